This is an optimization exercise on Yosys and OpenROAD, whose aim is small area, not a production implementation.
At most, simulation tests tie the RTL to the original design; equivalence was not proved.
Order is by start time. A run may have started before the one above it ended, and the first run may already hold edits.
Some runs may be left out. An edit can pass the tests and still lose a function that they never use.
No functional check of the RTL was part of runs 3, 4 and 6.
Power is estimated from default activity; no workload was simulated.

===== run.sh =====
#!/bin/bash
# synth_recipe.tcl (not shown) runs the flow's synth.tcl, then flattens the netlist and writes it again
# the make line also repeats each setting of config.mk as NAME=value (left out here)
make -C /OpenROAD-flow-scripts/flow DESIGN_CONFIG=/design/flow/config.mk WORK_HOME=/design/flow/orfs CLKGATE_MAP_FILE= SYNTH_SCRIPT=/design/flow/synth_recipe.tcl finish

===== config.mk =====
export PLATFORM = sky130hd
export DESIGN_NAME = Car_Simulator_Top
export DESIGN_NICKNAME = Car_Simulator_Top
export VERILOG_FILES = /design/flow/design.v
export SDC_FILE = /design/flow/constraint.sdc
export NUM_CORES = 4
export LEC_CHECK = 0
export CAP_MARGIN = 20
export CORE_MARGIN = 2
export CORE_UTILIZATION = 40
export SLEW_MARGIN = 20

===== constraint.sdc =====
create_clock -name core_clock -period 125.0 [get_ports {CLK}]
set_input_delay 25.0000 -clock core_clock [delete_from_list [all_inputs] [get_ports {CLK}]]
set_output_delay 25.0000 -clock core_clock [all_outputs]
set_load 0.01 [all_outputs]

===== design.v =====
module Clock_Gen (
    input clk,               
    input rst,
    output reg tick_1sec,    
    output reg tick_speed,   
    output reg tick_scan     
);
    reg [25:0] cnt_1sec;
    reg [21:0] cnt_speed; 
    reg [15:0] cnt_scan;
    always @(posedge clk) begin
        if (rst) begin
            cnt_1sec <= 0; cnt_speed <= 0; cnt_scan <= 0;
            tick_1sec <= 0; tick_speed <= 0; tick_scan <= 0;
        end else begin
            if (cnt_1sec >= 250 - 1) begin
                cnt_1sec <= 0; tick_1sec <= 1;
            end else begin
                cnt_1sec <= cnt_1sec + 1; tick_1sec <= 0;
            end
            if (cnt_speed >= 125 - 1) begin
                cnt_speed <= 0; tick_speed <= 1;
            end else begin
                cnt_speed <= cnt_speed + 1; tick_speed <= 0;
            end
            if (cnt_scan >= 50 - 1) begin
                cnt_scan <= 0; tick_scan <= 1;
            end else begin
                cnt_scan <= cnt_scan + 1; tick_scan <= 0;
            end
        end
    end
endmodule
module SPI_ADC_Controller (
    input clk, 
    input rst,
    output reg spi_sck, 
    output reg spi_cs_n, 
    output reg spi_mosi, 
    input spi_miso,
    output reg [7:0] adc_accel,   
    output reg [7:0] adc_cds      
);
    reg [15:0] clk_cnt;
    reg sck_enable_rise; 
    reg sck_enable_fall; 
    always @(posedge clk) begin
        if (rst) begin
            clk_cnt <= 0;
            spi_sck <= 0;
            sck_enable_rise <= 0;
            sck_enable_fall <= 0;
        end else begin
            sck_enable_rise <= 0;
            sck_enable_fall <= 0;
            if (clk_cnt >= 2) begin  
                clk_cnt <= 0;
                spi_sck <= ~spi_sck;
                if (spi_sck == 0) sck_enable_rise <= 1;  
                else sck_enable_fall <= 1;               
            end else begin
                clk_cnt <= clk_cnt + 1;
            end
        end
    end
    reg [1:0] state;
    reg [4:0] bit_cnt;
    reg [2:0] channel_addr;  
    reg [2:0] prev_addr;     
    reg [15:0] shift_in;     
    localparam S_IDLE = 0;
    localparam S_TRANS = 1;
    localparam S_DONE = 2;
    always @(posedge clk) begin
        if (rst) begin
            spi_cs_n <= 1;
            spi_mosi <= 0;
            state <= S_IDLE;
            bit_cnt <= 0;
            channel_addr <= 0; 
            prev_addr <= 0;
            adc_accel <= 0;
            adc_cds <= 0;
            shift_in <= 0;
        end else begin
            case (state)
                S_IDLE: begin
                    spi_cs_n <= 1;
                    if (sck_enable_fall) begin 
                        state <= S_TRANS;
                        spi_cs_n <= 0;  
                        bit_cnt <= 0;
                    end
                end
                S_TRANS: begin
                    if (sck_enable_rise) begin
                        if (bit_cnt >= 1 && bit_cnt <= 16) begin
                             shift_in <= {shift_in[14:0], spi_miso};
                        end
                        case (bit_cnt)
                            0: spi_mosi <= 1;  
                            1: spi_mosi <= 0;  
                            2: spi_mosi <= 0;  
                            3: spi_mosi <= channel_addr[2];  
                            4: spi_mosi <= channel_addr[1];  
                            5: spi_mosi <= channel_addr[0];  
                            6: spi_mosi <= 1;  
                            7: spi_mosi <= 1;  
                            8: spi_mosi <= 0;  
                            9: spi_mosi <= 0;  
                            10: spi_mosi <= 1;  
                            11: spi_mosi <= 1;  
                            default: spi_mosi <= 0;
                        endcase
                        bit_cnt <= bit_cnt + 1;
                        if (bit_cnt == 16) begin
                            state <= S_DONE;
                            spi_cs_n <= 1;
                        end
                    end
                end
                S_DONE: begin
                    if (prev_addr == 0) adc_cds <= shift_in[12:5];         
                    else if (prev_addr == 1) adc_accel <= shift_in[12:5];  
                    prev_addr <= channel_addr;
                    if (channel_addr == 0) channel_addr <= 1;
                    else channel_addr <= 0;
                    state <= S_IDLE;
                end
            endcase
        end
    end
endmodule
module Warning_Light_Logic (
    input clk,
    input rst,
    input tick_1sec,          
    input sw_hazard,          
    input ess_trigger,        
    input is_accel_pressed,   
    output reg blink_out,      
    output wire ess_active_out  
);
    reg [2:0] ess_timer;      
    reg ess_active;           
    assign ess_active_out = ess_active;
    always @(posedge clk) begin
        if (rst) begin
            ess_active <= 0;
            ess_timer <= 0;
        end else begin
            if (ess_trigger) begin
                ess_active <= 1;
                ess_timer <= 3;  
            end
            else if (ess_active) begin
                if (is_accel_pressed) begin
                    ess_active <= 0;
                    ess_timer <= 0;
                end
                else if (ess_timer == 0) begin
                    ess_active <= 0;
                end
                else if (tick_1sec) begin
                    ess_timer <= ess_timer - 1;
                end
            end
        end
    end
    reg [25:0] blink_cnt;
    wire blink_pulse;
    always @(posedge clk) begin
        if (rst) blink_cnt <= 0;
        else if (blink_cnt >= 50_000) blink_cnt <= 0;
        else blink_cnt <= blink_cnt + 1;
    end
    assign blink_pulse = (blink_cnt < 25_000);  
    always @(*) begin
        if (sw_hazard || ess_active) begin
            blink_out = blink_pulse;
        end else begin
            blink_out = 0;
        end
    end
endmodule
module Turn_Signal_Logic (
    input clk, input rst,
    input sw_left, input sw_right, input sw_hazard, input ess_active,
    output wire led_left, output wire led_right
);
    reg [25:0] blink_cnt;
    wire blink_pulse;
    always @(posedge clk) begin
        if (rst) blink_cnt <= 0;
        else if (blink_cnt >= 50_000) blink_cnt <= 0;  
        else blink_cnt <= blink_cnt + 1;
    end
    assign blink_pulse = (blink_cnt < 25_000);  
    assign led_left  = (sw_left || sw_hazard || ess_active) ? blink_pulse : 1'b0;
    assign led_right = (sw_right || sw_hazard || ess_active) ? blink_pulse : 1'b0;
endmodule
module Vehicle_Logic (
    input clk, input rst,
    input engine_on,
    input tick_1sec, input tick_speed,
    input [3:0] current_gear,  
    input is_low_gear_mode,  
    input [2:0] max_gear_limit,  
    input is_side_brake,  
    input [7:0] adc_accel,
    input is_brake_normal, input is_brake_hard,
    input is_fuel_drain,
    output reg [7:0] speed,
    output reg [13:0] rpm,
    output reg [7:0] fuel,
    output reg [7:0] temp,       
    output reg [31:0] odometer_raw,  
    output reg ess_trigger,
    output reg [2:0] gear_num  
);
    parameter IDLE_RPM = 800;
    reg [9:0] power;       
    reg [9:0] resistance;  
    reg [4:0] decel_counter;  
    wire [7:0] effective_accel;
    assign effective_accel = (adc_accel > 5) ? (adc_accel - 5) : 8'd0;
    wire [7:0] rpm_accel;
    assign rpm_accel = adc_accel;
    reg [13:0] calc_rpm; 
    reg [13:0] base_rpm; 
    reg [2:0] target_gear;  
    reg [1:0] rpm_jitter;
    reg [7:0] smooth_accel;  
    always @(posedge clk) begin
        if (rst) begin
            rpm_jitter <= 0;
            smooth_accel <= 0;
        end
        else if (tick_speed) begin
            rpm_jitter <= rpm_jitter + 1;
            if (effective_accel > smooth_accel) begin
                smooth_accel <= effective_accel;  
            end else if (effective_accel < smooth_accel) begin
                if (smooth_accel >= 8) smooth_accel <= smooth_accel - 8;
                else smooth_accel <= effective_accel;
            end
        end
    end
    always @(posedge clk) begin
        if (rst) begin 
            speed <= 0;
            ess_trigger <= 0; 
            decel_counter <= 0;
            gear_num <= 1;
        end
        else if (tick_speed) begin
            if (engine_on && current_gear == 4'd12) power = effective_accel;        
            else if (engine_on && current_gear == 4'd6) power = effective_accel / 2;  
            else power = 0;  
            resistance = speed + 5 + ((speed >= 180) ? 100 : 0);
            if (is_side_brake) resistance = resistance + 210;
            if (is_brake_hard) begin 
                if (speed > 150) begin
                    if(speed >= 2) speed <= speed - 2; else speed <= 0;
                end else if (speed > 80) begin
                    if(speed >= 4) speed <= speed - 4; else speed <= 0;
                end else begin
                    if(speed >= 8) speed <= speed - 8; else speed <= 0;
                end
                if(speed > 50) ess_trigger <= 1;
                else ess_trigger <= 0;
            end 
            else if (is_brake_normal) begin 
                if (speed > 150) begin
                    if(speed >= 1) speed <= speed - 1; else speed <= 0;
                end else if (speed > 80) begin
                    if(speed >= 2) speed <= speed - 2; else speed <= 0;
                end else begin
                    if(speed >= 3) speed <= speed - 3; else speed <= 0;
                end
                ess_trigger <= 0;
            end 
            else begin 
                ess_trigger <= 0;
                if (power > resistance) begin
                    decel_counter <= 0;  
                    if (current_gear == 4'd6 && speed >= 50) begin
                    end 
                    else if (is_low_gear_mode && current_gear == 4'd12) begin
                        if (max_gear_limit == 1 && speed >= 35) begin 
                            if (speed > 35) speed <= speed - 1;  
                        end
                        else if (max_gear_limit == 2 && speed >= 65) begin 
                            if (speed > 65) speed <= speed - 1;  
                        end
                        else if (max_gear_limit == 3 && speed >= 95) begin 
                            if (speed > 95) speed <= speed - 1;  
                        end
                        else if (speed < 250 && rpm < 7900) speed <= speed + 1;
                    end
                    else if (speed < 250 && rpm < 7900) begin  
                        speed <= speed + 1;
                    end
                end 
                else if (power < resistance) begin
                    if (is_side_brake) begin
                        if (speed > 0) begin
                            if (decel_counter >= 2) begin 
                                speed <= speed - 1; 
                                decel_counter <= 0; 
                            end else begin
                                decel_counter <= decel_counter + 1;
                            end
                        end
                    end
                    else begin
                        decel_counter <= decel_counter + 1;
                        if (speed > 0) begin
                            case (gear_num)
                                6: begin
                                    if (speed >= 170) begin 
                                        if (decel_counter >= 2) begin speed <= speed - 1; decel_counter <= 0; end
                                    end else if (speed >= 140) begin
                                        if (decel_counter >= 5) begin speed <= speed - 1; decel_counter <= 0; end
                                    end else begin
                                        if (decel_counter >= 20) begin speed <= speed - 1; decel_counter <= 0; end
                                    end
                                end
                                5: begin
                                    if (speed >= 120) begin
                                        if (decel_counter >= 8) begin speed <= speed - 1; decel_counter <= 0; end
                                    end else begin
                                        if (decel_counter >= 15) begin speed <= speed - 1; decel_counter <= 0; end
                                    end
                                end
                                4: if (decel_counter >= 10) begin speed <= speed - 1; decel_counter <= 0; end
                                3: if (decel_counter >= 6) begin speed <= speed - 1; decel_counter <= 0; end
                                2: if (decel_counter >= 3) begin speed <= speed - 1; decel_counter <= 0; end
                                1: if (decel_counter >= 1) begin speed <= speed - 1; decel_counter <= 0; end
                                default: begin speed <= speed - 1; decel_counter <= 0; end
                            endcase
                        end
                    end
                end
                else begin
                    decel_counter <= 0;
                end
                if (current_gear == 4'd12) begin  
                    if (effective_accel == 0) begin
                        if (speed < 20) gear_num <= 1;
                        else if (speed < 31) gear_num <= 2;
                        else if (speed < 50) gear_num <= 3;
                        else if (speed < 71) gear_num <= 4;
                        else if (speed < 105) gear_num <= 5;
                        else gear_num <= 6;
                    end else begin
                        case (gear_num)
                            1: if (speed >= 25) gear_num <= 2;
                            2: begin
                                if (speed < 20) gear_num <= 1;
                                else if (speed >= 36) gear_num <= 3;
                            end
                            3: begin
                                if (speed < 31) gear_num <= 2;
                                else if (speed >= 55) gear_num <= 4;
                            end
                            4: begin
                                if (speed < 50) gear_num <= 3;
                                else if (speed >= 76) gear_num <= 5;
                            end
                            5: begin
                                if (speed < 71) gear_num <= 4;
                                else if (speed >= 110) gear_num <= 6;
                            end
                            6: begin
                                if (speed < 105) gear_num <= 5;
                            end
                            default: gear_num <= 1;
                        endcase
                    end
                    if (is_low_gear_mode && gear_num > max_gear_limit) gear_num <= max_gear_limit;
                end else begin
                    gear_num <= 1;  
                end
            end
        end
    end
    always @(*) begin
        rpm = 0;
        calc_rpm = 0;
        base_rpm = IDLE_RPM;
        if (!engine_on) begin
            rpm = 0;
        end
        else if (current_gear == 4'd3 || current_gear == 4'd9) begin 
            calc_rpm = IDLE_RPM + (rpm_accel * 20) + rpm_jitter;
            if (calc_rpm > 4000) rpm = 4000 + rpm_jitter;
            else rpm = calc_rpm;
        end
        else begin 
            case (gear_num)
                1: base_rpm = speed * 100;   
                2: base_rpm = speed * 60;   
                3: base_rpm = speed * 40;   
                4: base_rpm = speed * 30;   
                5: base_rpm = speed * 24;    
                6: base_rpm = speed * 18;    
                default: base_rpm = IDLE_RPM;
            endcase
            if (base_rpm < IDLE_RPM) base_rpm = IDLE_RPM;
            if (base_rpm > 10000) base_rpm = IDLE_RPM;  
            rpm = base_rpm + (smooth_accel * 2) + rpm_jitter;
            if (rpm > 8000) rpm = 8000;
        end
    end
    reg [15:0] fuel_acc;       
    reg [15:0] temp_acc;       
    reg [31:0] dist_m_acc;     
    always @(posedge clk) begin
        if (rst) begin 
            fuel <= 100;
            temp <= 25;        
            odometer_raw <= 0; 
            fuel_acc <= 0;
            temp_acc <= 0;
            dist_m_acc <= 0;
        end
        else if (tick_1sec) begin
            if (engine_on && speed > 0) begin
                dist_m_acc <= dist_m_acc + (speed * 278);  
                if (dist_m_acc >= 10_000) begin
                    odometer_raw <= odometer_raw + 1;
                    dist_m_acc <= dist_m_acc - 10_000;
                end
            end
            if (is_fuel_drain) begin
                if (fuel >= 8) begin
                    fuel <= fuel - 8; 
                end
                else begin
                    fuel <= 0; 
                end
            end
            else if (engine_on) begin
                fuel_acc <= fuel_acc + 10 + (rpm / 100) + effective_accel;
                if (fuel_acc >= 5000) begin
                    if (fuel > 0) fuel <= fuel - 1;
                    fuel_acc <= 0;
                end
            end
            if (engine_on && rpm > 3500) begin
                if (temp < 130) begin
                    temp_acc <= temp_acc + 1;
                    if (temp_acc >= 3) begin  
                        temp <= temp + 1;
                        temp_acc <= 0;
                    end
                end
            end
            else if (engine_on) begin
                if (temp < 90) begin
                    temp_acc <= temp_acc + 1;
                    if (temp_acc >= 10) begin  
                        temp <= temp + 1;
                        temp_acc <= 0;
                    end
                end
                else if (temp >= 90) begin
                    if (temp > 90) begin
                        temp_acc <= temp_acc + 1;
                        if (temp_acc >= 15) begin  
                            temp <= temp - 1;
                            temp_acc <= 0;
                        end
                    end
                    else begin
                        temp_acc <= 0;
                    end
                end
            end
            else begin
                if (temp > 25) begin
                    temp_acc <= temp_acc + 1;
                    if (temp_acc >= 20) begin  
                        temp <= temp - 1;
                        temp_acc <= 0;
                    end
                end
            end
        end
    end
endmodule
module Light_Controller (
    input clk,
    input rst,
    input sw_headlight,       
    input sw_high_beam,       
    input [7:0] cds_val,      
    input is_brake,           
    input is_reverse,         
    input turn_left,          
    input turn_right,         
    output wire [3:0] fc_red,
    output wire [3:0] fc_green,
    output wire [3:0] fc_blue,
    output [7:0] led_port
);
    reg is_dark;
    always @(posedge clk) begin
        if (rst) is_dark <= 0;
        else begin
            if (cds_val < 150) is_dark <= 1;       
            else if (cds_val > 160) is_dark <= 0;  
        end
    end
    wire head_on = sw_headlight || is_dark;  
    wire low_beam_on = head_on; 
    wire high_beam_on = head_on && sw_high_beam;  
    assign fc_red[0]   = high_beam_on;
    assign fc_green[0] = high_beam_on;
    assign fc_blue[0]  = high_beam_on;
    assign fc_red[1]   = high_beam_on;
    assign fc_green[1] = high_beam_on;
    assign fc_blue[1]  = high_beam_on;
    assign fc_red[2]   = low_beam_on;
    assign fc_green[2] = low_beam_on;
    assign fc_blue[2]  = low_beam_on;
    assign fc_red[3]   = low_beam_on;
    assign fc_green[3] = low_beam_on;
    assign fc_blue[3]  = low_beam_on;
    reg [3:0] pwm_cnt;
    always @(posedge clk) begin
        if (rst) pwm_cnt <= 0;
        else if (pwm_cnt >= 9) pwm_cnt <= 0;
        else pwm_cnt <= pwm_cnt + 1;
    end
    wire pwm_100 = 1'b1;
    wire pwm_70  = (pwm_cnt < 7);
    wire pwm_30  = (pwm_cnt < 3);
    wire tail_outer;  
    wire tail_inner;  
    assign tail_outer = is_brake ? pwm_100 : (head_on ? pwm_30 : 1'b0);
    assign tail_inner = is_reverse ? pwm_70 : (is_brake ? pwm_100 : (head_on ? pwm_30 : 1'b0));
    assign led_port[7] = turn_left;
    assign led_port[6] = turn_left;
    assign led_port[5] = tail_outer;
    assign led_port[4] = tail_inner;  
    assign led_port[3] = tail_inner;  
    assign led_port[2] = tail_outer;
    assign led_port[1] = turn_right;
    assign led_port[0] = turn_right;
endmodule
module Step_Motor_Controller (
    input clk,               
    input rst,
    input engine_on,         
    input key_left,          
    input key_right,         
    input key_center,        
    output reg [3:0] step_out  
);
    parameter SPEED_FAST = 900; 
    parameter SPEED_SLOW = 1_600; 
    parameter LIMIT_POS = 75; 
    reg [21:0] cnt;  
    reg tick;
    reg [2:0] step_idx; 
    reg signed [31:0] current_pos; 
    wire [21:0] current_speed_limit;
    assign current_speed_limit = (engine_on) ? SPEED_FAST : SPEED_SLOW;
    always @(posedge clk) begin
        if (rst) begin
            cnt <= 0; tick <= 0;
        end else begin
            if (cnt >= current_speed_limit) begin
                cnt <= 0; tick <= 1;
            end else begin
                cnt <= cnt + 1; tick <= 0;
            end
        end
    end
    always @(posedge clk) begin
        if (rst) begin
            step_idx <= 0;
            step_out <= 4'b0000;
            current_pos <= 0; 
        end else if (tick) begin 
            if (key_left && !key_right) begin
                if (current_pos > -LIMIT_POS) begin
                    step_idx <= step_idx - 1;
                    current_pos <= current_pos - 1;
                end
            end 
            else if (key_right && !key_left) begin
                if (current_pos < LIMIT_POS) begin
                    step_idx <= step_idx + 1;
                    current_pos <= current_pos + 1;
                end
            end
            else if (key_center) begin
                if (current_pos > 0) begin       
                    step_idx <= step_idx - 1;    
                    current_pos <= current_pos - 1;
                end else if (current_pos < 0) begin 
                    step_idx <= step_idx + 1;   
                    current_pos <= current_pos + 1;
                end
            end
            case (step_idx)
                3'd0: step_out <= 4'b1000;
                3'd1: step_out <= 4'b1100;
                3'd2: step_out <= 4'b0100;
                3'd3: step_out <= 4'b0110;
                3'd4: step_out <= 4'b0010;
                3'd5: step_out <= 4'b0011;
                3'd6: step_out <= 4'b0001;
                3'd7: step_out <= 4'b1001;
            endcase
        end 
    end
endmodule
module Display_Unit (
    input clk, 
    input rst,               
    input tick_scan, 
    input obd_mode_sw,       
    input [13:0] rpm, 
    input [7:0] speed, 
    input [7:0] fuel, 
    input [7:0] temp, 
    input [3:0] gear_char, 
    input [2:0] gear_num,  
    input is_low_gear_mode,  
    input [2:0] max_gear_limit,  
    output reg [7:0] seg_data, 
    output reg [7:0] seg_com,
    output reg [7:0] seg_1_data
);
    reg [15:0] left_val, right_val; 
    reg [2:0] scan_idx; 
    reg [3:0] hex_digit;
    function [15:0] to_bcd4_blank;
        input [15:0] value;
        integer temp_val;
        integer thousands, hundreds, tens, ones;
        begin
            temp_val = value;
            if (temp_val > 9999) temp_val = 9999;
            thousands = temp_val / 1000;
            temp_val = temp_val % 1000;
            hundreds = temp_val / 100;
            temp_val = temp_val % 100;
            tens = temp_val / 10;
            ones = temp_val % 10;
            if (thousands == 0) begin
                thousands = 4'hF; 
                if (hundreds == 0) begin
                    hundreds = 4'hF; 
                    if (tens == 0) tens = 4'hF; 
                end
            end
            to_bcd4_blank = {thousands[3:0], hundreds[3:0], tens[3:0], ones[3:0]};
        end
    endfunction
    function [7:0] encode_digit;
        input [3:0] digit;
        begin
            case (digit)
                4'h0: encode_digit = 8'b0011_1111;  
                4'h1: encode_digit = 8'b0000_0110;
                4'h2: encode_digit = 8'b0101_1011;
                4'h3: encode_digit = 8'b0100_1111;
                4'h4: encode_digit = 8'b0110_0110;
                4'h5: encode_digit = 8'b0110_1101;
                4'h6: encode_digit = 8'b0111_1101;
                4'h7: encode_digit = 8'b0000_0111;
                4'h8: encode_digit = 8'b0111_1111;
                4'h9: encode_digit = 8'b0110_1111;
                4'hF: encode_digit = 8'b0000_0000;  
                default: encode_digit = 8'b0000_0000;
            endcase
        end
    endfunction
    always @(*) begin
        left_val = to_bcd4_blank({2'b0, rpm});
        if (obd_mode_sw) begin 
            right_val = to_bcd4_blank({8'b0, temp});
        end else begin 
            right_val = to_bcd4_blank({8'b0, speed});
        end
    end
    always @(posedge clk) begin
        if (rst) scan_idx <= 0;
        else if (tick_scan) scan_idx <= scan_idx + 1;
    end
    always @(*) begin
        hex_digit = 4'h0;  
        if (rst) begin
            seg_com = 8'hFF;
            seg_data = 8'h00; 
        end else begin
            seg_com = 8'hFF;
            seg_com[scan_idx] = 0; 
            case (scan_idx)
                0: hex_digit = right_val[3:0];
                1: hex_digit = right_val[7:4];
                2: hex_digit = right_val[11:8]; 
                3: hex_digit = right_val[15:12];
                4: hex_digit = left_val[3:0]; 
                5: hex_digit = left_val[7:4];
                6: hex_digit = left_val[11:8]; 
                7: hex_digit = left_val[15:12];
            endcase
            seg_data = encode_digit(hex_digit);
        end
    end
    always @(*) begin
        if (rst) seg_1_data = 8'h00;
        else begin
            if (obd_mode_sw && gear_char == 4'd12) begin
                case (gear_num)
                    3'd1: seg_1_data = 8'b0110_0000;  
                    3'd2: seg_1_data = 8'b1101_1010;  
                    3'd3: seg_1_data = 8'b1111_0010;  
                    3'd4: seg_1_data = 8'b0110_0110;  
                    3'd5: seg_1_data = 8'b1011_0110;  
                    3'd6: seg_1_data = 8'b0011_1110;  
                    default: seg_1_data = 8'b0000_0000;
                endcase
            end else begin
                case (gear_char)
                    4'd3:  seg_1_data = 8'hCE;  
                    4'd6:  seg_1_data = 8'h0A;  
                    4'd9:  seg_1_data = 8'h2A;  
                    4'd12: begin  
                        if (is_low_gear_mode) begin
                            case (max_gear_limit)
                                3'd1: seg_1_data = 8'b0110_0000;  
                                3'd2: seg_1_data = 8'b1101_1010;  
                                3'd3: seg_1_data = 8'b1111_0010;  
                                default: seg_1_data = 8'h7A;  
                            endcase
                        end else begin
                            seg_1_data = 8'h7A;  
                        end
                    end
                    default: seg_1_data = 8'h00;
                endcase
            end
        end
    end
endmodule
module LCD_Module (
    input clk, input rst, 
    input engine_on,         
    input is_off,            
    input [31:0] odometer, input [7:0] fuel, input is_side_brake,
    output reg lcd_rs, output reg lcd_rw, output reg lcd_e, output reg [7:0] lcd_data
);
    parameter [5:0] S_DELAY_POW=0, S_INIT_1=1, S_INIT_2=2, S_INIT_3=3, S_FUNC_SET=4, S_DISP_OFF=5, 
                    S_CLR_DISP=6, S_ENTRY_MODE=7, S_DISP_ON=8, S_IDLE=9, S_LINE1_CMD=10, S_LINE1_WR=11, 
                    S_LINE2_CMD=12, S_LINE2_WR=13;
    reg [5:0] state; 
    reg [19:0] cnt_delay; 
    reg [19:0] wait_time; 
    reg [4:0] char_idx;
    reg [7:0] line1_buf [0:15]; 
    reg [7:0] line2_buf [0:15];
    reg [27:0] engine_start_timer;
    reg prev_engine_on;
    reg show_engine_on_msg;
    reg [27:0] key_on_timer;
    reg prev_is_off;
    reg show_key_on_msg;
    function [7:0] digit2ascii; input [3:0] d; begin if(d<10) digit2ascii=d+8'h30; else digit2ascii=8'h20; end endfunction
    always @(posedge clk) begin
        if (rst) begin
            engine_start_timer <= 0;
            prev_engine_on <= 0;
            show_engine_on_msg <= 0;
            key_on_timer <= 0;
            prev_is_off <= 1;
            show_key_on_msg <= 0;
        end else begin
            prev_engine_on <= engine_on;
            if (!engine_on) begin
                show_engine_on_msg <= 0;
                engine_start_timer <= 0;
            end else if (engine_on && !prev_engine_on) begin
                engine_start_timer <= 50_000;  
                show_engine_on_msg <= 1;
            end else if (engine_start_timer > 0) begin
                engine_start_timer <= engine_start_timer - 1;
                if (engine_start_timer == 1) show_engine_on_msg <= 0;
            end
            prev_is_off <= is_off;
            if (is_off) begin
                show_key_on_msg <= 0;
                key_on_timer <= 0;
            end else if (!is_off && prev_is_off) begin
                key_on_timer <= 50_000;  
                show_key_on_msg <= 1;
            end else if (key_on_timer > 0) begin
                key_on_timer <= key_on_timer - 1;
                if (key_on_timer == 1) show_key_on_msg <= 0;
            end
        end
    end
    always @(posedge clk) begin
        if (is_off) begin
            line1_buf[0]<=" "; line1_buf[1]<=" "; line1_buf[2]<=" "; line1_buf[3]<=" ";
            line1_buf[4]<=" "; line1_buf[5]<=" "; line1_buf[6]<=" "; line1_buf[7]<=" ";
            line1_buf[8]<=" "; line1_buf[9]<=" "; line1_buf[10]<=" "; line1_buf[11]<=" ";
            line1_buf[12]<=" "; line1_buf[13]<=" "; line1_buf[14]<=" "; line1_buf[15]<=" ";
            line2_buf[0]<=" "; line2_buf[1]<=" "; line2_buf[2]<=" "; line2_buf[3]<=" ";
            line2_buf[4]<=" "; line2_buf[5]<=" "; line2_buf[6]<=" "; line2_buf[7]<=" ";
            line2_buf[8]<=" "; line2_buf[9]<=" "; line2_buf[10]<=" "; line2_buf[11]<=" ";
            line2_buf[12]<=" "; line2_buf[13]<=" "; line2_buf[14]<=" "; line2_buf[15]<=" ";
        end 
        else if (show_engine_on_msg) begin
            line1_buf[0]<=" "; line1_buf[1]<=" "; line1_buf[2]<=" "; line1_buf[3]<="E";
            line1_buf[4]<="N"; line1_buf[5]<="G"; line1_buf[6]<="I"; line1_buf[7]<="N";
            line1_buf[8]<="E"; line1_buf[9]<=" "; line1_buf[10]<="O"; line1_buf[11]<="N";
            line1_buf[12]<="!"; line1_buf[13]<=" "; line1_buf[14]<=" "; line1_buf[15]<=" ";
            line2_buf[0]<=" "; line2_buf[1]<=" "; line2_buf[2]<=" "; line2_buf[3]<=" ";
            line2_buf[4]<=" "; line2_buf[5]<=" "; line2_buf[6]<=" "; line2_buf[7]<=" ";
            line2_buf[8]<=" "; line2_buf[9]<=" "; line2_buf[10]<=" "; line2_buf[11]<=" ";
            line2_buf[12]<=" "; line2_buf[13]<=" "; line2_buf[14]<=" "; line2_buf[15]<=" ";
        end 
        else if (show_key_on_msg) begin
            line1_buf[0]<=" "; line1_buf[1]<=" "; line1_buf[2]<=" "; line1_buf[3]<=" ";
            line1_buf[4]<="K"; line1_buf[5]<="E"; line1_buf[6]<="Y"; line1_buf[7]<=" ";
            line1_buf[8]<="O"; line1_buf[9]<="N"; line1_buf[10]<=" "; line1_buf[11]<=" ";
            line1_buf[12]<=" "; line1_buf[13]<=" "; line1_buf[14]<=" "; line1_buf[15]<=" ";
            line2_buf[0]<=" "; line2_buf[1]<=" "; line2_buf[2]<=" "; line2_buf[3]<=" ";
            line2_buf[4]<=" "; line2_buf[5]<=" "; line2_buf[6]<=" "; line2_buf[7]<=" ";
            line2_buf[8]<=" "; line2_buf[9]<=" "; line2_buf[10]<=" "; line2_buf[11]<=" ";
            line2_buf[12]<=" "; line2_buf[13]<=" "; line2_buf[14]<=" "; line2_buf[15]<=" ";
        end
        else begin
            line1_buf[0]<="O"; line1_buf[1]<="D"; line1_buf[2]<="O"; line1_buf[3]<=":"; line1_buf[4]<=" ";
            line1_buf[5]<=digit2ascii((odometer/10000)%10); line1_buf[6]<=digit2ascii((odometer/1000)%10);
            line1_buf[7]<=digit2ascii((odometer/100)%10); line1_buf[8]<=digit2ascii((odometer/10)%10);
            line1_buf[9]<=digit2ascii(odometer%10); line1_buf[10]<=" "; line1_buf[11]<="k"; line1_buf[12]<="m";
            line1_buf[13]<=" "; line1_buf[14]<=" "; line1_buf[15]<=" ";
            if(is_side_brake) begin
                line2_buf[0]<=" "; line2_buf[1]<=" "; line2_buf[2]<=" "; line2_buf[3]<="S";
                line2_buf[4]<="I"; line2_buf[5]<="D"; line2_buf[6]<="E"; line2_buf[7]<=" ";
                line2_buf[8]<="O"; line2_buf[9]<="N"; line2_buf[10]<="!"; line2_buf[11]<=" ";
                line2_buf[12]<=" "; line2_buf[13]<=" "; line2_buf[14]<=" "; line2_buf[15]<=" ";
            end else begin
                line2_buf[0]<=" "; line2_buf[1]<="F"; line2_buf[2]<="U"; line2_buf[3]<="E";
                line2_buf[4]<="L"; line2_buf[5]<=":"; line2_buf[6]<=" "; 
                if(fuel>=100) line2_buf[7]<="1"; else line2_buf[7]<=" ";
                line2_buf[8]<=digit2ascii((fuel/10)%10); line2_buf[9]<=digit2ascii(fuel%10);
                line2_buf[10]<=" "; line2_buf[11]<="%"; line2_buf[12]<=" ";
                if(fuel<15) begin line2_buf[13]<="!"; line2_buf[14]<="!"; end else begin line2_buf[13]<=" "; line2_buf[14]<=" "; end
                line2_buf[15]<=" ";
            end
        end
    end
    reg prev_is_off_fsm;
    always @(posedge clk) begin
        if(rst) begin 
            state<=S_DELAY_POW; cnt_delay<=0; char_idx<=0; lcd_e<=0; lcd_rs<=0; lcd_rw<=0; lcd_data<=0; wait_time<=2_000; 
            prev_is_off_fsm <= 1;
        end
        else begin
            prev_is_off_fsm <= is_off;
            if (prev_is_off_fsm && !is_off) begin
                state<=S_DELAY_POW; cnt_delay<=0; char_idx<=0; lcd_e<=0; lcd_rs<=0; lcd_rw<=0; lcd_data<=0; wait_time<=2_000;
            end
            else if(cnt_delay<wait_time) begin
                cnt_delay<=cnt_delay+1;
                if(state!=S_DELAY_POW && cnt_delay==5) lcd_e<=1; else if(cnt_delay==15) lcd_e<=0;
            end else begin
                cnt_delay<=0;
                case(state)
                    S_DELAY_POW: begin state<=S_INIT_1; wait_time<=250; end
                    S_INIT_1: begin lcd_rs<=0; lcd_data<=8'h30; state<=S_INIT_2; wait_time<=10; end
                    S_INIT_2: begin lcd_rs<=0; lcd_data<=8'h30; state<=S_INIT_3; wait_time<=5; end
                    S_INIT_3: begin lcd_rs<=0; lcd_data<=8'h30; state<=S_FUNC_SET; wait_time<=5; end
                    S_FUNC_SET: begin lcd_rs<=0; lcd_data<=8'h38; state<=S_DISP_OFF; wait_time<=5; end
                    S_DISP_OFF: begin lcd_rs<=0; lcd_data<=8'h08; state<=S_CLR_DISP; wait_time<=100; end 
                    S_CLR_DISP: begin lcd_rs<=0; lcd_data<=8'h01; state<=S_ENTRY_MODE; wait_time<=100; end
                    S_ENTRY_MODE: begin lcd_rs<=0; lcd_data<=8'h06; state<=S_DISP_ON; wait_time<=5; end
                    S_DISP_ON: begin lcd_rs<=0; lcd_data<=8'h0C; state<=S_IDLE; wait_time<=50; end
                    S_IDLE: begin state<=S_LINE1_CMD; wait_time<=50; end
                    S_LINE1_CMD: begin lcd_rs<=0; lcd_data<=8'h80; char_idx<=0; state<=S_LINE1_WR; wait_time<=20; end
                    S_LINE1_WR: begin lcd_rs<=1; lcd_data<=line1_buf[char_idx]; if(char_idx<15) begin char_idx<=char_idx+1; state<=S_LINE1_WR; end else state<=S_LINE2_CMD; wait_time<=20; end
                    S_LINE2_CMD: begin lcd_rs<=0; lcd_data<=8'hC0; char_idx<=0; state<=S_LINE2_WR; wait_time<=20; end
                    S_LINE2_WR: begin lcd_rs<=1; lcd_data<=line2_buf[char_idx]; if(char_idx<15) begin char_idx<=char_idx+1; state<=S_LINE2_WR; end else state<=S_IDLE; wait_time<=20; end
                endcase
            end
        end
    end
endmodule
module Servo_Controller (
    input clk,
    input rst,
    input [7:0] speed,
    output reg servo_pwm
);
    localparam integer PERIOD_CYCLES = 1_000;
    localparam integer MIN_PULSE = 25;   
    localparam integer MAX_PULSE = 125;  
    reg [19:0] period_cnt;
    reg [19:0] pulse_width;
    integer scaled_width;
    always @(*) begin
        scaled_width = MIN_PULSE + ((speed * 133) >> 8);  
        if (scaled_width > MAX_PULSE) scaled_width = MAX_PULSE;
        pulse_width = scaled_width[19:0];
    end
    always @(posedge clk) begin
        if (rst) begin
            period_cnt <= 0;
            servo_pwm <= 1'b0;
        end else begin
            if (period_cnt >= PERIOD_CYCLES - 1) begin
                period_cnt <= 0;
            end else begin
                period_cnt <= period_cnt + 1'b1;
            end
            servo_pwm <= (period_cnt < pulse_width);
        end
    end
endmodule
module Sound_Unit (
    input clk,               
    input rst,               
    input [13:0] rpm,        
    input ess_active,        
    input is_horn,           
    input is_reverse,        
    input turn_signal_on,    
    input engine_on,         
    input accel_active,      
    output reg piezo_out     
);
    localparam NOTE_C4  = 96;
    localparam NOTE_E4  = 76;
    localparam NOTE_GS4 = 60;
    localparam NOTE_A4  = 57;
    localparam NOTE_B4  = 51;
    localparam NOTE_C5  = 48;
    localparam NOTE_D5  = 43;
    localparam NOTE_DS5 = 40;
    localparam NOTE_E5  = 38;
    localparam NOTE_REST = 0;
    reg [5:0] note_idx;  
    reg [24:0] note_timer; 
    reg [19:0] current_tone_period;
    reg reverse_melody_active; 
    always @(posedge clk) begin
        if (rst) begin
            note_idx <= 0;
            note_timer <= 0;
            current_tone_period <= 0;
            reverse_melody_active <= 0;
        end else begin
            if (is_reverse && engine_on) begin
                reverse_melody_active <= 1;
                if (note_timer >= 12_500) begin
                    note_timer <= 0;
                    if (note_idx >= 45) note_idx <= 0;  
                    else note_idx <= note_idx + 1;
                end else begin
                    note_timer <= note_timer + 1;
                end
                case (note_idx)
                    0: current_tone_period <= NOTE_E5;
                    1: current_tone_period <= NOTE_DS5;
                    2: current_tone_period <= NOTE_E5;
                    3: current_tone_period <= NOTE_DS5;
                    4: current_tone_period <= NOTE_E5;
                    5: current_tone_period <= NOTE_B4;
                    6: current_tone_period <= NOTE_D5;
                    7: current_tone_period <= NOTE_C5;
                    8: current_tone_period <= NOTE_A4;
                    9: current_tone_period <= NOTE_A4;  
                    10: current_tone_period <= NOTE_REST;
                    11: current_tone_period <= NOTE_C4;
                    12: current_tone_period <= NOTE_E4;
                    13: current_tone_period <= NOTE_A4;
                    14: current_tone_period <= NOTE_B4;
                    15: current_tone_period <= NOTE_B4;  
                    16: current_tone_period <= NOTE_REST;
                    17: current_tone_period <= NOTE_E4;
                    18: current_tone_period <= NOTE_GS4;
                    19: current_tone_period <= NOTE_B4;
                    20: current_tone_period <= NOTE_C5;
                    21: current_tone_period <= NOTE_C5;  
                    22: current_tone_period <= NOTE_REST;
                    23: current_tone_period <= NOTE_E4;
                    24: current_tone_period <= NOTE_E5;
                    25: current_tone_period <= NOTE_DS5;
                    26: current_tone_period <= NOTE_E5;
                    27: current_tone_period <= NOTE_DS5;
                    28: current_tone_period <= NOTE_E5;
                    29: current_tone_period <= NOTE_B4;
                    30: current_tone_period <= NOTE_D5;
                    31: current_tone_period <= NOTE_C5;
                    32: current_tone_period <= NOTE_A4;
                    33: current_tone_period <= NOTE_A4;  
                    34: current_tone_period <= NOTE_REST;
                    35: current_tone_period <= NOTE_C4;
                    36: current_tone_period <= NOTE_E4;
                    37: current_tone_period <= NOTE_A4;
                    38: current_tone_period <= NOTE_B4;
                    39: current_tone_period <= NOTE_B4;  
                    40: current_tone_period <= NOTE_REST;
                    41: current_tone_period <= NOTE_E4;
                    42: current_tone_period <= NOTE_C5;
                    43: current_tone_period <= NOTE_B4;
                    44: current_tone_period <= NOTE_A4;
                    45: current_tone_period <= NOTE_A4;  
                    default: current_tone_period <= NOTE_REST;
                endcase
            end else begin
                reverse_melody_active <= 0;
                note_idx <= 0;
                note_timer <= 0;
                current_tone_period <= 0;
            end
        end
    end
    reg [19:0] reverse_tone_cnt;
    reg reverse_wave;
    always @(posedge clk) begin
        if (rst) begin
            reverse_wave <= 0;
            reverse_tone_cnt <= 0;
        end else if (reverse_melody_active && current_tone_period > 0) begin
            if (reverse_tone_cnt >= (current_tone_period << 1)) begin 
                reverse_tone_cnt <= 0;
            end else reverse_tone_cnt <= reverse_tone_cnt + 1;
            reverse_wave <= (reverse_tone_cnt < (current_tone_period >> 2));
        end else begin
            reverse_wave <= 0;
            reverse_tone_cnt <= 0;
        end
    end
    reg prev_turn_signal;
    reg [19:0] click_cnt;
    reg click_sound_active;
    reg is_tick;  
    always @(posedge clk) begin
        if (rst) begin
            prev_turn_signal <= 0;
            click_cnt <= 0;
            click_sound_active <= 0;
            is_tick <= 0;
        end else begin
            prev_turn_signal <= turn_signal_on;
            if (turn_signal_on != prev_turn_signal) begin
                click_cnt <= 150;  
                click_sound_active <= 1;
                is_tick <= turn_signal_on;  
            end
            if (click_cnt > 0) begin
                click_cnt <= click_cnt - 1;
                click_sound_active <= 1;
            end else begin
                click_sound_active <= 0;
            end
        end
    end
    reg [15:0] click_tone_cnt;
    reg click_wave;
    wire [15:0] click_limit = (is_tick ? 13 : 16);
    always @(posedge clk) begin
        if (rst) begin
            click_wave <= 0;
            click_tone_cnt <= 0;
        end else if (click_sound_active) begin
            if (click_tone_cnt >= (click_limit << 1)) begin 
                click_tone_cnt <= 0;
            end else click_tone_cnt <= click_tone_cnt + 1;
            click_wave <= (click_tone_cnt < (click_limit >> 2));
        end else begin
            click_wave <= 0;
            click_tone_cnt <= 0;
        end
    end
    reg [19:0] horn_cnt;
    reg horn_wave;
    always @(posedge clk) begin
        if (rst) begin
            horn_wave <= 0;
            horn_cnt <= 0;
        end else if (is_horn) begin
            if (horn_cnt >= 125) begin
                horn_cnt <= 0;
            end else horn_cnt <= horn_cnt + 1;
            horn_wave <= (horn_cnt < 31);
        end else begin
            horn_wave <= 0;
            horn_cnt <= 0;
        end
    end
    reg [19:0] engine_cnt;
    reg [19:0] engine_period;
    reg engine_wave;
    always @(posedge clk) begin
        if (rst) begin
            engine_wave <= 0;
            engine_cnt <= 0;
            engine_period <= 0;
        end else if (engine_on) begin
            if (rpm > 8000) engine_period <= 100;  
            else engine_period <= 400 - ((rpm * 205) >> 12);  
            if (engine_cnt >= (engine_period << 1)) begin
                engine_cnt <= 0;
            end else begin
                engine_cnt <= engine_cnt + 1;
            end
            engine_wave <= (engine_cnt < (engine_period >> 4));
        end else begin
            engine_wave <= 0;
            engine_cnt <= 0;
        end
    end
    always @(*) begin
        if (is_horn) begin
            piezo_out = horn_wave;  
        end 
        else if (click_sound_active) begin
            piezo_out = click_wave;  
        end 
        else if (reverse_melody_active) begin
            piezo_out = reverse_wave;  
        end
        else if (engine_on) begin
            piezo_out = engine_wave;  
        end
        else begin
            piezo_out = 1'b0;  
        end
    end
endmodule
module Car_Simulator_Top (
    input CLK,
    input RST,  
    input KEY_1, KEY_2, KEY_3, KEY_4, KEY_5, KEY_6,
    input KEY_7, KEY_8, KEY_9, KEY_STAR, KEY_0, KEY_SHARP,
    input [7:0] DIP_SW,
    output SPI_SCK, SPI_AD, SPI_DIN, input SPI_DOUT,
    output [7:0] SEG_DATA, SEG_COM,
    output PIEZO,
    output [7:0] LED,
    output LCD_RS, LCD_RW, LCD_E, output [7:0] LCD_DATA,
    output [7:0] SEG_1_DATA, 
    output SERVO_PWM,
    output [3:0] FC_RED, output [3:0] FC_GREEN, output [3:0] FC_BLUE,
    output [3:0] STEP_MOTOR
);
    wire tick_1s, tick_spd, tick_scn, tick_snd;
    wire [7:0] spd_w, fuel_w, temp_w, adc_accel_w, adc_cds_w;
    wire [13:0] rpm_w;
    wire [31:0] odo_w;
    wire ess_trig, led_l, led_r;
    wire accel_active;
    reg [3:0] gear_reg;
    reg engine_on;
    wire global_safe_rst;
    assign global_safe_rst = (KEY_8 && (spd_w == 0) && (gear_reg == 4'd3) && KEY_STAR && DIP_SW[7]);
    wire rst_all = RST || global_safe_rst;
    wire [7:0] adc_accel_raw;  
    Clock_Gen u_clk (.clk(CLK), .rst(rst_all), .tick_1sec(tick_1s), .tick_speed(tick_spd), .tick_scan(tick_scn));
    SPI_ADC_Controller u_adc (.clk(CLK), .rst(rst_all), .spi_sck(SPI_SCK), .spi_cs_n(SPI_AD), .spi_mosi(SPI_DIN), .spi_miso(SPI_DOUT), .adc_accel(adc_accel_raw), .adc_cds(adc_cds_w));
    assign adc_accel_w = (fuel_w > 0) ? adc_accel_raw : 8'd0;
    assign accel_active = (adc_accel_w > 8'd10);
    wire ess_active_wire;
    Warning_Light_Logic u_warn (
        .clk(CLK), .rst(rst_all), .tick_1sec(tick_1s),
        .sw_hazard(DIP_SW[2]), .ess_trigger(ess_trig), 
        .is_accel_pressed(accel_active),
        .blink_out(), 
        .ess_active_out(ess_active_wire)
    );
    parameter STATE_OFF = 2'd0;
    parameter STATE_ACC = 2'd1;
    parameter STATE_RUN = 2'd2;
    reg [1:0] power_state;
    reg prev_key_0;
    always @(posedge CLK) begin
        if (rst_all) begin
            power_state <= STATE_OFF;
            prev_key_0 <= 0;
        end else if (tick_spd) begin 
            prev_key_0 <= KEY_0;
            if (power_state == STATE_RUN && fuel_w == 0) begin
                power_state <= STATE_ACC;
            end
            if (KEY_0 && !prev_key_0) begin
                case (power_state)
                    STATE_OFF: begin
                        if (KEY_STAR && gear_reg == 4'd3) begin
                            if (fuel_w > 0) power_state <= STATE_RUN;
                            else power_state <= STATE_ACC;
                        end
                        else power_state <= STATE_ACC;  
                    end
                    STATE_ACC: begin
                        if (KEY_STAR && gear_reg == 4'd3) begin
                             if (fuel_w > 0) power_state <= STATE_RUN;
                        end
                        else power_state <= STATE_OFF;
                    end
                    STATE_RUN: begin
                        if (spd_w == 0) power_state <= STATE_OFF;
                    end
                endcase
            end
        end
    end
    always @(*) engine_on = (power_state == STATE_RUN);
    reg [2:0] max_gear_limit;  
    reg prev_key_6, prev_key_sharp;
    always @(posedge CLK) begin
        if (rst_all) begin
            gear_reg <= 4'd3;
            max_gear_limit <= 3'd3;
            prev_key_6 <= 0; prev_key_sharp <= 0;
        end
        else begin
            prev_key_6 <= KEY_6;
            prev_key_sharp <= KEY_SHARP;
            if (KEY_3 && spd_w == 0) gear_reg <= 4'd3;       
            else if (KEY_9) gear_reg <= 4'd9;  
            else if (DIP_SW[5]) begin
                if (KEY_6 && !prev_key_6) begin
                    if (max_gear_limit < 3) max_gear_limit <= max_gear_limit + 1;
                end
                else if (KEY_SHARP && !prev_key_sharp) begin
                    if (max_gear_limit > 1) max_gear_limit <= max_gear_limit - 1;
                end
            end
            else begin
                if (KEY_6) begin             
                    if (spd_w == 0) gear_reg <= 4'd6;  
                end
                else if (KEY_SHARP) begin
                    if (spd_w == 0) gear_reg <= 4'd12;  
                end
            end
        end
    end
    wire [2:0] gear_num_w;  
    Vehicle_Logic u_logic (
        .clk(CLK), .rst(rst_all), .engine_on(engine_on), 
        .tick_1sec(tick_1s), .tick_speed(tick_spd), 
        .current_gear(gear_reg), 
        .is_low_gear_mode(DIP_SW[5]), .max_gear_limit(max_gear_limit), 
        .is_side_brake(DIP_SW[6]),  
        .adc_accel(adc_accel_w), 
        .is_brake_normal(KEY_STAR), .is_brake_hard(KEY_7),
        .is_fuel_drain(KEY_8), 
        .speed(spd_w), .rpm(rpm_w), .fuel(fuel_w), .temp(temp_w), .odometer_raw(odo_w), 
        .ess_trigger(ess_trig), .gear_num(gear_num_w)
    );
    wire [7:0] led_logic_out;
    wire [7:0] lcd_data_logic;
    wire lcd_rs_logic, lcd_rw_logic, lcd_e_logic;
    wire is_brake_active;
    assign is_brake_active = (KEY_7 || KEY_STAR);
    wire [3:0] fc_r_w, fc_g_w, fc_b_w;
    Turn_Signal_Logic u_sig (.clk(CLK), .rst(rst_all), .sw_left(DIP_SW[0]), .sw_right(DIP_SW[1]), .sw_hazard(DIP_SW[2]), .ess_active(ess_active_wire), .led_left(led_l), .led_right(led_r));
    Light_Controller u_light (
        .clk(CLK), .rst(rst_all), 
        .sw_headlight(DIP_SW[3]), .sw_high_beam(DIP_SW[4]), .cds_val(adc_cds_w), 
        .is_brake(is_brake_active), .is_reverse(gear_reg == 4'd6), 
        .turn_left(led_l), .turn_right(led_r), 
        .fc_red(fc_r_w), .fc_green(fc_g_w), .fc_blue(fc_b_w), .led_port(led_logic_out)
    );
    assign LED = (engine_on) ? led_logic_out : 
                 ((led_logic_out & 8'b11000011) | 
                  (is_brake_active ? 8'b00111100 : 8'b0));
    assign FC_RED   = (engine_on) ? fc_r_w : 4'd0;
    assign FC_GREEN = (engine_on) ? fc_g_w : 4'd0;
    assign FC_BLUE  = (engine_on) ? fc_b_w : 4'd0;
    Step_Motor_Controller u_steer (
        .clk(CLK), .rst(rst_all),
        .engine_on(engine_on || (power_state == STATE_ACC)), 
        .key_left(KEY_4), .key_right(KEY_5), .key_center(KEY_2),  
        .step_out(STEP_MOTOR)
    );
    Display_Unit u_disp (
        .clk(CLK), 
        .rst(rst_all || (power_state == STATE_OFF)), 
        .tick_scan(tick_scn), 
        .obd_mode_sw(DIP_SW[7]), 
        .rpm(engine_on ? rpm_w : 14'd0), 
        .speed(engine_on ? spd_w : 8'd0), 
        .fuel(fuel_w),  
        .temp(temp_w),  
        .gear_char(gear_reg),  
        .gear_num(gear_num_w),  
        .is_low_gear_mode(DIP_SW[5]), .max_gear_limit(max_gear_limit),  
        .seg_data(SEG_DATA), 
        .seg_com(SEG_COM), 
        .seg_1_data(SEG_1_DATA)
    );
    LCD_Module u_lcd (
        .clk(CLK), .rst(rst_all), 
        .engine_on(engine_on), .is_off(power_state == STATE_OFF), 
        .odometer(odo_w), .fuel(fuel_w), .is_side_brake(DIP_SW[6]), 
        .lcd_rs(lcd_rs_logic), .lcd_rw(lcd_rw_logic), .lcd_e(lcd_e_logic), .lcd_data(lcd_data_logic)
    );
    assign LCD_RS   = lcd_rs_logic;
    assign LCD_RW   = lcd_rw_logic;
    assign LCD_E    = lcd_e_logic;
    assign LCD_DATA = lcd_data_logic;
    Servo_Controller u_servo (.clk(CLK), .rst(rst_all), .speed(spd_w), .servo_pwm(SERVO_PWM));
    Sound_Unit u_snd (.clk(CLK), .rst(rst_all), .rpm(rpm_w), .ess_active(led_l | led_r), .is_horn(KEY_1), .is_reverse(gear_reg == 4'd6), .turn_signal_on(led_l | led_r), .engine_on(engine_on), .accel_active(accel_active), .piezo_out(PIEZO));
endmodule

==> flow_summary.json, run 1 <==
{
  "dr.pass1.iters": 8,
  "relSlewSlack_pct": 28.71,
  "coreArea_um2": 224200,
  "cpMostUsedCell": "inv_1",
  "ys_types": 176,
  "holdPathEnd": "u_light.is_dark",
  "via_per_inst": 5.901,
  "hold_depth": 1,
  "hold_path_startpoint": "u_adc.adc_cds[7]",
  "hold_path_class": "reg -> reg",
  "finClkSkew_ps": 50.35,
  "antenna_found_initial": 1,
  "tns_ps": 0,
  "setup_viol": 0,
  "clock_path_buffers": 3,
  "cp-start-kind": "primary input",
  "hold_viol": 0,
  "yosysMostFrequentCell": "nor2_1",
  "r2r-end": "u_lcd.line1_buf[5][0]",
  "multi_input_area_um2": 71200,
  "grt_pass1_vias": 84410,
  "syn_inst": 12560,
  "maxCapViolations": 0,
  "largestRegisters": "u_lcd.line1_buf x34, u_logic.odometer_raw x32, u_steer.current_pos x32",
  "crit-reg2reg-launch": "u_logic.odometer_raw[28]",
  "fin_util_pct": 43.04,
  "critPathMaxStageDelay_ps": 560,
  "rsz0062_at_grt": "no",
  "synth_top_area_share_pct": 15.95,
  "num_rows": 174,
  "ctsResizeCount": 0,
  "ant_nets": 0,
  "place.gp.congestion": 0.9311,
  "synth_flop_cell": "dfxtp_1",
  "grt_pass1_wl_um": 441700,
  "die_w_um": 478.4,
  "clk_pin_slew_worst_paths_ps": 60,
  "worstMarginPinSlew_ps": 1069,
  "synth_top_area_cell": "dfxtp_1",
  "clock.fmax_ghz": 0.01758,
  "drt_iter0_markers": 7454,
  "ir_drop_mv": 0.01389,
  "final_nets": 13040,
  "path_max_fanout": 32,
  "die_h_um": 478.4,
  "seqCellArea_um2": 14360,
  "use_met1_pct": 30.16,
  "drive_above_1_share_pct": 6.040,
  "rrSetupSlack_ps": 73260,
  "postCtsHoldBufs": 0,
  "cp.required_ps": 100000,
  "cts.sinks": 717,
  "status": "finished clean",
  "post-route-min-period_ps": 56890,
  "ctsHtreeMaxLevel": 3,
  "cts_setup_buffers": 0,
  "slew_viol_final": 0,
  "async_flop_share_pct": 0,
  "port_buffers": 83,
  "totalWireLength_um": 269200,
  "synthTopCellsByArea": "dfxtp_1 16%, ha_1 7.3%, xnor2_1 6.9%, nor2_1 6.1%, a21oi_1 5.1%",
  "p_total_mw": 0.8294,
  "largest-register": "u_lcd.line1_buf",
  "ys_seq_area_share_pct": 15.95,
  "end_kind": "output pin",
  "die_area_um2": 228800,
  "grt.overflow.total": 0,
  "post-dp-hpwl_um": 204200,
  "cts_made_buffers": 79,
  "drc": 0,
  "arrival_ps": 31890,
  "power_leakage_nw": 38.45,
  "grt_util_met3_pct": 1.615,
  "syn_avg_cell_area_um2": 7.165,
  "cp_top_family": "compound AO/OA/AOI/OAI gates",
  "critical_path_class": "in -> out",
  "gr-max-usage-layer": "met2",
  "fin_crit_sh_pct": 45.51,
  "start_util_pct": 40.14,
  "synth_edf_count": 0,
  "setup_slack_ps": 68110,
  "groute.usage.overall_pct": 22.54,
  "ys_seq_elements": 717,
  "yosysWarnings": 14,
  "clkLatencyLatePin_ps": 720,
  "cts_tree": "yes",
  "crit_buf_inv": 8,
  "via_count": 91330,
  "reg2reg_depth": 128,
  "use_met2_pct": 38.07,
  "slowest_stage": "clkdlybuf4s50_1",
  "syn2layout_area_growth_pct": 7.236,
  "n_fill_cell": 23570,
  "synth_commonest_cells": "1458 x nor2_1, 1134 x nand2_1, 913 x a21oi_1, 717 x dfxtp_1, 708 x xnor2_1",
  "syn_area_um2": 90000,
  "cellPowerDensity_nw_per_um2": 8.593,
  "largest_register_ffs": 34,
  "cts_root_buf": "clkbuf_16",
  "wl_per_cell_um": 17.40,
  "place_ws_ps": 68110,
  "grt_start_max_net_pins": 73,
  "ios": 87
}
==> cell type report <==
cell class,instances,area share (%)
antenna,1,0.002593
clock buffer,98,2.249
clock inverter,48,0.7661
inverter,608,2.367
multi-input combinational,10770,73.77
sequential,717,14.87
tap,2992,3.879
timing repair buffer,242,2.098
==> cell families (layout without fill, tap and decap cells) <==
kind of cell	Yosys count	count (layout)	share of synthesized area, %
buffers and inverters	1223	996	5.714
AND/OR/NAND/NOR	5040	5040	27.85
AO/OA/AOI/OAI	3651	3651	28.00
other	2	152	0.008344
multiplexers	242	242	2.797
adder cells (fa/ha/maj)	647	647	9.486
flip-flops	717	717	15.95
XOR/XNOR	1039	1039	10.20
==> through the flow <==
step	instance area (um2)	cells	hold WS [ps]
detailed placement	93580	15330	421.9
global route	96520	15480	464.8
finish	96520	15480	430.1
CTS	96490	15480	430.5
floorplan	90560	12710	407.3
global placement	93570	15330	416.5
==> where the power goes <==
part	leakage [nW]	total (mW)	internal [mW]	switching [mW]
logic	31.2	0.308	0.121	0.186
clock network	1.40	0.260	0.153	0.107
registers	5.85	0.262	0.245	0.0167
==> cells in the final DEF, fill, tap and decap left out, types with 50 or more instances in the layout <==
cell,instances
nor2_1,1455
nand2_1,1134
a21oi_1,913
dfxtp_1,716
xnor2_1,708
o21ai_0,653
inv_1,585
ha_1,524
nand3_1,452
nor3_1,416
xor2_1,321
a31oi_1,194
nor4_1,188
and2_1,183
nand4_1,182
mux2i_1,174
buf_4,159
conb_1,151
a211oi_1,150
or3_1,148
nand2b_1,142
and3_1,140
nor2b_1,129
o211ai_1,123
a21o_1,121
o31ai_1,99
o21a_1,99
o22ai_1,97
o21ai_1,93
clkdlybuf4s50_1,83
clkbuf_16,81
or2_2,77
fa_1,75
a221oi_1,67
a22oi_1,66
o221ai_1,62
or4_1,57
a311oi_1,52
mux2_2,50
==> worst max-delay path by stage <==
stage	to	slack [ps]	cells past startpoint	from
after global routing	SEG_DATA[0]	67470	32	DIP_SW[7]
after CTS	SEG_DATA[0]	68090	31	DIP_SW[7]
final	SEG_DATA[0]	68110	31	DIP_SW[7]
after floorplan	SEG_DATA[0]	70310	27	DIP_SW[7]
after detailed placement	SEG_DATA[0]	68110	31	DIP_SW[7]
after global placement	SEG_DATA[0]	68060	31	DIP_SW[7]
==> per-layer routing <==
layer / vias to the layer above / routed length (um)
li1: 45770 / -
met1: 42720 / 123500
met5: - / 0
met3: 407 / 12450
met4: 0 / 8646
met2: 2423 / 124700
==> run 2, diff against run 1 <==
==> design.v (replaced) <==
module Car_Simulator_Top (
    input CLK,
    input RST,  
    input KEY_1, KEY_2, KEY_3, KEY_4, KEY_5, KEY_6,
    input KEY_7, KEY_8, KEY_9, KEY_STAR, KEY_0, KEY_SHARP,
    input [7:0] DIP_SW,
    output SPI_SCK, SPI_AD, SPI_DIN, input SPI_DOUT,
    output [7:0] SEG_DATA, SEG_COM,
    output PIEZO,
    output [7:0] LED,
    output LCD_RS, LCD_RW, LCD_E, output [7:0] LCD_DATA,
    output [7:0] SEG_1_DATA,
    output SERVO_PWM,
    output [3:0] FC_RED, output [3:0] FC_GREEN, output [3:0] FC_BLUE,
    output [3:0] STEP_MOTOR
);
    function [23:0] add;         
        input [23:0] a, b;
        input ci;
        integer i;
        reg c;
        begin
            c = ci;
            for (i = 0; i < 24; i = i + 1) begin
                add[i] = a[i] ^ b[i] ^ c;
                c = (a[i] & b[i]) | (a[i] & c) | (b[i] & c);
            end
        end
    endfunction
    function ge;                 
        input [23:0] a, b;
        integer i;
        reg c;
        begin
            c = 1'b1;
            for (i = 0; i < 24; i = i + 1)
                c = (a[i] & ~b[i]) | (a[i] & c) | (~b[i] & c);
            ge = c;
        end
    endfunction
    function [15:0] l16; input [15:0] s; l16 = {s[14:0], ~(s[15] ^ s[14] ^ s[12] ^ s[3])}; endfunction
    function [13:0] l14; input [13:0] s; l14 = {s[12:0], ~(s[13] ^ s[4] ^ s[2] ^ s[0])}; endfunction
    function [10:0] l11; input [10:0] s; l11 = {s[9:0], ~(s[10] ^ s[8])}; endfunction
    function [7:0]  l8;  input [7:0] s;  l8  = {s[6:0], ~(s[7] ^ s[5] ^ s[4] ^ s[3])}; endfunction
    function [6:0]  l7;  input [6:0] s;  l7  = {s[5:0], ~(s[6] ^ s[5])}; endfunction
    reg  [7:0] speed;
    reg  [1:0] gear;             
    wire gP = (gear == 2'd0);
    wire gR = (gear == 2'd1);
    wire gN = (gear == 2'd2);
    wire gD = (gear == 2'd3);
    wire spd0 = (speed == 8'd0);
    wire rst = RST | (KEY_8 & spd0 & gP & KEY_STAR & DIP_SW[7]);
    reg jr;                      
    always @(posedge CLK) jr <= rst;
    reg [7:0] c250;
    reg [1:0] c4;
    always @(posedge CLK) begin
        if (rst) begin c250 <= 0; c4 <= 0; end
        else if (c250 == 8'd249) begin c250 <= 0; c4 <= c4 + 1'b1; end
        else c250 <= add(c250, 0, 1'b1);
    end
    wire c0       = (c250 == 8'd0) & ~jr;
    wire tick_1s  = c0;
    wire tick_spd = c0 | (c250 == 8'd125);
    wire tick_scn = c0 | (c250 == 8'd50) | (c250 == 8'd100) | (c250 == 8'd150) | (c250 == 8'd200);
    reg [3:0] pwm;               
    always @(posedge CLK) begin
        if (rst || pwm == 4'd9) pwm <= 0;
        else pwm <= pwm + 1'b1;
    end
    reg [2:0] p;
    always @(posedge CLK) begin
        if (rst || p == 3'd5) p <= 0;
        else p <= p + 1'b1;
    end
    wire sck_rise = (p == 3'd3);
    wire sck_fall = (p == 3'd0) & ~jr;
    reg       spi_t;             
    reg [4:0] bcnt;
    reg       ch, prv;
    reg [7:0] sr;
    reg [7:0] accel_raw;
    reg [1:0] cds_cls;           
    wire spi_done = ~spi_t & (bcnt == 5'd17) & (p == 3'd4);
    always @(posedge CLK) begin
        if (spi_t & sck_rise & (bcnt >= 5'd4) & (bcnt <= 5'd11))
            sr <= {sr[6:0], SPI_DOUT};
    end
    always @(posedge CLK) begin
        if (rst) begin
            spi_t <= 0; bcnt <= 0; ch <= 0; prv <= 0; accel_raw <= 0; cds_cls <= 2'b01;
        end else begin
            if (!spi_t) begin
                if (spi_done) begin
                    if (prv) accel_raw <= sr;
                    else cds_cls <= {ge(sr, 161), ~ge(sr, 150)};
                    prv <= ch;
                    ch <= ~ch;
                end
                if (sck_fall) begin spi_t <= 1; bcnt <= 0; end
            end else if (sck_rise) begin
                bcnt <= bcnt + 1'b1;
                if (bcnt == 5'd16) spi_t <= 0;
            end
        end
    end
    assign SPI_SCK = p[2] | (p[1] & p[0]);
    assign SPI_AD  = ~spi_t;
    assign SPI_DIN = (bcnt == 5'd1) | (bcnt == 5'd7) | (bcnt == 5'd8) | (bcnt == 5'd11) |
                     (bcnt == 5'd12) | ((bcnt == 5'd6) & ch);
    reg [6:0] F;
    reg [1:0] fop;               
    wire F_ge8 = ge(F, 8);
    wire fuel_nz = (fop == 2'd0) ? (F != 7'd0) :
                   (fop == 2'd1) ? (F[6:1] != 6'd0) :
                   (fop == 2'd2) ? ge(F, 9) : 1'b0;
    wire [7:0] accel = fuel_nz ? accel_raw : 8'd0;
    wire accel_active = ge(accel, 11);
    wire [7:0] eff = ge(accel, 6) ? add(accel, ~18'd5, 1'b1) : 8'd0;
    reg [1:0] pst;               
    reg prev_key_0;
    wire engine_on = (pst == 2'd2);
    wire is_off = (pst == 2'd0);
    always @(posedge CLK) begin
        if (rst) begin
            pst <= 0; prev_key_0 <= 0;
        end else if (tick_spd) begin
            prev_key_0 <= KEY_0;
            if (engine_on && !fuel_nz) pst <= 2'd1;
            if (KEY_0 && !prev_key_0) begin
                case (pst)
                    2'd0: begin
                        if (KEY_STAR && gP) pst <= fuel_nz ? 2'd2 : 2'd1;
                        else pst <= 2'd1;
                    end
                    2'd1: begin
                        if (KEY_STAR && gP) begin
                            if (fuel_nz) pst <= 2'd2;
                        end else pst <= 2'd0;
                    end
                    2'd2: if (spd0) pst <= 2'd0;
                    default: ;
                endcase
            end
        end
    end
    reg [1:0] mgl;               
    reg prev_key_6, prev_key_sharp;
    always @(posedge CLK) begin
        if (rst) begin
            gear <= 2'd0; mgl <= 2'd3; prev_key_6 <= 0; prev_key_sharp <= 0;
        end else begin
            prev_key_6 <= KEY_6;
            prev_key_sharp <= KEY_SHARP;
            if (KEY_3 && spd0) gear <= 2'd0;
            else if (KEY_9) gear <= 2'd2;
            else if (DIP_SW[5]) begin
                if (KEY_6 && !prev_key_6) begin
                    if (mgl != 2'd3) mgl <= mgl + 1'b1;
                end else if (KEY_SHARP && !prev_key_sharp) begin
                    if (mgl[1]) mgl <= mgl - 1'b1;
                end
            end else begin
                if (KEY_6) begin
                    if (spd0) gear <= 2'd1;
                end else if (KEY_SHARP) begin
                    if (spd0) gear <= 2'd3;
                end
            end
        end
    end
    reg [1:0] jit;
    reg [7:0] smooth;
    wire eff_ge_sm = ge(eff, smooth);
    wire sm_ge_eff = ge(smooth, eff);
    always @(posedge CLK) begin
        if (rst) begin
            jit <= 0; smooth <= 0;
        end else if (tick_spd) begin
            jit <= jit + 1'b1;
            if (!sm_ge_eff) smooth <= eff;
            else if (!eff_ge_sm) begin
                if (smooth[7:3] != 5'd0) smooth <= {smooth[7:3] - 1'b1, smooth[2:0]};
                else smooth <= eff;
            end
        end
    end
    reg [13:0] rpm;
    reg ess_trig;
    reg [4:0] decel;
    reg [2:0] gear_num;
    wire side = DIP_SW[6];
    wire low_mode = DIP_SW[5];
    wire [7:0] power = (engine_on && gD) ? eff :
                       (engine_on && gR) ? {1'b0, eff[7:1]} : 8'd0;
    wire s_ge180 = ge(speed, 180);
    wire [9:0] radd = s_ge180 ? (side ? 10'd315 : 10'd105) : (side ? 10'd215 : 10'd5);
    wire [9:0] resist = add(speed, radd, 1'b0);
    wire pw_ge = ge(power, resist);
    wire rs_ge = ge(resist, power);
    wire pw_gt = ~rs_ge;
    wire pw_lt = ~pw_ge;
    wire can_up = ~ge(speed, 250) & ~ge(rpm, 7900);
    wire s_gt150 = ge(speed, 151);
    wire s_gt80  = ge(speed, 81);
    reg [4:0] dthr;              
    always @(*) begin
        case (gear_num)
            3'd6: dthr = ge(speed, 170) ? 5'd2 : ge(speed, 140) ? 5'd5 : 5'd20;
            3'd5: dthr = ge(speed, 120) ? 5'd8 : 5'd15;
            3'd4: dthr = 5'd10;
            3'd3: dthr = 5'd6;
            3'd2: dthr = 5'd3;
            3'd1: dthr = 5'd1;
            default: dthr = 5'd0;
        endcase
    end
    wire dec_ok = ge(decel, dthr);
    reg [7:0] sdel;
    reg szero, supd;
    always @(*) begin
        sdel = 8'd0; szero = 1'b0; supd = 1'b0;
        if (KEY_7) begin
            supd = 1'b1;
            if (s_gt150) sdel = 8'hfe;
            else if (s_gt80) sdel = 8'hfc;
            else if (ge(speed, 8)) sdel = 8'hf8;
            else szero = 1'b1;
        end else if (KEY_STAR) begin
            supd = 1'b1;
            if (s_gt150) sdel = 8'hff;
            else if (s_gt80) sdel = 8'hfe;
            else if (ge(speed, 3)) sdel = 8'hfd;
            else szero = 1'b1;
        end else if (pw_gt) begin
            if (gR && ge(speed, 50)) begin
            end else if (low_mode && gD && mgl == 2'd1 && ge(speed, 35)) begin
                if (speed != 8'd35) begin supd = 1'b1; sdel = 8'hff; end
            end else if (low_mode && gD && mgl == 2'd2 && ge(speed, 65)) begin
                if (speed != 8'd65) begin supd = 1'b1; sdel = 8'hff; end
            end else if (low_mode && gD && mgl == 2'd3 && ge(speed, 95)) begin
                if (speed != 8'd95) begin supd = 1'b1; sdel = 8'hff; end
            end else if (can_up) begin
                supd = 1'b1; sdel = 8'h01;
            end
        end else if (pw_lt) begin
            if (side) begin
                if (!spd0 && ge(decel, 2)) begin supd = 1'b1; sdel = 8'hff; end
            end else begin
                if (!spd0 && dec_ok) begin supd = 1'b1; sdel = 8'hff; end
            end
        end
    end
    wire [7:0] spd_next = szero ? 8'd0 : add(speed, sdel, 1'b0);
    always @(posedge CLK) begin
        if (rst) begin
            speed <= 0; ess_trig <= 0; decel <= 0; gear_num <= 3'd1;
        end else if (tick_spd) begin
            if (supd) speed <= spd_next;
            if (KEY_7) begin
                ess_trig <= ge(speed, 51);
            end else if (KEY_STAR) begin
                ess_trig <= 0;
            end else begin
                ess_trig <= 0;
                if (pw_gt) begin
                    decel <= 0;
                end else if (pw_lt) begin
                    if (side) begin
                        if (!spd0) begin
                            if (ge(decel, 2)) decel <= 0;
                            else decel <= decel + 1'b1;
                        end
                    end else begin
                        if (!spd0 && dec_ok) decel <= 0;
                        else decel <= decel + 1'b1;
                    end
                end else begin
                    decel <= 0;
                end
                if (gD) begin
                    if (eff == 8'd0) begin
                        if (!ge(speed, 20)) gear_num <= 3'd1;
                        else if (!ge(speed, 31)) gear_num <= 3'd2;
                        else if (!ge(speed, 50)) gear_num <= 3'd3;
                        else if (!ge(speed, 71)) gear_num <= 3'd4;
                        else if (!ge(speed, 105)) gear_num <= 3'd5;
                        else gear_num <= 3'd6;
                    end else begin
                        case (gear_num)
                            3'd1: if (ge(speed, 25)) gear_num <= 3'd2;
                            3'd2: begin
                                if (!ge(speed, 20)) gear_num <= 3'd1;
                                else if (ge(speed, 36)) gear_num <= 3'd3;
                            end
                            3'd3: begin
                                if (!ge(speed, 31)) gear_num <= 3'd2;
                                else if (ge(speed, 55)) gear_num <= 3'd4;
                            end
                            3'd4: begin
                                if (!ge(speed, 50)) gear_num <= 3'd3;
                                else if (ge(speed, 76)) gear_num <= 3'd5;
                            end
                            3'd5: begin
                                if (!ge(speed, 71)) gear_num <= 3'd4;
                                else if (ge(speed, 110)) gear_num <= 3'd6;
                            end
                            3'd6: if (!ge(speed, 105)) gear_num <= 3'd5;
                            default: gear_num <= 3'd1;
                        endcase
                    end
                    if (low_mode && gear_num > {1'b0, mgl}) gear_num <= {1'b0, mgl};
                end else begin
                    gear_num <= 3'd1;
                end
            end
        end
    end
    wire [9:0] s3 = add({speed, 1'b0}, speed, 1'b0);
    reg [12:0] bx, by;
    always @(*) begin
        case (gear_num)
            3'd1: begin bx = {s3, 4'b0}; by = {speed, 1'b0}; end      
            3'd2: begin bx = {s3, 3'b0}; by = {s3, 1'b0}; end         
            3'd3: begin bx = {speed, 4'b0}; by = {speed, 2'b0}; end   
            3'd4: begin bx = {s3, 2'b0}; by = s3; end                 
            3'd5: begin bx = {s3, 2'b0}; by = 13'd0; end              
            3'd6: begin bx = {s3, 1'b0}; by = s3; end                 
            default: begin bx = 13'd400; by = 13'd0; end
        endcase
    end
    wire [12:0] bh = add(bx, by, 1'b0);
    wire [12:0] bh2 = (~ge(bh, 400) | ge(bh, 5001)) ? 13'd400 : bh;
    wire [12:0] hsum = add(bh2, smooth, jit[1]);
    wire [11:0] pn = ge(accel, 160) ? 12'd4000 : add(12'd800, add({accel, 4'b0}, {accel, 2'b0}, 1'b0), 1'b0);
    always @(*) begin
        if (!engine_on) rpm = 14'd0;
        else if (gP || gN) rpm = {pn[11:2], jit};
        else if (ge(hsum, 4001) || (hsum == 13'd4000 && jit[0])) rpm = 14'd8000;
        else rpm = {hsum, jit[0]};
    end
    function [3:0] a3;           
        input [3:0] d;
        begin
            a3[3] = d[3] | (d[2] & (d[1] | d[0]));
            a3[2] = (d[2] & ~d[1] & ~d[0]) | (d[3] & d[0]);
            a3[1] = (d[1] & ~d[2] & ~d[3]) | (d[2] & d[1] & d[0]) | (d[3] & ~d[0]);
            a3[0] = (d[0] & ~d[2] & ~d[3]) | (d[2] & d[1] & ~d[0]) | (d[3] & ~d[0]);
        end
    endfunction
    function [15:0] bcd13;
        input [12:0] v;
        integer i;
        reg [15:0] b;
        begin
            b = 0;
            for (i = 12; i >= 0; i = i - 1) begin
                b[3:0] = a3(b[3:0]);
                b[7:4] = a3(b[7:4]);
                b[11:8] = a3(b[11:8]);
                b[15:12] = a3(b[15:12]);
                b = {b[14:0], v[i]};
            end
            bcd13 = b;
        end
    endfunction
    function [11:0] bcd8;
        input [7:0] v;
        integer i;
        reg [11:0] b;
        begin
            b = 0;
            for (i = 7; i >= 0; i = i - 1) begin
                b[3:0] = a3(b[3:0]);
                b[7:4] = a3(b[7:4]);
                b[11:8] = a3(b[11:8]);
                b = {b[10:0], v[i]};
            end
            bcd8 = b;
        end
    endfunction
    wire [15:0] rpm_bcd = bcd13(rpm[12:0]);
    wire [6:0] rpm_div100 = add(add({rpm_bcd[15:12], 3'b0}, {rpm_bcd[15:12], 1'b0}, 1'b0), rpm_bcd[11:8], 1'b0);
    reg [12:0] fuel_acc;
    reg [7:0]  temp;
    reg [4:0]  temp_acc;
    reg [16:0] dist_acc;
    reg        odo_p;            
    wire rpm_gt3500 = ge(rpm, 3501);
    reg tact, tup, tclr;
    reg [4:0] tthr;
    always @(*) begin
        tact = 1'b0; tup = 1'b0; tclr = 1'b0; tthr = 5'd20;
        if (engine_on && rpm_gt3500) begin
            tact = ~ge(temp, 130); tup = 1'b1; tthr = 5'd3;
        end else if (engine_on) begin
            if (!ge(temp, 90)) begin tact = 1'b1; tup = 1'b1; tthr = 5'd10; end
            else if (temp != 8'd90) begin tact = 1'b1; tthr = 5'd15; end
            else tclr = 1'b1;
        end else begin
            tact = ge(temp, 26);
        end
    end
    reg dsub;
    wire dact = engine_on & ~spd0;
    reg [16:0] dop;
    reg dstep;
    always @(*) begin
        dstep = dact;
        case (c250)
            8'd246: dop = dsub ? 17'h1d8f0 : {1'b0, speed, 8'b0};
            8'd247: begin dop = {speed, 4'b0}; dstep = dact & ~dsub; end
            8'd248: begin dop = {speed, 2'b0}; dstep = dact & ~dsub; end
            8'd249: begin dop = {speed, 1'b0}; dstep = dact & ~dsub; end
            default: begin dop = 17'd0; dstep = 1'b0; end
        endcase
    end
    always @(posedge CLK) begin
        if (rst) begin
            dist_acc <= 0; dsub <= 0;
        end else begin
            if (c250 == 8'd245) dsub <= ge(dist_acc, 10000);
            if (dstep) dist_acc <= add(dist_acc, dop, 1'b0);
        end
    end
    always @(posedge CLK) begin
        if (rst) begin
            F <= 7'd100; fop <= 0; fuel_acc <= 0; temp <= 8'd25; temp_acc <= 0; odo_p <= 0;
        end else begin
            if (fop == 2'd3) F <= 0;
            else if (fop != 2'd0) F <= add(F, fop[1] ? 7'h78 : 7'h7f, 1'b0);
            fop <= 0;
            odo_p <= 0;
            if (tick_1s) begin
                odo_p <= dact & dsub;
                if (KEY_8) begin
                    fop <= F_ge8 ? 2'd2 : 2'd3;
                end else if (engine_on) begin
                    if (ge(fuel_acc, 5000)) begin
                        if (F != 0) fop <= 2'd1;
                        fuel_acc <= 0;
                    end else
                        fuel_acc <= add(add(fuel_acc, eff, 1'b0), add(rpm_div100, 18'd10, 1'b0), 1'b0);
                end
                if (tact) begin
                    if (ge(temp_acc, tthr)) begin
                        temp <= add(temp, tup ? 8'h01 : 8'hff, 1'b0);
                        temp_acc <= 0;
                    end else temp_acc <= add(temp_acc, 0, 1'b1);
                end else if (tclr) temp_acc <= 0;
            end
        end
    end
    reg [19:0] odo;
    reg [15:0] odo_w;
    function [3:0] dinc;
        input [3:0] d;
        dinc = (d == 4'd9) ? 4'd0 : add(d, 0, 1'b1);
    endfunction
    wire [4:0] o9 = {odo[19:16] == 4'd9, odo[15:12] == 4'd9, odo[11:8] == 4'd9,
                     odo[7:4] == 4'd9, odo[3:0] == 4'd9};
    always @(posedge CLK) begin
        if (rst) begin
            odo <= 0; odo_w <= 0;
        end else if (odo_p) begin
            if (odo_w == 16'h5fee && odo == 20'h67295) begin      
                odo <= 0; odo_w <= 0;
            end else begin
                odo[3:0] <= dinc(odo[3:0]);
                if (o9[0]) odo[7:4] <= dinc(odo[7:4]);
                if (&o9[1:0]) odo[11:8] <= dinc(odo[11:8]);
                if (&o9[2:0]) odo[15:12] <= dinc(odo[15:12]);
                if (&o9[3:0]) odo[19:16] <= dinc(odo[19:16]);
                if (&o9) odo_w <= l16(odo_w);
            end
        end
    end
    reg ess_active;
    reg [1:0] ess_timer;
    always @(posedge CLK) begin
        if (rst) begin
            ess_active <= 0; ess_timer <= 0;
        end else if (ess_trig) begin
            ess_active <= 1; ess_timer <= 2'd3;
        end else if (ess_active) begin
            if (accel_active) begin ess_active <= 0; ess_timer <= 0; end
            else if (ess_timer == 0) ess_active <= 0;
            else if (tick_1s) ess_timer <= ess_timer - 1'b1;
        end
    end
    reg [15:0] blink;
    reg blink_on;
    always @(posedge CLK) begin
        if (rst || blink == 16'h290f) begin
            blink <= 0; blink_on <= 1;
        end else begin
            blink <= l16(blink);
            if (blink == 16'h5801) blink_on <= 0;
        end
    end
    wire led_l = (DIP_SW[0] | DIP_SW[2] | ess_active) & blink_on;
    wire led_r = (DIP_SW[1] | DIP_SW[2] | ess_active) & blink_on;
    reg is_dark;
    always @(posedge CLK) begin
        if (rst) is_dark <= 0;
        else if (cds_cls[0]) is_dark <= 1;
        else if (cds_cls[1]) is_dark <= 0;
    end
    wire head_on = DIP_SW[3] | is_dark;
    wire high_on = head_on & DIP_SW[4];
    wire brake = KEY_7 | KEY_STAR;
    wire pwm70 = ~ge(pwm, 7);
    wire pwm30 = ~ge(pwm, 3);
    wire tail_outer = brake | (head_on & pwm30);
    wire tail_inner = gR ? pwm70 : tail_outer;
    wire [7:0] led_port = {led_l, led_l, tail_outer, tail_inner, tail_inner, tail_outer, led_r, led_r};
    assign LED = engine_on ? led_port : ((led_port & 8'b11000011) | (brake ? 8'b00111100 : 8'b0));
    wire [3:0] fc = engine_on ? {head_on, head_on, high_on, high_on} : 4'd0;
    assign FC_RED = fc;
    assign FC_GREEN = fc;
    assign FC_BLUE = fc;
    reg [10:0] st_cnt;           
    reg st_g900;                 
    reg st_tick;
    reg [7:0] pos;               
    reg [3:0] step_out;
    wire st_wrap = is_off ? (st_cnt == 11'h293) : st_g900;
    always @(posedge CLK) begin
        if (rst) begin
            st_cnt <= 0; st_g900 <= 0; st_tick <= 0;
        end else if (st_wrap) begin
            st_cnt <= 0; st_g900 <= 0; st_tick <= 1;
        end else begin
            st_cnt <= l11(st_cnt); st_tick <= 0;
            if (st_cnt == 11'h69f) st_g900 <= 1;
        end
    end
    wire pos_neg = pos[7];
    wire pos_zero = (pos == 8'd0);
    reg pdn, pmv;
    always @(*) begin
        pdn = 1'b0; pmv = 1'b0;
        if (KEY_4 && !KEY_5) begin pdn = 1'b1; pmv = (pos != 8'hb5); end          
        else if (KEY_5 && !KEY_4) pmv = (pos != 8'd75);                           
        else if (KEY_2) begin pdn = ~pos_neg; pmv = ~pos_zero; end
    end
    always @(posedge CLK) begin
        if (rst) begin
            pos <= 0; step_out <= 0;
        end else if (st_tick) begin
            if (pmv) pos <= add(pos, pdn ? 8'hff : 8'h01, 1'b0);
            case (pos[2:0])
                3'd0: step_out <= 4'b1000;
                3'd1: step_out <= 4'b1100;
                3'd2: step_out <= 4'b0100;
                3'd3: step_out <= 4'b0110;
                3'd4: step_out <= 4'b0010;
                3'd5: step_out <= 4'b0011;
                3'd6: step_out <= 4'b0001;
                3'd7: step_out <= 4'b1001;
            endcase
        end
    end
    assign STEP_MOTOR = step_out;
    wire [9:0] sp5 = add({speed, 2'b0}, speed, 1'b0);
    wire [15:0] sp133 = add({speed, 7'b0}, sp5, 1'b0);
    wire [7:0] pw_raw = add(sp133[15:8], 18'd25, 1'b0);
    wire [7:0] pw = ge(pw_raw, 126) ? 8'd125 : pw_raw;
    reg servo;
    always @(posedge CLK) begin
        if (rst) servo <= 0;
        else servo <= (c4 == 2'd0) & ~ge(c250, pw);
    end
    assign SERVO_PWM = servo;
    reg [2:0] scan_idx;
    wire disp_rst = rst | is_off;
    always @(posedge CLK) begin
        if (disp_rst) scan_idx <= 0;
        else if (tick_scn) scan_idx <= scan_idx + 1'b1;
    end
    wire [7:0] rval = DIP_SW[7] ? temp : (engine_on ? speed : 8'd0);
    wire [11:0] r_bcd = bcd8(rval);
    function [7:0] enc;
        input [3:0] d;
        begin
            case (d)
                4'h0: enc = 8'b0011_1111;
                4'h1: enc = 8'b0000_0110;
                4'h2: enc = 8'b0101_1011;
                4'h3: enc = 8'b0100_1111;
                4'h4: enc = 8'b0110_0110;
                4'h5: enc = 8'b0110_1101;
                4'h6: enc = 8'b0111_1101;
                4'h7: enc = 8'b0000_0111;
                4'h8: enc = 8'b0111_1111;
                4'h9: enc = 8'b0110_1111;
                default: enc = 8'b0000_0000;
            endcase
        end
    endfunction
    reg [3:0] digit;
    reg blank;
    always @(*) begin
        blank = 1'b0;
        case (scan_idx)
            3'd0: digit = r_bcd[3:0];
            3'd1: begin digit = r_bcd[7:4]; blank = (r_bcd[11:4] == 8'd0); end
            3'd2: begin digit = r_bcd[11:8]; blank = (r_bcd[11:8] == 4'd0); end
            3'd3: begin digit = 4'd0; blank = 1'b1; end
            3'd4: digit = rpm_bcd[3:0];
            3'd5: begin digit = rpm_bcd[7:4]; blank = (rpm_bcd[15:4] == 12'd0); end
            3'd6: begin digit = rpm_bcd[11:8]; blank = (rpm_bcd[15:8] == 8'd0); end
            default: begin digit = rpm_bcd[15:12]; blank = (rpm_bcd[15:12] == 4'd0); end
        endcase
    end
    assign SEG_DATA = (disp_rst | blank) ? 8'h00 : enc(digit);
    assign SEG_COM = disp_rst ? 8'hFF : ~(8'd1 << scan_idx);
    reg [7:0] seg1;
    always @(*) begin
        if (disp_rst) seg1 = 8'h00;
        else if (DIP_SW[7] && gD) begin
            case (gear_num)
                3'd1: seg1 = 8'b0110_0000;
                3'd2: seg1 = 8'b1101_1010;
                3'd3: seg1 = 8'b1111_0010;
                3'd4: seg1 = 8'b0110_0110;
                3'd5: seg1 = 8'b1011_0110;
                3'd6: seg1 = 8'b0011_1110;
                default: seg1 = 8'b0000_0000;
            endcase
        end else begin
            case (gear)
                2'd0: seg1 = 8'hCE;
                2'd1: seg1 = 8'h0A;
                2'd2: seg1 = 8'h2A;
                default: begin
                    if (low_mode) begin
                        case (mgl)
                            2'd1: seg1 = 8'b0110_0000;
                            2'd2: seg1 = 8'b1101_1010;
                            2'd3: seg1 = 8'b1111_0010;
                            default: seg1 = 8'h7A;
                        endcase
                    end else seg1 = 8'h7A;
                end
            endcase
        end
    end
    assign SEG_1_DATA = seg1;
    reg prev_eng, prev_off;
    reg [15:0] etmr, ktmr;
    reg emsg, kmsg;
    wire estart = engine_on & ~prev_eng;
    wire kstart = ~is_off & prev_off;
    always @(posedge CLK) begin
        etmr <= estart ? 16'd0 : l16(etmr);
        ktmr <= kstart ? 16'd0 : l16(ktmr);
    end
    always @(posedge CLK) begin
        if (rst) begin
            prev_eng <= 0; emsg <= 0; prev_off <= 1; kmsg <= 0;
        end else begin
            prev_eng <= engine_on;
            if (!engine_on) emsg <= 0;
            else if (!prev_eng) emsg <= 1;
            else if (etmr == 16'h9487) emsg <= 0;
            prev_off <= is_off;
            if (is_off) kmsg <= 0;
            else if (prev_off) kmsg <= 1;
            else if (ktmr == 16'h9487) kmsg <= 0;
        end
    end
    reg emsg_l, kmsg_l, side_l;
    always @(posedge CLK) begin
        emsg_l <= emsg; kmsg_l <= kmsg; side_l <= side;
    end
    wire off_l = prev_off;
    function [7:0] dch;          
        input [3:0] d;
        dch = {4'h3, d};
    endfunction
    wire [11:0] f_bcd = bcd8({1'b0, F});
    reg [7:0] ch1, ch2;
    reg [3:0] cidx;
    always @(*) begin
        if (off_l) ch1 = " ";
        else if (emsg_l) begin
            case (cidx)
                4'd3: ch1 = "E"; 4'd4: ch1 = "N"; 4'd5: ch1 = "G"; 4'd6: ch1 = "I";
                4'd7: ch1 = "N"; 4'd8: ch1 = "E"; 4'd10: ch1 = "O"; 4'd11: ch1 = "N";
                4'd12: ch1 = "!";
                default: ch1 = " ";
            endcase
        end else if (kmsg_l) begin
            case (cidx)
                4'd4: ch1 = "K"; 4'd5: ch1 = "E"; 4'd6: ch1 = "Y";
                4'd8: ch1 = "O"; 4'd9: ch1 = "N";
                default: ch1 = " ";
            endcase
        end else begin
            case (cidx)
                4'd0: ch1 = "O"; 4'd1: ch1 = "D"; 4'd2: ch1 = "O"; 4'd3: ch1 = ":";
                4'd5: ch1 = dch(odo[19:16]); 4'd6: ch1 = dch(odo[15:12]);
                4'd7: ch1 = dch(odo[11:8]); 4'd8: ch1 = dch(odo[7:4]); 4'd9: ch1 = dch(odo[3:0]);
                4'd11: ch1 = "k"; 4'd12: ch1 = "m";
                default: ch1 = " ";
            endcase
        end
    end
    always @(*) begin
        if (off_l || emsg_l || kmsg_l) ch2 = " ";
        else if (side_l) begin
            case (cidx)
                4'd3: ch2 = "S"; 4'd4: ch2 = "I"; 4'd5: ch2 = "D"; 4'd6: ch2 = "E";
                4'd8: ch2 = "O"; 4'd9: ch2 = "N"; 4'd10: ch2 = "!";
                default: ch2 = " ";
            endcase
        end else begin
            case (cidx)
                4'd1: ch2 = "F"; 4'd2: ch2 = "U"; 4'd3: ch2 = "E"; 4'd4: ch2 = "L"; 4'd5: ch2 = ":";
                4'd7: ch2 = f_bcd[8] ? "1" : " ";
                4'd8: ch2 = dch(f_bcd[7:4]); 4'd9: ch2 = dch(f_bcd[3:0]);
                4'd11: ch2 = "%";
                4'd13, 4'd14: ch2 = ge(F, 15) ? " " : "!";
                default: ch2 = " ";
            endcase
        end
    end
    localparam [3:0] S_POW = 0, S_I1 = 1, S_I2 = 2, S_I3 = 3, S_FS = 4, S_DOFF = 5, S_CLR = 6,
                     S_ENT = 7, S_DON = 8, S_IDLE = 9, S_L1C = 10, S_L1W = 11, S_L2C = 12,
                     S_L2W = 13, S_IDLE2 = 14;
    reg [3:0] lst;
    reg [10:0] lcnt;             
    reg lcd_e, lcd_rs;
    reg [7:0] lcd_data;
    reg [10:0] lend;             
    always @(*) begin
        case (lst)
            S_POW: lend = 11'h3a7;                           
            S_I1: lend = 11'h77c;                            
            S_I2: lend = 11'h3fe;                            
            S_CLR, S_ENT: lend = 11'h438;                    
            S_IDLE, S_L1C: lend = 11'h027;                   
            S_L1W, S_L2C, S_L2W, S_IDLE2: lend = 11'h1fc;    
            default: lend = 11'h01f;                         
        endcase
    end
    always @(posedge CLK) begin
        if (rst || (prev_off && !is_off)) begin
            lst <= S_POW; lcnt <= 0; cidx <= 0; lcd_e <= 0; lcd_rs <= 0; lcd_data <= 0;
        end else if (lcnt != lend) begin
            lcnt <= l11(lcnt);
            if (lst != S_POW && lcnt == 11'h01f) lcd_e <= 1;           
            else if (lcnt == 11'h7cf) lcd_e <= 0;                      
        end else begin
            lcnt <= 0;
            case (lst)
                S_POW: lst <= S_I1;
                S_I1: begin lcd_rs <= 0; lcd_data <= 8'h30; lst <= S_I2; end
                S_I2: begin lcd_rs <= 0; lcd_data <= 8'h30; lst <= S_I3; end
                S_I3: begin lcd_rs <= 0; lcd_data <= 8'h30; lst <= S_FS; end
                S_FS: begin lcd_rs <= 0; lcd_data <= 8'h38; lst <= S_DOFF; end
                S_DOFF: begin lcd_rs <= 0; lcd_data <= 8'h08; lst <= S_CLR; end
                S_CLR: begin lcd_rs <= 0; lcd_data <= 8'h01; lst <= S_ENT; end
                S_ENT: begin lcd_rs <= 0; lcd_data <= 8'h06; lst <= S_DON; end
                S_DON: begin lcd_rs <= 0; lcd_data <= 8'h0C; lst <= S_IDLE; end
                S_IDLE, S_IDLE2: lst <= S_L1C;
                S_L1C: begin lcd_rs <= 0; lcd_data <= 8'h80; cidx <= 0; lst <= S_L1W; end
                S_L1W: begin
                    lcd_rs <= 1; lcd_data <= ch1;
                    if (cidx != 4'd15) cidx <= cidx + 1'b1; else lst <= S_L2C;
                end
                S_L2C: begin lcd_rs <= 0; lcd_data <= 8'hC0; cidx <= 0; lst <= S_L2W; end
                S_L2W: begin
                    lcd_rs <= 1; lcd_data <= ch2;
                    if (cidx != 4'd15) cidx <= cidx + 1'b1; else lst <= S_IDLE2;
                end
                default: ;
            endcase
        end
    end
    assign LCD_RS = lcd_rs;
    assign LCD_RW = 1'b0;
    assign LCD_E = lcd_e;
    assign LCD_DATA = lcd_data;
    wire rev_on = gR & engine_on;
    reg [5:0] note_idx;
    reg [13:0] note_tmr;         
    reg [6:0] tone_p;
    reg rev_act;
    reg [6:0] note_tab;
    always @(*) begin
        case (note_idx)
            6'd0, 6'd2, 6'd4, 6'd24, 6'd26, 6'd28: note_tab = 7'd38;
            6'd1, 6'd3, 6'd25, 6'd27: note_tab = 7'd40;
            6'd5, 6'd14, 6'd15, 6'd19, 6'd29, 6'd38, 6'd39, 6'd43: note_tab = 7'd51;
            6'd6, 6'd30: note_tab = 7'd43;
            6'd7, 6'd20, 6'd21, 6'd31, 6'd42: note_tab = 7'd48;
            6'd8, 6'd9, 6'd13, 6'd32, 6'd33, 6'd37, 6'd44, 6'd45: note_tab = 7'd57;
            6'd11, 6'd35: note_tab = 7'd96;
            6'd12, 6'd17, 6'd23, 6'd36, 6'd41: note_tab = 7'd76;
            6'd18: note_tab = 7'd60;
            default: note_tab = 7'd0;
        endcase
    end
    always @(posedge CLK) begin
        if (rst || !rev_on) begin
            note_idx <= 0; note_tmr <= 0; tone_p <= 0; rev_act <= 0;
        end else begin
            rev_act <= 1;
            if (note_tmr == 14'h14fa) begin
                note_tmr <= 0;
                if (note_idx == 6'd45) note_idx <= 0; else note_idx <= note_idx + 1'b1;
            end else note_tmr <= l14(note_tmr);
            tone_p <= note_tab;
        end
    end
    reg [7:0] rev_cnt;
    reg rev_wave;
    always @(posedge CLK) begin
        if (rst || !(rev_act && tone_p != 0)) begin
            rev_wave <= 0; rev_cnt <= 0;
        end else begin
            if (ge(rev_cnt, {tone_p, 1'b0})) rev_cnt <= 0; else rev_cnt <= add(rev_cnt, 0, 1'b1);
            rev_wave <= ~ge(rev_cnt, tone_p[6:2]);
        end
    end
    wire turn_sig = led_l | led_r;
    reg prev_turn;
    reg [7:0] click_cnt;         
    reg click_run, click_act, is_tick;
    wire click_load = (turn_sig != prev_turn) & ~click_run;
    always @(posedge CLK) click_cnt <= click_load ? 8'd0 : l8(click_cnt);
    always @(posedge CLK) begin
        if (rst) begin
            prev_turn <= 0; click_run <= 0; click_act <= 0; is_tick <= 0;
        end else begin
            prev_turn <= turn_sig;
            if (turn_sig != prev_turn) is_tick <= turn_sig;
            if (click_load) click_run <= 1;
            else if (click_cnt == 8'h67) click_run <= 0;                 
            click_act <= click_run;
        end
    end
    reg [5:0] ctone_cnt;
    reg click_wave;
    always @(posedge CLK) begin
        if (rst || !click_act) begin
            click_wave <= 0; ctone_cnt <= 0;
        end else begin
            if (ge(ctone_cnt, is_tick ? 6'd26 : 6'd32)) ctone_cnt <= 0; else ctone_cnt <= ctone_cnt + 1'b1;
            click_wave <= ~ge(ctone_cnt, is_tick ? 6'd3 : 6'd4);
        end
    end
    reg [6:0] horn_cnt;          
    reg horn_lt31;
    reg horn_wave;
    always @(posedge CLK) begin
        if (rst || !KEY_1) begin
            horn_wave <= 0; horn_cnt <= 0; horn_lt31 <= 1;
        end else begin
            if (horn_cnt == 7'h20) begin
                horn_cnt <= 0; horn_lt31 <= 1;
            end else begin
                horn_cnt <= l7(horn_cnt);
                if (horn_cnt == 7'h43) horn_lt31 <= 0;
            end
            horn_wave <= horn_lt31;
        end
    end
    reg [9:0] eng_cnt;
    reg [8:0] eng_per;
    reg eng_wave;
    wire [8:0] q20 = add(add({rpm_div100, 2'b0}, rpm_div100, 1'b0), rpm_bcd[7:5], 1'b0);
    reg corr;
    always @(*) begin
        case (rpm_bcd[3:0])
            4'd3: corr = ge(q20, 358);
            4'd4: corr = ge(q20, 307);
            4'd5: corr = ge(q20, 256);
            4'd6: corr = ge(q20, 204);
            4'd7: corr = ge(q20, 153);
            4'd8: corr = ge(q20, 102);
            4'd9: corr = ge(q20, 51);
            default: corr = 1'b0;
        endcase
        corr = corr & rpm_bcd[4];
    end
    always @(posedge CLK) begin
        if (rst) begin
            eng_wave <= 0; eng_cnt <= 0; eng_per <= 0;
        end else if (engine_on) begin
            eng_per <= add(9'd400, ~q20, ~corr);
            if (ge(eng_cnt, {eng_per, 1'b0})) eng_cnt <= 0; else eng_cnt <= add(eng_cnt, 0, 1'b1);
            eng_wave <= ~ge(eng_cnt, eng_per[8:4]);
        end else begin
            eng_wave <= 0; eng_cnt <= 0;
        end
    end
    assign PIEZO = KEY_1 ? horn_wave :
                   click_act ? click_wave :
                   rev_act ? rev_wave :
                   engine_on ? eng_wave : 1'b0;
endmodule
--- a/config.mk
+++ b/config.mk
@@ -6,4 +6,5 @@
 export NUM_CORES = 4
 export LEC_CHECK = 0
+export ABC_AREA = 1
 export CAP_MARGIN = 20
 export CORE_MARGIN = 2
==> flow_summary.json, run 2 <==
{
  "clk_pin_slew_worst_paths_ps": 60,
  "place.gp.congestion": 0.9296,
  "end_kind": "output pin",
  "yosysMostFrequentCell": "nand2_1",
  "rsz0062_at_grt": "no",
  "largest-register": "odo",
  "num_rows": 95,
  "synth_top_area_share_pct": 27.78,
  "arrival_ps": 30160,
  "slew_viol_final": 0,
  "coreArea_um2": 67510,
  "final_nets": 4271,
  "p_switching_mw": 0.1078,
  "tns_ps": 0,
  "critical_path_class": "in -> out",
  "drc": 0,
  "hold_depth": 0,
  "pwr-share-clk_pct": 39.9,
  "drt_iter0_markers": 1609,
  "postCtsHoldBufs": 0,
  "cellPowerDensity_nw_per_um2": 11.47,
  "ys_types": 70,
  "cts_root_buf": "clkbuf_16",
  "worstMarginPinSlew_ps": 1089,
  "async_flop_share_pct": 0,
  "hold_path_class": "reg -> reg",
  "r2r-end": "eng_per[7]",
  "swShare_pct": 30.60,
  "post-route-min-period_ps": 55160,
  "ant_nets": 0,
  "ys_seq_elements": 388,
  "post-dp-hpwl_um": 54560,
  "start_util_pct": 40.56,
  "die_h_um": 265.6,
  "grt.overflow.total": 0,
  "rrSetupSlack_ps": 105970,
  "antenna_found_initial": 2,
  "use_met1_pct": 27.74,
  "clock.fmax_ghz": 0.01813,
  "ys_seq_area_share_pct": 28.66,
  "syn2layout_area_growth_pct": 12.15,
  "via_count": 25160,
  "setup_viol": 0,
  "hold_viol": 0,
  "syn_inst": 3880,
  "via_per_inst": 5.174,
  "yosysWarnings": 1,
  "finClkSkew_ps": 68.46,
  "hold_path_startpoint": "emsg",
  "clock_path_buffers": 3,
  "p_seq_share_pct": 39.3,
  "reg2reg_depth": 102,
  "largest_register_ffs": 20,
  "slowest_stage": "clkdlybuf4s50_1",
  "synth_commonest_cells": "662 x nand2_1, 661 x inv_1, 473 x nor2_1, 380 x dfxtp_1, 217 x o21ai_0",
  "cpMostUsedCell": "nand2_1",
  "ios": 87,
  "syn_area_um2": 27380,
  "drive_above_1_share_pct": 6.643,
  "die_area_um2": 70560,
  "wl_per_cell_um": 14.58,
  "cts_setup_buffers": 0,
  "grt_start_max_net_pins": 51,
  "synth_top_area_cell": "dfxtp_1",
  "gr-max-usage-layer": "met2",
  "totalWireLength_um": 70910,
  "critPathMaxStageDelay_ps": 540,
  "holdPathEnd": "emsg_l",
  "ir_drop_mv": 0.009906,
  "die_w_um": 265.6,
  "synth_flop_cell": "dfxtp_1",
  "synthTopCellsByArea": "dfxtp_1 28%, ha_1 9.2%, nand2_1 9.1%, inv_1 9.1%, fa_1 6.8%",
  "crit-reg2reg-launch": "speed[1]",
  "syn_avg_cell_area_um2": 7.057,
  "ctsResizeCount": 0,
  "dr.pass1.iters": 6,
  "port_buffers": 83,
  "cts_made_buffers": 46,
  "relSlewSlack_pct": 26.81,
  "synth_edf_count": 8,
  "cp.required_ps": 100000,
  "clkLatencyLatePin_ps": 610,
  "path_max_fanout": 16,
  "maxCapViolations": 0,
  "fin_crit_sh_pct": 44.12,
  "placedCellCount": 4779,
  "final_cell_mix": "661 x nand2_1, 660 x inv_1, 473 x nor2_1",
  "power_leakage_nw": 13.75,
  "status": "finished clean",
  "grt_pass1_wl_um": 118200,
  "use_met2_pct": 33.25,
  "groute.usage.overall_pct": 20.11,
  "cts_tree": "yes",
  "cp-start-kind": "primary input",
  "layout_commonest_cell": "nand2_1",
  "finalNonFillerCells": 4863,
  "grt_util_met3_pct": 2.240,
  "internal_power_mw": 0.2444,
  "p_comb_share_pct": 20.8,
  "grt_pass1_vias": 23520,
  "cts.sinks": 388,
  "ctsHtreeMaxLevel": 2
}
==> run 2: layer usage <==
layer	share of wire (%)	wire length, um	up-vias
met5	0	0	-
met4	2.3	1620	0
met3	4.5	3177	99
met2	45	31800	560
met1	48	34310	11610
li1	-	-	12890
==> run 2: worst max-delay path, delay by kind of cell <==
family / cells / cell delay [ps]
and+or+nand+nor: 15 / 1400
AOI/OAI and AO/OA: 7 / 1590
buffers and inverters: 9 / 1890
adders and majority gates: 1 / 270
==> run 2: cell families after synthesis <==
| group | synth area share [%] |
|---|---|
| xor+xnor | 1.727 |
| fa+ha+maj | 16.17 |
| other cells | 0.01370 |
| buf+inv | 11.13 |
| compound gates | 15.83 |
| flops | 28.66 |
| simple gates | 26.47 |
==> run 2: how the worst max path moves through the flow <==
stage,slack (ps),startpoint,endpoint
2_1_floorplan,71680,DIP_SW[7],SEG_DATA[3]
3_3_place_gp,70080,DIP_SW[7],SEG_DATA[3]
3_5_place_dp,69900,DIP_SW[7],SEG_DATA[3]
4_1_cts,69880,DIP_SW[7],SEG_DATA[3]
5_1_grt,69330,DIP_SW[7],SEG_DATA[3]
6_report,69840,DIP_SW[7],SEG_DATA[3]
==> run 2: final cells by class <==
class,count,area (um2)
fillers,6904,36810
multi-input cells,2702,16500
flip-flops and latches,388,7848
inverters,709,2664
clock buffers,62,1291
well taps,873,1092
repair buffers,107,1011
clock inverters,21,299.0
diodes,1,2.502
==> run 2: through the flow <==
step / instance area [um2] / setup WS [ps] / power (mW) / util (%) / hold slack (ps)
final: 30710 / 69840 / 0.3522 / 45.48 / 325.5
after global routing: 30710 / 69330 / 0.3734 / 45.48 / 332.6
after CTS: 30710 / 69880 / 0.3568 / 45.48 / 324.7
after detailed placement: 29120 / 69900 / 0.2138 / 43.12 / 368.6
after global placement: 29120 / 70080 / 0.2134 / 43.12 / 371.7
after floorplan: 27390 / 71680 / 0.1951 / - / 330.4
==> run 2: power by group through the flow <==
stage	clock, mW	sequential [mW]	combinational, mW
after detailed placement	0	0.141	0.0729
final	0.141	0.138	0.0732
after global routing	0.150	0.139	0.0843
after floorplan	0	0.139	0.0558
after global placement	0	0.141	0.0726
after CTS	0.145	0.138	0.0735
==> run 3, diff against run 2 <==
--- a/design.v
+++ b/design.v
@@ -546,4 +546,8 @@
         else if (KEY_2) begin pdn = ~pos_neg; pmv = ~pos_zero; end
     end
+    wire [3:0] step_dec = {pos[2:0] == 3'd0 || pos[2:0] == 3'd1 || pos[2:0] == 3'd7,
+                           pos[2:0] == 3'd1 || pos[2:0] == 3'd2 || pos[2:0] == 3'd3,
+                           pos[2:0] == 3'd3 || pos[2:0] == 3'd4 || pos[2:0] == 3'd5,
+                           pos[2:0] == 3'd5 || pos[2:0] == 3'd6 || pos[2:0] == 3'd7};
     always @(posedge CLK) begin
         if (rst) begin
@@ -551,14 +555,5 @@
         end else if (st_tick) begin
             if (pmv) pos <= add(pos, pdn ? 8'hff : 8'h01, 1'b0);
-            case (pos[2:0])
-                3'd0: step_out <= 4'b1000;
-                3'd1: step_out <= 4'b1100;
-                3'd2: step_out <= 4'b0100;
-                3'd3: step_out <= 4'b0110;
-                3'd4: step_out <= 4'b0010;
-                3'd5: step_out <= 4'b0011;
-                3'd6: step_out <= 4'b0001;
-                3'd7: step_out <= 4'b1001;
-            endcase
+            step_out <= step_dec;
         end
     end
@@ -585,17 +580,9 @@
         input [3:0] d;
         begin
-            case (d)
-                4'h0: enc = 8'b0011_1111;
-                4'h1: enc = 8'b0000_0110;
-                4'h2: enc = 8'b0101_1011;
-                4'h3: enc = 8'b0100_1111;
-                4'h4: enc = 8'b0110_0110;
-                4'h5: enc = 8'b0110_1101;
-                4'h6: enc = 8'b0111_1101;
-                4'h7: enc = 8'b0000_0111;
-                4'h8: enc = 8'b0111_1111;
-                4'h9: enc = 8'b0110_1111;
-                default: enc = 8'b0000_0000;
-            endcase
+            enc = (d == 4'h0) ? 8'b0011_1111 : (d == 4'h1) ? 8'b0000_0110 :
+                  (d == 4'h2) ? 8'b0101_1011 : (d == 4'h3) ? 8'b0100_1111 :
+                  (d == 4'h4) ? 8'b0110_0110 : (d == 4'h5) ? 8'b0110_1101 :
+                  (d == 4'h6) ? 8'b0111_1101 : (d == 4'h7) ? 8'b0000_0111 :
+                  (d == 4'h8) ? 8'b0111_1111 : (d == 4'h9) ? 8'b0110_1111 : 8'b0000_0000;
         end
     endfunction
@@ -617,44 +604,28 @@
     assign SEG_DATA = (disp_rst | blank) ? 8'h00 : enc(digit);
     assign SEG_COM = disp_rst ? 8'hFF : ~(8'd1 << scan_idx);
-    reg [7:0] seg1;
-    always @(*) begin
-        if (disp_rst) seg1 = 8'h00;
-        else if (DIP_SW[7] && gD) begin
-            case (gear_num)
-                3'd1: seg1 = 8'b0110_0000;
-                3'd2: seg1 = 8'b1101_1010;
-                3'd3: seg1 = 8'b1111_0010;
-                3'd4: seg1 = 8'b0110_0110;
-                3'd5: seg1 = 8'b1011_0110;
-                3'd6: seg1 = 8'b0011_1110;
-                default: seg1 = 8'b0000_0000;
-            endcase
-        end else begin
-            case (gear)
-                2'd0: seg1 = 8'hCE;
-                2'd1: seg1 = 8'h0A;
-                2'd2: seg1 = 8'h2A;
-                default: begin
-                    if (low_mode) begin
-                        case (mgl)
-                            2'd1: seg1 = 8'b0110_0000;
-                            2'd2: seg1 = 8'b1101_1010;
-                            2'd3: seg1 = 8'b1111_0010;
-                            default: seg1 = 8'h7A;
-                        endcase
-                    end else seg1 = 8'h7A;
-                end
-            endcase
-        end
-    end
+    wire [2:0] dnum = (DIP_SW[7] && gD) ? gear_num : (gD && low_mode) ? {1'b0, mgl} : 3'd0;
+    wire [7:0] seg1 = disp_rst ? 8'h00 :
+                      (dnum == 3'd1) ? 8'b0110_0000 : (dnum == 3'd2) ? 8'b1101_1010 :
+                      (dnum == 3'd3) ? 8'b1111_0010 : (dnum == 3'd4) ? 8'b0110_0110 :
+                      (dnum == 3'd5) ? 8'b1011_0110 : (dnum == 3'd6) ? 8'b0011_1110 :
+                      (DIP_SW[7] && gD) ? 8'h00 :
+                      gP ? 8'hCE : gR ? 8'h0A : gN ? 8'h2A : 8'h7A;
     assign SEG_1_DATA = seg1;
     reg prev_eng, prev_off;
-    reg [15:0] etmr, ktmr;
     reg emsg, kmsg;
+    reg [2:0] eph, kph;
+    reg [5:0] ecnt, kcnt;
     wire estart = engine_on & ~prev_eng;
     wire kstart = ~is_off & prev_off;
-    always @(posedge CLK) begin
-        etmr <= estart ? 16'd0 : l16(etmr);
-        ktmr <= kstart ? 16'd0 : l16(ktmr);
+    wire c1 = (c250 == 8'd1);
+    wire c126 = (c250 == 8'd126);
+    wire ematch = (c4 == eph[2:1]) & (eph[0] ? c126 : c1);
+    wire kmatch = (c4 == kph[2:1]) & (kph[0] ? c126 : c1);
+    function [5:0] l6; input [5:0] s; l6 = {s[4:0], ~(s[5] ^ s[4])}; endfunction
+    always @(posedge CLK) begin
+        if (estart) begin eph <= {c4, c126}; ecnt <= 0; end
+        else if (ematch) ecnt <= l6(ecnt);
+        if (kstart) begin kph <= {c4, c126}; kcnt <= 0; end
+        else if (kmatch) kcnt <= l6(kcnt);
     end
     always @(posedge CLK) begin
@@ -665,9 +636,9 @@
             if (!engine_on) emsg <= 0;
             else if (!prev_eng) emsg <= 1;
-            else if (etmr == 16'h9487) emsg <= 0;
+            else if (ematch && ecnt == 6'h09) emsg <= 0;             
             prev_off <= is_off;
             if (is_off) kmsg <= 0;
             else if (prev_off) kmsg <= 1;
-            else if (ktmr == 16'h9487) kmsg <= 0;
+            else if (kmatch && kcnt == 6'h09) kmsg <= 0;
         end
     end
@@ -682,50 +653,19 @@
     endfunction
     wire [11:0] f_bcd = bcd8({1'b0, F});
-    reg [7:0] ch1, ch2;
     reg [3:0] cidx;
-    always @(*) begin
-        if (off_l) ch1 = " ";
-        else if (emsg_l) begin
-            case (cidx)
-                4'd3: ch1 = "E"; 4'd4: ch1 = "N"; 4'd5: ch1 = "G"; 4'd6: ch1 = "I";
-                4'd7: ch1 = "N"; 4'd8: ch1 = "E"; 4'd10: ch1 = "O"; 4'd11: ch1 = "N";
-                4'd12: ch1 = "!";
-                default: ch1 = " ";
-            endcase
-        end else if (kmsg_l) begin
-            case (cidx)
-                4'd4: ch1 = "K"; 4'd5: ch1 = "E"; 4'd6: ch1 = "Y";
-                4'd8: ch1 = "O"; 4'd9: ch1 = "N";
-                default: ch1 = " ";
-            endcase
-        end else begin
-            case (cidx)
-                4'd0: ch1 = "O"; 4'd1: ch1 = "D"; 4'd2: ch1 = "O"; 4'd3: ch1 = ":";
-                4'd5: ch1 = dch(odo[19:16]); 4'd6: ch1 = dch(odo[15:12]);
-                4'd7: ch1 = dch(odo[11:8]); 4'd8: ch1 = dch(odo[7:4]); 4'd9: ch1 = dch(odo[3:0]);
-                4'd11: ch1 = "k"; 4'd12: ch1 = "m";
-                default: ch1 = " ";
-            endcase
-        end
-    end
-    always @(*) begin
-        if (off_l || emsg_l || kmsg_l) ch2 = " ";
-        else if (side_l) begin
-            case (cidx)
-                4'd3: ch2 = "S"; 4'd4: ch2 = "I"; 4'd5: ch2 = "D"; 4'd6: ch2 = "E";
-                4'd8: ch2 = "O"; 4'd9: ch2 = "N"; 4'd10: ch2 = "!";
-                default: ch2 = " ";
-            endcase
-        end else begin
-            case (cidx)
-                4'd1: ch2 = "F"; 4'd2: ch2 = "U"; 4'd3: ch2 = "E"; 4'd4: ch2 = "L"; 4'd5: ch2 = ":";
-                4'd7: ch2 = f_bcd[8] ? "1" : " ";
-                4'd8: ch2 = dch(f_bcd[7:4]); 4'd9: ch2 = dch(f_bcd[3:0]);
-                4'd11: ch2 = "%";
-                4'd13, 4'd14: ch2 = ge(F, 15) ? " " : "!";
-                default: ch2 = " ";
-            endcase
-        end
-    end
+    localparam [127:0] L_ENG  = "   ENGINE ON!   ";
+    localparam [127:0] L_KEY  = "    KEY ON      ";
+    localparam [127:0] L_ODO  = "ODO: 00000 km   ";
+    localparam [127:0] L_SIDE = "   SIDE ON!     ";
+    localparam [127:0] L_FUEL = " FUEL:  00 %    ";
+    wire [127:0] odo_line = {L_ODO[127:88], 4'h3, odo[19:16], 4'h3, odo[15:12], 4'h3, odo[11:8],
+                             4'h3, odo[7:4], 4'h3, odo[3:0], L_ODO[47:0]};
+    wire [7:0] warn = ge(F, 15) ? " " : "!";
+    wire [127:0] fuel_line = {L_FUEL[127:72], f_bcd[8] ? "1" : " ", 4'h3, f_bcd[7:4], 4'h3, f_bcd[3:0],
+                              L_FUEL[47:24], warn, warn, L_FUEL[7:0]};
+    wire [127:0] line1 = off_l ? {16{8'h20}} : emsg_l ? L_ENG : kmsg_l ? L_KEY : odo_line;
+    wire [127:0] line2 = (off_l || emsg_l || kmsg_l) ? {16{8'h20}} : side_l ? L_SIDE : fuel_line;
+    wire [7:0] ch1 = line1[8 * (15 - cidx) +: 8];
+    wire [7:0] ch2 = line2[8 * (15 - cidx) +: 8];
     localparam [3:0] S_POW = 0, S_I1 = 1, S_I2 = 2, S_I3 = 3, S_FS = 4, S_DOFF = 5, S_CLR = 6,
                      S_ENT = 7, S_DON = 8, S_IDLE = 9, S_L1C = 10, S_L1W = 11, S_L2C = 12,
@@ -735,16 +675,11 @@
     reg lcd_e, lcd_rs;
     reg [7:0] lcd_data;
-    reg [10:0] lend;             
-    always @(*) begin
-        case (lst)
-            S_POW: lend = 11'h3a7;                           
-            S_I1: lend = 11'h77c;                            
-            S_I2: lend = 11'h3fe;                            
-            S_CLR, S_ENT: lend = 11'h438;                    
-            S_IDLE, S_L1C: lend = 11'h027;                   
-            S_L1W, S_L2C, S_L2W, S_IDLE2: lend = 11'h1fc;    
-            default: lend = 11'h01f;                         
-        endcase
-    end
+    wire [10:0] lend = (lst == S_POW) ? 11'h3a7 :                                   
+                       (lst == S_I1) ? 11'h77c :                                    
+                       (lst == S_I2) ? 11'h3fe :                                    
+                       (lst == S_CLR || lst == S_ENT) ? 11'h438 :                   
+                       (lst == S_IDLE || lst == S_L1C) ? 11'h027 :                  
+                       (lst == S_L1W || lst == S_L2C || lst == S_L2W || lst == S_IDLE2) ? 11'h1fc :  
+                       11'h01f;                                                     
     always @(posedge CLK) begin
         if (rst || (prev_off && !is_off)) begin
@@ -786,35 +721,36 @@
     assign LCD_DATA = lcd_data;
     wire rev_on = gR & engine_on;
-    reg [5:0] note_idx;
+    reg [5:0] ni;
+    reg nw;
+    wire [5:0] note_idx = nw ? ((ni == 6'd45) ? 6'd0 : ni + 1'b1) : ni;
     reg [13:0] note_tmr;         
-    reg [6:0] tone_p;
     reg rev_act;
-    reg [6:0] note_tab;
-    always @(*) begin
-        case (note_idx)
-            6'd0, 6'd2, 6'd4, 6'd24, 6'd26, 6'd28: note_tab = 7'd38;
-            6'd1, 6'd3, 6'd25, 6'd27: note_tab = 7'd40;
-            6'd5, 6'd14, 6'd15, 6'd19, 6'd29, 6'd38, 6'd39, 6'd43: note_tab = 7'd51;
-            6'd6, 6'd30: note_tab = 7'd43;
-            6'd7, 6'd20, 6'd21, 6'd31, 6'd42: note_tab = 7'd48;
-            6'd8, 6'd9, 6'd13, 6'd32, 6'd33, 6'd37, 6'd44, 6'd45: note_tab = 7'd57;
-            6'd11, 6'd35: note_tab = 7'd96;
-            6'd12, 6'd17, 6'd23, 6'd36, 6'd41: note_tab = 7'd76;
-            6'd18: note_tab = 7'd60;
-            default: note_tab = 7'd0;
-        endcase
-    end
+    function in_set;             
+        input [5:0] n;
+        input [63:0] set;
+        in_set = set[n];
+    endfunction
+    wire [6:0] note_tab =
+        in_set(ni, 64'h0000000015000015) ? 7'd38 :                  
+        in_set(ni, 64'h000000000a00000a) ? 7'd40 :                  
+        in_set(ni, 64'h000008c02008c020) ? 7'd51 :                  
+        in_set(ni, 64'h0000000040000040) ? 7'd43 :                  
+        in_set(ni, 64'h0000040080300080) ? 7'd48 :                  
+        in_set(ni, 64'h0000302300002300) ? 7'd57 :                  
+        in_set(ni, 64'h0000000800000800) ? 7'd96 :                  
+        in_set(ni, 64'h0000021000821000) ? 7'd76 :                  
+        in_set(ni, 64'h0000000000040000) ? 7'd60 : 7'd0;            
+    wire note_end = (note_tmr == 14'h14fa);
     always @(posedge CLK) begin
         if (rst || !rev_on) begin
-            note_idx <= 0; note_tmr <= 0; tone_p <= 0; rev_act <= 0;
+            ni <= 0; nw <= 0; note_tmr <= 0; rev_act <= 0;
         end else begin
             rev_act <= 1;
-            if (note_tmr == 14'h14fa) begin
-                note_tmr <= 0;
-                if (note_idx == 6'd45) note_idx <= 0; else note_idx <= note_idx + 1'b1;
-            end else note_tmr <= l14(note_tmr);
-            tone_p <= note_tab;
+            ni <= note_idx;
+            nw <= note_end;
+            note_tmr <= note_end ? 14'd0 : l14(note_tmr);
         end
     end
+    wire [6:0] tone_p = note_tab;
     reg [7:0] rev_cnt;
     reg rev_wave;
==> flow/run.sh (new file) <==
#!/bin/bash
# Own layout flow: the standard synthesis, then the combinational logic is
# re-mapped with a stronger ABC script (every flip-flop of the standard synthesis
# is kept, with its name and cell), then the standard flow from floorplan to
# the final layout, with small port buffers and a clock tree without dummy loads.
set -euo pipefail
W=$PWD
P=${FLOW_PLATFORM:-sky130hd}
LIB=$FLOW_HOME/platforms/$P/lib/sky130_fd_sc_hd__tt_025C_1v80.lib
R=$W/orfs/results/$P/Car_Simulator_Top/base
L=$W/orfs/logs/$P/Car_Simulator_Top/base

# 1. standard synthesis
bash standard.sh synth > $W/log_1_standard_synth.log 2>&1
cp $R/1_2_yosys.v $W/synth_standard.v

# 2. combinational cell models from the liberty file
yosys -q -l $W/log_2_cells.log -p "read_liberty -ignore_miss_func $LIB; write_verilog -noattr $W/allcells.v" > /dev/null 2>&1
python3 $W/flow/comb_cells.py $W/allcells.v $W/comb_cells.v > $W/log_3_comb_cells.log 2>&1

# 3. re-map (same don't-use cells as the standard synthesis)
DU=$(grep -o "abc -script.*" $L/1_2_yosys.log | head -1 | grep -o -- "-dont_use [^ ]*" | tr '\n' ' ' || true)
sed -e "s|{LIB}|$LIB|g" -e "s|{IN}|$W/synth_standard.v|" -e "s|{TOP}|$FLOW_TOP|" \
    -e "s|{CELLS}|$W/comb_cells.v|" -e "s|{ABC}|$W/flow/area.abc|" -e "s|{DONTUSE}|$DU|" \
    -e "s|{STAT}|$W/synth_remap_stat.txt|" -e "s|{OUT}|$W/synth_remap.v|" $W/flow/remap.ys > $W/remap.ys
yosys -l $W/log_4_remap.log -s $W/remap.ys > /dev/null 2>&1
cp $W/synth_remap.v $R/1_2_yosys.v
rm -f $R/1_synth.odb $R/1_synth.sdc

# 4. standard flow from the re-mapped netlist
export BUFFER_PORTS_ARGS="-buffer_cell sky130_fd_sc_hd__buf_1"
export CTS_ARGS="-sink_clustering_enable -repair_clock_nets -dont_use_dummy_load -buf_list sky130_fd_sc_hd__clkbuf_16 -sink_clustering_size 30 -sink_clustering_max_diameter 100"
bash standard.sh finish > $W/log_5_standard_flow.log 2>&1
==> flow/area.abc (new file) <==
strash
&get -n
&deepsyn -T 90
&put
dch -f
map -a
topo
==> flow/comb_cells.py (new file) <==
# Keep only the combinational cell models from a Verilog dump of the liberty file.
import re, sys
src = open(sys.argv[1]).read()
mods = re.findall(r'(module\s+(\S+?)\s*\(.*?endmodule)', src, re.S)
keep = [body for body, name in mods
        if not re.search(r'\breg\b|always|\$_DFF|\$_DLATCH|\$dff|\$dlatch|\$_SR', body)]
open(sys.argv[2], 'w').write('\n'.join(keep) + '\n')
print(len(keep), 'combinational cell models of', len(mods))
==> flow/remap.ys (new file) <==
# Re-map the combinational logic of the standard synthesis; flip-flops are kept as they are.
read_liberty -lib {LIB}
read_verilog {IN}
hierarchy -top {TOP}
techmap -map {CELLS}
techmap
opt -fast -purge
abc -script {ABC} -liberty {LIB} {DONTUSE}
opt_clean -purge
setundef -zero
hilomap -singleton -hicell sky130_fd_sc_hd__conb_1 HI -locell sky130_fd_sc_hd__conb_1 LO
splitnets
opt_clean -purge
insbuf -buf sky130_fd_sc_hd__buf_1 A X
rename -hide w:*.*
opt_clean -purge
check -assert
tee -o {STAT} stat -liberty {LIB}
write_verilog -noattr -nohex -nodec {OUT}
==> standard.sh (new file) <==
#!/bin/bash
# synth_recipe.tcl (not shown) runs the flow's synth.tcl, then flattens the netlist and writes it again
# the make line also repeats each setting of config.mk as NAME=value (left out here)
make -C /OpenROAD-flow-scripts/flow DESIGN_CONFIG=/design/flow/config.mk WORK_HOME=/design/flow/orfs CLKGATE_MAP_FILE= SYNTH_SCRIPT=/design/flow/synth_recipe.tcl "${@:-finish}"
removed: run.sh
==> flow_summary.json, run 3 <==
{
  "setup_viol": 0,
  "layout_commonest_cell": "nor2_1",
  "start_util_pct": 40.34,
  "syn_area_um2": 21620,
  "cts.sinks": 352,
  "groute.usage.overall_pct": 22.63,
  "port_buffers": 83,
  "clk_pin_slew_worst_paths_ps": 110,
  "tns_ps": 0,
  "rsz0062_at_grt": "no",
  "place_ws_ps": 70320,
  "via_count": 22620,
  "grt_start_max_net_pins": 43,
  "post-route-min-period_ps": 54770,
  "drt_iter0_markers": 1727,
  "final_cell_mix": "682 x nor2_1, 621 x clkinv_1, 472 x nand2_1",
  "num_rows": 85,
  "die_area_um2": 55930,
  "die_w_um": 236.5,
  "coreArea_um2": 53600,
  "clock.fmax_ghz": 0.01826,
  "ir_drop_mv": 0.008388,
  "syn_inst": 3438,
  "drc": 0,
  "end_kind": "output pin",
  "largest_register_ffs": 20,
  "maxCapViolations": 0,
  "arrival_ps": 29770,
  "ios": 87,
  "cp-start-kind": "primary input",
  "drive_above_1_share_pct": 2.189,
  "cts_tree": "yes",
  "ctsHtreeMaxLevel": 1,
  "rrSetupSlack_ps": 106700,
  "clock_path_buffers": 3,
  "cts_root_buf": "clkbuf_16",
  "cellPowerDensity_nw_per_um2": 9.805,
  "hold_depth": 0,
  "grt_pass1_wl_um": 105700,
  "die_h_um": 236.5,
  "hold_path_class": "reg -> reg",
  "status": "finished clean",
  "worstMarginPinSlew_ps": 968.5,
  "cts_made_buffers": 20,
  "dr.pass1.iters": 7,
  "clkLatencyLatePin_ps": 560,
  "syn_avg_cell_area_um2": 6.289,
  "ctsResizeCount": 0,
  "path_max_fanout": 17,
  "via_per_inst": 5.367,
  "antenna_found_initial": 1,
  "cts_setup_buffers": 0,
  "critical_path_class": "in -> out",
  "yosysWarnings": 1,
  "largest-register": "odo",
  "setup_slack_ps": 70230,
  "ant_nets": 0,
  "critPathMaxStageDelay_ps": 390,
  "grt_pass1_vias": 20870,
  "hold_viol": 0,
  "postCtsHoldBufs": 0,
  "power_leakage_nw": 7.861,
  "grt.overflow.total": 0,
  "reg2reg_depth": 107,
  "syn2layout_area_growth_pct": 7.772,
  "fin_crit_sh_pct": 43.81,
  "wl_per_cell_um": 15.27,
  "slew_viol_final": 0,
  "slowest_stage": "a21boi_0",
  "fin_util_pct": 43.47,
  "finClkSkew_ps": 56.93,
  "post-dp-hpwl_um": 50120,
  "place.gp.congestion": 0.9690,
  "final_nets": 3542,
  "relSlewSlack_pct": 35.35,
  "cp.required_ps": 100000,
  "totalWireLength_um": 64350
}
==> run 3: changes by cell type in the layout (fill, tap and decap cells not counted), moves of 41 or more <==
cell             previous run  this run
clkdlybuf4s50_1            83         0
nand2_1                   661       472
nor3_1                     62       130
buf_1                       0        83
ha_1                      201         0
fa_1                       93         0
inv_1                     660         0
nor2_1                    473       682
o21ai_0                   217       258
dfxtp_1                   380       338
nand2_2                    42         0
nand3_1                   192       126
clkinv_1                   11       621
==> run 3: power breakdown <==
group / internal (mW) / switching, mW / total [mW] / leakage [nW]
registers: 0.116 / 0.00312 / 0.119 / 2.86
clock network: 0.0286 / 0.0368 / 0.0654 / 0.246
logic: 0.0130 / 0.0308 / 0.0438 / 4.76
total: 0.158 / 0.0707 / 0.228 / 7.86
==> run 3: area by class of cell <==
class / count / area, um2
Fill cell: 5749 / 30300
Multi-Input combinational cell: 2421 / 11950
Sequential cell: 352 / 7187
Inverter: 622 / 2335
Tap cell: 696 / 870.8
Clock buffer: 20 / 500.5
Timing Repair Buffer: 102 / 454.2
Antenna cell: 2 / 5.005
==> run 3: path summary, 6_finish.rpt <==
kind,start,to
setup / recovery,DIP_SW[7],SEG_DATA[6]
setup reg to reg,speed[1],fuel_acc[10]
hold reg to reg,emsg,emsg_l
hold / removal,emsg,emsg_l
==> run 3: routing by layer <==
metal / track usage [%] / wire length [um] / vias to the layer above
met5: 0 / 0 / -
met4: 9.033 / 2481 / 0
met3: 2.670 / 3577 / 138
met2: 37.50 / 28700 / 637
met1: 30.00 / 29600 / 10160
li1: - / - / 11690
==> run 3: through the flow <==
stage                     power (mW)  hold slack (ps)  instance area [um2]  std cells
after floorplan               0.1523            324.9                21630       3440
after global placement        0.1651            339.8                22800       4193
after detailed placement      0.1648            343.4                22800       4193
after CTS                     0.2310            362.2                23300       4213
after global routing          0.2409            373.5                23300       4213
final                         0.2285            361.7                23300       4215
==> run 3: worst max-delay path, delay by kind of cell <==
kind,cells,cell delay (ps)
AO/OA/AOI/OAI,8,1650
buffers and inverters,9,1390
AND/OR/NAND/NOR,12,1430
XOR/XNOR,1,270
==> run 4, diff against run 3 <==
--- a/flow/run.sh
+++ b/flow/run.sh
@@ -30,4 +30,4 @@
 # 4. standard flow from the re-mapped netlist
 export BUFFER_PORTS_ARGS="-buffer_cell sky130_fd_sc_hd__buf_1"
-export CTS_ARGS="-sink_clustering_enable -repair_clock_nets -dont_use_dummy_load -buf_list sky130_fd_sc_hd__clkbuf_16 -sink_clustering_size 30 -sink_clustering_max_diameter 100"
+export CTS_ARGS="-sink_clustering_enable -repair_clock_nets -dont_use_dummy_load -buf_list sky130_fd_sc_hd__clkbuf_8 -sink_clustering_size 16 -sink_clustering_max_diameter 60"
 bash standard.sh finish > $W/log_5_standard_flow.log 2>&1
==> flow_summary.json, run 4 <==
{
  "final_nets": 3559,
  "clk_pin_slew_worst_paths_ps": 100,
  "ctsHtreeMaxLevel": 2,
  "cts_tree": "yes",
  "totalWireLength_um": 64970,
  "via_count": 22810,
  "hold_path_class": "reg -> reg",
  "power_leakage_nw": 7.880,
  "cts_made_buffers": 37,
  "crit_start": "DIP_SW[7]",
  "die_area_um2": 55930,
  "post-dp-hpwl_um": 50120,
  "grt_pass1_wl_um": 106100,
  "start_util_pct": 40.34,
  "cp.required_ps": 100000,
  "layout_commonest_cell": "nor2_1",
  "place_area_um2": 22800,
  "cp-start-kind": "primary input",
  "cts.sinks": 352,
  "cellPowerDensity_nw_per_um2": 9.784,
  "hold_path_startpoint": "kmsg",
  "drt_iter0_markers": 1766,
  "finClkSkew_ps": 67.12,
  "met3_wirelength_um": 3842,
  "crit-reg2reg-launch": "speed[1]",
  "wl_per_cell_um": 15.34,
  "setup_viol": 0,
  "syn_inst": 3438,
  "via_per_inst": 5.386,
  "antenna_found_initial": 2,
  "drive_above_1_share_pct": 2.660,
  "dr.pass1.iters": 6,
  "dr_wl_met2_um": 28750,
  "syn_area_um2": 21620,
  "tns_ps": 0,
  "hold_viol": 0,
  "stdcell_area_um2": 23310,
  "clock.fmax_ghz": 0.01827,
  "coreArea_um2": 53600,
  "grt_pass1_vias": 21060,
  "place.gp.congestion": 0.9690,
  "cp_top_family": "compound AO/OA/AOI/OAI gates",
  "maxCapViolations": 0,
  "largest_register_ffs": 20,
  "num_rows": 85,
  "drc": 0,
  "status": "finished clean",
  "arrival_ps": 29730,
  "grt_start_max_net_pins": 43,
  "final_cell_mix": "682 x nor2_1, 621 x clkinv_1, 472 x nand2_1",
  "met1_length_um": 29590,
  "fin_crit_sh_pct": 43.78,
  "slew_viol_final": 0,
  "ios": 87,
  "ctsResizeCount": 0,
  "cts_root_buf": "clkbuf_8",
  "syn_avg_cell_area_um2": 6.289,
  "routed.top_layer": "met4",
  "relSlewSlack_pct": 35.73,
  "syn2layout_area_growth_pct": 7.836,
  "postCtsHoldBufs": 0,
  "clock_path_buffers": 3,
  "port_buffers": 83,
  "largest-register": "odo",
  "slowest_stage": "a21boi_0",
  "end_kind": "output pin",
  "ir_drop_mv": 0.01032,
  "groute.usage.overall_pct": 22.86,
  "path_max_fanout": 17,
  "critical_path_class": "in -> out",
  "ant_nets": 0,
  "rsz0062_at_grt": "no",
  "cts_setup_buffers": 0,
  "die_h_um": 236.5,
  "die_w_um": 236.5,
  "yosysWarnings": 1,
  "worstMarginPinSlew_ps": 960.4,
  "critPathMaxStageDelay_ps": 380,
  "grt.overflow.total": 0,
  "fin_util_pct": 43.50,
  "crit_buf_inv": 9,
  "clkLatencyLatePin_ps": 620,
  "post-route-min-period_ps": 54730
}
-- run 4: metal layers --
layer / track usage, % / up-vias
li1: - / 11720
met1: 29.87 / 10250
met2: 37.33 / 679
met3: 3.241 / 156
met4: 10.53 / 0
met5: 0 / -
-- run 4: cell type report --
cell class / count / area (um2)
sequential: 352 / 7187
multi-input combinational: 2421 / 11950
tap: 696 / 870.8
inverter: 622 / 2335
fill: 5761 / 30290
clock buffer: 37 / 509.2
timing repair buffer: 102 / 454.2
antenna: 4 / 10.01
-- run 4: worst paths after layout --
path                            cells after the start  slack, ps           end
worst max-delay path                               30      70270   SEG_DATA[6]
worst min-delay path                                0        340        kmsg_l
worst max register to register                    107     106780  fuel_acc[11]
worst min register to register                      0        340        kmsg_l
-- run 4: where the power goes --
group | switching, mW | internal (mW) | total, mW
clock network | 0.0386 | 0.0264 | 0.0650
logic | 0.0308 | 0.0130 | 0.0438
registers | 0.00314 | 0.116 | 0.119
total | 0.0726 | 0.156 | 0.228
-- run 4: worst register-to-register path: cells and delay by family, from the launching register on --
| family | cells | cell delay (ps) |
|---|---|---|
| XOR/XNOR | 2 | 560 |
| adder cells (fa/ha/maj) | 2 | 770 |
| AND/OR/NAND/NOR | 54 | 7370 |
| flip-flops | 1 | 890 |
| buffers and inverters | 21 | 3420 |
| AO/OA/AOI/OAI | 28 | 5190 |
-- run 4: stage by stage --
| step | power [mW] | hold WS, ps | worst slack (ps) | cells |
|---|---|---|---|---|
| after floorplan | 0.1523 | 324.9 | 69020 | 3440 |
| after global placement | 0.1651 | 339.8 | 70270 | 4193 |
| after detailed placement | 0.1648 | 343.4 | 70320 | 4193 |
| after CTS | 0.2310 | 340.4 | 70300 | 4230 |
| after global routing | 0.2405 | 351.3 | 69560 | 4232 |
| final | 0.2281 | 342.4 | 70270 | 4234 |
==> run 5, diff against run 4 <==
--- a/design.v
+++ b/design.v
@@ -386,5 +386,5 @@
     reg [7:0]  temp;
     reg [4:0]  temp_acc;
-    reg [16:0] dist_acc;
+    reg [15:0] dist_acc;         
     reg        odo_p;            
     wire rpm_gt3500 = ge(rpm, 3501);
@@ -405,14 +405,14 @@
     reg dsub;
     wire dact = engine_on & ~spd0;
-    reg [16:0] dop;
+    reg [15:0] dop;
     reg dstep;
     always @(*) begin
         dstep = dact;
         case (c250)
-            8'd246: dop = dsub ? 17'h1d8f0 : {1'b0, speed, 8'b0};
-            8'd247: begin dop = {speed, 4'b0}; dstep = dact & ~dsub; end
-            8'd248: begin dop = {speed, 2'b0}; dstep = dact & ~dsub; end
-            8'd249: begin dop = {speed, 1'b0}; dstep = dact & ~dsub; end
-            default: begin dop = 17'd0; dstep = 1'b0; end
+            8'd246: dop = dsub ? 16'hec78 : {1'b0, speed, 7'b0};     
+            8'd247: begin dop = {speed, 3'b0}; dstep = dact & ~dsub; end
+            8'd248: begin dop = {speed, 1'b0}; dstep = dact & ~dsub; end
+            8'd249: begin dop = {8'b0, speed}; dstep = dact & ~dsub; end
+            default: begin dop = 16'd0; dstep = 1'b0; end
         endcase
     end
@@ -421,5 +421,5 @@
             dist_acc <= 0; dsub <= 0;
         end else begin
-            if (c250 == 8'd245) dsub <= ge(dist_acc, 10000);
+            if (c250 == 8'd245) dsub <= ge(dist_acc, 5000);
             if (dstep) dist_acc <= add(dist_acc, dop, 1'b0);
         end
--- a/flow/run.sh
+++ b/flow/run.sh
@@ -30,4 +30,4 @@
 # 4. standard flow from the re-mapped netlist
 export BUFFER_PORTS_ARGS="-buffer_cell sky130_fd_sc_hd__buf_1"
-export CTS_ARGS="-sink_clustering_enable -repair_clock_nets -dont_use_dummy_load -buf_list sky130_fd_sc_hd__clkbuf_8 -sink_clustering_size 16 -sink_clustering_max_diameter 60"
+export CTS_ARGS="-sink_clustering_enable -repair_clock_nets -dont_use_dummy_load -buf_list sky130_fd_sc_hd__clkbuf_16 -sink_clustering_size 30 -sink_clustering_max_diameter 100"
 bash standard.sh finish > $W/log_5_standard_flow.log 2>&1
==> flow_summary.json, run 5 <==
{
  "status": "finished clean",
  "arrival_ps": 30380,
  "p_switching_mw": 0.09120,
  "worstMarginPinSlew_ps": 999.1,
  "port_buffers": 83,
  "cts_root_buf": "clkbuf_16",
  "drt_iter0_markers": 1760,
  "totalWireLength_um": 65850,
  "drc": 0,
  "largest_register_ffs": 20,
  "antenna_found_initial": 2,
  "ctsResizeCount": 0,
  "grt_start_max_net_pins": 51,
  "cp.required_ps": 100000,
  "setup_viol": 0,
  "cts.sinks": 352,
  "die_w_um": 237.1,
  "pwr-share-clk_pct": 25.4,
  "cts_tree": "yes",
  "crit_buf_inv": 6,
  "wl_per_cell_um": 15.49,
  "slowest_stage": "o32ai_1",
  "ctsHtreeMaxLevel": 1,
  "maxCapViolations": 0,
  "swShare_pct": 35.13,
  "via_per_inst": 5.388,
  "hold_path_class": "reg -> reg",
  "die_h_um": 237.1,
  "n_fill_cell": 5826,
  "syn2layout_area_growth_pct": 7.771,
  "cts_setup_buffers": 0,
  "hold_viol": 0,
  "ios": 87,
  "p_comb_share_pct": 27.2,
  "post-dp-hpwl_um": 51220,
  "drive_above_1_share_pct": 2.195,
  "cp-start-kind": "primary input",
  "ant_nets": 0,
  "clock_path_buffers": 3,
  "fin_crit_sh_pct": 44.31,
  "critical_path_class": "in -> out",
  "yosysWarnings": 1,
  "start_util_pct": 40.39,
  "syn_inst": 3472,
  "syn_area_um2": 21740,
  "critPathMaxStageDelay_ps": 440,
  "p_total_mw": 0.2596,
  "final_nets": 3578,
  "relSlewSlack_pct": 32.69,
  "grt_pass1_wl_um": 107500,
  "rsz0062_at_grt": "no",
  "grt.overflow.total": 0,
  "place.gp.congestion": 0.9994,
  "clk_pin_slew_worst_paths_ps": 80,
  "num_rows": 85,
  "postCtsHoldBufs": 0,
  "p_seq_share_pct": 47.4,
  "internal_power_mw": 0.1684,
  "final_cell_mix": "693 x nor2_1, 608 x clkinv_1, 523 x nand2_1",
  "tns_ps": 0,
  "cts_made_buffers": 20,
  "clock.fmax_ghz": 0.01806,
  "clkLatencyLatePin_ps": 560,
  "dr.pass1.iters": 8,
  "coreArea_um2": 53810,
  "path_max_fanout": 17,
  "die_area_um2": 56220,
  "finClkSkew_ps": 63.35,
  "power_leakage_nw": 7.899,
  "layout_commonest_cell": "nor2_1",
  "ir_drop_mv": 0.01072,
  "groute.usage.overall_pct": 23.15,
  "seqCellArea_um2": 7187,
  "cp_top_family": "compound AO/OA/AOI/OAI gates",
  "slew_viol_final": 0,
  "syn_avg_cell_area_um2": 6.261,
  "end_kind": "output pin",
  "post-route-min-period_ps": 55380,
  "grt_pass1_vias": 21060,
  "cellPowerDensity_nw_per_um2": 11.08,
  "multi_input_area_um2": 12120,
  "largest-register": "odo",
  "via_count": 22900,
  "cpMostUsedCell": "o21ai_0"
}
[run 5: area by class of cell]
| type | count | share of cell area (%) |
|---|---|---|
| Sequential cell | 352 | 30.68 |
| Antenna cell | 1 | 0.01068 |
| Timing Repair Buffer | 103 | 1.971 |
| Clock buffer | 20 | 2.136 |
| Tap cell | 696 | 3.717 |
| Multi-Input combinational cell | 2469 | 51.73 |
| Inverter | 609 | 9.758 |
[run 5: power groups by stage]
stage | Clock (mW) | Combinational, mW | Sequential [mW]
after CTS | 0.0690 | 0.0699 | 0.123
after floorplan | 0 | 0.0504 | 0.125
after detailed placement | 0 | 0.0695 | 0.126
after global routing | 0.0725 | 0.0791 | 0.124
final | 0.0660 | 0.0706 | 0.123
after global placement | 0 | 0.0699 | 0.126
[run 5: through the flow]
stage / hold slack [ps] / util (%) / area [um2] / cells / setup slack, ps
global route: 374.9 / 43.53 / 23420 / 4249 / 69100
global placement: 351.1 / 42.60 / 22920 / 4229 / 69750
detailed placement: 354.7 / 42.60 / 22920 / 4229 / 69720
CTS: 370.7 / 43.53 / 23420 / 4249 / 69680
finish: 371.8 / 43.53 / 23430 / 4250 / 69620
floorplan: 330.4 / - / 21740 / 3474 / 69030
[run 5: metal layers]
layer  part of all wire, %  GRT usage, %
met5                 0.033             0
met4                   3.5         8.176
met3                   6.6         4.069
met2                    44         37.96
met1                    46         30.59
[run 5: final timing paths]
kind                from      endpoint  slack, ps  cells after the start
max            DIP_SW[7]   SEG_DATA[3]      69620                     29
min                 kmsg        kmsg_l        370                      0
max reg2reg  gear_num[2]  fuel_acc[11]     105480                    102
min reg2reg         kmsg        kmsg_l        370                      0
==> run 6, diff against run 5 <==
--- a/design.v
+++ b/design.v
@@ -810,18 +810,7 @@
     reg eng_wave;
     wire [8:0] q20 = add(add({rpm_div100, 2'b0}, rpm_div100, 1'b0), rpm_bcd[7:5], 1'b0);
-    reg corr;
-    always @(*) begin
-        case (rpm_bcd[3:0])
-            4'd3: corr = ge(q20, 358);
-            4'd4: corr = ge(q20, 307);
-            4'd5: corr = ge(q20, 256);
-            4'd6: corr = ge(q20, 204);
-            4'd7: corr = ge(q20, 153);
-            4'd8: corr = ge(q20, 102);
-            4'd9: corr = ge(q20, 51);
-            default: corr = 1'b0;
-        endcase
-        corr = corr & rpm_bcd[4];
-    end
+    wire [4:0] r20 = rpm_bcd[4] ? 5'd10 : 5'd0;
+    wire [5:0] rsum = add(add(r20, rpm_bcd[3:0], 1'b0), rpm[12:10], 1'b0);
+    wire corr = ge(rsum, 20);
     always @(posedge CLK) begin
         if (rst) begin
==> flow/run.sh (replaced) <==
#!/bin/bash
# Own layout flow: the standard synthesis, then the combinational logic is
# re-mapped with a stronger ABC script (every flip-flop of the standard synthesis
# is kept, with its name and cell; four seeds are tried and the smallest result is
# used), then the standard flow from floorplan to the final layout, with small
# port buffers and a clock tree of small buffers without dummy loads.
set -euo pipefail
W=$PWD
P=${FLOW_PLATFORM:-sky130hd}
LIB=$FLOW_HOME/platforms/$P/lib/sky130_fd_sc_hd__tt_025C_1v80.lib
R=$W/orfs/results/$P/Car_Simulator_Top/base
L=$W/orfs/logs/$P/Car_Simulator_Top/base
T=240

# 1. standard synthesis
bash standard.sh synth > $W/log_1_standard_synth.log 2>&1
cp $R/1_2_yosys.v $W/synth_standard.v

# 2. combinational cell models from the liberty file
yosys -q -l $W/log_2_cells.log -p "read_liberty -ignore_miss_func $LIB; write_verilog -noattr $W/allcells.v" > /dev/null 2>&1
python3 $W/flow/comb_cells.py $W/allcells.v $W/comb_cells.v > $W/log_3_comb_cells.log 2>&1

# 3. re-map with four seeds in parallel (same don't-use cells as the standard synthesis)
DU=$(grep -o "abc -script.*" $L/1_2_yosys.log | head -1 | grep -o -- "-dont_use [^ ]*" | tr '\n' ' ' || true)
for S in 1 2 3 4; do
  sed -e "s|{T}|$T|" -e "s|{SEED}|$S|" $W/flow/area.abc > $W/area_$S.abc
  sed -e "s|{LIB}|$LIB|g" -e "s|{IN}|$W/synth_standard.v|" -e "s|{TOP}|$FLOW_TOP|" \
      -e "s|{CELLS}|$W/comb_cells.v|" -e "s|{ABC}|$W/area_$S.abc|" -e "s|{DONTUSE}|$DU|" \
      -e "s|{STAT}|$W/synth_remap_stat_$S.txt|" -e "s|{OUT}|$W/synth_remap_$S.v|" $W/flow/remap.ys > $W/remap_$S.ys
  (yosys -l $W/log_4_remap_$S.log -s $W/remap_$S.ys > /dev/null 2>&1 || rm -f $W/synth_remap_$S.v) &
done
wait
BEST=""; BESTA=""
for S in 1 2 3 4; do
  if [[ -s $W/synth_remap_$S.v ]]; then
    A=$(grep "Chip area" $W/synth_remap_stat_$S.txt | awk '{print $NF}')
    echo "seed $S: $A" >> $W/log_5_choice.log
    if [[ -z "$BEST" ]] || python3 -c "import sys; sys.exit(0 if $A < $BESTA else 1)"; then BEST=$S; BESTA=$A; fi
  fi
done
if [[ -n "$BEST" ]]; then
  echo "using seed $BEST ($BESTA)" >> $W/log_5_choice.log
  cp $W/synth_remap_$BEST.v $W/synth_remap.v
  cp $W/synth_remap.v $R/1_2_yosys.v
  rm -f $R/1_synth.odb $R/1_synth.sdc
else
  echo "no re-mapped netlist; keeping the standard synthesis" >> $W/log_5_choice.log
fi

# 4. standard flow from the (re-mapped) netlist
export BUFFER_PORTS_ARGS="-buffer_cell sky130_fd_sc_hd__buf_1"
export CTS_ARGS="-sink_clustering_enable -repair_clock_nets -dont_use_dummy_load -buf_list {sky130_fd_sc_hd__clkbuf_4 sky130_fd_sc_hd__clkbuf_8} -sink_clustering_size 10 -sink_clustering_max_diameter 40"
bash standard.sh finish > $W/log_6_standard_flow.log 2>&1
==> flow/area.abc (replaced) <==
strash
&get -n
&deepsyn -T {T} -S {SEED}
&put
&get -n
&dch -f
&nf -a -R 1000
&put
topo
--- a/config.mk
+++ b/config.mk
@@ -9,4 +9,4 @@
 export CAP_MARGIN = 20
 export CORE_MARGIN = 2
-export CORE_UTILIZATION = 40
+export CORE_UTILIZATION = 65
 export SLEW_MARGIN = 20
==> flow_summary.json, run 6 <==
{
  "status": "finished clean",
  "grt_pass1_vias": 19530,
  "setup_viol": 0,
  "p_total_mw": 0.2496,
  "place.gp.congestion": 0.9968,
  "totalWireLength_um": 59740,
  "relSlewSlack_pct": 30.40,
  "path_max_fanout": 21,
  "syn_inst": 2763,
  "syn_avg_cell_area_um2": 7.558,
  "die_w_um": 183.2,
  "clkLatencyLatePin_ps": 670,
  "ctsHtreeMaxLevel": 2,
  "die_area_um2": 33580,
  "finClkSkew_ps": 96.15,
  "dr.pass1.iters": 6,
  "syn2layout_area_growth_pct": 7.201,
  "rsz0062_at_grt": "no",
  "cts_tree": "yes",
  "power_leakage_nw": 7.817,
  "setup_slack_ps": 69860,
  "cts_setup_buffers": 0,
  "critical_path_class": "in -> out",
  "ir_drop_mv": 0.009480,
  "n_fill_cell": 2616,
  "fin_crit_sh_pct": 44.11,
  "antenna_found_initial": 1,
  "post-dp-hpwl_um": 43570,
  "grt_pass1_wl_um": 97120,
  "groute.usage.overall_pct": 35.27,
  "final_nets": 2897,
  "hold_viol": 0,
  "arrival_ps": 30140,
  "cellPowerDensity_nw_per_um2": 11.15,
  "clock_path_buffers": 3,
  "start_util_pct": 66.01,
  "via_count": 21370,
  "drive_above_1_share_pct": 2.437,
  "cts.sinks": 352,
  "holdWs_ps": 352.9,
  "yosysWarnings": 1,
  "place_area_um2": 21690,
  "cts_made_buffers": 50,
  "grt_start_max_net_pins": 57,
  "postCtsHoldBufs": 0,
  "grt.overflow.total": 0,
  "end_kind": "output pin",
  "clock.fmax_ghz": 0.01813,
  "stdcell_area_um2": 22390,
  "placedCellCount": 3224,
  "num_rows": 65,
  "clk_pin_slew_worst_paths_ps": 60,
  "multi_input_area_um2": 13290,
  "hold_path_class": "reg -> reg",
  "coreArea_um2": 31640,
  "ant_nets": 0,
  "ios": 87,
  "die_h_um": 183.2,
  "drt_iter0_markers": 2186,
  "post-route-min-period_ps": 55140,
  "cp.required_ps": 100000,
  "fin_util_pct": 70.77,
  "largest_register_ffs": 20,
  "layout_commonest_cell": "nor2_1",
  "ctsResizeCount": 0,
  "maxCapViolations": 0,
  "port_buffers": 83,
  "finalNonFillerCells": 3276,
  "wl_per_cell_um": 18.24,
  "tns_ps": 0,
  "cts_root_buf": "clkbuf_8",
  "cp-start-kind": "primary input",
  "place_ws_ps": 69950,
  "final_cell_mix": "341 x nor2_1, 338 x dfxtp_1, 316 x nand2_1",
  "slew_viol_final": 0,
  "via_per_inst": 6.524,
  "worstMarginPinSlew_ps": 1043,
  "drc": 0,
  "largest-register": "odo",
  "syn_area_um2": 20880,
  "seqCellArea_um2": 7187
}
-- run 6: path summary, 6_finish.rpt --
| path | start | endpoint | slack (ps) | cells after the start |
|---|---|---|---|---|
| setup / recovery | DIP_SW[7] | SEG_DATA[6] | 69860 | 21 |
| hold / removal | kmsg | kmsg_l | 350 | 0 |
| setup reg to reg | gear_num[0] | fuel_acc[11] | 104040 | 75 |
| hold reg to reg | kmsg | kmsg_l | 350 | 0 |
-- run 6: where the power goes --
| part | internal, mW | switching (mW) |
|---|---|---|
| Combinational | 0.0183 | 0.0337 |
| Sequential | 0.117 | 0.00528 |
| Clock | 0.0351 | 0.0398 |
-- run 6: cell type report --
cell class,count,area share [%]
Antenna cell,2,0.02236
Inverter,72,1.207
Timing Repair Buffer,101,1.995
Sequential cell,352,32.10
Multi-Input combinational cell,2297,59.35
Clock buffer,50,3.074
Tap cell,402,2.247
-- run 6: worst max-delay path: stages --
cell and delay (ps):
buf_1 90, buf_4 290, mux2i_1 340, or2_0 350, and2_0 230, o21ai_0 110, a21oi_1 320, nor3_1 90
or3_1 420, a21oi_1 340, o21bai_1 260, and2_0 240, nor2_1 60, o31ai_1 400, o21ai_0 180, a221oi_1 590
or2_0 230, nor2_1 80, or2_0 240, a21oi_1 120, buf_1 170
-- run 6: layer usage --
metal | vias up | share of wire [%] | GRT usage, %
met5 | - | 0 | 0
met4 | 0 | 4.8 | 17.38
met3 | 216 | 8.2 | 5.818
met2 | 1002 | 45 | 56.68
met1 | 9866 | 42 | 46.14
li1 | 10290 | - | -
==> run 7, diff against run 6 <==
--- a/design.v
+++ b/design.v
@@ -82,5 +82,5 @@
     reg [7:0] sr;
     reg [7:0] accel_raw;
-    reg [1:0] cds_cls;           
+    reg       cds_new;           
     wire spi_done = ~spi_t & (bcnt == 5'd17) & (p == 3'd4);
     always @(posedge CLK) begin
@@ -90,10 +90,10 @@
     always @(posedge CLK) begin
         if (rst) begin
-            spi_t <= 0; bcnt <= 0; ch <= 0; prv <= 0; accel_raw <= 0; cds_cls <= 2'b01;
+            spi_t <= 0; bcnt <= 0; ch <= 0; prv <= 0; accel_raw <= 0; cds_new <= 0;
         end else begin
+            cds_new <= spi_done & ~prv;
             if (!spi_t) begin
                 if (spi_done) begin
                     if (prv) accel_raw <= sr;
-                    else cds_cls <= {ge(sr, 161), ~ge(sr, 150)};
                     prv <= ch;
                     ch <= ~ch;
@@ -505,6 +505,9 @@
     always @(posedge CLK) begin
         if (rst) is_dark <= 0;
-        else if (cds_cls[0]) is_dark <= 1;
-        else if (cds_cls[1]) is_dark <= 0;
+        else if (jr) is_dark <= 1;
+        else if (cds_new) begin
+            if (~ge(sr, 150)) is_dark <= 1;
+            else if (ge(sr, 161)) is_dark <= 0;
+        end
     end
     wire head_on = DIP_SW[3] | is_dark;
@@ -791,17 +794,11 @@
     end
     reg [6:0] horn_cnt;          
-    reg horn_lt31;
     reg horn_wave;
     always @(posedge CLK) begin
         if (rst || !KEY_1) begin
-            horn_wave <= 0; horn_cnt <= 0; horn_lt31 <= 1;
+            horn_wave <= 0; horn_cnt <= 0;
         end else begin
-            if (horn_cnt == 7'h20) begin
-                horn_cnt <= 0; horn_lt31 <= 1;
-            end else begin
-                horn_cnt <= l7(horn_cnt);
-                if (horn_cnt == 7'h43) horn_lt31 <= 0;
-            end
-            horn_wave <= horn_lt31;
+            horn_cnt <= (horn_cnt == 7'h20) ? 7'd0 : l7(horn_cnt);
+            horn_wave <= (horn_cnt == 7'd0) | (horn_wave & (horn_cnt != 7'h06));
         end
     end
--- a/flow/run.sh
+++ b/flow/run.sh
@@ -50,4 +50,4 @@
 # 4. standard flow from the (re-mapped) netlist
 export BUFFER_PORTS_ARGS="-buffer_cell sky130_fd_sc_hd__buf_1"
-export CTS_ARGS="-sink_clustering_enable -repair_clock_nets -dont_use_dummy_load -buf_list {sky130_fd_sc_hd__clkbuf_4 sky130_fd_sc_hd__clkbuf_8} -sink_clustering_size 10 -sink_clustering_max_diameter 40"
+export CTS_ARGS="-sink_clustering_enable -repair_clock_nets -dont_use_dummy_load -buf_list sky130_fd_sc_hd__clkbuf_4 -sink_clustering_size 9 -sink_clustering_max_diameter 40"
 bash standard.sh finish > $W/log_6_standard_flow.log 2>&1
==> flow/area.abc (replaced) <==
strash
&get -n
&deepsyn -T {T} -S {SEED}
&put
&get -n
&dch -f
&nf -a -R 1000
&put
strash
&get -n
&dch -f
&nf -a -R 1000
&put
topo
==> flow_summary.json, run 7 <==
{
  "status": "finished clean",
  "place.gp.congestion": 1.006,
  "cts_tree": "yes",
  "die_area_um2": 33480,
  "largest_register_ffs": 20,
  "via_count": 21610,
  "p_total_mw": 0.2885,
  "worstMarginPinSlew_ps": 1029,
  "totalWireLength_um": 60490,
  "cts_root_buf": "clkbuf_4",
  "placedCellCount": 3268,
  "syn2layout_area_growth_pct": 6.250,
  "reg2reg_depth": 83,
  "fin_crit_sh_pct": 44.01,
  "end_kind": "output pin",
  "grt_pass1_wl_um": 98160,
  "drc": 0,
  "clk_pin_slew_worst_paths_ps": 100,
  "clock.fmax_ghz": 0.01818,
  "drt_iter0_markers": 2240,
  "grt_start_max_net_pins": 47,
  "drive_above_1_share_pct": 2.912,
  "place_ws_ps": 70070,
  "yosysWarnings": 1,
  "hold_path_class": "reg -> reg",
  "clock_path_buffers": 3,
  "power_leakage_nw": 7.739,
  "post-dp-hpwl_um": 44210,
  "cts_made_buffers": 53,
  "r2r-end": "fuel_acc[10]",
  "port_buffers": 83,
  "setup_slack_ps": 69990,
  "slew_viol_final": 0,
  "arrival_ps": 30010,
  "postCtsHoldBufs": 0,
  "cts.sinks": 350,
  "syn_avg_cell_area_um2": 7.444,
  "cts_setup_buffers": 0,
  "cp-start-kind": "primary input",
  "die_h_um": 183.0,
  "ios": 87,
  "syn_inst": 2797,
  "antenna_found_initial": 2,
  "die_w_um": 183.0,
  "cellPowerDensity_nw_per_um2": 13.04,
  "syn_area_um2": 20820,
  "grt.overflow.total": 0,
  "n_fill_cell": 2611,
  "dr.pass1.iters": 6,
  "groute.usage.overall_pct": 35.21,
  "finClkSkew_ps": 118.8,
  "via_per_inst": 6.502,
  "num_rows": 65,
  "start_util_pct": 65.98,
  "cp.required_ps": 100000,
  "setup_viol": 0,
  "crit-reg2reg-launch": "speed[1]",
  "tns_ps": 0,
  "finalNonFillerCells": 3323,
  "endpoint": "SEG_DATA[6]",
  "rsz0062_at_grt": "no",
  "path_max_fanout": 25,
  "coreArea_um2": 31560,
  "rrSetupSlack_ps": 106070,
  "largest-register": "odo",
  "hold_viol": 0,
  "ir_drop_mv": 0.01114,
  "ctsHtreeMaxLevel": 2,
  "wl_per_cell_um": 18.20,
  "critical_path_class": "in -> out",
  "ctsResizeCount": 0,
  "crit_start": "DIP_SW[7]",
  "post-route-min-period_ps": 55010,
  "layout_commonest_cell": "nor2_1",
  "relSlewSlack_pct": 30.74,
  "maxCapViolations": 0,
  "ant_nets": 0,
  "clkLatencyLatePin_ps": 770,
  "grt_pass1_vias": 20090,
  "final_cell_mix": "366 x nor2_1, 349 x nand2_1, 336 x dfxtp_1",
  "final_nets": 2944
}
==> run 7: where the power goes <==
part / internal (mW) / leakage (nW) / switching, mW
combinational: 0.0376 / 4.65 / 0.0698
clock: 0.0193 / 0.244 / 0.0375
sequential: 0.118 / 2.85 / 0.00618
total: 0.175 / 7.74 / 0.113
==> run 7: worst min-delay path by stage <==
stage,start,endpoint,slack (ps),cells past startpoint
after floorplan,emsg,emsg_l,330,0
after global placement,emsg,emsg_l,350,0
after detailed placement,emsg,emsg_l,340,0
after CTS,emsg,emsg_l,360,0
after global routing,emsg,emsg_l,370,0
final,emsg,emsg_l,360,0
==> run 7: per-layer routing <==
layer	GRT usage, %	vias up	wire, um
met1	44.98	10000	25040
met5	0	-	0
met4	17.25	0	3017
met3	5.203	228	4959
li1	-	10390	-
met2	58.41	992	27480
==> run 7: final cells by class <==
| type | count | area, um2 | share of cell area [%] |
|---|---|---|---|
| multi-input combinational | 2320 | 13230 | 59.80 |
| sequential | 350 | 7147 | 32.31 |
| timing repair buffer | 111 | 521.8 | 2.359 |
| tap | 402 | 503.0 | 2.274 |
| clock buffer | 53 | 397.9 | 1.799 |
| inverter | 85 | 319.1 | 1.442 |
| antenna | 2 | 5.005 | 0.02262 |
==> run 7: worst max-delay path: stages <==
cell	delay [ps]
buf_1	70
buf_4	290
nor2_1	110
a22oi_1	640
o21ai_0	240
nor2b_1	200
or2_0	230
a22oi_1	220
xnor2_1	210
nor2_1	130
a211o_1	240
a31oi_1	320
nor2b_1	130
or3_1	330
a2111oi_0	510
nor4_1	180
a21oi_1	330
nand2_1	90
nand3_1	110
nor2_1	70
a21oi_1	180
buf_1	180
==> run 7: metrics by stage <==
stage          hold slack, ps  utilization [%]  area (um2)
2_1_floorplan           330.4                -       20830
3_3_place_gp            348.6            68.83       21720
3_5_place_dp            344.6            68.83       21720
4_1_cts                 361.4            70.09       22120
5_1_grt                 367.4            70.10       22120
6_report                359.2            70.10       22120
==> run 8, diff against run 7 <==
--- a/flow/run.sh
+++ b/flow/run.sh
@@ -2,5 +2,5 @@
 # Own layout flow: the standard synthesis, then the combinational logic is
 # re-mapped with a stronger ABC script (every flip-flop of the standard synthesis
-# is kept, with its name and cell; four seeds are tried and the smallest result is
+# is kept, with its name and cell; eight seeds are tried and the smallest result is
 # used), then the standard flow from floorplan to the final layout, with small
 # port buffers and a clock tree of small buffers without dummy loads.
@@ -11,5 +11,5 @@
 R=$W/orfs/results/$P/Car_Simulator_Top/base
 L=$W/orfs/logs/$P/Car_Simulator_Top/base
-T=240
+T=200
 
 # 1. standard synthesis
@@ -21,16 +21,20 @@
 python3 $W/flow/comb_cells.py $W/allcells.v $W/comb_cells.v > $W/log_3_comb_cells.log 2>&1
 
-# 3. re-map with four seeds in parallel (same don't-use cells as the standard synthesis)
+# 3. re-map with eight seeds, four at a time (same don't-use cells as the standard synthesis)
 DU=$(grep -o "abc -script.*" $L/1_2_yosys.log | head -1 | grep -o -- "-dont_use [^ ]*" | tr '\n' ' ' || true)
-for S in 1 2 3 4; do
+remap() {
+  local S=$1
   sed -e "s|{T}|$T|" -e "s|{SEED}|$S|" $W/flow/area.abc > $W/area_$S.abc
   sed -e "s|{LIB}|$LIB|g" -e "s|{IN}|$W/synth_standard.v|" -e "s|{TOP}|$FLOW_TOP|" \
       -e "s|{CELLS}|$W/comb_cells.v|" -e "s|{ABC}|$W/area_$S.abc|" -e "s|{DONTUSE}|$DU|" \
       -e "s|{STAT}|$W/synth_remap_stat_$S.txt|" -e "s|{OUT}|$W/synth_remap_$S.v|" $W/flow/remap.ys > $W/remap_$S.ys
-  (yosys -l $W/log_4_remap_$S.log -s $W/remap_$S.ys > /dev/null 2>&1 || rm -f $W/synth_remap_$S.v) &
-done
+  yosys -l $W/log_4_remap_$S.log -s $W/remap_$S.ys > /dev/null 2>&1 || rm -f $W/synth_remap_$S.v
+}
+for S in 1 2 3 4; do remap $S & done
+wait
+for S in 5 6 7 8; do remap $S & done
 wait
 BEST=""; BESTA=""
-for S in 1 2 3 4; do
+for S in 1 2 3 4 5 6 7 8; do
   if [[ -s $W/synth_remap_$S.v ]]; then
     A=$(grep "Chip area" $W/synth_remap_stat_$S.txt | awk '{print $NF}')
--- a/flow/area.abc
+++ b/flow/area.abc
@@ -12,3 +12,8 @@
 &nf -a -R 1000
 &put
+strash
+&get -n
+&dch -f
+&nf -a -R 1000
+&put
 topo
--- a/config.mk
+++ b/config.mk
@@ -10,3 +10,4 @@
 export CORE_MARGIN = 2
 export CORE_UTILIZATION = 65
+export GPL_TIMING_DRIVEN = 0
 export SLEW_MARGIN = 20
==> flow_summary.json, run 8 <==
{
  "p_switching_mw": 0.1258,
  "use_met2_pct": 55.60,
  "syn_inst": 2768,
  "internal_power_mw": 0.1770,
  "post-route-min-period_ps": 56200,
  "clk_pin_slew_worst_paths_ps": 100,
  "placedCellCount": 3261,
  "cts_tree": "yes",
  "via_count": 21270,
  "via_per_inst": 6.411,
  "cpMostUsedCell": "nor2_1",
  "largest-register": "odo",
  "n_fill_cell": 2693,
  "place.gp.congestion": 0.9968,
  "hold_path_class": "reg -> reg",
  "use_met1_pct": 44.90,
  "drc": 0,
  "p_total_mw": 0.3028,
  "port_buffers": 83,
  "ir_drop_mv": 0.01844,
  "syn_avg_cell_area_um2": 7.442,
  "arrival_ps": 31200,
  "totalWireLength_um": 58090,
  "slowest_stage": "o21ai_0",
  "grt_pass1_wl_um": 94270,
  "start_util_pct": 65.62,
  "wl_per_cell_um": 17.51,
  "clock.fmax_ghz": 0.01779,
  "post-dp-hpwl_um": 42230,
  "die_w_um": 182.0,
  "ios": 87,
  "cts_setup_buffers": 0,
  "antenna_found_initial": 2,
  "rsz0062_at_grt": "no",
  "ant_nets": 0,
  "tns_ps": 0,
  "gr-max-usage-layer": "met2",
  "grt_util_met3_pct": 5.656,
  "worstMarginPinSlew_ps": 1138,
  "grt_pass1_vias": 19400,
  "path_max_fanout": 25,
  "critical_path_class": "in -> out",
  "fin_crit_sh_pct": 44.96,
  "syn2layout_area_growth_pct": 6.833,
  "fin_util_pct": 70.10,
  "die_h_um": 182.0,
  "p_comb_share_pct": 37.2,
  "cts.sinks": 350,
  "finClkSkew_ps": 125.7,
  "cp-start-kind": "primary input",
  "cp.required_ps": 100000,
  "setup_viol": 0,
  "drive_above_1_share_pct": 2.505,
  "maxCapViolations": 0,
  "hold_viol": 0,
  "groute.usage.overall_pct": 34.28,
  "final_nets": 2939,
  "end_kind": "output pin",
  "grt.overflow.total": 0,
  "power_leakage_nw": 7.830,
  "dr.pass1.iters": 6,
  "clock_path_buffers": 3,
  "final_cell_mix": "362 x nand2_1, 359 x nor2_1, 332 x dfxtp_1",
  "crit_chain": "clkbuf_2 -> nor2_1 -> a22oi_1 -> nand3b_1 -> nand2b_1 -> a31oi_1 -> mux2i_1 -> o21ai_0 -> o21ai_0 -> nor2_1 -> o31ai_1 -> o21ai_0 -> a21oi_1 -> o41ai_1 -> nor4_1 -> and2_0 -> nor2_1 -> a41oi_1 -> nand3_1 -> nor2_1 -> a21oi_1 -> buf_1 -> buf_1",
  "critPathMaxStageDelay_ps": 670,
  "setup_slack_ps": 68800,
  "cts_root_buf": "clkbuf_4",
  "num_rows": 65,
  "ctsResizeCount": 0,
  "finalNonFillerCells": 3318,
  "cts_made_buffers": 55,
  "status": "finished clean",
  "postCtsHoldBufs": 0,
  "largest_register_ffs": 20,
  "layout_commonest_cell": "nand2_1",
  "place_ws_ps": 68590,
  "drt_iter0_markers": 1976,
  "cellPowerDensity_nw_per_um2": 13.76,
  "clkLatencyLatePin_ps": 840,
  "pwr-share-clk_pct": 19.0,
  "p_seq_share_pct": 43.8,
  "syn_area_um2": 20600,
  "coreArea_um2": 31390,
  "slew_viol_final": 0,
  "grt_start_max_net_pins": 73,
  "yosysWarnings": 1,
  "swShare_pct": 41.56,
  "reg2reg_depth": 83,
  "hold_depth": 0,
  "ctsHtreeMaxLevel": 2,
  "die_area_um2": 33130,
  "relSlewSlack_pct": 24.14
}
==> run 8: metal layers <==
metal / up-vias / routed length (um) / part of all wire, %
li1: 10330 / - / -
met3: 192 / 4670 / 8.0
met2: 953 / 25890 / 45
met4: 0 / 2737 / 4.7
met1: 9801 / 24790 / 43
met5: - / 0 / 0
==> run 8: area by class of cell <==
type / count / area (um2) / share of cell area [%]
sequential: 350 / 7152 / 32.50
tap: 402 / 503.0 / 2.286
buffer: 44 / 165.2 / 0.7505
inverter: 62 / 237.7 / 1.080
multi-input combinational: 2314 / 13100 / 59.53
antenna: 2 / 5.005 / 0.02274
timing repair buffer: 89 / 429.2 / 1.950
clock buffer: 55 / 412.9 / 1.876
==> run 8: path summary, 6_finish.rpt <==
kind | from | to | slack [ps]
min reg2reg | emsg | emsg_l | 350
max | DIP_SW[7] | SEG_DATA[6] | 68800
max reg2reg | speed[3] | fuel_acc[11] | 105780
min | emsg | emsg_l | 350
==> run 8: power groups by stage <==
stage | registers [mW] | clock network [mW] | logic, mW
final | 0.133 | 0.0576 | 0.113
after global routing | 0.134 | 0.0636 | 0.124
after CTS | 0.132 | 0.0592 | 0.110
after detailed placement | 0.134 | 0 | 0.109
after global placement | 0.134 | 0 | 0.105
after floorplan | 0.129 | 0 | 0.0813
==> run 8: worst max-delay path: cells and delay by family <==
kind,cells,cell delay [ps]
AO/OA/AOI/OAI,10,3100
buffers and inverters,3,700
AND/OR/NAND/NOR,9,1950
multiplexers,1,430
==> run 8: stage by stage <==
stage	hold slack, ps	instance area [um2]
after floorplan	330.4	20610
after global placement	335.9	21420
after detailed placement	336.3	21580
after CTS	357.0	21990
after global routing	372.3	22010
final	350.6	22010
==> run 9, diff against run 8 <==
--- a/design.v
+++ b/design.v
@@ -110,10 +110,11 @@
     assign SPI_DIN = (bcnt == 5'd1) | (bcnt == 5'd7) | (bcnt == 5'd8) | (bcnt == 5'd11) |
                      (bcnt == 5'd12) | ((bcnt == 5'd6) & ch);
-    reg [6:0] F;
+    reg [3:0] Ft, Fo;            
     reg [1:0] fop;               
-    wire F_ge8 = ge(F, 8);
-    wire fuel_nz = (fop == 2'd0) ? (F != 7'd0) :
-                   (fop == 2'd1) ? (F[6:1] != 6'd0) :
-                   (fop == 2'd2) ? ge(F, 9) : 1'b0;
+    wire Ft_nz = (Ft != 4'd0);
+    wire F_ge8 = Ft_nz | (Fo[3] & 1'b1);                        
+    wire fuel_nz = (fop == 2'd0) ? (Ft_nz | (Fo != 4'd0)) :
+                   (fop == 2'd1) ? (Ft_nz | (Fo[3:1] != 3'd0)) :
+                   (fop == 2'd2) ? (Ft_nz | (Fo == 4'd9)) : 1'b0;
     wire [7:0] accel = fuel_nz ? accel_raw : 8'd0;
     wire accel_active = ge(accel, 11);
@@ -427,8 +428,14 @@
     always @(posedge CLK) begin
         if (rst) begin
-            F <= 7'd100; fop <= 0; fuel_acc <= 0; temp <= 8'd25; temp_acc <= 0; odo_p <= 0;
+            Ft <= 4'd10; Fo <= 4'd0; fop <= 0; fuel_acc <= 0; temp <= 8'd25; temp_acc <= 0; odo_p <= 0;
         end else begin
-            if (fop == 2'd3) F <= 0;
-            else if (fop != 2'd0) F <= add(F, fop[1] ? 7'h78 : 7'h7f, 1'b0);
+            if (fop == 2'd3) begin Ft <= 0; Fo <= 0; end
+            else if (fop == 2'd1) begin                                  
+                if (Fo == 4'd0) begin Ft <= Ft - 1'b1; Fo <= 4'd9; end
+                else Fo <= Fo - 1'b1;
+            end else if (fop == 2'd2) begin                              
+                if (Fo[3]) Fo <= {3'b0, Fo[0]};
+                else begin Ft <= Ft - 1'b1; Fo <= Fo + 4'd2; end
+            end
             fop <= 0;
             odo_p <= 0;
@@ -439,5 +446,5 @@
                 end else if (engine_on) begin
                     if (ge(fuel_acc, 5000)) begin
-                        if (F != 0) fop <= 2'd1;
+                        if (Ft_nz | (Fo != 4'd0)) fop <= 2'd1;
                         fuel_acc <= 0;
                     end else
@@ -655,5 +662,5 @@
         dch = {4'h3, d};
     endfunction
-    wire [11:0] f_bcd = bcd8({1'b0, F});
+    wire [11:0] f_bcd = {3'b0, Ft == 4'd10, (Ft == 4'd10) ? 4'd0 : Ft, Fo};
     reg [3:0] cidx;
     localparam [127:0] L_ENG  = "   ENGINE ON!   ";
@@ -664,5 +671,5 @@
     wire [127:0] odo_line = {L_ODO[127:88], 4'h3, odo[19:16], 4'h3, odo[15:12], 4'h3, odo[11:8],
                              4'h3, odo[7:4], 4'h3, odo[3:0], L_ODO[47:0]};
-    wire [7:0] warn = ge(F, 15) ? " " : "!";
+    wire [7:0] warn = (Ft[3:1] != 3'd0 || (Ft == 4'd1 && ge(Fo, 5))) ? " " : "!";
     wire [127:0] fuel_line = {L_FUEL[127:72], f_bcd[8] ? "1" : " ", 4'h3, f_bcd[7:4], 4'h3, f_bcd[3:0],
                               L_FUEL[47:24], warn, warn, L_FUEL[7:0]};
--- a/flow/run.sh
+++ b/flow/run.sh
@@ -2,5 +2,5 @@
 # Own layout flow: the standard synthesis, then the combinational logic is
 # re-mapped with a stronger ABC script (every flip-flop of the standard synthesis
-# is kept, with its name and cell; eight seeds are tried and the smallest result is
+# is kept, with its name and cell; sixteen seeds are tried and the smallest result is
 # used), then the standard flow from floorplan to the final layout, with small
 # port buffers and a clock tree of small buffers without dummy loads.
@@ -21,5 +21,5 @@
 python3 $W/flow/comb_cells.py $W/allcells.v $W/comb_cells.v > $W/log_3_comb_cells.log 2>&1
 
-# 3. re-map with eight seeds, four at a time (same don't-use cells as the standard synthesis)
+# 3. re-map with sixteen seeds, four at a time (same don't-use cells as the standard synthesis)
 DU=$(grep -o "abc -script.*" $L/1_2_yosys.log | head -1 | grep -o -- "-dont_use [^ ]*" | tr '\n' ' ' || true)
 remap() {
@@ -35,6 +35,10 @@
 for S in 5 6 7 8; do remap $S & done
 wait
+for S in 9 10 11 12; do remap $S & done
+wait
+for S in 13 14 15 16; do remap $S & done
+wait
 BEST=""; BESTA=""
-for S in 1 2 3 4 5 6 7 8; do
+for S in $(seq 1 16); do
   if [[ -s $W/synth_remap_$S.v ]]; then
     A=$(grep "Chip area" $W/synth_remap_stat_$S.txt | awk '{print $NF}')
--- a/config.mk
+++ b/config.mk
@@ -10,4 +10,3 @@
 export CORE_MARGIN = 2
 export CORE_UTILIZATION = 65
-export GPL_TIMING_DRIVEN = 0
 export SLEW_MARGIN = 20
==> flow_summary.json, run 9 <==
{
  "status": "finished clean",
  "drc": 0,
  "hold_viol": 0,
  "groute.usage.overall_pct": 34.95,
  "hold_path_class": "reg -> reg",
  "cp-start-kind": "primary input",
  "num_rows": 64,
  "cellPowerDensity_nw_per_um2": 11.47,
  "grt.overflow.total": 0,
  "cts_made_buffers": 52,
  "cts_root_buf": "clkbuf_4",
  "via_per_inst": 6.520,
  "layout_commonest_cell": "nor2_1",
  "stdcell_area_um2": 21740,
  "die_w_um": 181.5,
  "crit-reg2reg-launch": "speed[1]",
  "grt_start_max_net_pins": 52,
  "ios": 87,
  "setup_viol": 0,
  "totalWireLength_um": 58330,
  "largest-register": "odo",
  "clock_path_buffers": 3,
  "ant_nets": 0,
  "antenna_found_initial": 2,
  "final_cell_mix": "352 x nor2_1, 338 x nand2_1, 337 x dfxtp_1",
  "largest_register_ffs": 20,
  "cts_setup_buffers": 0,
  "tns_ps": 0,
  "die_area_um2": 32940,
  "syn2layout_area_growth_pct": 6.153,
  "rsz0062_at_grt": "no",
  "crit_start": "DIP_SW[7]",
  "hold_path_startpoint": "emsg",
  "finClkSkew_ps": 103.7,
  "start_util_pct": 66.42,
  "postCtsHoldBufs": 0,
  "place.gp.congestion": 1.008,
  "grt_pass1_wl_um": 95680,
  "power_leakage_nw": 7.696,
  "post-route-min-period_ps": 54900,
  "ctsHtreeMaxLevel": 2,
  "ir_drop_mv": 0.009350,
  "port_buffers": 83,
  "syn_avg_cell_area_um2": 7.476,
  "fin_crit_sh_pct": 43.92,
  "ctsResizeCount": 0,
  "worstMarginPinSlew_ps": 1089,
  "clk_pin_slew_worst_paths_ps": 100,
  "drive_above_1_share_pct": 2.835,
  "die_h_um": 181.5,
  "wl_per_cell_um": 17.92,
  "syn_inst": 2739,
  "cp.required_ps": 100000,
  "via_count": 21220,
  "cts.sinks": 351,
  "drt_iter0_markers": 2132,
  "maxCapViolations": 0,
  "cts_tree": "yes",
  "critical_path_class": "in -> out",
  "arrival_ps": 29900,
  "clkLatencyLatePin_ps": 850,
  "yosysWarnings": 1,
  "slew_viol_final": 0,
  "place_area_um2": 21340,
  "final_nets": 2882,
  "coreArea_um2": 30830,
  "relSlewSlack_pct": 26.65,
  "syn_area_um2": 20480,
  "path_max_fanout": 23,
  "clock.fmax_ghz": 0.01821,
  "dr.pass1.iters": 6,
  "end_kind": "output pin",
  "post-dp-hpwl_um": 42300,
  "grt_pass1_vias": 19410
}
[run 9: metal layers]
layer / vias up / global-route usage, % / wire length, um
met5: - / 0 / 0
met4: 0 / 18.21 / 2827
met3: 186 / 6.077 / 5056
met2: 949 / 56.29 / 25930
met1: 9870 / 45.08 / 24520
li1: 10220 / - / -
[run 9: through the flow]
step	std cells	hold slack [ps]	setup slack [ps]	power (mW)	utilization, %
global route	3254	377.9	69640	0.2622	70.50
finish	3255	365.9	70100	0.2493	70.51
floorplan	2741	330.4	68520	0.1743	-
CTS	3253	366.2	70290	0.2485	70.47
global placement	3201	347.4	70510	0.1909	69.20
detailed placement	3201	345.8	70320	0.1924	69.21
[run 9: worst max-delay path: stages]
cell and delay, ps:
buf_1 70, buf_4 230, nor2_1 280, nand2_1 170, o22ai_1 370, a21oi_1 170, nand3_1 160, o31a_1 180
clkinv_1 80, o211ai_1 180, nor2_1 70, o21ai_0 220, a21oi_1 80, nand2_1 90, o21ai_0 130, o21ai_0 340
and2_0 220, o22ai_1 90, a21oi_1 180, a211oi_1 80, nand2_1 100, a31oi_1 50, nor3_1 490, clkinv_1 180
a21o_1 220, a21oi_1 160, nor2b_1 150, buf_1 160
[run 9: final timing paths]
| path | slack [ps] | cells after the start | end |
|---|---|---|---|
| max | 70100 | 28 | SEG_DATA[3] |
| min | 370 | 0 | emsg_l |
| min reg2reg | 370 | 0 | emsg_l |
| max reg2reg | 105860 | 87 | fuel_acc[11] |
[run 9: where the power goes]
group | leakage, nW | internal (mW) | total, mW | switching (mW)
Sequential | 2.86 | 0.117 | 0.123 | 0.00562
Combinational | 4.60 | 0.0239 | 0.0691 | 0.0452
Clock | 0.239 | 0.0189 | 0.0571 | 0.0382
[run 9: cell type report]
type,count,area (um2)
Sequential cell,351,7167
Timing Repair Buffer,108,499.2
Tap cell,396,495.5
Multi-Input combinational cell,2270,12890
Clock buffer,52,390.4
Inverter,76,285.3
Fill cell,2593,9092
Antenna cell,2,5.005
==> run 10, diff against run 9 <==
--- a/design.v
+++ b/design.v
@@ -77,11 +77,11 @@
     wire sck_rise = (p == 3'd3);
     wire sck_fall = (p == 3'd0) & ~jr;
-    reg       spi_t;             
-    reg [4:0] bcnt;
+    reg [4:0] bcnt;              
+    wire      spi_t = ~bcnt[4] | (bcnt[3:0] == 4'd0);               
     reg       ch, prv;
     reg [7:0] sr;
     reg [7:0] accel_raw;
     reg       cds_new;           
-    wire spi_done = ~spi_t & (bcnt == 5'd17) & (p == 3'd4);
+    wire spi_done = (bcnt == 5'd17) & (p == 3'd4);
     always @(posedge CLK) begin
         if (spi_t & sck_rise & (bcnt >= 5'd4) & (bcnt <= 5'd11))
@@ -90,5 +90,5 @@
     always @(posedge CLK) begin
         if (rst) begin
-            spi_t <= 0; bcnt <= 0; ch <= 0; prv <= 0; accel_raw <= 0; cds_new <= 0;
+            bcnt <= 5'd18; ch <= 0; prv <= 0; accel_raw <= 0; cds_new <= 0;
         end else begin
             cds_new <= spi_done & ~prv;
@@ -99,8 +99,7 @@
                     ch <= ~ch;
                 end
-                if (sck_fall) begin spi_t <= 1; bcnt <= 0; end
+                if (sck_fall) bcnt <= 0;
             end else if (sck_rise) begin
                 bcnt <= bcnt + 1'b1;
-                if (bcnt == 5'd16) spi_t <= 0;
             end
         end
@@ -658,8 +657,4 @@
     end
     wire off_l = prev_off;
-    function [7:0] dch;          
-        input [3:0] d;
-        dch = {4'h3, d};
-    endfunction
     wire [11:0] f_bcd = {3'b0, Ft == 4'd10, (Ft == 4'd10) ? 4'd0 : Ft, Fo};
     reg [3:0] cidx;
--- a/flow/run.sh
+++ b/flow/run.sh
@@ -2,5 +2,5 @@
 # Own layout flow: the standard synthesis, then the combinational logic is
 # re-mapped with a stronger ABC script (every flip-flop of the standard synthesis
-# is kept, with its name and cell; sixteen seeds are tried and the smallest result is
+# is kept, with its name and cell; 24 seeds are tried and the smallest result is
 # used), then the standard flow from floorplan to the final layout, with small
 # port buffers and a clock tree of small buffers without dummy loads.
@@ -21,5 +21,5 @@
 python3 $W/flow/comb_cells.py $W/allcells.v $W/comb_cells.v > $W/log_3_comb_cells.log 2>&1
 
-# 3. re-map with sixteen seeds, four at a time (same don't-use cells as the standard synthesis)
+# 3. re-map with 24 seeds, four at a time (same don't-use cells as the standard synthesis)
 DU=$(grep -o "abc -script.*" $L/1_2_yosys.log | head -1 | grep -o -- "-dont_use [^ ]*" | tr '\n' ' ' || true)
 remap() {
@@ -39,6 +39,10 @@
 for S in 13 14 15 16; do remap $S & done
 wait
+for S in 17 18 19 20; do remap $S & done
+wait
+for S in 21 22 23 24; do remap $S & done
+wait
 BEST=""; BESTA=""
-for S in $(seq 1 16); do
+for S in $(seq 1 24); do
   if [[ -s $W/synth_remap_$S.v ]]; then
     A=$(grep "Chip area" $W/synth_remap_stat_$S.txt | awk '{print $NF}')
==> flow_summary.json, run 10 <==
{
  "status": "finished clean",
  "yosysWarnings": 1,
  "ctsHtreeMaxLevel": 2,
  "die_h_um": 181.4,
  "drive_above_1_share_pct": 2.825,
  "cts.sinks": 350,
  "end_kind": "output pin",
  "postCtsHoldBufs": 0,
  "placedCellCount": 3175,
  "critPathMaxStageDelay_ps": 450,
  "antenna_found_initial": 1,
  "setup_slack_ps": 70130,
  "place.gp.congestion": 1.053,
  "grt_pass1_wl_um": 93170,
  "clock.fmax_ghz": 0.01822,
  "hold_viol": 0,
  "die_w_um": 181.4,
  "relSlewSlack_pct": 28.07,
  "grt_pass1_vias": 18940,
  "finalNonFillerCells": 3229,
  "cellPowerDensity_nw_per_um2": 12.14,
  "syn_inst": 2714,
  "fin_crit_sh_pct": 43.90,
  "syn_avg_cell_area_um2": 7.535,
  "drt_iter0_markers": 2438,
  "critical_path_class": "in -> out",
  "via_per_inst": 6.474,
  "place_area_um2": 21290,
  "ir_drop_mv": 0.009345,
  "cts_root_buf": "clkbuf_4",
  "layout_commonest_cell": "nor2_1",
  "power_leakage_nw": 7.690,
  "ios": 87,
  "wl_per_cell_um": 17.89,
  "syn2layout_area_growth_pct": 6.113,
  "slowest_stage": "o21ai_0",
  "cp.required_ps": 100000,
  "largest-register": "odo",
  "drc": 0,
  "final_nets": 2857,
  "post-dp-hpwl_um": 42480,
  "clk_pin_slew_worst_paths_ps": 100,
  "port_buffers": 83,
  "clkLatencyLatePin_ps": 780,
  "rsz0062_at_grt": "no",
  "post-route-min-period_ps": 54870,
  "maxCapViolations": 0,
  "ant_nets": 0,
  "arrival_ps": 29870,
  "die_area_um2": 32900,
  "groute.usage.overall_pct": 33.97,
  "crit_buf_inv": 3,
  "hold_path_startpoint": "emsg",
  "final_cell_mix": "359 x nor2_1, 339 x nand2_1, 336 x dfxtp_1",
  "grt_start_max_net_pins": 62,
  "dr.pass1.iters": 6,
  "tns_ps": 0,
  "totalWireLength_um": 57780,
  "cp-start-kind": "primary input",
  "place_ws_ps": 70280,
  "coreArea_um2": 30750,
  "cts_tree": "yes",
  "cpMostUsedCell": "nor2b_1",
  "start_util_pct": 66.50,
  "ctsResizeCount": 0,
  "largest_register_ffs": 20,
  "syn_area_um2": 20450,
  "grt.overflow.total": 0,
  "cp_top_family": "compound AO/OA/AOI/OAI gates",
  "cts_setup_buffers": 0,
  "via_count": 20910,
  "crit_chain": "buf_1 -> buf_4 -> mux2_1 -> nor2b_1 -> nor2b_1 -> nor2_1 -> o22ai_1 -> xnor2_1 -> nand2_1 -> o21ai_0 -> xor2_1 -> nor2_1 -> a31o_1 -> xor2_1 -> nand2_1 -> nand2b_1 -> o21ai_0 -> a32o_1 -> or2_0 -> o21bai_1 -> a21oi_1 -> nor2b_1 -> buf_1",
  "num_rows": 64,
  "crit-reg2reg-launch": "gear_num[2]",
  "setup_viol": 0,
  "finClkSkew_ps": 106.6,
  "worstMarginPinSlew_ps": 1064,
  "clock_path_buffers": 3,
  "stdcell_area_um2": 21700,
  "hold_path_class": "reg -> reg",
  "slew_viol_final": 0,
  "path_max_fanout": 27,
  "cts_made_buffers": 53,
  "crit_start": "DIP_SW[7]"
}
-- run 10: report_power, final --
group	leakage [nW]	total [mW]	internal [mW]	switching, mW
registers	2.85	0.125	0.118	0.00721
clock network	0.244	0.0564	0.0193	0.0371
logic	4.59	0.0817	0.0279	0.0538
total	7.69	0.264	0.165	0.0981
-- run 10: per-layer routing --
layer | vias up | GRT usage (%) | wire (um)
li1 | 10050 | - | -
met1 | 9642 | 44.50 | 24210
met2 | 1015 | 56.54 | 26350
met3 | 194 | 5.415 | 5094
met4 | 0 | 12.98 | 2125
met5 | - | 0 | 0
-- run 10: path summary, 6_finish.rpt --
| check | depth (start not counted) | to | slack (ps) |
|---|---|---|---|
| max | 23 | SEG_DATA[3] | 70130 |
| max reg2reg | 88 | fuel_acc[11] | 104540 |
| min | 0 | emsg_l | 370 |
| min reg2reg | 0 | emsg_l | 370 |
-- run 10: per-stage QoR --
| step | total power [mW] | hold WS, ps | util [%] |
|---|---|---|---|
| 2_1_floorplan | 0.1848 | 330.8 | - |
| 3_3_place_gp | 0.2042 | 336.8 | 69.25 |
| 3_5_place_dp | 0.2065 | 343.1 | 69.25 |
| 4_1_cts | 0.2620 | 363.3 | 70.54 |
| 5_1_grt | 0.2773 | 373.2 | 70.57 |
| 6_report | 0.2635 | 368.5 | 70.57 |
-- run 10: cell type report --
type,instances,area [um2]
Tap cell,396,495.5
Multi-Input combinational cell,2256,12920
Clock buffer,53,397.9
Timing Repair Buffer,107,491.7
Antenna cell,1,2.502
Inverter,66,247.7
Sequential cell,350,7147
Fill cell,2668,9050

[separate check: timing with driven ports]
The results above use ideal ports. As a check the final layouts listed here were re-extracted and re-timed, cells and wires unchanged. Step 1 sets driving cells, clkbuf_16 on the clock port and buf_2 on the other inputs (assumed; they add their load-dependent delay and slew). Step 2 moves the port delays by t, midway between the first and last clock arrival at a register: inputs arrive t later, outputs are due t later. That takes back most of the time a late clock gives input paths. Slacks: ideal ports / drivers / drivers and shift; pairs: ideal ports / drivers.
run	t, ns	setup WS [ns]	worst hold slack (ns)	slew at the worst register clock pin (ns)
run 1	0.768	68.108 / 68.086 / 68.086	0.430 / 0.430 / 0.430	0.07 / 0.07
run 2	0.643	69.844 / 69.820 / 69.820	0.325 / 0.325 / 0.325	0.07 / 0.07
run 3	0.595	70.234 / 70.209 / 70.209	0.362 / 0.362 / 0.362	0.11 / 0.11
run 4	0.650	70.271 / 70.245 / 70.245	0.342 / 0.342 / 0.342	0.10 / 0.10
run 5	0.587	69.616 / 69.594 / 69.594	0.372 / 0.372 / 0.372	0.11 / 0.11
run 6	0.675	69.857 / 69.835 / 69.835	0.353 / 0.353 / 0.353	0.07 / 0.07
run 7	0.761	69.987 / 69.964 / 69.964	0.359 / 0.359 / 0.359	0.11 / 0.11
run 8	0.829	68.797 / 68.762 / 68.762	0.351 / 0.351 / 0.351	0.10 / 0.10
run 9	0.852	70.097 / 70.077 / 70.077	0.366 / 0.366 / 0.366	0.11 / 0.11
run 10	0.770	70.128 / 70.103 / 70.103	0.369 / 0.369 / 0.369	0.10 / 0.10
After both steps setup and hold are still met in every run listed. The setup slack of run 8, which loses most, moves by -0.035 ns with the drivers and by -0.035 ns with both steps.
